From an optimization exercise on the open Yosys and OpenROAD flow, aimed at small area; shortcuts taken in it are not production practice. Where RTL was checked, it was by simulation tests only, not by an equivalence proof against the original. The runs stand in the order in which they began. Some may have run side by side, so a run need not build on the results above it, and the first need not be the original design. The series may have gaps, and a smaller design here may also do less where the tests do not look. No functional check of the RTL was part of run 5. The flow treats the clock pin as an ideal source, which a real chip does not have.

==> flow/design.v <==
`timescale 1ns / 1ps
module bin_counter #(parameter x = 3, parameter n=8)
(input clk, reset, enable, output reg [x-1:0]count);
always @(posedge clk) begin
 if (reset) begin
    count <= 0; 
 end
  else if(enable) begin
 if(count == n-1)begin
     count <= 0;
    end
  else begin
    count <= count +1;
        end
    end
 end
endmodule
`timescale 1ns / 1ps
module clk_divider #(parameter n = 50_000_000)
(input clk, rst, output reg clk_out, output tick);
wire [31:0] count;
bin_counter #(32,n) C1(.clk(clk), .reset(rst), .enable(1'b1),.count(count));
always @ (posedge clk) begin
if (rst)  
clk_out <= 0;
else if (count == n-1)
clk_out <= ~ clk_out;
end
assign tick = (count == n-1) & ~clk_out;
endmodule
`timescale 1ns / 1ps
module debouncer(input clk, rst, en, in, output out);
reg q1,q2,q3;
always@(posedge clk) begin
 if(rst) begin
 q1 <= 0;
 q2 <= 0;
 q3 <= 0;
 end
 else if (en) begin
 q1 <= in;
 q2 <= q1;
 q3 <= q2;
 end
end
assign out = (rst) ? 0 : q1&q2&q3;
endmodule
`timescale 1ns / 1ps
module synchronizer(input SIG, clk, rst, en, output reg SIG1);
reg META;
always @ (posedge clk) begin
if (rst) begin
META <= 0;
SIG1 <= 0;
end
else if (en) begin
META<= SIG;
SIG1<= META;
end
end
endmodule
`timescale 1ns / 1ps
module rising_egde_detect(input clk, rst, en, x, output z );
reg [1:0] state;
reg [1:0] next_state;
localparam  [1:0] A=2'b00,B=2'b01,C=2'b10;
always @ (*) begin
case (state)
A:if(x==0) 
next_state = A;
else 
next_state = B;
B:if(x==0) 
next_state = A;
else 
next_state = C;
C:if(x==0) 
next_state = A;
else 
next_state = C;
default: next_state = A;
endcase
end 
always @(posedge clk) begin 
if(rst)
state <= A;
else if (en)
state <=next_state ;
end
assign z = (state == B);
endmodule
`timescale 1ns / 1ps
module pushbutton_detect #(parameter n = 50_000) (input clk, rst, in, output out);
wire w1, w2, clk_out, tick;
clk_divider #(n) new_clk(.clk(clk),.rst(rst),.clk_out(clk_out),.tick(tick));
debouncer debounce(.clk(clk), .rst(rst), .en(tick), .in(in),.out(w1));
synchronizer sync(.SIG(w1),.clk(clk),.rst(rst),.en(tick),.SIG1(w2));
rising_egde_detect posedg(.clk(clk),.rst(rst),.en(tick),.x(w2),.z(out));
endmodule
`timescale 1ns / 1ps
module CU #(parameter n = 50_000) (input clk, input rst, input BTNL, input BTNR,
input BTNC, output sel_1,output sel_2, output reg load);
wire clk_out;
wire tick;
clk_divider #(n) clkdiv(.clk(clk), .rst(rst), .clk_out(clk_out), .tick(tick));
reg [1:0]counter;
  always @ (posedge clk) begin
  if (rst)
  load <= 1'b0;
  else if (tick)
  load <= BTNC;
  end
 always @(posedge clk ) begin
 if (rst)
 counter <= 2'b00;
 else if (tick) begin
 if (BTNL & ~BTNR) begin
 if (counter<2)
 counter <= counter + 1;
 end
 else if (BTNR & ~BTNL) begin
 if(counter>0)
 counter <= counter-1;
 end
else
begin
counter <=counter;
end
 end
 end
 assign {sel_1,sel_2}=counter;
endmodule
`timescale 1ns / 1ps
module multiplier(
    input  [7:0] MP,
    input [7:0]MC,
    input clk,
    input rst,
    input load, 
    output  sign,
    output   zero_flag,
    output   done,
    output reg  [15:0] product
    );
wire [7:0] MP_middle;
wire [7:0] MC_middle;
wire b0;
assign MP_middle = (MP[7] == 1'b1)? ~MP+1: MP;
assign MC_middle = (MC[7] == 1'b1)? ~MC+1:MC;
reg [15:0]Shift_Left;
reg [7:0]Shift_Right;
reg done_flag;
always @(posedge clk ) begin
if (rst)
begin
Shift_Left <=16'b0;
Shift_Right <=8'b1;
product <=16'b0;
done_flag <= 0;
end
else if(load)
begin
Shift_Left <={8'd0,MC_middle};
Shift_Right<=MP_middle;
product <=0;
done_flag  <= 1;
end
else if(~zero_flag)
begin
Shift_Left <=Shift_Left <<1;
Shift_Right <=Shift_Right >>1;
if(b0) begin
product <=product +Shift_Left; 
end
else begin
product <=product; 
end
end
end
assign zero_flag=!Shift_Right;   
assign b0=Shift_Right[0];
assign sign = (MC[7]^MP[7])&& product;
assign done = zero_flag && done_flag ;
endmodule
`timescale 1ns / 1ps
module bin_to_BCD (
    input [15:0] bin,
    output reg [19:0] bcd_output
);
  integer i, j;
  reg [20:0] BCD;
  always @* begin
    BCD = 21'b000_0000_0000_0000_0000_0000;
    BCD[15:0] = bin;
    for (i = 0; i <= 12; i = i + 1)
      for (j = 0; j <= i / 3; j = j + 1)
        if (BCD[16 - i + 4 * j -: 4] > 4)
          BCD[16 - i + 4 * j -: 4] = BCD[16 - i + 4 * j -: 4] + 4'd3;
  end
  always @* begin
    bcd_output = BCD[19:0];
  end
endmodule
`timescale 1ns / 1ps
module BCD_to_7seg(
input en, input [1:0]count,
input [3:0] num, input sign,
output reg [6:0] segments,
output reg [3:0] anode_active);
always @ (*) begin
    if(en) begin
    case(count)
    0: anode_active = 4'b1110;
    1: anode_active = 4'b1101;
    2: anode_active = 4'b1011;
    3: if(sign) anode_active = 4'b0111;
    else
    anode_active = 4'b1111;
    endcase
    end 
    else begin
        anode_active = 4'b1111;
    end
if (count < 3)
begin 
 case(num)
0: segments =7'b0000001;
1: segments =7'b1001111;
2: segments =7'b0010010;
3: segments =7'b0000110;
4: segments =7'b1001100;
5: segments =7'b0100100;
6: segments =7'b0100000;
7: segments =7'b0001111;
8: segments =7'b0000000;
9: segments =7'b0000100;
default: segments = 7'd0;
endcase
end
else
begin
case (sign)
0: segments =7'b1111111;  
1: segments =7'b1111110;  
default: segments = 7'd0;
endcase
end
end
endmodule
`timescale 1ns / 1ps
module Top_module(input clk, input rst, input BTNC, input BTNL, input BTNR, input [7:0] MP,input [7:0] MC, output  done, output [6:0] segments, output [3:0]anode_active);
localparam PB_DIV = 8;     
localparam DISP_DIV = 40;  
wire bright;
wire bleft;
wire bcenter;
pushbutton_detect #(PB_DIV) center_pb ( .clk(clk), .rst(rst), .in(BTNC), .out(bcenter));
pushbutton_detect #(PB_DIV) right_pb ( .clk(clk), .rst(rst), .in(BTNR), .out(bright));
pushbutton_detect #(PB_DIV) left_pb ( .clk(clk), .rst(rst), .in(BTNL), .out(bleft));
wire load_int;
wire [15:0] product;
wire zflag; 
wire sign;
multiplier multiply ( .MP(MP) ,.MC(MC),.clk(clk),.rst(rst),.load(load_int), .sign(sign), .zero_flag(zflag), .done(done), .product(product));  
wire s1;
wire s2;
CU #(PB_DIV) control( .clk(clk), .rst(rst), .BTNL(bleft),  .BTNR(bright),  .BTNC(bcenter), .sel_1(s1), .sel_2(s2), .load(load_int));  
wire [19:0] BCD_product;
bin_to_BCD BCD (.bin(product), .bcd_output(BCD_product));  
reg [3:0] digit_1;
reg [3:0] digit_2;
reg [3:0] digit_3;
always @ (*) begin
case ({s1,s2})
0: begin  
digit_1 = BCD_product [3:0];
digit_2 = BCD_product [7:4];
digit_3 = BCD_product [11:8];
end
1: begin
digit_1 = BCD_product [7:4];
digit_2 = BCD_product [11:8];
digit_3 = BCD_product [15:12];
end 
2: begin
digit_1 = BCD_product [11:8];
digit_2 = BCD_product [15:12];
digit_3 = BCD_product [19:16];
end 
default: begin
digit_1 = BCD_product [3:0];
digit_2 = BCD_product [7:4];
digit_3 = BCD_product [11:8];
end
endcase
end
wire const_zero;
assign const_zero = 1'b0;
wire clk_out;
wire disp_tick;
clk_divider #(DISP_DIV) clk_inst( .clk(clk), .rst(rst),.clk_out(clk_out),.tick(disp_tick));
wire const_one;
assign const_one = 1'b1; 
wire [1:0]dis_sel;
bin_counter #( 2, 3) count_dis (.clk(clk), .reset(rst), .enable(disp_tick), .count(dis_sel));
wire [1:0]count;
reg [3:0] num;
always @ (*) begin
case (count)
0: num = digit_1 ;
1: num = digit_2;
2: num = digit_3;
default: num = 4'b0;
endcase
end
bin_counter #( 2, 4) counter (.clk(clk), .reset(rst), .enable(disp_tick), .count(count));
BCD_to_7seg segment(.en(done), .count(count), .num(num), .sign(sign), .segments(segments),.anode_active(anode_active)); 
endmodule
==> flow/run.sh <==
#!/bin/bash
# synth_recipe.tcl (not shown) runs the flow's synth.tcl, then flattens the netlist and writes it again
# the make line also repeats each setting of config.mk as NAME=value (left out here)
make -C /OpenROAD-flow-scripts/flow DESIGN_CONFIG=/design/flow/config.mk WORK_HOME=/design/flow/orfs CLKGATE_MAP_FILE= SYNTH_SCRIPT=/design/flow/synth_recipe.tcl finish
==> flow/config.mk <==
export PLATFORM = sky130hd
export DESIGN_NAME = Top_module
export DESIGN_NICKNAME = Top_module
export VERILOG_FILES = /design/flow/design.v
export SDC_FILE = /design/flow/constraint.sdc
export NUM_CORES = 4
export LEC_CHECK = 0
export CAP_MARGIN = 20
export CORE_MARGIN = 2
export CORE_UTILIZATION = 40
export SLEW_MARGIN = 20
==> flow/constraint.sdc <==
create_clock -name core_clock -period 15.0 [get_ports {clk}]
set_input_delay 3.0000 -clock core_clock [delete_from_list [all_inputs] [get_ports {clk}]]
set_output_delay 3.0000 -clock core_clock [all_outputs]
set_load 0.01 [all_outputs]
==> summary.txt, run 1 <==
Status
  • Outcome: finished clean

Route
  • Number of DRC markers in iteration 0: 1,033
  • Residual DRC count: 0
  • Final Routed Wirelength: 43,500 um
  • Vias: 16.2k
  • Antenna Nets Post-Route: 0
  • DR pass1 iterations: 5
  • WL per Instance: 15.4 um
  • Vias per cell: 5.71

CTS
  • Clk sinks: 232
  • Post-CTS Hold Buffers: 0
  • H-tree levels: 1
  • Worst-path clk slew: 60 ps
  • Num CTS Buffers: 23
  • CTS tree: done
  • Skew-Pair Late Insertion Delay: 520 ps
  • Clock root cell: clkbuf_16
  • CTS max path bufs: 3

STA
  • Ratio of final minimum period to clock period: 0.965
  • Worst Skew: 18.2 ps
  • Worst-margin pin slew: 981 ps
  • Worst rel slew slack: 0.345
  • Max Freq: 69.1 MHz
  • Setup Viol. Count Final: 0
  • Fin crit period: 14,480 ps
  • Slew Viols, Final: 0
  • Final hold violations: 0

Yosys
  • Register area share after synthesis: 0.264
  • Unique cell type count in the Yosys netlist: 126
  • Synth Instances: 2,203
  • Mapped cell area: 17,600 um^2
  • Top post-synthesis cells by count: 337 x nor2_1, 232 x dfxtp_1, 164 x nand2_1
  • Synth top area cells: dfxtp_1 26%, nor2_1 7.2%, ha_1 5.8%, xor2_1 5.8%, mux2i_1 4.0%
  • Post-synth top area share: 0.264
  • YS warnings: 14
  • Number of synthesized flops with an enable pin: 0
  • Most frequent cell after synthesis: nor2_1
  • Primary FF master, synth: dfxtp_1
  • Async SR Flop Fraction: 0
  • Cell taking the most area after synthesis: dfxtp_1
  • Syn_area_per_cell: 7.97 um^2
  • Seq cells post-synth: 232
  • Syn_nets: 2,307

GRT
  • Vias in the first global route: 15.0k
  • GRT Overall Usage: 0.188
  • Largest net degree at the start of global routing: 55
  • GRT Residual Overflow: 0
  • Initial antenna violation count: 0
  • Global-route wire length before repair: 73,100 um

Worst setup path
  • FF-to-FF Start: multiply.product[1]$_SDFFE_PP0P_
  • Critical path peak fanout: 10
  • Worst EP arrival: 11,480 ps
  • Crit start category: register
  • FF-to-FF setup slack: 11,390 ps
  • WS Path Type: register to output port
  • Critical path endpoint category: output port
  • CP dominant cell by count: inv_1
  • Worst r2r dst: multiply.product[15]$_SDFFE_PP0P_
  • CP max stage cell: clkdlybuf4s50_1
  • R2R cell count: 19
  • CP max stage delay: 470 ps
  • Critical path origin: multiply.product[13]$_SDFFE_PP0P_
  • Required time of the critical path: 12,000 ps

Place
  • Routability Congestion: 0.916
  • Placed Cells incl. Taps: 2,766
  • DP HPWL: 31,800 um
  • Placed Area: 18,500 um^2
  • IO Port Bufs: 32

Layout
  • Nets: 2,336
  • Filler instances: 4,241
  • Multi-input gate area: 12,500 um^2
  • Final instance area: 19,700 um^2
  • Non-Filler Instances: 2,833
  • Share of cells above drive strength 1: 0.118
  • Sequential Area: 4650 um^2
  • Antenna Cells: 0
  • Layout area overhead: 12.1%

Run
  • Max-cap violations: 0

Hold path
  • Hold path endpoint: clk_inst.C1.count[0]$_SDFF_PP0_
  • HP Start: clk_inst.C1.count[0]$_SDFF_PP0_
  • Hold WC Path Type: register to register
  • Number of cells on the worst hold path: 1

Die
  • Core ar.: 43,200 um^2
  • Starting density of the core: 0.407
  • Die extent in x: 214 um
  • Full die area: 45,600 um^2
  • Die H: 214 um
  • I/O pin count: 33
  • Number of placement rows: 76
-- worst max-delay path, delay by kind of cell, from the launching register on --
family,cells,cell delay (ps)
and+or+nand+nor,13,2520
muxes,2,650
buffers and inverters,8,1220
AOI/OAI and AO/OA,18,3540
adders and majority gates,9,2090
xor gates and xnor gates,3,530
DFF,1,410
-- final cells by class --
type	count	area share
Clock inverter	11	0.00572
Inverter	79	0.0151
Timing Repair Buffer	93	0.0399
Tap cell	585	0.0372
Clock buffer	30	0.0331
Multi-Input combinational cell	1803	0.633
Sequential cell	232	0.236
-- stage by stage --
stage | setup WS, ps | hold slack [ps] | utilization | setup TNS, ps
after floorplan | 1210 | 418 | - | 0
after global placement | 393 | 427 | 0.428 | 0
after detailed placement | 40.4 | 436 | 0.428 | 0
after CTS | 2.54 | 450 | 0.446 | 0
after global routing | -101 | 463 | 0.456 | -409
final | 520 | 446 | 0.456 | 0
-- routing by layer --
layer,share of wire,routed length (um),up-vias,track usage
met4,0.016,693,0,0.0443
met5,0,0,-,0
met2,0.47,20400,438,0.313
li1,-,-,8078,-
met1,0.47,20500,7606,0.261
met3,0.044,1930,63,0.0180
-- worst max path at each step --
stage	end	slack (ps)	cells after the start
floorplan	segments[6]	1210	53
global placement	segments[2]	390	55
detailed placement	segments[2]	40	53
CTS	segments[2]	3	52
global route	segments[1]	-100	55
finish	segments[6]	520	53
-- timing repair --
item                       4_1_cts  5_1_grt
setup buffers                    0       26
setup endpoints to repair        7        7
pin swaps                        0       19
gates resized for setup         10       57
-- state kept, by name, indices dropped and copies added (netlist names), 2 cells and up --
signal / cells
counter.count: 2
left_pb.posedg.state: 2
control.clkdiv.C1.count: 32
left_pb.new_clk.C1.count: 32
multiply.product: 16
clk_inst.C1.count: 32
right_pb.new_clk.C1.count: 32
multiply.Shift_Right: 8
right_pb.posedg.state: 2
control.counter: 2
center_pb.new_clk.C1.count: 32
center_pb.posedg.state: 2
multiply.Shift_Left: 16
-- cells in the final DEF, fill, tap and decap left out, types with 14 or more instances in the layout --
cell,n
a211oi_1,31
a21o_1,21
a21oi_1,99
a31oi_1,20
and3_1,44
buf_4,59
clkbuf_16,23
clkdlybuf4s50_1,30
dfxtp_1,229
ha_1,72
inv_1,75
mux2i_1,69
nand2_1,162
nand2b_1,19
nand3_1,100
nand4_1,42
nor2_1,334
nor2b_1,15
nor3_1,53
nor4_1,47
o211ai_1,20
o21a_1,18
o21ai_0,51
o21bai_1,14
o22ai_1,15
or3_1,18
xnor2_1,78
xor2_1,116
-- cell families after synthesis --
| group | after synthesis | synth area share |
|---|---|---|
| buffers and inverters | 168 | 0.0408 |
| adders and majority gates | 84 | 0.0602 |
| and+or+nand+nor | 920 | 0.254 |
| AOI/OAI and AO/OA | 510 | 0.225 |
| xor gates and xnor gates | 200 | 0.102 |
| DFF | 232 | 0.264 |
| muxes | 89 | 0.0537 |
Power of run 1 is not shown: the default activity estimate is doubtful for this run.
==> run 2, diff against run 1 <==
==> flow/design.v (replaced) <==
`timescale 1ns / 1ps
module bin_counter(input clk, reset, enable, output reg [1:0] count);
reg [2:0] c5;
always @(posedge clk) begin
  if (reset) begin
    c5 <= 3'd2;
    count <= 2'd0;
  end else if (enable) begin
    c5 <= c5[2] ? 3'd0 : c5 + 3'd1;
    if (c5[2]) count <= count + 2'd1;
  end
end
endmodule
`timescale 1ns / 1ps
module clk_divider(input clk, rst, output tick);
reg [3:0] c16;
always @(posedge clk) begin
  if (rst) c16 <= 4'd8;
  else c16 <= c16 + 4'd1;
end
assign tick = &c16;
endmodule
`timescale 1ns / 1ps
`timescale 1ns / 1ps
`timescale 1ns / 1ps
`timescale 1ns / 1ps
module pushbutton_detect(input clk, rst, en, in, output out);
reg [1:0] run;
reg [2:0] pos;
always @(posedge clk) begin
  if (rst) begin
    run <= 2'd0;
    pos <= 3'd0;
  end else if (en) begin
    run <= in ? (run == 2'd3 ? 2'd3 : run + 2'd1) : 2'd0;
    pos <= (in && run == 2'd2) ? 3'd4 : (pos != 3'd0 ? pos - 3'd1 : 3'd0);
  end
end
assign out = (pos == 3'd1);
endmodule
`timescale 1ns / 1ps
module CU(input clk, input rst, input en, input BTNL, input BTNR,
input BTNC, output reg [1:0] window, output reg load);
always @(posedge clk) begin
  if (rst) begin
    load <= 1'b0;
    window <= 2'd0;
  end else if (en) begin
    load <= BTNC;
    if (BTNL & ~BTNR) begin
      if (window != 2'd2) window <= window + 2'd1;
    end else if (BTNR & ~BTNL) begin
      if (window != 2'd0) window <= window - 2'd1;
    end
  end
end
endmodule
`timescale 1ns / 1ps
module bcd_add_digit(input [3:0] a, input [3:0] b, input ci, output [3:0] r, output co);
wire [4:0] k;
wire [3:0] z;
assign k[0] = ci;
genvar j;
generate for (j = 0; j < 4; j = j + 1) begin : fa
  assign z[j] = a[j] ^ b[j] ^ k[j];
  assign k[j+1] = (a[j] & b[j]) | (k[j] & (a[j] ^ b[j]));
end endgenerate
assign co = k[4];
assign r[0] = z[0];
assign r[1] = z[1] ^ co;
assign r[2] = z[2] ^ (co & ~z[1]);
assign r[3] = z[3] ^ (co & (z[2] | z[1]));
endmodule
module multiplier(
    input  [7:0] MP,
    input  [7:0] MC,
    input clk,
    input rst,
    input load,
    output sign,
    output done,
    output reg [16:0] product
    );
wire [7:0] mp_mag = MP[7] ? -MP : MP;
wire [8:0] mc_bcd;
bin_to_BCD conv(.bin(MC), .bcd(mc_bcd));
localparam [16:0] ZERO = 17'h06666;
reg [7:0] R;
reg [16:0] S;
reg done_flag;
wire [16:0] S2;
wire [3:0] q0, q1, q2, q3;
bcd_dbl b0(.d(S[3:0]), .q(q0));
bcd_dbl b1(.d(S[7:4]), .q(q1));
bcd_dbl b2(.d(S[11:8]), .q(q2));
bcd_dbl b3(.d(S[15:12]), .q(q3));
assign S2 = {q3[3], q3[2:0], q2[3], q2[2:0], q1[3], q1[2:0], q0[3], q0[2:0], 1'b0};
wire [16:0] sum;
wire c1, c2, c3, c4;
bcd_add_digit a0(.a(product[3:0]),   .b(S[3:0]),   .ci(1'b0), .r(sum[3:0]),   .co(c1));
bcd_add_digit a1(.a(product[7:4]),   .b(S[7:4]),   .ci(c1),   .r(sum[7:4]),   .co(c2));
bcd_add_digit a2(.a(product[11:8]),  .b(S[11:8]),  .ci(c2),   .r(sum[11:8]),  .co(c3));
bcd_add_digit a3(.a(product[15:12]), .b(S[15:12]), .ci(c3),   .r(sum[15:12]), .co(c4));
assign sum[16] = product[16] | S[16] | c4;
wire zero_flag = ~|R;
always @(posedge clk) begin
  if (rst) begin
    product <= ZERO;
    done_flag <= 1'b0;
  end else if (load) begin
    product <= ZERO;
    done_flag <= 1'b1;
  end else if (done_flag & R[0]) begin
    product <= sum;
  end
end
always @(posedge clk) begin
  if (load) begin
    R <= mp_mag;
    S <= {8'd0, mc_bcd};
  end else begin
    R <= R >> 1;
    S <= S2;
  end
end
assign sign = (MC[7] ^ MP[7]) & (product != ZERO);
assign done = zero_flag & done_flag;
endmodule
`timescale 1ns / 1ps
module bcd_dbl(input [3:0] d, output [3:0] q);
assign q[0] = (d[3] & ~d[0]) | (~d[3] & ~d[2] & d[0]) | (d[2] & d[1] & ~d[0]);
assign q[1] = (d[3] & ~d[0]) | (~d[2] & d[1]) | (d[1] & d[0]);
assign q[2] = (d[3] & d[0]) | (d[2] & ~d[1] & ~d[0]);
assign q[3] = (d[2] & d[0]) | (d[2] & d[1]) | d[3];
endmodule
module bin_to_BCD(input [7:0] bin, output [8:0] bcd);
wire s = bin[7];
wire [6:0] a = bin[6:0];
wire [6:0] below;
assign below[0] = 1'b0;
genvar i;
generate for (i = 1; i < 7; i = i + 1) begin : neg
  assign below[i] = below[i-1] | a[i-1];
end endgenerate
wire [6:0] m = a ^ ({7{s}} & below);
wire big = s & ~|a;
wire [3:0] o1, o2, o3, o4, t1;
bcd_dbl d1(.d({1'b0, m[6:4]}), .q(o1));
bcd_dbl d2(.d({o1[2:0], m[3]}), .q(o2));
bcd_dbl d3(.d({o2[2:0], m[2]}), .q(o3));
bcd_dbl d4(.d({o3[2:0], m[1]}), .q(o4));
bcd_dbl d5(.d({1'b0, o1[3], o2[3], o3[3]}), .q(t1));
assign bcd[3:0] = {o4[2] | big, o4[1:0], m[0]};
assign bcd[7:4] = {t1[2:1], t1[0] | big, o4[3]};
assign bcd[8] = t1[3] | big;
endmodule
`timescale 1ns / 1ps
module BCD_to_7seg(input [3:0] d, output [6:0] segments);
assign segments[0] = (~d[3] & d[1]) | (d[2] & ~d[1] & d[0]);
assign segments[1] = (~d[3] & d[0]) | (~d[2] & ~d[1]) | (~d[1] & d[0]);
assign segments[2] = d[0] | (~d[2] & d[1]);
assign segments[3] = (~d[3] & d[0]) | (~d[2] & d[1] & ~d[0]) | (d[2] & ~d[1] & d[0]);
assign segments[4] = (~d[2] & ~d[1] & ~d[0]) | (~d[3] & ~d[2]);
assign segments[5] = (~d[2] & d[1] & d[0]) | (d[2] & ~d[1] & ~d[0]) | (~d[3] & ~d[2]);
assign segments[6] = (~d[2] & d[1] & ~d[0]) | (~d[3] & d[0]);
endmodule
`timescale 1ns / 1ps
module Top_module(input clk, input rst, input BTNC, input BTNL, input BTNR, input [7:0] MP,input [7:0] MC, output  done, output [6:0] segments, output [3:0]anode_active);
wire tick;
clk_divider div(.clk(clk), .rst(rst), .tick(tick));
wire bcenter, bleft, bright;
pushbutton_detect center_pb(.clk(clk), .rst(rst), .en(tick), .in(BTNC), .out(bcenter));
pushbutton_detect right_pb (.clk(clk), .rst(rst), .en(tick), .in(BTNR), .out(bright));
pushbutton_detect left_pb  (.clk(clk), .rst(rst), .en(tick), .in(BTNL), .out(bleft));
wire load;
wire [1:0] w;
CU control(.clk(clk), .rst(rst), .en(tick), .BTNL(bleft), .BTNR(bright), .BTNC(bcenter), .window(w), .load(load));
wire [16:0] p;
wire sign;
multiplier multiply(.MP(MP), .MC(MC), .clk(clk), .rst(rst), .load(load), .sign(sign), .done(done), .product(p));
wire [1:0] c;
bin_counter counter(.clk(clk), .reset(rst), .enable(tick), .count(c));
reg [3:0] num;
always @(*) begin
  case ({w, c})
    4'b00_00: num = p[3:0];
    4'b00_01, 4'b01_00: num = p[7:4];
    4'b00_10, 4'b01_01, 4'b10_00: num = p[11:8];
    4'b01_10, 4'b10_01: num = p[15:12];
    4'b10_10: num = {3'b011, p[16]};
    default: num = {2'b00, ~sign, 1'b1};
  endcase
end
BCD_to_7seg segment(.d(num), .segments(segments));
wire on = done & ~(c[1] & c[0] & ~sign);
assign anode_active = ~({4{on}} & (4'b0001 << c));
endmodule
==> summary.txt, run 2 <==
GRT
  • Initial antenna violation count: 0 (unchanged)
  • GRT met1 Usage: 0.226 (-0.0350)
  • GRT Residual Overflow: 0 (unchanged)
  • GRT Overall Usage: 0.166 (-0.0211)
  • Vias in the first global route: 3,881 (-74%)
  • Largest net degree at the start of global routing: 47 (-15%)
  • Top Usage Layer GRT: met2
  • Global Route met3 Usage: 0.0249 (+0.00687)
  • Global-route wire length before repair: 17,900 um (-75%)
  • Met2 Track Usage GR: 0.267 (-0.0464)

Yosys
  • Syn_area_per_cell: 7.81 um^2 (-2.0%)
  • Post-synth top area share: 0.280 (+0.0152)
  • Unique cell type count in the Yosys netlist: 68 (-46%)
  • Primary FF master, synth: dfxtp_1
  • Synth top area cells: dfxtp_1 28%, fa_1 6.2%, a21oi_1 5.9%, nand2_1 5.5%, ha_1 4.6%
  • Cell taking the most area after synthesis: dfxtp_1
  • Most frequent cell after synthesis: nand2_1
  • YS warnings: 6 (-8)
  • Syn_nets: 677 (-71%)
  • Seq cells post-synth: 70 (-70%)
  • Mapped cell area: 4870 um^2 (-72%)
  • Register area share after synthesis: 0.292 (+0.0275)
  • Async SR Flop Fraction: 0 (unchanged)
  • Top post-synthesis cells by count: 71 x nand2_1, 68 x dfxtp_1, 58 x nor2_1
  • Number of synthesized flops with an enable pin: 2 (+2)
  • Synth Instances: 623 (-72%)

CTS
  • Clk sinks: 70 (-70%)
  • Post-CTS Setup Bufs: 0 (unchanged)
  • CTS tree: done
  • Num CTS Buffers: 9 (-61%)
  • Skew-Pair Late Insertion Delay: 330 ps (-190 ps)
  • Clock root cell: clkbuf_16
  • H-tree levels: 3 (+2)
  • Post_cts resized: 0 (-10)
  • Worst-path clk slew: 50 ps (about the same)
  • Post-CTS Hold Buffers: 0 (unchanged)
  • CTS max path bufs: 2 (-1)

Die
  • Die H: 114 um (-46%)
  • Core ar.: 12,000 um^2 (-72%)
  • I/O pin count: 33 (unchanged)
  • Full die area: 13,100 um^2 (-71%)
  • Die extent in x: 114 um (-46%)
  • Starting density of the core: 0.407 (about the same)
  • Number of placement rows: 40 (-47%)

Layout
  • Non-Filler Instances: 779 (-73%)
  • Most common cell after layout, fill and taps aside: nand2_1
  • Register with the most flip-flops: multiply.product
  • Antenna Cells: 0 (unchanged)
  • Multi-input gate area: 3100 um^2 (-75%)
  • Sequential Area: 1420 um^2 (-69%)
  • Filler instances: 1,120 (-74%)
  • Share of cells above drive strength 1: 0.0411 (-0.0772)
  • Biggest regs: multiply.product x17, multiply.S x13, multiply.R x8
  • Nets: 683 (-71%)
  • Final instance area: 5490 um^2 (-72%)
  • Commonest cells after routing, fill and taps aside: 71 x nand2_1, 68 x dfxtp_1, 58 x nor2_1
  • Number of flip-flops in the largest register: 17
  • Layout area overhead: 12.9%

Worst setup path
  • Delay-heaviest family, CP: buffers and inverters
  • CP bufs+invs: 2 (-6)
  • CP dominant cell by count: clkdlybuf4s50_1
  • Required time of the critical path: 12,000 ps (about the same)
  • CP max stage cell: clkdlybuf4s50_1
  • Worst EP arrival: 5830 ps (-5650 ps)
  • Crit start category: input port
  • Critical path endpoint category: output port
  • Critical path peak fanout: 25 (+15)
  • Crit path cell chain: clkdlybuf4s50_1 -> xnor2_1 -> a31oi_1 -> mux2_2 -> or2_2 -> mux2i_1 -> clkdlybuf4s50_1
  • CP max stage delay: 840 ps (+370 ps)
  • WS Path Type: input port to output port

Route
  • Final Routed Wirelength: 10,400 um (-76%)
  • Vias per cell: 5.55 (-2.8%)
  • Number of DRC markers in iteration 0: 205 (-80%)
  • Vias: 4,324 (-73%)
  • Antenna Nets Post-Route: 0 (unchanged)
  • Residual DRC count: 0 (unchanged)
  • DR pass1 iterations: 5 (unchanged)
  • WL per Instance: 13.3 um (-13%)

STA
  • Sum of negative setup slack: 0 ps (unchanged)
  • Ratio of final minimum period to clock period: 0.589 (-0.377)
  • Max Freq: 113 MHz (+64%)
  • Slew Viols, Final: 0 (unchanged)
  • Final hold violations: 0 (unchanged)
  • Worst Skew: 7.72 ps (-10.5 ps)
  • Setup Viol. Count Final: 0 (unchanged)
  • Fin crit period: 8830 ps (-5650 ps)
  • Worst rel slew slack: 0.286 (-0.0594)
  • Worst-margin pin slew: 1040 ps (+60.6 ps)
  • RSZ-0062 raised after global routing: false

Hold path
  • Hold WC Path Type: register to register

Place
  • Placed Area: 5210 um^2 (-72%)
  • IO Port Bufs: 32 (unchanged)
  • Placed Cells incl. Taps: 765 (-72%)
  • Routability Congestion: 0.855 (-6.6%)
  • DP HPWL: 7500 um (-76%)

Run
  • Max-cap violations: 0 (unchanged)

Status
  • Outcome: finished clean
[run 2: path summary, 6_finish.rpt]
check	from	to	slack, ps	depth (start not counted)
worst min-delay path	multiply.R[2]$_DFF_P_	multiply.R[1]$_DFF_P_	470	2
worst min register to register	multiply.R[2]$_DFF_P_	multiply.R[1]$_DFF_P_	470	2
worst max register to register	multiply.S[0]$_SDFF_PN0_	multiply.product[14]$_SDFFE_PP1P_	8590	28
worst max-delay path	MC[7]	segments[6]	6170	7
[run 2: tightest hold or removal path, cell delays in order (launching register included)]
cell and delay (ps):
dfxtp_1 300, nor2_1 80, a21oi_1 40
[run 2: area by class of cell]
cell class	count	area share
inverters	46	0.0314
multi-input cells	468	0.563
flip-flops and latches	70	0.259
repair buffers	34	0.0610
clock buffers	14	0.0519
well taps	147	0.0335
[run 2: cell families after synthesis]
| logic type | Yosys count | synth area share |
|---|---|---|
| adder cells (fa/ha/maj) | 33 | 0.108 |
| multiplexers | 13 | 0.0272 |
| AND/OR/NAND/NOR | 236 | 0.241 |
| AO/OA/AOI/OAI | 160 | 0.213 |
| flip-flops | 70 | 0.292 |
| buffers and inverters | 85 | 0.0720 |
| XOR/XNOR | 26 | 0.0468 |
[run 2: metrics by stage]
stage | hold slack [ps] | worst slack, ps | util
floorplan | 430 | 7700 | -
global placement | 450 | 6230 | 0.435
detailed placement | 456 | 6190 | 0.435
CTS | 468 | 6190 | 0.459
global route | 484 | 6020 | 0.459
finish | 466 | 6170 | 0.459
[run 2: metal layers]
metal,vias to the layer above,routed length [um]
li1,2202,-
met1,2027,5020
met2,82,4850
met3,13,368
met4,0,163
met5,-,0
Power of run 2 is not shown: the default activity estimate is doubtful for this run.
==> run 3, diff against run 2 <==
--- a/flow/config.mk
+++ b/flow/config.mk
@@ -5,7 +5,8 @@
 export SDC_FILE = /design/flow/constraint.sdc
 export NUM_CORES = 4
 export LEC_CHECK = 0
+export ABC_AREA = 1
 export CAP_MARGIN = 20
 export CORE_MARGIN = 2
-export CORE_UTILIZATION = 40
+export CORE_UTILIZATION = 70
 export SLEW_MARGIN = 20
==> summary.txt, run 3 <==
CTS
  • Clk sinks: 70 (unchanged)
  • Worst-path clk slew: 80 ps (+30 ps)
  • Post_cts resized: 0 (unchanged)
  • Post-CTS Hold Buffers: 0 (unchanged)
  • H-tree levels: 3 (unchanged)
  • CTS max path bufs: 2 (unchanged)
  • Num CTS Buffers: 9 (unchanged)
  • Skew-Pair Late Insertion Delay: 350 ps (+20 ps)
  • Clock root cell: clkbuf_8
  • CTS tree: done
  • Post-CTS Setup Bufs: 0 (unchanged)

Worst setup path
  • FF-to-FF Start: multiply.S[0]$_SDFF_PN0_
  • Worst EP arrival: 5410 ps (-420 ps)
  • R2R cell count: 28 (unchanged)
  • Crit start category: input port
  • Crit path cell chain: clkdlybuf4s50_1 -> xor2_1 -> o21a_1 -> nand2_1 -> nand2_1 -> inv_1 -> o31ai_1 -> clkdlybuf4s50_1
  • Critical path origin: MC[7]
  • CP max stage delay: 740 ps (-100 ps)
  • FF-to-FF setup slack: 8520 ps (-70 ps)
  • CP max stage cell: clkdlybuf4s50_1
  • Required time of the critical path: 12,000 ps (about the same)
  • Critical path endpoint category: output port
  • WS Path Type: input port to output port
  • Critical path peak fanout: 13 (-48%)
  • Worst r2r dst: multiply.product[14]$_SDFFE_PP1P_

STA
  • Setup Viol. Count Final: 0 (unchanged)
  • Sum of negative setup slack: 0 ps (unchanged)
  • Final hold violations: 0 (unchanged)
  • Worst rel slew slack: 0.294 (+0.00831)
  • Ratio of final minimum period to clock period: 0.561 (-0.0277)
  • Slew Viols, Final: 0 (unchanged)
  • Worst Skew: 14.2 ps (+6.49 ps)
  • Worst-margin pin slew: 1050 ps (+13.4 ps)
  • Fin crit period: 8410 ps (-416 ps)
  • Max Freq: 119 MHz (+4.9%)
  • RSZ-0062 raised after global routing: false

Hold path
  • Hold path endpoint: div.c16[0]$_SDFF_PP0_
  • HP Start: div.c16[0]$_SDFF_PP0_
  • Number of cells on the worst hold path: 1 (-1)
  • Hold WC Path Type: register to register

Yosys
  • Most frequent cell after synthesis: nand2_1
  • Cell taking the most area after synthesis: dfxtp_1
  • Mapped cell area: 4380 um^2 (-10%)
  • Largest family of logic cells by synthesized area: simple AND/OR/NAND/NOR gates
  • Synthesized-area fraction occupied by xor and xnor cells: 0.0280 (-0.0188)
  • Post-synthesis adder-cell area fraction: 0.120 (+0.0120)
  • Synth Area in Simple Gates: 0.266 (+0.0258)
  • Post-synth top area share: 0.311 (+0.0310)
  • Number of synthesized flops with an enable pin: 2 (unchanged)
  • Register area share after synthesis: 0.324 (+0.0324)
  • Post-synthesis mux area share: 0 (-0.0272)
  • Syn_nets: 664 (-1.9%)
  • Unique cell type count in the Yosys netlist: 40 (-41%)
  • Primary FF master, synth: dfxtp_1
  • Synth Instances: 610 (-2.1%)
  • Synth top area cells: dfxtp_1 31%, nand2_1 11%, inv_1 8.7%, fa_1 6.9%, nand3_1 5.3%
  • Seq cells post-synth: 70 (unchanged)
  • Async SR Flop Fraction: 0 (unchanged)
  • YS warnings: 6 (unchanged)
  • Syn_area_per_cell: 7.18 um^2 (-8.1%)
  • Synth Area in Compound Gates: 0.154 (-0.0597)
  • Top post-synthesis cells by count: 127 x nand2_1, 101 x inv_1, 68 x dfxtp_1

Route
  • Final Routed Wirelength: 9520 um (-8.5%)
  • Number of DRC markers in iteration 0: 265 (+29%)
  • WL per Instance: 13.2 um (-0.98%)
  • Residual DRC count: 0 (unchanged)
  • Vias per cell: 5.65 (+1.7%)
  • Vias: 4,065 (-6.0%)
  • DR pass1 iterations: 6 (+1)
  • Antenna Nets Post-Route: 0 (unchanged)

Layout
  • Share of cells above drive strength 1: 0.0574 (+0.0162)
  • Nets: 694 (+1.6%)
  • Biggest regs: multiply.product x17, multiply.S x13, multiply.R x8
  • Number of flip-flops in the largest register: 17 (unchanged)
  • Register with the most flip-flops: multiply.product
  • Commonest cells after routing, fill and taps aside: 127 x nand2_1, 101 x inv_1, 68 x dfxtp_1
  • Sequential Area: 1420 um^2 (unchanged)
  • Multi-input gate area: 2490 um^2 (-20%)
  • Filler instances: 414 (-63%)
  • Antenna Cells: 0 (unchanged)
  • Most common cell after layout, fill and taps aside: nand2_1
  • Layout area overhead: 12.3%

Place
  • Routability Congestion: 0.895 (+4.7%)
  • DP HPWL: 7220 um (-3.8%)
  • IO Port Bufs: 32 (unchanged)

Die
  • Starting density of the core: 0.731 (+0.325)
  • Die extent in x: 83.1 um (-27%)
  • Die H: 83.1 um (-27%)
  • Core ar.: 5990 um^2 (-50%)
  • I/O pin count: 33 (unchanged)
  • Full die area: 6910 um^2 (-47%)
  • Number of placement rows: 28 (-30%)

GRT
  • GRT Overall Usage: 0.287 (+0.121)
  • Largest net degree at the start of global routing: 33 (-30%)
  • Vias in the first global route: 3,861 (-0.52%)
  • Initial antenna violation count: 0 (unchanged)
  • GRT Residual Overflow: 0 (unchanged)
  • Global-route wire length before repair: 16,500 um (-8.0%)

Status
  • Outcome: finished clean

Run
  • Max-cap violations: 0 (unchanged)
[run 3: worst max-delay path by stage]
stage          depth (start not counted)  slack [ps]          end
2_1_floorplan                          7        7890  segments[4]
3_3_place_gp                           8        6730  segments[4]
3_5_place_dp                           8        6610  segments[4]
4_1_cts                                8        6610  segments[4]
5_1_grt                                8        6490  segments[4]
6_report                               8        6590  segments[4]
[run 3: per-stage QoR]
step / hold slack [ps] / cell area [um^2] / worst slack (ps) / utilization / instances
2_1_floorplan: 418 / 4380 / 7890 / - / 610
3_3_place_gp: 426 / 4730 / 6730 / 0.789 / 704
3_5_place_dp: 446 / 4730 / 6610 / 0.789 / 704
4_1_cts: 457 / 4920 / 6610 / 0.821 / 720
5_1_grt: 482 / 4920 / 6490 / 0.821 / 720
6_report: 455 / 4920 / 6590 / 0.821 / 720
[run 3: layer usage]
metal	up-vias	track usage	wire length (um)
met1	1840	0.355	4150
li1	2055	-	-
met5	-	0	0
met4	0	0.101	161
met2	149	0.501	4690
met3	21	0.0527	518
[run 3: cell type report]
class | instances | share of cell area
tap | 75 | 0.0191
inverter | 105 | 0.0801
timing repair buffer | 33 | 0.0666
clock buffer | 11 | 0.0310
multi-input combinational | 421 | 0.506
sequential | 70 | 0.289
clock inverter | 5 | 0.00839
[run 3: kinds of logic after synthesis]
kind of cell / Yosys count
buf+inv: 119
simple gates: 263
flops: 70
fa+ha+maj: 33
compound gates: 111
xor+xnor: 14
[run 3: worst max-delay path, delay by kind of cell]
family / cells / cell delay, ps
buf+inv: 3 / 1420
compound gates: 2 / 470
xor+xnor: 1 / 310
simple gates: 2 / 230
Power of run 3 is not shown: the default activity estimate is doubtful for this run.
==> run 4, diff against run 3 <==
--- a/flow/design.v
+++ b/flow/design.v
@@ -15,8 +15,8 @@
 module clk_divider(input clk, rst, output tick);
 reg [3:0] c16;
 always @(posedge clk) begin
-  if (rst) c16 <= 4'd8;
-  else c16 <= c16 + 4'd1;
+  if (rst) c16 <= 4'b1000;
+  else c16 <= c16 ^ {c16[2] & c16[1] & c16[0], c16[1] & c16[0], c16[0], 1'b1};
 end
 assign tick = &c16;
 endmodule
@@ -81,13 +81,15 @@
     output done,
     output reg [16:0] product
     );
-wire [7:0] mp_mag = MP[7] ? -MP : MP;
+localparam [16:0] ZERO = 17'h06666;
 wire [8:0] mc_bcd;
 bin_to_BCD conv(.bin(MC), .bcd(mc_bcd));
-localparam [16:0] ZERO = 17'h06666;
 reg [7:0] R;
+reg inv;
 reg [16:0] S;
 reg done_flag;
+wire bit_k = R[0] ^ inv;
+wire zero_flag = ~|R | (inv & &R);
 wire [16:0] S2;
 wire [3:0] q0, q1, q2, q3;
 bcd_dbl b0(.d(S[3:0]), .q(q0));
@@ -95,31 +97,31 @@
 bcd_dbl b2(.d(S[11:8]), .q(q2));
 bcd_dbl b3(.d(S[15:12]), .q(q3));
 assign S2 = {q3[3], q3[2:0], q2[3], q2[2:0], q1[3], q1[2:0], q0[3], q0[2:0], 1'b0};
+wire add = done_flag & bit_k;
+wire [16:0] Sa = S & {17{add}};
 wire [16:0] sum;
 wire c1, c2, c3, c4;
-bcd_add_digit a0(.a(product[3:0]),   .b(S[3:0]),   .ci(1'b0), .r(sum[3:0]),   .co(c1));
-bcd_add_digit a1(.a(product[7:4]),   .b(S[7:4]),   .ci(c1),   .r(sum[7:4]),   .co(c2));
-bcd_add_digit a2(.a(product[11:8]),  .b(S[11:8]),  .ci(c2),   .r(sum[11:8]),  .co(c3));
-bcd_add_digit a3(.a(product[15:12]), .b(S[15:12]), .ci(c3),   .r(sum[15:12]), .co(c4));
-assign sum[16] = product[16] | S[16] | c4;
-wire zero_flag = ~|R;
+bcd_add_digit a0(.a(product[3:0]),   .b(Sa[3:0]),   .ci(1'b0), .r(sum[3:0]),   .co(c1));
+bcd_add_digit a1(.a(product[7:4]),   .b(Sa[7:4]),   .ci(c1),   .r(sum[7:4]),   .co(c2));
+bcd_add_digit a2(.a(product[11:8]),  .b(Sa[11:8]),  .ci(c2),   .r(sum[11:8]),  .co(c3));
+bcd_add_digit a3(.a(product[15:12]), .b(Sa[15:12]), .ci(c3),   .r(sum[15:12]), .co(c4));
+assign sum[16] = product[16] | Sa[16] | c4;
 always @(posedge clk) begin
-  if (rst) begin
-    product <= ZERO;
-    done_flag <= 1'b0;
-  end else if (load) begin
-    product <= ZERO;
-    done_flag <= 1'b1;
-  end else if (done_flag & R[0]) begin
-    product <= sum;
-  end
+  if (rst | load) product <= ZERO;
+  else product <= sum;
+end
+always @(posedge clk) begin
+  if (rst) done_flag <= 1'b0;
+  else if (load) done_flag <= 1'b1;
 end
 always @(posedge clk) begin
   if (load) begin
-    R <= mp_mag;
+    R <= MP;
+    inv <= 1'b0;
     S <= {8'd0, mc_bcd};
   end else begin
-    R <= R >> 1;
+    R <= {R[7], R[7:1]};
+    inv <= inv | (R[7] & R[0]);
     S <= S2;
   end
 end
@@ -180,17 +182,17 @@
 multiplier multiply(.MP(MP), .MC(MC), .clk(clk), .rst(rst), .load(load), .sign(sign), .done(done), .product(p));
 wire [1:0] c;
 bin_counter counter(.clk(clk), .reset(rst), .enable(tick), .count(c));
-reg [3:0] num;
-always @(*) begin
-  case ({w, c})
-    4'b00_00: num = p[3:0];
-    4'b00_01, 4'b01_00: num = p[7:4];
-    4'b00_10, 4'b01_01, 4'b10_00: num = p[11:8];
-    4'b01_10, 4'b10_01: num = p[15:12];
-    4'b10_10: num = {3'b011, p[16]};
-    default: num = {2'b00, ~sign, 1'b1};
-  endcase
-end
+wire c3 = c[1] & c[0];
+wire s0 = ~w[1] & ~w[0] & ~c[1] & ~c[0];
+wire s1 = ~w[1] & ((~w[0] & ~c[1] & c[0]) | (w[0] & ~c[1] & ~c[0]));
+wire s2 = (~w[1] & ~w[0] & c[1] & ~c[0]) | (~w[1] & w[0] & ~c[1] & c[0]) | (w[1] & ~c[1] & ~c[0]);
+wire s3 = (w[0] & c[1] & ~c[0]) | (w[1] & ~c[1] & c[0]);
+wire s4 = w[1] & c[1] & ~c[0];
+wire [3:0] num;
+assign num[3] = (s0 & p[3]) | (s1 & p[7]) | (s2 & p[11]) | (s3 & p[15]);
+assign num[2] = (s0 & p[2]) | (s1 & p[6]) | (s2 & p[10]) | (s3 & p[14]) | s4;
+assign num[1] = (s0 & p[1]) | (s1 & p[5]) | (s2 & p[9])  | (s3 & p[13]) | s4 | (c3 & ~sign);
+assign num[0] = (s0 & p[0]) | (s1 & p[4]) | (s2 & p[8])  | (s3 & p[12]) | (s4 & p[16]) | c3;
 BCD_to_7seg segment(.d(num), .segments(segments));
 wire on = done & ~(c[1] & c[0] & ~sign);
 assign anode_active = ~({4{on}} & (4'b0001 << c));
--- a/flow/config.mk
+++ b/flow/config.mk
@@ -8,5 +8,5 @@
 export ABC_AREA = 1
 export CAP_MARGIN = 20
 export CORE_MARGIN = 2
-export CORE_UTILIZATION = 70
+export CORE_UTILIZATION = 80
 export SLEW_MARGIN = 20
==> summary.txt, run 4 <==
Status
  • Outcome: finished clean

STA
  • RSZ-0062 raised after global routing: false
  • Sum of negative setup slack: 0 ps (unchanged)
  • Worst Skew: 11.7 ps (-2.50 ps)
  • Minimum hold slack: 487 ps (+32.0 ps)
  • Slew Viols, Final: 0 (unchanged)
  • Worst-margin pin slew: 856 ps (-199 ps)
  • Fin crit period: 8450 ps (+31.5 ps)
  • Final hold violations: 0 (unchanged)
  • Worst rel slew slack: 0.428 (+0.134)
  • Ratio of final minimum period to clock period: 0.563 (+0.00210)
  • Setup Viol. Count Final: 0 (unchanged)
  • Max Freq: 118 MHz (-0.37%)

Yosys
  • Post-synth top area share: 0.319 (+0.00857)
  • YS warnings: 5 (-1)
  • Cell taking the most area after synthesis: dfxtp_1
  • Seq cells post-synth: 71 (+1.4%)
  • Number of synthesized flops with an enable pin: 3 (+1)
  • Synth top area cells: dfxtp_1 32%, nand2_1 13%, inv_1 7.5%, fa_1 7.0%, nand3_1 5.5%
  • Syn_nets: 645 (-2.9%)
  • Top post-synthesis cells by count: 148 x nand2_1, 85 x inv_1, 68 x dfxtp_1
  • Async SR Flop Fraction: 0 (unchanged)
  • Register area share after synthesis: 0.340 (+0.0160)
  • Unique cell type count in the Yosys netlist: 45 (+13%)
  • Syn_area_per_cell: 7.20 um^2 (+0.27%)
  • Synth Instances: 592 (-3.0%)
  • Primary FF master, synth: dfxtp_1
  • Mapped cell area: 4260 um^2 (-2.7%)
  • Most frequent cell after synthesis: nand2_1

GRT
  • Initial antenna violation count: 0 (unchanged)
  • Vias in the first global route: 4,486 (+16%)
  • GRT Residual Overflow: 0 (unchanged)
  • Global-route wire length before repair: 20,200 um (+22%)
  • GRT Overall Usage: 0.426 (+0.139)
  • Largest net degree at the start of global routing: 28 (-15%)

CTS
  • Clock root cell: clkbuf_8
  • Skew-Pair Late Insertion Delay: 360 ps (about the same)
  • Num CTS Buffers: 9 (unchanged)
  • Clk sinks: 71 (+1.4%)
  • Worst-path clk slew: 80 ps (about the same)
  • Post-CTS Hold Buffers: 0 (unchanged)
  • Post_cts resized: 0 (unchanged)
  • Post-CTS Setup Bufs: 0 (unchanged)
  • CTS tree: done
  • H-tree levels: 3 (unchanged)
  • CTS max path bufs: 2 (unchanged)

Layout
  • Share of cells above drive strength 1: 0.0728 (+0.0154)
  • Register with the most flip-flops: multiply.product
  • Antenna Cells: 0 (unchanged)
  • Nets: 680 (-2.0%)
  • Filler instances: 168 (-59%)
  • Fin util: 0.939 (+0.118)
  • Number of flip-flops in the largest register: 17 (unchanged)
  • Commonest cells after routing, fill and taps aside: 148 x nand2_1, 85 x inv_1, 68 x dfxtp_1
  • Most common cell after layout, fill and taps aside: nand2_1
  • Layout area overhead: 13.2%
  • Biggest regs: multiply.product x17, multiply.S x13, multiply.R x8

Die
  • Die extent in x: 77.0 um (-7.4%)
  • Core ar.: 5140 um^2 (-14%)
  • Full die area: 5930 um^2 (-14%)
  • Die H: 77.0 um (-7.4%)
  • I/O pin count: 33 (unchanged)
  • Starting density of the core: 0.830 (+0.0982)
  • Number of placement rows: 26 (-7.1%)

Route
  • Final Routed Wirelength: 11,700 um (+22%)
  • WL per Instance: 16.6 um (+26%)
  • Number of DRC markers in iteration 0: 495 (+87%)
  • DR pass1 iterations: 7 (+1)
  • Residual DRC count: 0 (unchanged)
  • Antenna Nets Post-Route: 0 (unchanged)
  • Vias per cell: 6.27 (+11%)
  • Vias: 4,404 (+8.3%)

Place
  • Routability Congestion: 0.883 (-1.4%)
  • IO Port Bufs: 32 (unchanged)
  • DP HPWL: 7640 um (+5.8%)

Worst setup path
  • Critical path endpoint category: output port
  • Crit start category: input port
  • WS Path Type: input port to output port
  • Required time of the critical path: 12,000 ps (about the same)
  • Worst EP arrival: 5450 ps (+40 ps)
  • Critical path peak fanout: 12 (-1)
  • CP max stage delay: 750 ps (about the same)
  • CP max stage cell: clkdlybuf4s50_1
  • Crit path cell chain: clkdlybuf4s50_1 -> xnor2_1 -> o21ai_0 -> nand2_1 -> nor2_1 -> nand2_1 -> o211ai_1 -> clkdlybuf4s50_1

Run
  • Max-cap violations: 0 (unchanged)

Hold path
  • Hold WC Path Type: register to register
## run 4: cell count changes in the layout (fill, tap and decap cells not counted), sizes merged, moves of 3 or more
cell | previous run | this run
nand2 | 140 | 160
inv | 104 | 89
o211ai | 12 | 5
o21ai | 33 | 27
o221ai | 4 | 0
xnor2 | 5 | 1
xor2 | 9 | 5
and3 | 0 | 3
clkinv | 4 | 7
nand3 | 48 | 51
nor3 | 10 | 13
## run 4: final timing paths
check / startpoint / end / slack (ps) / cells past startpoint
setup / recovery: MC[7] / segments[5] / 6550 / 8
hold / removal: multiply.R[1]$_DFF_P_ / multiply.R[0]$_DFF_P_ / 490 / 2
setup reg to reg: multiply.R[0]$_DFF_P_ / multiply.product[15]$_SDFF_PP0_ / 7830 / 32
hold reg to reg: multiply.R[1]$_DFF_P_ / multiply.R[0]$_DFF_P_ / 490 / 2
## run 4: logic make-up (layout without fill, tap and decap cells)
| family | after synthesis | after routing | share of synthesized area |
|---|---|---|---|
| simple gates | 291 | 291 | 0.307 |
| fa+ha+maj | 32 | 32 | 0.120 |
| compound gates | 92 | 92 | 0.129 |
| buf+inv | 100 | 140 | 0.0895 |
| flops | 71 | 71 | 0.340 |
| xor+xnor | 6 | 6 | 0.0141 |
## run 4: layout make-up
cell class	instances	area (um^2)	share of cell area
Clock buffer	9	124	0.0257
Multi-Input combinational cell	421	2430	0.504
Inverter	90	340	0.0705
Timing Repair Buffer	34	335	0.0695
Tap cell	70	87.6	0.0181
Sequential cell	71	1450	0.301
Clock inverter	7	56.3	0.0117
## run 4: routing by layer
layer | vias to the layer above | part of all wire | track usage
met5 | - | 0 | 0
met4 | 0 | 0.063 | 0.245
met3 | 110 | 0.084 | 0.124
met2 | 330 | 0.49 | 0.727
met1 | 1966 | 0.36 | 0.475
li1 | 1998 | - | -
## run 4: critical path, delay by kind of cell
family                 cells  cell delay (ps)
AND/OR/NAND/NOR            3              450
XOR/XNOR                   1              210
AO/OA/AOI/OAI              2              480
buffers and inverters      2             1310
## run 4: through the flow
stage / instance area, um^2 / std cells / setup WS, ps
final: 4830 / 702 / 6550
after global routing: 4830 / 702 / 6410
after CTS: 4830 / 702 / 6650
after detailed placement: 4650 / 686 / 6650
after global placement: 4650 / 686 / 6750
after floorplan: 4260 / 592 / 8030
Power of run 4 is not shown: the default activity estimate is doubtful for this run.
==> run 5, diff against run 4 <==
==> flow/design.v (replaced) <==
`timescale 1ns / 1ps
module bin_counter(input clk, reset, enable, output reg [1:0] count);
reg [2:0] c5;
wire dtick = c5[2] & ~c5[1];
always @(posedge clk) begin
  if (reset) begin
    c5 <= 3'b111;
    count <= 2'b00;
  end else if (enable) begin
    c5 <= {c5[1:0], ~(c5[2] & c5[1])};
    if (dtick) count <= {count[0], ~count[1]};
  end
end
endmodule
`timescale 1ns / 1ps
module clk_divider(input clk, rst, output tick);
reg [3:0] c16;
wire f = c16[3] ^ c16[2] ^ (c16[2:0] == 3'b000);
always @(posedge clk) begin
  if (rst) c16 <= 4'b0000;
  else c16 <= {c16[2:0], f};
end
assign tick = (c16 == 4'b1101);
endmodule
`timescale 1ns / 1ps
`timescale 1ns / 1ps
`timescale 1ns / 1ps
`timescale 1ns / 1ps
module pushbutton_detect #(parameter L = 3) (input clk, rst, en, in, output out);
reg [1:0] run;
reg [L-1:0] s;
wire newp = in & run[1] & run[0];
always @(posedge clk) begin
  if (rst) begin
    run <= 2'b00;
    s <= 0;
  end else if (en) begin
    run <= {in & (run[0] | run[1]), in & ~run[1]};
    s <= {newp | (s[L-1] & ~s[L-2]), s[L-1:1]};
  end
end
assign out = s[0] & ~s[1];
endmodule
`timescale 1ns / 1ps
module CU(input clk, input rst, input en, input BTNL, input BTNR,
output reg [1:0] window);
wire inc = BTNL & ~BTNR;
wire dec = BTNR & ~BTNL;
always @(posedge clk) begin
  if (rst) window <= 2'b00;
  else if (en) begin
    if (inc) window <= {window[0], 1'b1};
    else if (dec) window <= {1'b0, window[1]};
  end
end
endmodule
`timescale 1ns / 1ps
module bcd_add_digit(input [3:0] a, input [3:0] b, input ci, output [3:0] r, output co);
wire [4:0] k;
wire [3:0] z;
assign k[0] = ci;
genvar j;
generate for (j = 0; j < 4; j = j + 1) begin : fa
  assign z[j] = a[j] ^ b[j] ^ k[j];
  assign k[j+1] = (a[j] & b[j]) | (k[j] & (a[j] ^ b[j]));
end endgenerate
assign co = k[4];
assign r[0] = z[0];
assign r[1] = z[1] ^ co;
assign r[2] = z[2] ^ (co & ~z[1]);
assign r[3] = z[3] ^ (co & (z[2] | z[1]));
endmodule
module multiplier(
    input  [7:0] MP,
    input  [7:0] MC,
    input clk,
    input rst,
    input load,
    output sign,
    output done,
    output reg [16:0] product
    );
localparam [16:0] ZERO = 17'h06666;
wire [7:0] mc_half;
bin_to_BCD conv(.bin(MC), .bcd(mc_half));
reg [7:0] R;
reg inv;
reg [16:0] S;
reg done_flag;
wire bit_k = R[0] ^ inv;
wire zero_flag = ~|R | (inv & &R);
wire [15:0] Sd = load ? {8'd0, mc_half} : S[15:0];
wire [16:0] S2;
wire [3:0] q0, q1, q2, q3;
bcd_dbl b0(.d(Sd[3:0]), .q(q0));
bcd_dbl b1(.d(Sd[7:4]), .q(q1));
bcd_dbl b2(.d(Sd[11:8]), .q(q2));
bcd_dbl b3(.d(Sd[15:12]), .q(q3));
assign S2 = {q3[3], q3[2:0], q2[3], q2[2:0], q1[3], q1[2:0], q0[3], q0[2:0], load & MC[0]};
wire add = done_flag & bit_k;
wire [16:0] Sa = S & {17{add}};
wire [16:0] sum;
wire c1, c2, c3, c4;
bcd_add_digit a0(.a(product[3:0]),   .b(Sa[3:0]),   .ci(1'b0), .r(sum[3:0]),   .co(c1));
bcd_add_digit a1(.a(product[7:4]),   .b(Sa[7:4]),   .ci(c1),   .r(sum[7:4]),   .co(c2));
bcd_add_digit a2(.a(product[11:8]),  .b(Sa[11:8]),  .ci(c2),   .r(sum[11:8]),  .co(c3));
bcd_add_digit a3(.a(product[15:12]), .b(Sa[15:12]), .ci(c3),   .r(sum[15:12]), .co(c4));
assign sum[16] = product[16] | Sa[16] | c4;
always @(posedge clk) begin
  if (rst | load) product <= ZERO;
  else product <= sum;
end
always @(posedge clk) begin
  if (rst) done_flag <= 1'b0;
  else if (load) done_flag <= 1'b1;
end
always @(posedge clk) begin
  if (load) begin
    R <= MP;
    inv <= 1'b0;
  end else begin
    R <= {R[7], R[7:1]};
    inv <= inv | (R[7] & R[0]);
  end
  S <= S2;
end
assign sign = (MC[7] ^ MP[7]) & (product != ZERO);
assign done = zero_flag & done_flag;
endmodule
`timescale 1ns / 1ps
module bcd_dbl(input [3:0] d, output [3:0] q);
assign q[0] = (d[3] & ~d[0]) | (~d[3] & ~d[2] & d[0]) | (d[2] & d[1] & ~d[0]);
assign q[1] = (d[3] & ~d[0]) | (~d[2] & d[1]) | (d[1] & d[0]);
assign q[2] = (d[3] & d[0]) | (d[2] & ~d[1] & ~d[0]);
assign q[3] = (d[2] & d[0]) | (d[2] & d[1]) | d[3];
endmodule
module bin_to_BCD(input [7:0] bin, output [7:0] bcd);
wire s = bin[7];
wire [6:0] a = bin[6:0];
wire [6:0] below;
assign below[0] = 1'b0;
genvar i;
generate for (i = 1; i < 7; i = i + 1) begin : neg
  assign below[i] = below[i-1] | a[i-1];
end endgenerate
wire [6:1] m = a[6:1] ^ ({6{s}} & below[6:1]);
wire big = s & ~|a;
wire [3:0] o1, o2, o3;
bcd_dbl d1(.d({1'b0, m[6:4]}), .q(o1));
bcd_dbl d2(.d({o1[2:0], m[3]}), .q(o2));
bcd_dbl d3(.d({o2[2:0], m[2]}), .q(o3));
assign bcd[3:0] = {o3[2:0], m[1]} | {1'b0, big, 2'b00};
assign bcd[7:4] = {1'b0, o1[3], o2[3], o3[3]} | {1'b0, big, big, 1'b0};
endmodule
`timescale 1ns / 1ps
module BCD_to_7seg(input [3:0] d, output [6:0] segments);
assign segments[0] = (~d[3] & d[1]) | (d[2] & ~d[1] & d[0]);
assign segments[1] = (~d[3] & d[0]) | (~d[2] & ~d[1]) | (~d[1] & d[0]);
assign segments[2] = d[0] | (~d[2] & d[1]);
assign segments[3] = (~d[3] & d[0]) | (~d[2] & d[1] & ~d[0]) | (d[2] & ~d[1] & d[0]);
assign segments[4] = (~d[2] & ~d[1] & ~d[0]) | (~d[3] & ~d[2]);
assign segments[5] = (~d[2] & d[1] & d[0]) | (d[2] & ~d[1] & ~d[0]) | (~d[3] & ~d[2]);
assign segments[6] = (~d[2] & d[1] & ~d[0]) | (~d[3] & d[0]);
endmodule
`timescale 1ns / 1ps
module Top_module(input clk, input rst, input BTNC, input BTNL, input BTNR, input [7:0] MP,input [7:0] MC, output  done, output [6:0] segments, output [3:0]anode_active);
wire tick;
clk_divider div(.clk(clk), .rst(rst), .tick(tick));
wire load, bleft, bright;
pushbutton_detect #(4) center_pb(.clk(clk), .rst(rst), .en(tick), .in(BTNC), .out(load));
pushbutton_detect #(3) right_pb (.clk(clk), .rst(rst), .en(tick), .in(BTNR), .out(bright));
pushbutton_detect #(3) left_pb  (.clk(clk), .rst(rst), .en(tick), .in(BTNL), .out(bleft));
wire [1:0] w;
CU control(.clk(clk), .rst(rst), .en(tick), .BTNL(bleft), .BTNR(bright), .window(w));
wire [16:0] p;
wire sign;
multiplier multiply(.MP(MP), .MC(MC), .clk(clk), .rst(rst), .load(load), .sign(sign), .done(done), .product(p));
wire [1:0] c;
bin_counter counter(.clk(clk), .reset(rst), .enable(tick), .count(c));
wire cd0 = ~c[1] & ~c[0], cd1 = ~c[1] & c[0], cd2 = c[1] & c[0], c3 = c[1] & ~c[0];
wire wd0 = ~w[0], wd1 = w[0] & ~w[1], wd2 = w[1];
wire s0 = wd0 & cd0;
wire s1 = (wd0 & cd1) | (wd1 & cd0);
wire s2 = (wd0 & cd2) | (wd1 & cd1) | (wd2 & cd0);
wire s3 = (wd1 & cd2) | (wd2 & cd1);
wire s4 = wd2 & cd2;
wire [3:0] num;
assign num[3] = (s0 & p[3]) | (s1 & p[7]) | (s2 & p[11]) | (s3 & p[15]);
assign num[2] = (s0 & p[2]) | (s1 & p[6]) | (s2 & p[10]) | (s3 & p[14]) | s4;
assign num[1] = (s0 & p[1]) | (s1 & p[5]) | (s2 & p[9])  | (s3 & p[13]) | s4 | (c3 & ~sign);
assign num[0] = (s0 & p[0]) | (s1 & p[4]) | (s2 & p[8])  | (s3 & p[12]) | (s4 & p[16]) | c3;
BCD_to_7seg segment(.d(num), .segments(segments));
assign anode_active = ~({4{done}} & {c3 & sign, cd2, cd1, cd0});
endmodule
==> flow/flow/run.sh (new file) <==
#!/bin/bash
set -euo pipefail
here=$(pwd)

# 1. standard synthesis with the stronger ABC script
rm -rf "$here/scripts_synth"
cp -r "$FLOW_HOME/scripts" "$here/scripts_synth"
cp "$here/flow/abc_area.script" "$here/scripts_synth/abc_area.script"
SCRIPTS_DIR="$here/scripts_synth" bash standard.sh synth > "$here/synth.log" 2>&1

# 2. and 3. the rest of the standard flow's layout
export BUFFER_PORTS_ARGS="-buffer_cell sky130_fd_sc_hd__buf_1"
export CTS_ARGS="-sink_clustering_enable -repair_clock_nets -dont_use_dummy_load -buf_list sky130_fd_sc_hd__clkbuf_4 -root_buf sky130_fd_sc_hd__clkbuf_8"
bash standard.sh finish > "$here/layout.log" 2>&1
test -s "$here/out/final.def"
==> flow/flow/abc_area.script (new file) <==
strash
&get -n
&deepsyn -T 60
&put
dch -f
map -a
strash
dch -f
map -a
topo
stime -c
==> flow/standard.sh (new file) <==
#!/bin/bash
# synth_recipe.tcl (not shown) runs the flow's synth.tcl, then flattens the netlist and writes it again
# the make line also repeats each setting of config.mk as NAME=value (left out here)
make -C /OpenROAD-flow-scripts/flow DESIGN_CONFIG=/design/flow/config.mk WORK_HOME=/design/flow/orfs CLKGATE_MAP_FILE= SYNTH_SCRIPT=/design/flow/synth_recipe.tcl "${@:-finish}"
--- a/flow/config.mk
+++ b/flow/config.mk
@@ -8,5 +8,5 @@
 export ABC_AREA = 1
 export CAP_MARGIN = 20
 export CORE_MARGIN = 2
-export CORE_UTILIZATION = 80
+export CORE_UTILIZATION = 70
 export SLEW_MARGIN = 20
removed: flow/run.sh
==> summary.txt, run 5 <==
Status
  • Outcome: finished clean

GRT
  • GRT Overall Usage: 0.290 (-0.136)
  • GRT met1 Usage: 0.368 (-0.107)
  • Global-route wire length before repair: 12,200 um (-40%)
  • Largest net degree at the start of global routing: 31 (+11%)
  • Global Route met3 Usage: 0.0723 (-0.0512)
  • Initial antenna violation count: 0 (unchanged)
  • Vias in the first global route: 2,881 (-36%)
  • GRT Residual Overflow: 0 (unchanged)
  • Met2 Track Usage GR: 0.474 (-0.254)
  • Top Usage Layer GRT: met2

Worst setup path
  • Cell depth of the worst setup path: 31 (+23)
  • FF-to-FF setup slack: 7380 ps (-450 ps)
  • CP max stage delay: 520 ps (-230 ps)
  • CP max stage cell: fa_1
  • Required time of the critical path: 15,220 ps (+3220 ps)
  • Worst EP arrival: 7840 ps (+2390 ps)
  • Worst r2r dst: multiply.product[15]$_SDFF_PP0_
  • CP bufs+invs: 9 (+7)
  • Critical path peak fanout: 10 (-2)
  • WS Path Type: register to register
  • FF-to-FF Start: multiply.R[0]$_DFF_P_
  • Delay-heaviest family, CP: adder cells
  • R2R cell count: 31 (-3.1%)
  • Crit start category: register
  • Critical path endpoint category: register
  • CP dominant cell by count: fa_1

CTS
  • H-tree levels: 3 (unchanged)
  • Post-CTS Hold Buffers: 0 (unchanged)
  • Post-CTS Setup Bufs: 0 (unchanged)
  • CTS max path bufs: 2 (unchanged)
  • Worst-path clk slew: 70 ps (about the same)
  • CTS tree: done
  • Post_cts resized: 0 (unchanged)
  • Num CTS Buffers: 9 (unchanged)
  • Skew-Pair Late Insertion Delay: 350 ps (about the same)
  • Clock root cell: clkbuf_8
  • Clk sinks: 71 (unchanged)

Layout
  • Most common cell after layout, fill and taps aside: nand2_1
  • Nets: 546 (-20%)
  • Commonest cells after routing, fill and taps aside: 84 x nand2_1, 80 x clkinv_1, 70 x dfxtp_1
  • Layout area overhead: 9.61%
  • Filler instances: 345 (+110%)
  • Antenna Cells: 0 (unchanged)
  • Share of cells above drive strength 1: 0.0359 (-0.0369)
  • Biggest regs: multiply.S x17, multiply.product x17, multiply.R x8

STA
  • Max Freq: 131 MHz (+11%)
  • Ratio of final minimum period to clock period: 0.508 (-0.0552)
  • Slew Viols, Final: 0 (unchanged)
  • Final hold violations: 0 (unchanged)
  • Worst-margin pin slew: 595 ps (-261 ps)
  • Post-layout worst setup margin: 7380 ps (+829 ps)
  • Worst rel slew slack: 0.602 (+0.174)
  • Fin crit period: 7620 ps (-829 ps)
  • RSZ-0062 raised after global routing: false
  • Sum of negative setup slack: 0 ps (unchanged)
  • Worst Skew: 20.1 ps (+8.41 ps)
  • Setup Viol. Count Final: 0 (unchanged)

Yosys
  • Synth Instances: 459 (-22%)
  • Most frequent cell after synthesis: nand2_1
  • Syn_nets: 502 (-22%)
  • YS warnings: 6 (+1)
  • Cell taking the most area after synthesis: dfxtp_1
  • Register area share after synthesis: 0.407 (+0.0669)
  • Syn_area_per_cell: 7.66 um^2 (+6.3%)
  • Top post-synthesis cells by count: 84 x nand2_1, 80 x clkinv_1, 70 x dfxtp_1
  • Synth top area cells: dfxtp_1 40%, nand2_1 9.0%, clkinv_1 8.5%, fa_1 8.5%, nor2_1 6.5%
  • Unique cell type count in the Yosys netlist: 32 (-29%)
  • Mapped cell area: 3510 um^2 (-18%)
  • Post-synth top area share: 0.399 (+0.0795)
  • Primary FF master, synth: dfxtp_1
  • Number of synthesized flops with an enable pin: 1 (-2)
  • Seq cells post-synth: 71 (unchanged)
  • Async SR Flop Fraction: 0 (unchanged)

Hold path
  • HP Start: counter.c5[0]$_SDFFE_PP1P_
  • Hold path endpoint: counter.c5[1]$_SDFFE_PP1P_
  • Number of cells on the worst hold path: 2 (unchanged)
  • Hold WC Path Type: register to register

Route
  • Residual DRC count: 0 (unchanged)
  • WL per Instance: 12.8 um (-23%)
  • Number of DRC markers in iteration 0: 198 (-60%)
  • Final Routed Wirelength: 7260 um (-38%)
  • DR pass1 iterations: 5 (-2)
  • Vias: 3,128 (-29%)
  • Antenna Nets Post-Route: 0 (unchanged)
  • Vias per cell: 5.51 (-12%)

Place
  • Pre-CTS setup slack: 7450 ps (+808 ps)
  • Routability Congestion: 0.863 (-2.3%)
  • IO Port Bufs: 32 (unchanged)
  • DP HPWL: 5570 um (-27%)

Die
  • Die H: 74.9 um (-2.8%)
  • Full die area: 5600 um^2 (-5.5%)
  • Core ar.: 4790 um^2 (-6.9%)
  • Number of placement rows: 25 (-3.8%)
  • Die extent in x: 74.9 um (-2.8%)
  • Starting density of the core: 0.734 (-0.0952)
  • I/O pin count: 33 (unchanged)

Run
  • Max-cap violations: 0 (unchanged)
==> run 5: changes by cell type after synthesis, moves of 7 or more <==
cell	delta
inv_1	-85
clkinv_1	+77
nand2_1	-64
nand3_1	-31
nor2_1	+16
o22ai_1	+14
ha_1	-10
a211oi_1	-9
clkbuf_1	-9
nand2_2	-9
a21oi_1	-7
==> run 5: worst max path at each step <==
stage                                     start                         endpoint  slack [ps]
final                     multiply.R[0]$_DFF_P_  multiply.product[15]$_SDFF_PP0_        7380
after global routing      multiply.R[0]$_DFF_P_  multiply.product[15]$_SDFF_PP0_        6870
after CTS                 multiply.R[0]$_DFF_P_  multiply.product[15]$_SDFF_PP0_        7370
after detailed placement  multiply.R[0]$_DFF_P_  multiply.product[15]$_SDFF_PP0_        7450
after global placement                    MC[7]                      segments[4]        7620
after floorplan                           MC[7]                      segments[4]        7970
==> run 5: layout make-up <==
cell class                 count  area (um^2)  area share
tap                           67         83.8      0.0218
inverter                      80          300      0.0779
timing repair buffer          33          128      0.0331
sequential                    71         1430       0.372
multi-input combinational    308         1790       0.463
clock buffer                   9          124      0.0322
==> run 5: routing by layer <==
metal / share of wire / vias to the layer above
li1: - / 1605
met1: 0.46 / 1405
met2: 0.47 / 102
met3: 0.054 / 16
met4: 0.017 / 0
met5: 0 / -
==> run 5: worst reg2reg max path, delay by kind of cell, from the launching register on <==
kind,cells,cell delay (ps)
fa+ha+maj,16,5170
buf+inv,9,970
simple gates,4,760
flops,1,330
compound gates,2,280
==> run 5: per-stage QoR <==
step            util  hold WS [ps]  instance area [um^2]  cells
5_1_grt        0.805           477                  3850    568
4_1_cts        0.805           432                  3850    568
3_5_place_dp   0.779           440                  3730    559
6_report       0.805           430                  3850    568
3_3_place_gp   0.779           423                  3730    559
2_1_floorplan      -           418                  3510    459
==> run 5: cell families after synthesis <==
family,share of synthesized area
XOR/XNOR,0.0199
buffers and inverters,0.0854
adder cells (fa/ha/maj),0.110
AND/OR/NAND/NOR,0.216
AO/OA/AOI/OAI,0.161
flip-flops,0.407
Power of run 5 is not shown: the default activity estimate is doubtful for this run.
==> run 6, diff against run 5 <==
--- a/flow/design.v
+++ b/flow/design.v
@@ -86,7 +86,7 @@
 reg [7:0] R;
 reg inv;
 reg [16:0] S;
-reg done_flag;
+wire done_flag = ~inv | R[7];
 wire bit_k = R[0] ^ inv;
 wire zero_flag = ~|R | (inv & &R);
 wire [15:0] Sd = load ? {8'd0, mc_half} : S[15:0];
@@ -111,17 +111,19 @@
   else product <= sum;
 end
 always @(posedge clk) begin
-  if (rst) done_flag <= 1'b0;
-  else if (load) done_flag <= 1'b1;
+  if (rst) begin
+    R[7] <= 1'b0;
+    inv <= 1'b1;
+  end else if (load) begin
+    R[7] <= MP[7];
+    inv <= 1'b0;
+  end else begin
+    inv <= inv | (R[7] & R[0]);
+  end
 end
 always @(posedge clk) begin
-  if (load) begin
-    R <= MP;
-    inv <= 1'b0;
-  end else begin
-    R <= {R[7], R[7:1]};
-    inv <= inv | (R[7] & R[0]);
-  end
+  if (load) R[6:0] <= MP[6:0];
+  else R[6:0] <= R[7:1];
   S <= S2;
 end
 assign sign = (MC[7] ^ MP[7]) & (product != ZERO);
==> summary.txt, run 6 <==
STA
  • Final hold violations: 0 (unchanged)
  • Fin crit period: 7460 ps (-162 ps)
  • RSZ-0062 raised after global routing: false
  • Slew Viols, Final: 0 (unchanged)
  • Worst-margin pin slew: 689 ps (+94.0 ps)
  • Worst rel slew slack: 0.539 (-0.0629)
  • Ratio of final minimum period to clock period: 0.497 (-0.0108)
  • Setup Viol. Count Final: 0 (unchanged)
  • Sum of negative setup slack: 0 ps (unchanged)
  • Worst Skew: 21.0 ps (+0.921 ps)
  • Max Freq: 134 MHz (+2.2%)

Worst setup path
  • Worst r2r dst: multiply.product[15]$_SDFF_PP0_
  • Critical path peak fanout: 7 (-3)
  • CP max stage cell: xor2_1
  • FF-to-FF setup slack: 7550 ps (+170 ps)
  • R2R cell count: 32 (+3.2%)
  • Crit start category: input port
  • Critical path endpoint category: output port
  • Worst EP arrival: 4460 ps (-3380 ps)
  • Required time of the critical path: 12,000 ps (-3220 ps)
  • Crit path cell chain: buf_1 -> xor2_1 -> o311ai_0 -> nand2_1 -> nand2_1 -> clkinv_1 -> o21ai_0 -> o21ai_0 -> buf_1
  • WS Path Type: input port to output port
  • CP max stage delay: 290 ps (-230 ps)
  • FF-to-FF Start: multiply.R[0]$_DFF_P_

Route
  • Antenna Nets Post-Route: 0 (unchanged)
  • DR pass1 iterations: 5 (unchanged)
  • Vias: 3,083 (-1.4%)
  • Final Routed Wirelength: 6980 um (-3.8%)
  • Number of DRC markers in iteration 0: 141 (-29%)
  • WL per Instance: 12.4 um (-2.6%)
  • Residual DRC count: 0 (unchanged)
  • Vias per cell: 5.50 (-0.21%)

CTS
  • Worst-path clk slew: 70 ps (about the same)
  • Post_cts resized: 0 (unchanged)
  • Num CTS Buffers: 9 (unchanged)
  • CTS max path bufs: 2 (unchanged)
  • Clock root cell: clkbuf_8
  • Post-CTS Hold Buffers: 0 (unchanged)
  • H-tree levels: 3 (unchanged)
  • CTS tree: done
  • Post-CTS Setup Bufs: 0 (unchanged)
  • Skew-Pair Late Insertion Delay: 350 ps (about the same)
  • Clk sinks: 70 (-1.4%)

GRT
  • GRT Residual Overflow: 0 (unchanged)
  • Initial antenna violation count: 0 (unchanged)
  • Global-route wire length before repair: 11,800 um (-3.4%)
  • Vias in the first global route: 2,869 (-0.42%)
  • Largest net degree at the start of global routing: 30 (-3.2%)
  • GRT Overall Usage: 0.282 (-0.00872)

Layout
  • Layout area overhead: 10.1%
  • Non-Filler Instances: 561 (-1.2%)
  • Nets: 539 (-1.3%)
  • Filler instances: 349 (+1.2%)
  • Most common cell after layout, fill and taps aside: nand2_1
  • Share of cells above drive strength 1: 0.0304 (-0.00556)
  • Commonest cells after routing, fill and taps aside: 81 x nand2_1, 79 x clkinv_1, 70 x dfxtp_1
  • Biggest regs: multiply.S x17, multiply.product x17, multiply.R x8
  • Antenna Cells: 0 (unchanged)

Yosys
  • Top post-synthesis cells by count: 81 x nand2_1, 79 x clkinv_1, 70 x dfxtp_1
  • Synth Instances: 451 (-1.7%)
  • Cell taking the most area after synthesis: dfxtp_1
  • YS warnings: 6 (unchanged)
  • Async SR Flop Fraction: 0 (unchanged)
  • Most frequent cell after synthesis: nand2_1
  • Primary FF master, synth: dfxtp_1
  • Syn_nets: 494 (-1.6%)
  • Syn_area_per_cell: 7.67 um^2 (+0.22%)
  • Mapped cell area: 3460 um^2 (-1.5%)
  • Post-synth top area share: 0.405 (+0.00620)
  • Number of synthesized flops with an enable pin: 0 (-1)
  • Register area share after synthesis: 0.405 (-0.00235)
  • Seq cells post-synth: 70 (-1.4%)
  • Unique cell type count in the Yosys netlist: 26 (-19%)
  • Synth top area cells: dfxtp_1 40%, nand2_1 8.8%, fa_1 8.7%, clkinv_1 8.6%, nor2_1 6.3%

Place
  • DP HPWL: 5410 um (-2.9%)
  • IO Port Bufs: 32 (unchanged)
  • Routability Congestion: 0.877 (+1.6%)
  • Placed Cells incl. Taps: 552 (-1.3%)

Die
  • Starting density of the core: 0.728 (-0.00648)
  • Die H: 74.3 um (-0.73%)
  • Core ar.: 4750 um^2 (-0.65%)
  • I/O pin count: 33 (unchanged)
  • Full die area: 5520 um^2 (-1.5%)
  • Die extent in x: 74.3 um (-0.73%)
  • Number of placement rows: 25 (unchanged)

Hold path
  • Hold path endpoint: counter.c5[0]$_SDFFE_PP1P_
  • Number of cells on the worst hold path: 2 (unchanged)
  • Hold WC Path Type: register to register
  • HP Start: counter.c5[0]$_SDFFE_PP1P_

Status
  • Outcome: finished clean

Run
  • Max-cap violations: 0 (unchanged)
[run 6: cell count changes in the layout (fill, tap and decap cells not counted), sizes merged, moves of 3 or more]
cell and delta:
and3 -3, nand2 -3, nor2 -3, xnor2 +3
[run 6: layout make-up]
| type | instances | area [um^2] | area share |
|---|---|---|---|
| multi-input combinational | 302 | 1770 | 0.465 |
| clock buffer | 9 | 124 | 0.0325 |
| inverter | 79 | 297 | 0.0778 |
| sequential | 70 | 1400 | 0.368 |
| tap | 67 | 83.8 | 0.0220 |
| timing repair buffer | 34 | 135 | 0.0355 |
[run 6: critical path, delay by kind of cell]
family / cells / cell delay, ps
buf+inv: 3 / 530
simple gates: 2 / 180
compound gates: 3 / 470
xor+xnor: 1 / 290
[run 6: worst max-delay path by stage]
stage                                     start  depth (start not counted)                              end  slack, ps
after floorplan           multiply.R[0]$_DFF_P_                         31  multiply.product[15]$_SDFF_PP0_       7690
after global placement                    MC[7]                          9                      segments[4]       7610
after detailed placement                  MC[7]                          9                      segments[4]       7560
after CTS                 multiply.R[0]$_DFF_P_                         32  multiply.product[15]$_SDFF_PP0_       7510
after global routing      multiply.R[0]$_DFF_P_                         32  multiply.product[15]$_SDFF_PP0_       7070
final                                     MC[7]                          9                      segments[4]       7540
[run 6: per-layer routing]
metal / global-route usage / routed length, um / up-vias
met5: 0 / 0 / -
met4: 0.117 / 101 / 0
met3: 0.0610 / 354 / 9
met2: 0.490 / 3350 / 92
met1: 0.339 / 3180 / 1409
li1: - / - / 1573
[run 6: per-stage QoR]
stage | utilization | worst slack [ps] | hold WS [ps] | instance area [um^2]
2_1_floorplan | - | 7690 | 418 | 3460
3_3_place_gp | 0.774 | 7610 | 434 | 3680
3_5_place_dp | 0.774 | 7560 | 438 | 3680
4_1_cts | 0.800 | 7510 | 449 | 3800
5_1_grt | 0.802 | 7070 | 463 | 3810
6_report | 0.802 | 7540 | 447 | 3810
[run 6: cell families after synthesis]
| family | after synthesis | share of synthesized area |
|---|---|---|
| fa+ha+maj | 22 | 0.112 |
| buf+inv | 79 | 0.0857 |
| flops | 70 | 0.405 |
| compound gates | 94 | 0.160 |
| xor+xnor | 12 | 0.0304 |
| simple gates | 174 | 0.207 |
Power of run 6 is not shown: the default activity estimate is doubtful for this run.
==> run 7, diff against run 6 <==
--- a/flow/design.v
+++ b/flow/design.v
@@ -26,29 +26,33 @@
 `timescale 1ns / 1ps
 `timescale 1ns / 1ps
 `timescale 1ns / 1ps
-module pushbutton_detect #(parameter L = 3) (input clk, rst, en, in, output out);
+module pushbutton_detect(input clk, rst, en, in, output out);
 reg [1:0] run;
-reg [L-1:0] s;
+reg [1:0] st;
 wire newp = in & run[1] & run[0];
+wire fresh = ~st[1] & st[0] & ~run[1] & run[0];
 always @(posedge clk) begin
   if (rst) begin
     run <= 2'b00;
-    s <= 0;
+    st <= 2'b00;
   end else if (en) begin
-    run <= {in & (run[0] | run[1]), in & ~run[1]};
-    s <= {newp | (s[L-1] & ~s[L-2]), s[L-1:1]};
-  end
-end
-assign out = s[0] & ~s[1];
+    run <= {in & ~newp & (run[1] | run[0]), newp | (in & ~run[1] & ~fresh)};
+    st <= {~newp & st[0] & ~fresh, newp | (st[0] & ~st[1])};
+  end
+end
+assign out = st[1] & ~st[0];
 endmodule
 `timescale 1ns / 1ps
 module CU(input clk, input rst, input en, input BTNL, input BTNR,
-output reg [1:0] window);
+input BTNC, output reg [1:0] window, output reg load);
 wire inc = BTNL & ~BTNR;
 wire dec = BTNR & ~BTNL;
 always @(posedge clk) begin
-  if (rst) window <= 2'b00;
-  else if (en) begin
+  if (rst) begin
+    window <= 2'b00;
+    load <= 1'b0;
+  end else if (en) begin
+    load <= BTNC;
     if (inc) window <= {window[0], 1'b1};
     else if (dec) window <= {1'b0, window[1]};
   end
@@ -168,12 +172,13 @@
 module Top_module(input clk, input rst, input BTNC, input BTNL, input BTNR, input [7:0] MP,input [7:0] MC, output  done, output [6:0] segments, output [3:0]anode_active);
 wire tick;
 clk_divider div(.clk(clk), .rst(rst), .tick(tick));
-wire load, bleft, bright;
-pushbutton_detect #(4) center_pb(.clk(clk), .rst(rst), .en(tick), .in(BTNC), .out(load));
-pushbutton_detect #(3) right_pb (.clk(clk), .rst(rst), .en(tick), .in(BTNR), .out(bright));
-pushbutton_detect #(3) left_pb  (.clk(clk), .rst(rst), .en(tick), .in(BTNL), .out(bleft));
+wire bcenter, bleft, bright;
+pushbutton_detect center_pb(.clk(clk), .rst(rst), .en(tick), .in(BTNC), .out(bcenter));
+pushbutton_detect right_pb (.clk(clk), .rst(rst), .en(tick), .in(BTNR), .out(bright));
+pushbutton_detect left_pb  (.clk(clk), .rst(rst), .en(tick), .in(BTNL), .out(bleft));
+wire load;
 wire [1:0] w;
-CU control(.clk(clk), .rst(rst), .en(tick), .BTNL(bleft), .BTNR(bright), .window(w));
+CU control(.clk(clk), .rst(rst), .en(tick), .BTNL(bleft), .BTNR(bright), .BTNC(bcenter), .window(w), .load(load));
 wire [16:0] p;
 wire sign;
 multiplier multiply(.MP(MP), .MC(MC), .clk(clk), .rst(rst), .load(load), .sign(sign), .done(done), .product(p));
==> summary.txt, run 7 <==
Die
  • I/O pin count: 33 (unchanged)
  • Die extent in x: 74.7 um (+0.51%)
  • Number of placement rows: 25 (unchanged)
  • Full die area: 5580 um^2 (+1.0%)
  • Starting density of the core: 0.731 (+0.00309)
  • Core ar.: 4790 um^2 (+0.66%)
  • Die H: 74.7 um (+0.51%)

STA
  • Slew Viols, Final: 0 (unchanged)
  • Worst rel slew slack: 0.435 (-0.104)
  • Setup Viol. Count Final: 0 (unchanged)
  • Final hold violations: 0 (unchanged)
  • Worst-margin pin slew: 844 ps (+156 ps)
  • RSZ-0062 raised after global routing: false
  • Sum of negative setup slack: 0 ps (unchanged)
  • Ratio of final minimum period to clock period: 0.507 (+0.00982)
  • Post-layout worst setup margin: 7400 ps (-147 ps)
  • Fin crit period: 7600 ps (+147 ps)
  • Max Freq: 132 MHz (-1.9%)
  • Worst Skew: 25.1 ps (+4.10 ps)

Yosys
  • Top post-synthesis cells by count: 86 x clkinv_1, 69 x nand2_1, 67 x dfxtp_1
  • YS warnings: 5 (-1)
  • Cell taking the most area after synthesis: dfxtp_1
  • Syn_area_per_cell: 7.44 um^2 (-3.0%)
  • Synth Area in Simple Gates: 0.213 (+0.00636)
  • Synth Area in Compound Gates: 0.178 (+0.0176)
  • Synth Instances: 470 (+4.2%)
  • Primary FF master, synth: dfxtp_1
  • Post-synth top area share: 0.383 (-0.0215)
  • Largest family of logic cells by synthesized area: simple AND/OR/NAND/NOR gates
  • Register area share after synthesis: 0.383 (-0.0215)
  • Mapped cell area: 3500 um^2 (+1.1%)
  • Most frequent cell after synthesis: clkinv_1
  • Seq cells post-synth: 67 (-4.3%)
  • Post-synthesis mux area share: 0 (unchanged)
  • Synth top area cells: dfxtp_1 38%, clkinv_1 9.2%, fa_1 8.6%, nand2_1 7.4%, nor2_1 6.5%
  • Syn_nets: 513 (+3.8%)
  • Unique cell type count in the Yosys netlist: 31 (+19%)
  • Async SR Flop Fraction: 0 (unchanged)
  • Post-synthesis adder-cell area fraction: 0.111 (-0.00120)
  • Synthesized-area fraction occupied by xor and xnor cells: 0.0225 (-0.00784)
  • Number of synthesized flops with an enable pin: 0 (unchanged)

Layout
  • Final instance area: 3850 um^2 (+0.98%)
  • Biggest regs: multiply.S x17, multiply.product x17, multiply.R x8
  • Layout area overhead: 10.0% (about the same)
  • Commonest cells after routing, fill and taps aside: 86 x clkinv_1, 69 x nand2_1, 67 x dfxtp_1
  • Most common cell after layout, fill and taps aside: clkinv_1
  • Nets: 559 (+3.7%)
  • Share of cells above drive strength 1: 0.0370 (+0.00660)
  • Filler instances: 357 (+2.3%)
  • Antenna Cells: 0 (unchanged)

Route
  • Antenna Nets Post-Route: 0 (unchanged)
  • Number of DRC markers in iteration 0: 164 (+16%)
  • Vias: 3,256 (+5.6%)
  • DR pass1 iterations: 4 (-1)
  • WL per Instance: 12.6 um (+1.2%)
  • Vias per cell: 5.60 (+2.0%)
  • Final Routed Wirelength: 7320 um (+4.9%)
  • Residual DRC count: 0 (unchanged)

Worst setup path
  • WS Path Type: input port to output port
  • Critical path endpoint category: output port
  • Critical path peak fanout: 8 (+1)
  • CP max stage delay: 320 ps (+30 ps)
  • FF-to-FF Start: multiply.R[0]$_DFF_P_
  • Crit start category: input port
  • Critical path origin: MC[7]
  • Worst EP arrival: 4600 ps (+140 ps)
  • Crit path cell chain: buf_1 -> o211ai_1 -> a21oi_1 -> o21a_1 -> nand3b_1 -> o21ai_0 -> nor2_1 -> nor2_1 -> nand2_1 -> nand2_1 -> buf_1
  • CP max stage cell: buf_1
  • Required time of the critical path: 12,000 ps (about the same)

Status
  • Outcome: finished clean

CTS
  • Num CTS Buffers: 9 (unchanged)
  • H-tree levels: 3 (unchanged)
  • Clock root cell: clkbuf_8
  • Skew-Pair Late Insertion Delay: 340 ps (about the same)
  • Post_cts resized: 0 (unchanged)
  • Post-CTS Hold Buffers: 0 (unchanged)
  • Post-CTS Setup Bufs: 0 (unchanged)
  • Worst-path clk slew: 60 ps (about the same)
  • CTS tree: done
  • Clk sinks: 67 (-4.3%)
  • CTS max path bufs: 2 (unchanged)

Place
  • DP HPWL: 5720 um (+5.6%)
  • Pre-CTS setup slack: 7400 ps (-156 ps)
  • Routability Congestion: 0.925 (+5.5%)
  • Placed Area: 3720 um^2 (+1.2%)
  • IO Port Bufs: 32 (unchanged)

GRT
  • GRT Residual Overflow: 0 (unchanged)
  • Vias in the first global route: 3,067 (+6.9%)
  • Initial antenna violation count: 0 (unchanged)
  • Largest net degree at the start of global routing: 31 (+3.3%)
  • GRT Overall Usage: 0.293 (+0.0111)
  • Global-route wire length before repair: 12,400 um (+5.9%)

Run
  • Max-cap violations: 0 (unchanged)

Hold path
  • Hold WC Path Type: register to register
  • HP Start: div.c16[1]$_SDFF_PP0_
[run 7: cell types whose count changed after synthesis, sizes merged, moves of 5 or more]
cell    previous run  this run
a21oi             28        38
a32o               5         0
clkinv            79        86
nand2             81        69
o21ai             31        42
o22ai             16         7
[run 7: layer usage]
metal	up-vias	global-route usage	share of wire
met5	-	0	0
li1	1652	-	-
met4	0	0.127	0.031
met3	22	0.0656	0.041
met1	1499	0.315	0.41
met2	83	0.547	0.51
[run 7: final cells by class]
cell class	count	area, um^2	share of cell area
inverters	86	323	0.0839
well taps	67	83.8	0.0218
repair buffers	35	143	0.0371
multi-input cells	317	1830	0.477
flip-flops and latches	67	1340	0.349
clock buffers	9	124	0.0322
[run 7: worst paths after layout]
kind	endpoint	slack [ps]	depth (start not counted)
setup reg to reg	multiply.product[14]$_SDFF_PP1_	7500	32
hold / removal	div.c16[2]$_SDFF_PP0_	450	2
hold reg to reg	div.c16[2]$_SDFF_PP0_	450	2
setup / recovery	segments[3]	7400	11
[run 7: per-stage QoR]
step           utilization  hold WS [ps]  cells
2_1_floorplan            -           425    470
3_3_place_gp         0.778           437    572
3_5_place_dp         0.778           440    572
4_1_cts              0.804           451    581
5_1_grt              0.804           466    581
6_report             0.804           450    581
[run 7: kinds of logic after synthesis]
group	Yosys count
flops	67
compound gates	110
fa+ha+maj	22
xor+xnor	9
simple gates	176
buf+inv	86
[run 7: worst max-delay path: cells and delay by family]
kind | cells | cell delay, ps
buffers and inverters | 2 | 440
and+or+nand+nor | 5 | 520
AOI/OAI and AO/OA | 4 | 640
Power of run 7 is not shown: the default activity estimate is doubtful for this run.
==> run 8, diff against run 7 <==
==> flow/flow/abc_area.script (replaced) <==
strash
&get -n
&deepsyn -T 60
&dch -f
&nf -R 1000 -p -a
&put
topo
stime -c
==> summary.txt, run 8 <==
Status
  • Outcome: finished clean

Place
  • IO Port Bufs: 32 (unchanged)
  • DP HPWL: 4970 um (-13%)
  • Routability Congestion: 0.791 (-14%)
  • Pre-CTS setup slack: 7220 ps (-177 ps)

Yosys
  • Synth Area in Simple Gates: 0.216 (+0.00324)
  • Synth Area in Compound Gates: 0.193 (+0.0148)
  • Syn_nets: 442 (-14%)
  • Most frequent cell after synthesis: dfxtp_1
  • Largest family of logic cells by synthesized area: simple AND/OR/NAND/NOR gates
  • Register area share after synthesis: 0.387 (+0.00388)
  • Synth top area cells: dfxtp_1 39%, fa_1 8.7%, nand2_1 5.3%, a21oi_1 5.1%, nor2_1 3.5%
  • Post-synthesis mux area share: 0.0285 (+0.0285)
  • YS warnings: 5 (unchanged)
  • Synthesized-area fraction occupied by xor and xnor cells: 0.0329 (+0.0103)
  • Async SR Flop Fraction: 0 (unchanged)
  • Top post-synthesis cells by count: 67 x dfxtp_1, 49 x nand2_1, 35 x a21oi_1
  • Cell taking the most area after synthesis: dfxtp_1
  • Unique cell type count in the Yosys netlist: 44 (+42%)
  • Mapped cell area: 3460 um^2 (-1.0%)
  • Post-synth top area share: 0.387 (+0.00388)
  • Primary FF master, synth: dfxtp_1
  • Syn_area_per_cell: 8.68 um^2 (+17%)
  • Number of synthesized flops with an enable pin: 0 (unchanged)
  • Synth Instances: 399 (-15%)
  • Post-synthesis adder-cell area fraction: 0.112 (+0.00112)
  • Seq cells post-synth: 67 (unchanged)

Die
  • Core ar.: 4750 um^2 (-0.65%)
  • Full die area: 5530 um^2 (-0.95%)
  • Starting density of the core: 0.728 (-0.00256)
  • Die extent in x: 74.3 um (-0.48%)
  • I/O pin count: 33 (unchanged)
  • Die H: 74.3 um (-0.48%)
  • Number of placement rows: 25 (unchanged)

Route
  • Vias: 2,875 (-12%)
  • Vias per cell: 5.64 (+0.59%)
  • Residual DRC count: 0 (unchanged)
  • Final Routed Wirelength: 6630 um (-9.4%)
  • Number of DRC markers in iteration 0: 171 (+4.3%)
  • DR pass1 iterations: 4 (unchanged)
  • Antenna Nets Post-Route: 0 (unchanged)
  • WL per Instance: 13.0 um (+3.2%)

Worst setup path
  • R2R cell count: 30 (-6.3%)
  • Crit start category: input port
  • Worst r2r dst: multiply.product[14]$_SDFF_PP1_
  • Worst EP arrival: 4820 ps (+220 ps)
  • WS Path Type: input port to output port
  • Critical path peak fanout: 10 (+2)
  • FF-to-FF setup slack: 7860 ps (+360 ps)
  • FF-to-FF Start: multiply.R[0]$_DFF_P_
  • Critical path endpoint category: output port
  • Required time of the critical path: 12,000 ps (about the same)

CTS
  • Post-CTS Setup Bufs: 0 (unchanged)
  • Clk sinks: 67 (unchanged)
  • Clock root cell: clkbuf_8
  • H-tree levels: 3 (unchanged)
  • CTS tree: done
  • CTS max path bufs: 2 (unchanged)
  • Skew-Pair Late Insertion Delay: 340 ps (about the same)
  • Post-CTS Hold Buffers: 0 (unchanged)
  • Num CTS Buffers: 9 (unchanged)
  • Worst-path clk slew: 70 ps (about the same)
  • Post_cts resized: 0 (unchanged)

Layout
  • Biggest regs: multiply.S x17, multiply.product x17, multiply.R x8
  • Fin util: 0.802 (-0.00208)
  • Antenna Cells: 0 (unchanged)
  • Commonest cells after routing, fill and taps aside: 67 x dfxtp_1, 49 x nand2_1, 35 x a21oi_1
  • Layout area overhead: 10.1% (about the same)
  • Share of cells above drive strength 1: 0.0271 (-0.00988)
  • Most common cell after layout, fill and taps aside: dfxtp_1
  • Filler instances: 351 (-1.7%)
  • Nets: 488 (-13%)

GRT
  • GRT Residual Overflow: 0 (unchanged)
  • GRT Overall Usage: 0.267 (-0.0261)
  • Initial antenna violation count: 0 (unchanged)
  • Vias in the first global route: 2,653 (-13%)
  • Global-route wire length before repair: 11,200 um (-10%)
  • Largest net degree at the start of global routing: 31 (unchanged)

Hold path
  • Number of cells on the worst hold path: 1 (-1)
  • HP Start: multiply.R[4]$_DFF_P_
  • Hold WC Path Type: register to register
  • Hold path endpoint: multiply.R[3]$_DFF_P_

STA
  • Slew Viols, Final: 0 (unchanged)
  • Worst Skew: 20.2 ps (-4.90 ps)
  • Worst rel slew slack: 0.428 (-0.00729)
  • RSZ-0062 raised after global routing: false
  • Max Freq: 128 MHz (-2.8%)
  • Fin crit period: 7820 ps (+215 ps)
  • Ratio of final minimum period to clock period: 0.521 (+0.0143)
  • Worst-margin pin slew: 855 ps (+10.4 ps)
  • Setup Viol. Count Final: 0 (unchanged)
  • Sum of negative setup slack: 0 ps (unchanged)
  • Final hold violations: 0 (unchanged)
  • Post-layout worst setup margin: 7180 ps (-215 ps)

Run
  • Max-cap violations: 0 (unchanged)
[run 8: cell count changes in the layout (fill, tap and decap cells not counted), sizes merged, moves of 6 or more]
cell	before	now
nand2	69	49
and2	0	16
nor2b	0	8
mux2	0	7
nand2b	0	16
nor2	61	32
nand3	17	10
a21boi	0	6
clkinv	86	28
o21ai	42	22
[run 8: worst max path at each step]
stage,cells after the start,endpoint,from
detailed placement,8,segments[3],MC[7]
CTS,8,segments[3],MC[7]
floorplan,6,segments[3],MP[7]
global placement,8,segments[3],MC[7]
finish,8,segments[3],MC[7]
global route,8,segments[3],MC[7]
[run 8: metal layers]
metal	vias up	part of all wire	global-route usage
li1	1493	-	-
met1	1327	0.48	0.316
met2	42	0.48	0.467
met3	13	0.029	0.0556
met4	0	0.020	0.119
met5	-	0	0
[run 8: cells by family (layout without fill, tap and decap cells)]
group / count (synthesis) / count (layout)
fa+ha+maj: 22 / 22
simple gates: 155 / 155
xor+xnor: 13 / 13
compound gates: 105 / 105
flops: 67 / 67
buf+inv: 28 / 72
mux: 9 / 9
[run 8: layout make-up]
type                    instances  area (um^2)  area share
multi-input cells             304         2020       0.529
inverters                      28          105      0.0276
flip-flops and latches         67         1340       0.352
well taps                      67         83.8      0.0220
repair buffers                 35          143      0.0374
clock buffers                   9          124      0.0325
[run 8: through the flow]
step                      hold WS (ps)  std cells  instance area (um^2)
after floorplan                    429        399                  3460
after CTS                          480        510                  3810
after detailed placement           473        501                  3690
after global placement             464        501                  3690
after global routing               501        510                  3810
final                              486        510                  3810
[run 8: worst max-delay path: stages]
cell      delay (ps)
buf_1            360
xor2_1           250
nand4b_1         150
a32oi_1          420
o21ai_0          200
a21boi_0         180
nand2b_1         150
buf_1            120
Power of run 8 is not shown: the default activity estimate is doubtful for this run.
==> run 9, diff against run 8 <==
--- a/flow/flow/run.sh
+++ b/flow/flow/run.sh
@@ -10,6 +10,6 @@
 
 # 2. and 3. the rest of the standard flow's layout
 export BUFFER_PORTS_ARGS="-buffer_cell sky130_fd_sc_hd__buf_1"
-export CTS_ARGS="-sink_clustering_enable -repair_clock_nets -dont_use_dummy_load -buf_list sky130_fd_sc_hd__clkbuf_4 -root_buf sky130_fd_sc_hd__clkbuf_8"
+export CTS_ARGS="-sink_clustering_enable -repair_clock_nets -dont_use_dummy_load -buf_list sky130_fd_sc_hd__clkbuf_4 -root_buf sky130_fd_sc_hd__clkbuf_4"
 bash standard.sh finish > "$here/layout.log" 2>&1
 test -s "$here/out/final.def"
==> summary.txt, run 9 <==
CTS
  • Post-CTS Hold Buffers: 0 (unchanged)
  • Worst-path clk slew: 110 ps (+40 ps)
  • H-tree levels: 3 (unchanged)
  • Skew-Pair Late Insertion Delay: 400 ps (+60 ps)
  • CTS max path bufs: 2 (unchanged)
  • Clk sinks: 67 (unchanged)
  • CTS tree: done
  • Post-CTS Setup Bufs: 0 (unchanged)
  • Clock root cell: clkbuf_4
  • Num CTS Buffers: 9 (unchanged)
  • Post_cts resized: 0 (unchanged)

STA
  • Fin crit period: 7840 ps (+17.8 ps)
  • Ratio of final minimum period to clock period: 0.522 (+0.00118)
  • Worst rel slew slack: 0.422 (-0.00657)
  • RSZ-0062 raised after global routing: false
  • Slew Viols, Final: 0 (unchanged)
  • Worst Skew: 29.6 ps (+9.35 ps)
  • Max Freq: 128 MHz (-0.23%)
  • Final hold violations: 0 (unchanged)
  • Setup Viol. Count Final: 0 (unchanged)
  • Worst-margin pin slew: 864 ps (+9.81 ps)
  • Sum of negative setup slack: 0 ps (unchanged)

Yosys
  • Syn_area_per_cell: 8.68 um^2 (unchanged)
  • Mapped cell area: 3460 um^2 (unchanged)
  • Top post-synthesis cells by count: 67 x dfxtp_1, 49 x nand2_1, 35 x a21oi_1
  • Unique cell type count in the Yosys netlist: 44 (unchanged)
  • Synth Instances: 399 (unchanged)
  • Seq cells post-synth: 67 (unchanged)
  • Register area share after synthesis: 0.387 (unchanged)
  • Async SR Flop Fraction: 0 (unchanged)
  • Syn_nets: 442 (unchanged)
  • Primary FF master, synth: dfxtp_1
  • Cell taking the most area after synthesis: dfxtp_1
  • YS warnings: 5 (unchanged)
  • Synth top area cells: dfxtp_1 39%, fa_1 8.7%, nand2_1 5.3%, a21oi_1 5.1%, nor2_1 3.5%
  • Most frequent cell after synthesis: dfxtp_1
  • Post-synth top area share: 0.387 (unchanged)
  • Number of synthesized flops with an enable pin: 0 (unchanged)

Die
  • Number of placement rows: 25 (unchanged)
  • Core ar.: 4750 um^2 (unchanged)
  • Full die area: 5530 um^2 (unchanged)
  • Die extent in x: 74.3 um (unchanged)
  • Starting density of the core: 0.728 (unchanged)
  • Die H: 74.3 um (unchanged)
  • I/O pin count: 33 (unchanged)

Place
  • IO Port Bufs: 32 (unchanged)
  • Placed Area: 3690 um^2 (unchanged)
  • DP HPWL: 4970 um (unchanged)
  • Routability Congestion: 0.791 (unchanged)

Layout
  • Filler instances: 363 (+3.4%)
  • Nets: 488 (unchanged)
  • Biggest regs: multiply.S x17, multiply.product x17, multiply.R x8
  • Most common cell after layout, fill and taps aside: dfxtp_1
  • Final instance area: 3760 um^2 (-1.5%)
  • Antenna Cells: 0 (unchanged)
  • Commonest cells after routing, fill and taps aside: 67 x dfxtp_1, 49 x nand2_1, 35 x a21oi_1
  • Share of cells above drive strength 1: 0.0271 (unchanged)
  • Layout area overhead: 8.49%

Route
  • Vias: 2,861 (-0.49%)
  • DR pass1 iterations: 4 (unchanged)
  • WL per Instance: 12.6 um (-3.3%)
  • Antenna Nets Post-Route: 0 (unchanged)
  • Vias per cell: 5.61 (-0.49%)
  • Residual DRC count: 0 (unchanged)
  • Number of DRC markers in iteration 0: 177 (+3.5%)
  • Final Routed Wirelength: 6420 um (-3.3%)

GRT
  • GRT Residual Overflow: 0 (unchanged)
  • GRT Overall Usage: 0.258 (-0.00841)
  • Largest net degree at the start of global routing: 31 (unchanged)
  • Vias in the first global route: 2,590 (-2.4%)
  • Global-route wire length before repair: 10,900 um (-2.7%)
  • Initial antenna violation count: 0 (unchanged)

Worst setup path
  • Crit path cell chain: buf_1 -> xor2_1 -> nand4b_1 -> a32oi_1 -> o21ai_0 -> a21boi_0 -> nand2b_1 -> buf_1
  • Critical path endpoint category: output port
  • Crit start category: input port
  • CP max stage cell: a32oi_1
  • CP dominant cell by count: buf_1
  • Worst EP arrival: 4840 ps (+20 ps)
  • WS Path Type: input port to output port
  • CP max stage delay: 430 ps (about the same)
  • Critical path peak fanout: 10 (unchanged)
  • Required time of the critical path: 12,000 ps (about the same)

Hold path
  • Hold WC Path Type: register to register

Status
  • Outcome: finished clean

Run
  • Max-cap violations: 0 (unchanged)
==> run 9: layer usage <==
layer  vias to the layer above  GRT usage  share of wire
li1                       1491          -              -
met1                      1294      0.313           0.47
met2                        63      0.448           0.47
met3                        13     0.0393          0.043
met4                         0      0.127          0.022
met5                         -          0              0
==> run 9: path summary, 6_finish.rpt <==
path	slack (ps)	start	cells after the start	endpoint
worst min-delay path	480	multiply.R[4]$_DFF_P_	1	multiply.R[3]$_DFF_P_
worst max-delay path	7160	MC[7]	8	segments[3]
worst max register to register	7920	multiply.R[0]$_DFF_P_	30	multiply.product[14]$_SDFF_PP1_
worst min register to register	480	multiply.R[4]$_DFF_P_	1	multiply.R[3]$_DFF_P_
==> run 9: area by class of cell <==
cell class              count  area (um^2)  area share
multi-input cells         304         2020       0.537
flip-flops and latches     67         1340       0.357
repair buffers             35          143      0.0380
inverters                  28          105      0.0280
well taps                  67         83.8      0.0223
clock buffers               9         67.6      0.0180
==> run 9: kinds of logic (layout without fill, tap and decap cells) <==
kind of cell	count (synthesis)	count (layout)	synth area share
DFF	67	67	0.387
xor gates and xnor gates	13	13	0.0329
adders and majority gates	22	22	0.112
muxes	9	9	0.0285
buffers and inverters	28	72	0.0303
and+or+nand+nor	155	155	0.216
AOI/OAI and AO/OA	105	105	0.193
==> run 9: worst max-delay path, delay by kind of cell <==
kind	cells	cell delay [ps]
buf+inv	2	480
compound gates	3	800
simple gates	2	300
xor+xnor	1	260
==> run 9: per-stage QoR <==
stage	hold slack, ps	util	worst slack [ps]	instances
floorplan	429	-	7630	399
global placement	464	0.776	7270	501
detailed placement	473	0.776	7220	501
CTS	477	0.790	7220	510
global route	506	0.790	6980	510
finish	479	0.790	7160	510
Power of run 9 is not shown: the default activity estimate is doubtful for this run.
==> run 10, diff against run 9 <==
==> flow/flow/run.sh (replaced) <==
#!/bin/bash
# Own layout flow: the standard flow (standard.sh) with three changes that
# only affect which cells make up the layout:
#  1. synthesis is the standard synthesis script, but ABC maps the logic with
#     a stronger area script (flow/abc_area.script, deepsyn). It runs with four
#     random seeds side by side and the smallest netlist is kept. Yosys's
#     passes before ABC, and so the registers, are the same in all of them;
#  2. the port buffers are sky130_fd_sc_hd__buf_1;
#  3. clock tree synthesis adds no dummy loads and uses clkbuf_4 buffers.
# Each step's output goes to a log file of its own in this folder; ORFS's own
# logs are under orfs/logs and trial*/orfs/logs.
set -euo pipefail
here=$(pwd)

# 1. standard synthesis with the stronger ABC script, four seeds
for s in 0 1 2 3; do
  d="$here/trial$s"
  rm -rf "$d"; mkdir -p "$d"
  cp -r "$FLOW_HOME/scripts" "$d/scripts"
  sed "s/@SEED@/$s/" "$here/flow/abc_area.script" > "$d/scripts/abc_area.script"
  sed "s#WORK_HOME=[^ ]*#WORK_HOME=$d/orfs#" "$here/standard.sh" > "$d/standard.sh"
  (SCRIPTS_DIR="$d/scripts" bash "$d/standard.sh" synth > "$here/synth_seed$s.log" 2>&1) &
done
wait
best=""; bestarea=""
for s in 0 1 2 3; do
  f="$here/trial$s/orfs/reports/sky130hd/Top_module/base/synth_stat.txt"
  [[ -s "$here/trial$s/orfs/results/sky130hd/Top_module/base/1_synth.odb" ]] || continue
  a=$(awk '/Chip area for module/ {print $NF}' "$f" | tail -1)
  echo "seed $s: synthesized area $a" >> "$here/synth_pick.log"
  if [[ -z "$best" ]] || awk -v a="$a" -v b="$bestarea" 'BEGIN{exit !(a < b)}'; then
    best=$s; bestarea=$a
  fi
done
[[ -n "$best" ]]
echo "kept seed $best ($bestarea)" >> "$here/synth_pick.log"
rm -rf "$here/orfs"
mv "$here/trial$best/orfs" "$here/orfs"
for s in 0 1 2 3; do rm -rf "$here/trial$s"; done

# 2. and 3. the rest of the standard flow's layout
export BUFFER_PORTS_ARGS="-buffer_cell sky130_fd_sc_hd__buf_1"
export CTS_ARGS="-sink_clustering_enable -repair_clock_nets -dont_use_dummy_load -buf_list sky130_fd_sc_hd__clkbuf_4 -root_buf sky130_fd_sc_hd__clkbuf_4"
bash standard.sh finish > "$here/layout.log" 2>&1
test -s "$here/out/final.def"
==> flow/flow/abc_area.script (replaced) <==
strash
&get -n
&deepsyn -T 60 -S @SEED@
&dch -f
&nf -R 1000 -p -a
&put
topo
stime -c
==> summary.txt, run 10 <==
Place
  • IO Port Bufs: 32 (unchanged)
  • DP HPWL: 5850 um (+18%)
  • Placed Cells incl. Taps: 513 (+2.4%)
  • Routability Congestion: 0.950 (+20%)

Worst setup path
  • R2R cell count: 31 (+3.3%)
  • Worst EP arrival: 4810 ps (-30 ps)
  • Worst r2r dst: multiply.product[14]$_SDFF_PP1_
  • FF-to-FF setup slack: 7900 ps (-20 ps)
  • Critical path endpoint category: output port
  • Required time of the critical path: 12,000 ps (about the same)
  • WS Path Type: input port to output port
  • Crit start category: input port
  • Critical path origin: MC[7]
  • FF-to-FF Start: multiply.R[7]$_SDFFE_PP0P_
  • Critical path peak fanout: 11 (+1)
  • CP Capture Point: segments[3]

Layout
  • Multi-input gate area: 2020 um^2 (unchanged)
  • Nets: 500 (+2.5%)
  • Fin util: 0.789 (about the same)
  • Share of cells above drive strength 1: 0.0242 (-0.00291)
  • Sequential Area: 1340 um^2 (unchanged)
  • Non-Filler Instances: 522 (+2.4%)
  • Layout area overhead: 8.26%
  • Antenna Cells: 0 (unchanged)
  • Biggest regs: multiply.S x17, multiply.product x17, multiply.R x8
  • Commonest cells after routing, fill and taps aside: 67 x dfxtp_1, 56 x nand2_1, 39 x a21oi_1, 39 x o21ai_0, 32 x buf_1
  • Filler instances: 352 (-3.0%)
  • Most common cell after layout, fill and taps aside: dfxtp_1

CTS
  • Num CTS Buffers: 9 (unchanged)
  • Post-CTS Setup Bufs: 0 (unchanged)
  • H-tree levels: 3 (unchanged)
  • CTS max path bufs: 2 (unchanged)
  • Clock root cell: clkbuf_4
  • Skew-Pair Late Insertion Delay: 390 ps (about the same)
  • Clk sinks: 67 (unchanged)
  • CTS tree: done
  • Worst-path clk slew: 90 ps (-20 ps)
  • Post-CTS Hold Buffers: 0 (unchanged)
  • Post_cts resized: 0 (unchanged)

Hold path
  • Hold WC Path Type: register to register
  • HP Start: multiply.S[16]$_DFF_P_

Die
  • Full die area: 5530 um^2 (about the same)
  • Die extent in x: 74.4 um (about the same)
  • Starting density of the core: 0.729 (+0.000789)
  • Die H: 74.4 um (about the same)
  • Core ar.: 4750 um^2 (unchanged)
  • I/O pin count: 33 (unchanged)
  • Number of placement rows: 25 (unchanged)

STA
  • Sum of negative setup slack: 0 ps (unchanged)
  • Worst Skew: 26.4 ps (-3.22 ps)
  • Minimum hold slack: 471 ps (-8.35 ps)
  • RSZ-0062 raised after global routing: false
  • Final hold violations: 0 (unchanged)
  • Fin crit period: 7810 ps (-23.5 ps)
  • Slew Viols, Final: 0 (unchanged)
  • Worst rel slew slack: 0.438 (+0.0161)
  • Max Freq: 128 MHz (+0.30%)
  • Worst-margin pin slew: 840 ps (-24.1 ps)
  • Setup Viol. Count Final: 0 (unchanged)
  • Ratio of final minimum period to clock period: 0.521 (-0.00157)

Route
  • Antenna Nets Post-Route: 0 (unchanged)
  • DR pass1 iterations: 4 (unchanged)
  • WL per Instance: 14.4 um (+14%)
  • Vias: 3,064 (+7.1%)
  • Final Routed Wirelength: 7520 um (+17%)
  • Residual DRC count: 0 (unchanged)
  • Vias per cell: 5.87 (+4.6%)
  • Number of DRC markers in iteration 0: 93 (-47%)

Yosys
  • Mapped cell area: 3470 um^2 (+0.11%)
  • Primary FF master, synth: dfxtp_1
  • Syn_area_per_cell: 8.42 um^2 (-3.1%)
  • YS warnings: 5 (unchanged)
  • Most frequent cell after synthesis: dfxtp_1
  • Register area share after synthesis: 0.387 (-0.000419)
  • Post-synth top area share: 0.387 (-0.000419)
  • Cell taking the most area after synthesis: dfxtp_1
  • Synth Instances: 412 (+3.3%)
  • Number of synthesized flops with an enable pin: 0 (unchanged)
  • Async SR Flop Fraction: 0 (unchanged)
  • Top post-synthesis cells by count: 67 x dfxtp_1, 56 x nand2_1, 39 x a21oi_1, 39 x o21ai_0, 29 x clkinv_1
  • Syn_nets: 455 (+2.9%)
  • Unique cell type count in the Yosys netlist: 41 (-6.8%)
  • Seq cells post-synth: 67 (unchanged)
  • Synth top area cells: dfxtp_1 39%, fa_1 8.7%, nand2_1 6.1%, a21oi_1 5.6%, o21ai_0 5.6%

Status
  • Outcome: finished clean

GRT
  • Initial antenna violation count: 0 (unchanged)
  • GRT Overall Usage: 0.304 (+0.0455)
  • Global Route met3 Usage: 0.0908 (+0.0515)
  • Vias in the first global route: 2,896 (+12%)
  • Global-route wire length before repair: 12,700 um (+17%)
  • Largest net degree at the start of global routing: 24 (-23%)
  • Top Usage Layer GRT: met2
  • Met2 Track Usage GR: 0.535 (+0.0865)
  • GRT Residual Overflow: 0 (unchanged)
  • GRT met1 Usage: 0.355 (+0.0419)

Run
  • Max-cap violations: 0 (unchanged)
## run 10: cell types whose count changed in the layout (fill, tap and decap cells not counted), moves of 3 or more
cell / delta
o211ai_1: +3
xor2_1: -4
nor3_1: -5
nand2_1: +7
a22o_1: -3
nand3_1: +10
a21oi_1: +4
o21ai_0: +17
nor2_1: -4
nand2b_1: -6
## run 10: cells by family after synthesis
| kind of cell | count (synthesis) | share of synthesized area |
|---|---|---|
| AND/OR/NAND/NOR | 161 | 0.224 |
| XOR/XNOR | 7 | 0.0177 |
| buffers and inverters | 29 | 0.0314 |
| flip-flops | 67 | 0.387 |
| multiplexers | 7 | 0.0224 |
| AO/OA/AOI/OAI | 119 | 0.205 |
| adder cells (fa/ha/maj) | 22 | 0.112 |
## run 10: metal layers
layer  vias to the layer above  part of all wire  wire length [um]
met3                        12             0.049               366
met2                        88              0.51              3810
met4                         0             0.015               116
met5                         -                 0                 0
li1                       1543                 -                 -
met1                      1421              0.43              3220
## run 10: critical path, cell delays in order
cell and delay [ps]:
buf_1 300, o21ai_0 140, a21oi_1 190, nand2_1 120, a22oi_1 370, o21ai_0 200
a21boi_0 180, nand2b_1 170, buf_1 130
## run 10: through the flow
step / setup WS (ps) / area, um^2
final: 7190 / 3750
after floorplan: 7660 / 3470
after CTS: 7240 / 3750
after global routing: 7010 / 3750
after detailed placement: 7260 / 3690
after global placement: 7360 / 3690
## run 10: worst min path at each step
stage,end,cells after the start
3_3_place_gp,counter.c5[1]$_SDFFE_PP1P_,1
3_5_place_dp,counter.c5[1]$_SDFFE_PP1P_,1
5_1_grt,counter.c5[1]$_SDFFE_PP1P_,1
4_1_cts,multiply.product[16]$_SDFF_PP0_,2
2_1_floorplan,multiply.S[6]$_DFF_P_,1
6_report,multiply.product[16]$_SDFF_PP0_,2
## run 10: cell type report
type | count | area share
Clock buffer | 9 | 0.0180
Inverter | 29 | 0.0290
Multi-Input combinational cell | 316 | 0.537
Sequential cell | 67 | 0.357
Tap cell | 67 | 0.0223
Timing Repair Buffer | 34 | 0.0360
Power of run 10 is not shown: the default activity estimate is doubtful for this run.
==> run 11, diff against run 10 <==
--- a/flow/flow/run.sh
+++ b/flow/flow/run.sh
@@ -1,14 +1,4 @@
 #!/bin/bash
-# Own layout flow: the standard flow (standard.sh) with three changes that
-# only affect which cells make up the layout:
-#  1. synthesis is the standard synthesis script, but ABC maps the logic with
-#     a stronger area script (flow/abc_area.script, deepsyn). It runs with four
-#     random seeds side by side and the smallest netlist is kept. Yosys's
-#     passes before ABC, and so the registers, are the same in all of them;
-#  2. the port buffers are sky130_fd_sc_hd__buf_1;
-#  3. clock tree synthesis adds no dummy loads and uses clkbuf_4 buffers.
-# Each step's output goes to a log file of its own in this folder; ORFS's own
-# logs are under orfs/logs and trial*/orfs/logs.
 set -euo pipefail
 here=$(pwd)
 
@@ -40,6 +30,16 @@
 
 # 2. and 3. the rest of the standard flow's layout
 export BUFFER_PORTS_ARGS="-buffer_cell sky130_fd_sc_hd__buf_1"
-export CTS_ARGS="-sink_clustering_enable -repair_clock_nets -dont_use_dummy_load -buf_list sky130_fd_sc_hd__clkbuf_4 -root_buf sky130_fd_sc_hd__clkbuf_4"
-bash standard.sh finish > "$here/layout.log" 2>&1
+cts="-sink_clustering_enable -repair_clock_nets -dont_use_dummy_load"
+CTS_ARGS="$cts -buf_list sky130_fd_sc_hd__clkbuf_4 -root_buf sky130_fd_sc_hd__clkbuf_4" \
+  bash standard.sh finish > "$here/layout.log" 2>&1
+res="$here/orfs/results/sky130hd/Top_module/base"
+slew=$(RES="$res" openroad -no_init -exit "$here/flow/clkslew.tcl" 2>&1 | tee "$here/clkslew.log" | awk '/^CLKSLEW/ {print $2}') || slew=""
+if [[ -z "$slew" ]] || awk -v s="$slew" 'BEGIN{exit !(s > 120)}'; then
+  echo "clock pin slew ${slew:-unknown} ps: clock tree again with clkbuf_8" >> "$here/clkslew.log"
+  rm -f "$res"/4_* "$res"/5_* "$res"/6_* "$here/out/final.def"
+  CTS_ARGS="$cts -buf_list sky130_fd_sc_hd__clkbuf_8 -root_buf sky130_fd_sc_hd__clkbuf_8" \
+    bash standard.sh finish > "$here/layout_clkbuf8.log" 2>&1
+  RES="$res" openroad -no_init -exit "$here/flow/clkslew.tcl" >> "$here/clkslew.log" 2>&1 || true
+fi
 test -s "$here/out/final.def"
==> flow/flow/abc_area.script (replaced) <==
strash
&get -n
&deepsyn -T 150 -S @SEED@
&dch -f
&nf -R 1000 -p -a
&put
topo
stime -c
==> flow/flow/clkslew.tcl (new file) <==
# Largest slew at the flip-flop clock pins of the final layout, in ps: per pin
# the largest of its early and late slews on either edge, with the parasitics
# ORFS extracted.
set platform $::env(FLOW_HOME)/platforms/sky130hd
read_lef $platform/lef/sky130_fd_sc_hd.tlef
read_lef $platform/lef/sky130_fd_sc_hd_merged.lef
read_liberty $platform/lib/sky130_fd_sc_hd__tt_025C_1v80.lib
read_db $::env(RES)/6_final.odb
read_sdc $::env(RES)/6_final.sdc
read_spef $::env(RES)/6_final.spef
set_propagated_clock [all_clocks]
set worst 0
foreach pin [all_registers -clock_pins -edge_triggered] {
  foreach edge {rise fall} {
    foreach analysis {min max} {
      set s [sta::time_ui_sta [get_property $pin slew_${analysis}_$edge]]
      set worst [expr {max($worst, $s * 1e12)}]
    }
  }
}
puts "CLKSLEW $worst"
==> summary.txt, run 11 <==
Layout
  • Share of cells above drive strength 1: 0.0221 (-0.00210)
  • Most common cell after layout, fill and taps aside: dfxtp_1
  • Nets: 498 (-0.40%)
  • Biggest regs: multiply.S x17, multiply.product x17, multiply.R x8
  • Antenna Cells: 0 (unchanged)
  • Layout area overhead: 9.76%
  • Commonest cells after routing, fill and taps aside: 67 x dfxtp_1, 59 x nand2_1, 40 x a21oi_1

Yosys
  • Largest family of logic cells by synthesized area: simple AND/OR/NAND/NOR gates
  • Primary FF master, synth: dfxtp_1
  • Synthesized-area fraction occupied by xor and xnor cells: 0.0178 (+0.000154)
  • Syn_area_per_cell: 8.36 um^2 (-0.62%)
  • Synth top area cells: dfxtp_1 39%, fa_1 8.7%, nand2_1 6.4%, a21oi_1 5.8%, o21ai_0 5.0%
  • YS warnings: 5 (unchanged)
  • Seq cells post-synth: 67 (unchanged)
  • Post-synthesis adder-cell area fraction: 0.113 (+0.000977)
  • Mapped cell area: 3440 um^2 (-0.87%)
  • Syn_nets: 454 (-0.22%)
  • Post-synthesis mux area share: 0.0226 (+0.000195)
  • Top post-synthesis cells by count: 67 x dfxtp_1, 59 x nand2_1, 40 x a21oi_1
  • Cell taking the most area after synthesis: dfxtp_1
  • Number of synthesized flops with an enable pin: 0 (unchanged)
  • Synth Instances: 411 (-0.24%)
  • Synth Area in Compound Gates: 0.186 (-0.0193)
  • Post-synth top area share: 0.390 (+0.00338)
  • Register area share after synthesis: 0.390 (+0.00338)
  • Unique cell type count in the Yosys netlist: 45 (+9.8%)
  • Synth Area in Simple Gates: 0.239 (+0.0143)
  • Most frequent cell after synthesis: dfxtp_1
  • Async SR Flop Fraction: 0 (unchanged)

GRT
  • GRT Overall Usage: 0.291 (-0.0125)
  • Global-route wire length before repair: 12,000 um (-5.1%)
  • Largest net degree at the start of global routing: 28 (+17%)
  • GRT Residual Overflow: 0 (unchanged)
  • Initial antenna violation count: 0 (unchanged)
  • Vias in the first global route: 2,724 (-5.9%)

Route
  • Residual DRC count: 0 (unchanged)
  • Final Routed Wirelength: 7230 um (-3.8%)
  • Vias per cell: 5.80 (-1.3%)
  • Number of DRC markers in iteration 0: 152 (+63%)
  • Vias: 3,014 (-1.6%)
  • WL per Instance: 13.9 um (-3.5%)
  • Antenna Nets Post-Route: 0 (unchanged)
  • DR pass1 iterations: 5 (+1)

Die
  • Die H: 74.1 um (-0.41%)
  • Starting density of the core: 0.728 (-0.00153)
  • Die extent in x: 74.1 um (-0.41%)
  • Number of placement rows: 25 (unchanged)
  • Core ar.: 4720 um^2 (-0.66%)
  • I/O pin count: 33 (unchanged)
  • Full die area: 5490 um^2 (-0.82%)

Place
  • Routability Congestion: 0.952 (+0.17%)
  • DP HPWL: 5210 um (-11%)
  • IO Port Bufs: 32 (unchanged)

CTS
  • H-tree levels: 3 (unchanged)
  • Post-CTS Setup Bufs: 0 (unchanged)
  • Worst-path clk slew: 50 ps (-40 ps)
  • Num CTS Buffers: 9 (unchanged)
  • Skew-Pair Late Insertion Delay: 350 ps (-40 ps)
  • Post_cts resized: 0 (unchanged)
  • Clock root cell: clkbuf_8
  • Post-CTS Hold Buffers: 0 (unchanged)
  • Clk sinks: 67 (unchanged)
  • CTS tree: done
  • CTS max path bufs: 2 (unchanged)

Worst setup path
  • Required time of the critical path: 12,000 ps (about the same)
  • R2R cell count: 30 (-3.2%)
  • Critical path peak fanout: 13 (+2)
  • Worst EP arrival: 4590 ps (-220 ps)
  • WS Path Type: input port to output port
  • Critical path endpoint category: output port
  • Crit start category: input port

STA
  • Slew Viols, Final: 0 (unchanged)
  • Worst-margin pin slew: 982 ps (+142 ps)
  • RSZ-0062 raised after global routing: false
  • Final hold violations: 0 (unchanged)
  • Fin crit period: 7590 ps (-224 ps)
  • Setup Viol. Count Final: 0 (unchanged)
  • Max Freq: 132 MHz (+2.9%)
  • Sum of negative setup slack: 0 ps (unchanged)
  • Worst rel slew slack: 0.344 (-0.0933)
  • Worst Skew: 23.4 ps (-2.92 ps)
  • Ratio of final minimum period to clock period: 0.506 (-0.0149)

Hold path
  • Hold WC Path Type: register to register
  • Number of cells on the worst hold path: 1 (-1)

Run
  • Max-cap violations: 0 (unchanged)

Status
  • Outcome: finished clean
## run 11: worst paths after layout
kind                                 from                         endpoint  slack (ps)
setup / recovery                    MC[7]                      segments[3]        7410
hold / removal      multiply.S[4]$_DFF_P_            multiply.S[6]$_DFF_P_         460
setup reg to reg  multiply.inv$_SDFF_PP1_  multiply.product[15]$_SDFF_PP0_        7810
hold reg to reg     multiply.S[4]$_DFF_P_            multiply.S[6]$_DFF_P_         460
## run 11: stage by stage
step	utilization	worst slack (ps)	instances	hold WS (ps)	instance area, um^2
after floorplan	-	8030	411	429	3440
after global placement	0.772	7550	511	456	3650
after detailed placement	0.772	7430	511	453	3650
after CTS	0.799	7430	520	457	3770
after global routing	0.799	7250	520	480	3770
final	0.799	7410	520	456	3770
## run 11: cells by family (layout without fill, tap and decap cells)
| group | Yosys count | in the layout |
|---|---|---|
| compound gates | 108 | 108 |
| xor+xnor | 7 | 7 |
| buf+inv | 29 | 71 |
| fa+ha+maj | 22 | 22 |
| mux | 7 | 7 |
| flops | 67 | 67 |
| simple gates | 171 | 171 |
## run 11: critical path: stages
cell      delay, ps
buf_1           220
a21oi_1         200
o211ai_1        190
a22oi_1         370
nand2_1         170
nand2_1         120
a21oi_1          50
nand2b_1        140
buf_1           120
## run 11: area by class of cell
type,instances,area [um^2]
clock buffers,9,124
fillers,366,951
inverters,29,109
multi-input cells,315,1990
flip-flops and latches,67,1340
well taps,67,83.8
repair buffers,33,128
## run 11: per-layer routing
layer | part of all wire | GRT usage | wire [um]
met5 | 0 | 0 | 0
met3 | 0.070 | 0.0528 | 505
met4 | 0.017 | 0.127 | 120
met1 | 0.45 | 0.381 | 3260
met2 | 0.46 | 0.474 | 3340
Power of run 11 is not shown: the default activity estimate is doubtful for this run.
==> run 12, diff against run 11 <==
--- a/flow/flow/run.sh
+++ b/flow/flow/run.sh
@@ -30,6 +30,7 @@
 
 # 2. and 3. the rest of the standard flow's layout
 export BUFFER_PORTS_ARGS="-buffer_cell sky130_fd_sc_hd__buf_1"
+export POST_CTS_TCL="$here/flow/post_cts.tcl"
 cts="-sink_clustering_enable -repair_clock_nets -dont_use_dummy_load"
 CTS_ARGS="$cts -buf_list sky130_fd_sc_hd__clkbuf_4 -root_buf sky130_fd_sc_hd__clkbuf_4" \
   bash standard.sh finish > "$here/layout.log" 2>&1
@@ -38,6 +39,7 @@
 if [[ -z "$slew" ]] || awk -v s="$slew" 'BEGIN{exit !(s > 120)}'; then
   echo "clock pin slew ${slew:-unknown} ps: clock tree again with clkbuf_8" >> "$here/clkslew.log"
   rm -f "$res"/4_* "$res"/5_* "$res"/6_* "$here/out/final.def"
+  unset POST_CTS_TCL
   CTS_ARGS="$cts -buf_list sky130_fd_sc_hd__clkbuf_8 -root_buf sky130_fd_sc_hd__clkbuf_8" \
     bash standard.sh finish > "$here/layout_clkbuf8.log" 2>&1
   RES="$res" openroad -no_init -exit "$here/flow/clkslew.tcl" >> "$here/clkslew.log" 2>&1 || true
==> flow/flow/post_cts.tcl (new file) <==
estimate_parasitics -placement
set bigger 0
foreach inst [get_cells -filter "ref_name==sky130_fd_sc_hd__clkbuf_4"] {
  set net [get_nets -of_objects [get_pins -of_objects $inst -filter "direction==output"]]
  set worst 0
  set flops 0
  foreach pin [get_pins -of_objects $net -filter "direction==input"] {
    if {[get_property $pin name] ne "CLK"} { continue }
    incr flops
    foreach edge {rise fall} {
      foreach a {min max} {
        set worst [expr {max($worst, [sta::time_ui_sta [get_property $pin slew_${a}_$edge]] * 1e12)}]
      }
    }
  }
  if {$flops > 0 && $worst > 95} {
    replace_cell $inst sky130_fd_sc_hd__clkbuf_8
    incr bigger
    puts "post_cts: [get_full_name $inst] clock pin slew [format %.1f $worst] ps, now clkbuf_8"
  }
}
if {$bigger > 0} {
  detailed_placement
  estimate_parasitics -placement
}
==> summary.txt, run 12 <==
Hold path
  • Hold WC Path Type: register to register

STA
  • Slew Viols, Final: 0 (unchanged)
  • Worst Skew: 27.0 ps (+3.58 ps)
  • Ratio of final minimum period to clock period: 0.541 (+0.0356)
  • Worst-margin pin slew: 953 ps (-29.1 ps)
  • Max Freq: 123 MHz (-6.6%)
  • Worst rel slew slack: 0.362 (+0.0179)
  • Final hold violations: 0 (unchanged)
  • Fin crit period: 8120 ps (+534 ps)
  • RSZ-0062 raised after global routing: false
  • Sum of negative setup slack: 0 ps (unchanged)
  • Setup Viol. Count Final: 0 (unchanged)

Yosys
  • Register area share after synthesis: 0.393 (+0.00257)
  • Unique cell type count in the Yosys netlist: 43 (-4.4%)
  • Syn_area_per_cell: 8.47 um^2 (+1.3%)
  • Most frequent cell after synthesis: dfxtp_1
  • Syn_nets: 446 (-1.8%)
  • Top post-synthesis cells by count: 67 x dfxtp_1, 54 x nand2_1, 46 x a21oi_1
  • Async SR Flop Fraction: 0 (unchanged)
  • Seq cells post-synth: 67 (unchanged)
  • Synth top area cells: dfxtp_1 39%, fa_1 8.8%, a21oi_1 6.7%, nand2_1 5.9%, nor2_1 4.2%
  • Synth Instances: 403 (-1.9%)
  • Post-synth top area share: 0.393 (+0.00257)
  • Cell taking the most area after synthesis: dfxtp_1
  • Number of synthesized flops with an enable pin: 0 (unchanged)
  • Primary FF master, synth: dfxtp_1
  • Mapped cell area: 3410 um^2 (-0.66%)
  • YS warnings: 5 (unchanged)

Route
  • Routed wl met2: 3240 um (-3.0%)
  • Top Metal Used: met4
  • Vias per cell: 5.73 (-1.1%)
  • Vias: 2,952 (-2.1%)
  • M1 wire length: 3080 um (-5.4%)
  • Final Routed Wirelength: 6790 um (-6.0%)
  • Met3 wire length: 345 um (-32%)
  • Number of DRC markers in iteration 0: 124 (-18%)
  • DR pass1 iterations: 4 (-1)
  • WL per Instance: 13.2 um (-5.1%)
  • Residual DRC count: 0 (unchanged)
  • Antenna Nets Post-Route: 0 (unchanged)

Layout
  • Commonest cells after routing, fill and taps aside: 67 x dfxtp_1, 54 x nand2_1, 46 x a21oi_1
  • Sequential Area: 1340 um^2 (unchanged)
  • Biggest regs: multiply.S x17, multiply.product x17, multiply.R x8
  • Nets: 493 (-1.0%)
  • Filler instances: 334 (-8.7%)
  • Antenna Cells: 0 (unchanged)
  • Share of cells above drive strength 1: 0.0290 (+0.00694)
  • Multi-input gate area: 1970 um^2 (-0.76%)
  • Layout area overhead: 9.20%
  • Most common cell after layout, fill and taps aside: dfxtp_1

Status
  • Outcome: finished clean

Die
  • Die extent in x: 73.8 um (-0.31%)
  • I/O pin count: 33 (unchanged)
  • Die H: 73.8 um (-0.31%)
  • Full die area: 5450 um^2 (-0.62%)
  • Starting density of the core: 0.723 (-0.00477)
  • Core ar.: 4720 um^2 (unchanged)
  • Number of placement rows: 25 (unchanged)

Worst setup path
  • Crit start category: input port
  • Required time of the critical path: 12,000 ps (about the same)
  • Critical path peak fanout: 14 (+1)
  • WS Path Type: input port to output port
  • Critical path endpoint category: output port
  • Worst EP arrival: 5120 ps (+530 ps)

GRT
  • Initial antenna violation count: 0 (unchanged)
  • Largest net degree at the start of global routing: 29 (+3.6%)
  • GRT Overall Usage: 0.275 (-0.0162)
  • Global-route wire length before repair: 11,200 um (-6.9%)
  • GRT Residual Overflow: 0 (unchanged)
  • Vias in the first global route: 2,619 (-3.9%)

Place
  • Routability Congestion: 0.869 (-8.7%)
  • IO Port Bufs: 32 (unchanged)
  • DP HPWL: 5140 um (-1.3%)

CTS
  • CTS tree: done
  • Skew-Pair Late Insertion Delay: 400 ps (+50 ps)
  • Worst-path clk slew: 90 ps (+40 ps)
  • Clk sinks: 67 (unchanged)

Run
  • Max-cap violations: 0 (unchanged)
-- run 12: cells by family after synthesis --
logic type	synth area share
muxes	0.0260
DFF	0.393
AOI/OAI and AO/OA	0.194
buffers and inverters	0.0297
and+or+nand+nor	0.224
adders and majority gates	0.114
xor gates and xnor gates	0.0205
-- run 12: stage by stage --
step	setup slack [ps]	std cells	cell area, um^2	hold slack (ps)	utilization
detailed placement	6940	506	3650	448	0.772
finish	6880	515	3730	446	0.789
global route	6680	515	3730	473	0.789
floorplan	7660	403	3410	416	-
global placement	7050	506	3650	424	0.772
-- run 12: worst paths after layout --
| check | start | end | slack [ps] | depth (start not counted) |
|---|---|---|---|---|
| setup / recovery | MC[7] | segments[3] | 6880 | 9 |
| setup reg to reg | multiply.R[7]$_SDFFE_PP0P_ | multiply.product[15]$_SDFF_PP0_ | 7760 | 30 |
| hold / removal | multiply.S[16]$_DFF_P_ | multiply.product[16]$_SDFF_PP0_ | 450 | 2 |
| hold reg to reg | multiply.S[16]$_DFF_P_ | multiply.product[16]$_SDFF_PP0_ | 450 | 2 |
-- run 12: final cells by class --
cell class	count	share of cell area
clock buffer	9	0.0215
inverter	27	0.0272
multi-input combinational	309	0.529
sequential	67	0.360
tap	67	0.0225
timing repair buffer	36	0.0403
-- run 12: critical path, cell delays in order --
cell and delay, ps:
buf_1 380, o21ai_0 140, a211oi_1 540, nor2_1 110
a21oi_1 330, o21ai_0 180, and2_0 190, nand2b_1 140
buf_1 120
-- run 12: routing by layer --
layer,vias up,global-route usage
met3,12,0.0878
li1,1504,-
met2,86,0.444
met1,1350,0.344
met4,0,0.101
met5,-,0
Power of run 12 is not shown: the default activity estimate is doubtful for this run.
==> run 13, diff against run 12 <==
--- a/flow/flow/run.sh
+++ b/flow/flow/run.sh
@@ -2,18 +2,21 @@
 set -euo pipefail
 here=$(pwd)
 
-# 1. standard synthesis with the stronger ABC script, four seeds
-for s in 0 1 2 3; do
-  d="$here/trial$s"
-  rm -rf "$d"; mkdir -p "$d"
-  cp -r "$FLOW_HOME/scripts" "$d/scripts"
-  sed "s/@SEED@/$s/" "$here/flow/abc_area.script" > "$d/scripts/abc_area.script"
-  sed "s#WORK_HOME=[^ ]*#WORK_HOME=$d/orfs#" "$here/standard.sh" > "$d/standard.sh"
-  (SCRIPTS_DIR="$d/scripts" bash "$d/standard.sh" synth > "$here/synth_seed$s.log" 2>&1) &
+# 1. standard synthesis with the stronger ABC script, eight seeds, four at a
+# time
+for batch in "0 1 2 3" "4 5 6 7"; do
+  for s in $batch; do
+    d="$here/trial$s"
+    rm -rf "$d"; mkdir -p "$d"
+    cp -r "$FLOW_HOME/scripts" "$d/scripts"
+    sed "s/@SEED@/$s/" "$here/flow/abc_area.script" > "$d/scripts/abc_area.script"
+    sed "s#WORK_HOME=[^ ]*#WORK_HOME=$d/orfs#" "$here/standard.sh" > "$d/standard.sh"
+    (SCRIPTS_DIR="$d/scripts" bash "$d/standard.sh" synth > "$here/synth_seed$s.log" 2>&1) &
+  done
+  wait
 done
-wait
 best=""; bestarea=""
-for s in 0 1 2 3; do
+for s in 0 1 2 3 4 5 6 7; do
   f="$here/trial$s/orfs/reports/sky130hd/Top_module/base/synth_stat.txt"
   [[ -s "$here/trial$s/orfs/results/sky130hd/Top_module/base/1_synth.odb" ]] || continue
   a=$(awk '/Chip area for module/ {print $NF}' "$f" | tail -1)
@@ -26,7 +29,7 @@
 echo "kept seed $best ($bestarea)" >> "$here/synth_pick.log"
 rm -rf "$here/orfs"
 mv "$here/trial$best/orfs" "$here/orfs"
-for s in 0 1 2 3; do rm -rf "$here/trial$s"; done
+for s in 0 1 2 3 4 5 6 7; do rm -rf "$here/trial$s"; done
 
 # 2. and 3. the rest of the standard flow's layout
 export BUFFER_PORTS_ARGS="-buffer_cell sky130_fd_sc_hd__buf_1"
==> summary.txt, run 13 <==
Layout
  • Biggest regs: multiply.S x17, multiply.product x17, multiply.R x8
  • Share of cells above drive strength 1: 0.0221 (-0.00694)
  • Fin util: 0.789 (unchanged)
  • Layout area overhead: 8.48%
  • Sequential Area: 1340 um^2 (unchanged)
  • Multi-input gate area: 1990 um^2 (+0.76%)
  • Commonest cells after routing, fill and taps aside: 67 x dfxtp_1, 59 x nand2_1, 40 x a21oi_1
  • Most common cell after layout, fill and taps aside: dfxtp_1
  • Nets: 498 (+1.0%)
  • Antenna Cells: 0 (unchanged)
  • Filler instances: 372 (+11%)

STA
  • Worst Skew: 15.1 ps (-11.9 ps)
  • Setup Viol. Count Final: 0 (unchanged)
  • Worst-margin pin slew: 967 ps (+13.8 ps)
  • Sum of negative setup slack: 0 ps (unchanged)
  • Worst rel slew slack: 0.355 (-0.00776)
  • Max Freq: 132 MHz (+7.1%)
  • Fin crit period: 7580 ps (-539 ps)
  • RSZ-0062 raised after global routing: false
  • Final hold violations: 0 (unchanged)
  • Ratio of final minimum period to clock period: 0.506 (-0.0360)
  • Slew Viols, Final: 0 (unchanged)

Die
  • Number of placement rows: 25 (unchanged)
  • Core ar.: 4720 um^2 (unchanged)
  • Die extent in x: 74.1 um (+0.31%)
  • Die H: 74.1 um (+0.31%)
  • Full die area: 5490 um^2 (+0.62%)
  • I/O pin count: 33 (unchanged)
  • Starting density of the core: 0.728 (+0.00477)

GRT
  • Largest net degree at the start of global routing: 28 (-3.4%)
  • Vias in the first global route: 2,677 (+2.2%)
  • GRT Residual Overflow: 0 (unchanged)
  • Initial antenna violation count: 0 (unchanged)
  • GRT Overall Usage: 0.281 (+0.00596)
  • Global-route wire length before repair: 11,700 um (+4.1%)

Yosys
  • Mapped cell area: 3440 um^2 (+0.66%)
  • Cell taking the most area after synthesis: dfxtp_1
  • Seq cells post-synth: 67 (unchanged)
  • YS warnings: 5 (unchanged)
  • Most frequent cell after synthesis: dfxtp_1
  • Number of synthesized flops with an enable pin: 0 (unchanged)
  • Synth Area in Simple Gates: 0.239 (+0.0153)
  • Async SR Flop Fraction: 0 (unchanged)
  • Unique cell type count in the Yosys netlist: 45 (+4.7%)
  • Syn_area_per_cell: 8.36 um^2 (-1.3%)
  • Primary FF master, synth: dfxtp_1
  • Top post-synthesis cells by count: 67 x dfxtp_1, 59 x nand2_1, 40 x a21oi_1
  • Synth top area cells: dfxtp_1 39%, fa_1 8.7%, nand2_1 6.4%, a21oi_1 5.8%, o21ai_0 5.0%
  • Syn_nets: 454 (+1.8%)
  • Post-synthesis mux area share: 0.0226 (-0.00345)
  • Synth Area in Compound Gates: 0.186 (-0.00782)
  • Synthesized-area fraction occupied by xor and xnor cells: 0.0178 (-0.00268)
  • Post-synth top area share: 0.390 (-0.00257)
  • Register area share after synthesis: 0.390 (-0.00257)
  • Post-synthesis adder-cell area fraction: 0.113 (-0.000744)
  • Largest family of logic cells by synthesized area: simple AND/OR/NAND/NOR gates
  • Synth Instances: 411 (+2.0%)

Worst setup path
  • Worst r2r dst: multiply.product[15]$_SDFF_PP0_
  • Worst EP arrival: 4580 ps (-540 ps)
  • FF-to-FF setup slack: 7930 ps (+170 ps)
  • Crit start category: input port
  • Critical path endpoint category: output port
  • Required time of the critical path: 12,000 ps (about the same)
  • Critical path peak fanout: 13 (-1)
  • R2R cell count: 30 (unchanged)
  • WS Path Type: input port to output port
  • FF-to-FF Start: multiply.inv$_SDFF_PP1_

Place
  • DP HPWL: 5210 um (+1.3%)
  • IO Port Bufs: 32 (unchanged)
  • Routability Congestion: 0.952 (+9.5%)

CTS
  • Worst-path clk slew: 80 ps (about the same)
  • CTS tree: done
  • Clk sinks: 67 (unchanged)
  • Skew-Pair Late Insertion Delay: 410 ps (about the same)

Route
  • Vias per cell: 5.75 (+0.38%)
  • Final Routed Wirelength: 6940 um (+2.1%)
  • Antenna Nets Post-Route: 0 (unchanged)
  • Residual DRC count: 0 (unchanged)
  • Number of DRC markers in iteration 0: 137 (+10%)
  • WL per Instance: 13.3 um (+1.1%)
  • Vias: 2,992 (+1.4%)
  • DR pass1 iterations: 5 (+1)

Hold path
  • Hold WC Path Type: register to register
  • Number of cells on the worst hold path: 1 (-1)
  • Hold path endpoint: multiply.S[6]$_DFF_P_
  • HP Start: multiply.S[4]$_DFF_P_

Status
  • Outcome: finished clean

Run
  • Max-cap violations: 0 (unchanged)
## run 13: changes by cell type after synthesis, moves of 3 or more
cell and delta:
nor3b_1 +4, nand2b_1 +3, nor3_1 +3, o21bai_1 -4, o21ai_0 +7, nand2_1 +5, a22oi_1 -6, o211ai_1 +3
or3_1 -4, a21oi_1 -6, o22a_1 +4, nand3_1 +5
## run 13: worst max-delay path, stage by stage
cell and delay (ps):
buf_1 210, a21oi_1 200, o211ai_1 190, a22oi_1 370, nand2_1 170, nand2_1 120
a21oi_1 50, nand2b_1 140, buf_1 120
## run 13: per-stage QoR
step / std cells / setup WS (ps) / cell area (um^2) / hold slack [ps]
2_1_floorplan: 411 / 8030 / 3440 / 429
3_3_place_gp: 511 / 7550 / 3650 / 456
3_5_place_dp: 511 / 7430 / 3650 / 453
5_1_grt: 520 / 7250 / 3730 / 484
6_report: 520 / 7420 / 3730 / 468
## run 13: layout make-up
type / count / area share
tap: 67 / 0.0225
inverter: 29 / 0.0292
sequential: 67 / 0.360
clock buffer: 9 / 0.0215
multi-input combinational: 315 / 0.533
timing repair buffer: 33 / 0.0342
## run 13: routing by layer
layer | up-vias | GRT usage | share of wire
li1 | 1526 | - | -
met1 | 1372 | 0.365 | 0.48
met2 | 79 | 0.454 | 0.45
met3 | 15 | 0.0542 | 0.050
met4 | 0 | 0.131 | 0.020
met5 | - | 0 | 0
## run 13: worst max-delay path by stage
| stage | start | end | cells after the start |
|---|---|---|---|
| global placement | MC[7] | segments[3] | 9 |
| floorplan | MC[7] | segments[3] | 7 |
| finish | MC[7] | segments[3] | 9 |
| global route | MC[7] | segments[3] | 8 |
| detailed placement | MC[7] | segments[3] | 9 |
## run 13: logic make-up (layout without fill, tap and decap cells)
group,after synthesis,after routing
and+or+nand+nor,171,171
AOI/OAI and AO/OA,108,108
DFF,67,67
adders and majority gates,22,22
xor gates and xnor gates,7,7
buffers and inverters,29,71
muxes,7,7
Power of run 13 is not shown: the default activity estimate is doubtful for this run.
==> run 14, diff against run 13 <==
--- a/flow/config.mk
+++ b/flow/config.mk
@@ -6,7 +6,8 @@
 export NUM_CORES = 4
 export LEC_CHECK = 0
 export ABC_AREA = 1
-export CAP_MARGIN = 20
+export CAP_MARGIN = 10
 export CORE_MARGIN = 2
 export CORE_UTILIZATION = 70
-export SLEW_MARGIN = 20
+export GPL_TIMING_DRIVEN = 0
+export SLEW_MARGIN = 10
==> summary.txt, run 14 <==
Layout
  • Commonest cells after routing, fill and taps aside: 67 x dfxtp_1, 59 x nand2_1, 40 x a21oi_1
  • Layout area overhead: 8.45% (about the same)
  • Fin util: 0.789 (about the same)
  • Antenna Cells: 0 (unchanged)
  • Most common cell after layout, fill and taps aside: dfxtp_1
  • Biggest regs: multiply.S x17, multiply.product x17, multiply.R x8
  • Multi-input gate area: 1990 um^2 (unchanged)
  • Share of cells above drive strength 1: 0.0199 (-0.00216)
  • Sequential Area: 1340 um^2 (unchanged)
  • Nets: 497 (-0.20%)
  • Filler instances: 345 (-7.3%)

STA
  • RSZ-0062 raised after global routing: false
  • Post-layout worst setup margin: 7410 ps (-5.68 ps)
  • Max Freq: 132 MHz (about the same)
  • Final hold violations: 0 (unchanged)
  • Slew Viols, Final: 0 (unchanged)
  • Ratio of final minimum period to clock period: 0.506 (about the same)
  • Worst Skew: 25.2 ps (+10.1 ps)
  • Fin crit period: 7590 ps (+5.68 ps)
  • Sum of negative setup slack: 0 ps (unchanged)
  • Worst rel slew slack: 0.289 (-0.0661)
  • Worst-margin pin slew: 1070 ps (+100 ps)
  • Setup Viol. Count Final: 0 (unchanged)

CTS
  • CTS tree: done
  • Worst-path clk slew: 90 ps (about the same)
  • Skew-Pair Late Insertion Delay: 410 ps (about the same)
  • Clk sinks: 67 (unchanged)

Route
  • Final Routed Wirelength: 6860 um (-1.1%)
  • Vias per cell: 5.80 (+0.80%)
  • Residual DRC count: 0 (unchanged)
  • Vias: 3,010 (+0.60%)
  • Antenna Nets Post-Route: 0 (unchanged)
  • DR pass1 iterations: 6 (+1)
  • Number of DRC markers in iteration 0: 120 (-12%)
  • WL per Instance: 13.2 um (-0.91%)

Worst setup path
  • WS Path Type: input port to output port
  • Required time of the critical path: 12,000 ps (about the same)
  • Crit start category: input port
  • CP max stage delay: 430 ps (+60 ps)
  • Critical path peak fanout: 13 (unchanged)
  • R2R cell count: 29 (-3.3%)
  • FF-to-FF Start: multiply.inv$_SDFF_PP1_
  • CP max stage cell: buf_1
  • Worst r2r dst: multiply.product[15]$_SDFF_PP0_
  • Crit path cell chain: buf_1 -> o211ai_1 -> a22oi_1 -> nand2_1 -> nand2_1 -> a21oi_1 -> nand2b_1 -> buf_1
  • Worst EP arrival: 4590 ps (about the same)
  • Critical path endpoint category: output port
  • Critical path origin: MC[7]
  • CP Capture Point: segments[3]
  • FF-to-FF setup slack: 7410 ps (-520 ps)

GRT
  • Largest net degree at the start of global routing: 28 (unchanged)
  • Global-route wire length before repair: 11,500 um (-1.9%)
  • GRT Overall Usage: 0.276 (-0.00540)
  • GRT Residual Overflow: 0 (unchanged)
  • Vias in the first global route: 2,676 (-0.037%)
  • Initial antenna violation count: 0 (unchanged)

Place
  • IO Port Bufs: 32 (unchanged)
  • Routability Congestion: 0.919 (-3.5%)
  • Pre-CTS setup slack: 7380 ps (-55.5 ps)
  • DP HPWL: 5230 um (+0.41%)

Hold path
  • Hold WC Path Type: register to register
  • Number of cells on the worst hold path: 1 (unchanged)

Yosys
  • Primary FF master, synth: dfxtp_1
  • YS warnings: 5 (unchanged)
  • Most frequent cell after synthesis: dfxtp_1
  • Seq cells post-synth: 67 (unchanged)
  • Synth top area cells: dfxtp_1 39%, fa_1 8.7%, nand2_1 6.4%, a21oi_1 5.8%, o21ai_0 5.0%
  • Number of synthesized flops with an enable pin: 0 (unchanged)
  • Post-synth top area share: 0.390 (unchanged)
  • Syn_area_per_cell: 8.36 um^2 (unchanged)
  • Synth Instances: 411 (unchanged)
  • Top post-synthesis cells by count: 67 x dfxtp_1, 59 x nand2_1, 40 x a21oi_1
  • Async SR Flop Fraction: 0 (unchanged)
  • Register area share after synthesis: 0.390 (unchanged)
  • Unique cell type count in the Yosys netlist: 45 (unchanged)
  • Mapped cell area: 3440 um^2 (unchanged)
  • Syn_nets: 454 (unchanged)
  • Cell taking the most area after synthesis: dfxtp_1

Run
  • Max-cap violations: 0 (unchanged)

Die
  • Core ar.: 4720 um^2 (unchanged)
  • I/O pin count: 33 (unchanged)
  • Die H: 74.1 um (unchanged)
  • Die extent in x: 74.1 um (unchanged)
  • Full die area: 5490 um^2 (unchanged)
  • Starting density of the core: 0.728 (unchanged)
  • Number of placement rows: 25 (unchanged)

Status
  • Outcome: finished clean
## run 14: through the flow
stage / hold slack [ps] / std cells / cell area, um^2
floorplan: 429 / 411 / 3440
global route: 487 / 519 / 3730
detailed placement: 463 / 510 / 3640
finish: 460 / 519 / 3730
global placement: 460 / 510 / 3640
## run 14: logic make-up after synthesis
logic type / share of synthesized area
AOI/OAI and AO/OA: 0.186
buffers and inverters: 0.0317
DFF: 0.390
and+or+nand+nor: 0.239
muxes: 0.0226
xor gates and xnor gates: 0.0178
adders and majority gates: 0.113
## run 14: area by class of cell
class                   count  share of cell area
clock buffers               9              0.0232
inverters                  29              0.0292
multi-input cells         315               0.533
flip-flops and latches     67               0.360
well taps                  67              0.0225
repair buffers             32              0.0322
## run 14: how the worst min path moves through the flow
| stage | startpoint | to | slack [ps] |
|---|---|---|---|
| detailed placement | counter.c5[0]$_SDFFE_PP1P_ | counter.c5[1]$_SDFFE_PP1P_ | 460 |
| global route | counter.c5[0]$_SDFFE_PP1P_ | counter.c5[1]$_SDFFE_PP1P_ | 490 |
| floorplan | multiply.S[4]$_DFF_P_ | multiply.S[6]$_DFF_P_ | 430 |
| global placement | counter.c5[0]$_SDFFE_PP1P_ | counter.c5[1]$_SDFFE_PP1P_ | 460 |
| finish | counter.c5[0]$_SDFFE_PP1P_ | counter.c5[1]$_SDFFE_PP1P_ | 460 |
## run 14: worst max-delay path: cells and delay by family
| kind | cells | cell delay (ps) |
|---|---|---|
| AO/OA/AOI/OAI | 3 | 610 |
| buffers and inverters | 2 | 550 |
| AND/OR/NAND/NOR | 3 | 410 |
## run 14: layer usage
metal | vias up | GRT usage | wire, um
li1 | 1519 | - | -
met3 | 16 | 0.0488 | 453
met5 | - | 0 | 0
met1 | 1379 | 0.364 | 3070
met4 | 0 | 0.135 | 159
met2 | 96 | 0.439 | 3170
Power of run 14 is not shown: the default activity estimate is doubtful for this run.
==> run 15, diff against run 14 <==
--- a/flow/flow/run.sh
+++ b/flow/flow/run.sh
@@ -2,16 +2,18 @@
 set -euo pipefail
 here=$(pwd)
 
-# 1. standard synthesis with the stronger ABC script, eight seeds, four at a
-# time
+# 1. standard synthesis with the stronger ABC scripts, eight runs, four at a
+# time: trial s uses script ${script[s]} with seed ${seed[s]}
+script=(a a a a b b b b)
+seed=(0 1 2 3 0 4 5 6)
 for batch in "0 1 2 3" "4 5 6 7"; do
   for s in $batch; do
     d="$here/trial$s"
     rm -rf "$d"; mkdir -p "$d"
     cp -r "$FLOW_HOME/scripts" "$d/scripts"
-    sed "s/@SEED@/$s/" "$here/flow/abc_area.script" > "$d/scripts/abc_area.script"
+    sed "s/@SEED@/${seed[s]}/" "$here/flow/abc_${script[s]}.script" > "$d/scripts/abc_area.script"
     sed "s#WORK_HOME=[^ ]*#WORK_HOME=$d/orfs#" "$here/standard.sh" > "$d/standard.sh"
-    (SCRIPTS_DIR="$d/scripts" bash "$d/standard.sh" synth > "$here/synth_seed$s.log" 2>&1) &
+    (SCRIPTS_DIR="$d/scripts" bash "$d/standard.sh" synth > "$here/synth_trial$s.log" 2>&1) &
   done
   wait
 done
@@ -20,13 +22,13 @@
   f="$here/trial$s/orfs/reports/sky130hd/Top_module/base/synth_stat.txt"
   [[ -s "$here/trial$s/orfs/results/sky130hd/Top_module/base/1_synth.odb" ]] || continue
   a=$(awk '/Chip area for module/ {print $NF}' "$f" | tail -1)
-  echo "seed $s: synthesized area $a" >> "$here/synth_pick.log"
+  echo "trial $s (script ${script[s]}, seed ${seed[s]}): synthesized area $a" >> "$here/synth_pick.log"
   if [[ -z "$best" ]] || awk -v a="$a" -v b="$bestarea" 'BEGIN{exit !(a < b)}'; then
     best=$s; bestarea=$a
   fi
 done
 [[ -n "$best" ]]
-echo "kept seed $best ($bestarea)" >> "$here/synth_pick.log"
+echo "kept trial $best ($bestarea)" >> "$here/synth_pick.log"
 rm -rf "$here/orfs"
 mv "$here/trial$best/orfs" "$here/orfs"
 for s in 0 1 2 3 4 5 6 7; do rm -rf "$here/trial$s"; done
==> flow/flow/abc_a.script (new file) <==
strash
&get -n
&deepsyn -T 150 -S @SEED@
&dch -f
&nf -R 1000 -p -a
&put
topo
stime -c
==> flow/flow/abc_b.script (new file) <==
strash
&get -n
&deepsyn -T 150 -S @SEED@
&dch -f
&nf -R 1000 -p -a -E 10
&put
topo
stime -c
removed: flow/flow/abc_area.script
==> summary.txt, run 15 <==
Status
  • Outcome: finished clean

STA
  • Max Freq: 126 MHz (-4.7%)
  • Worst rel slew slack: 0.322 (+0.0333)
  • Fin crit period: 7960 ps (+372 ps)
  • Slew Viols, Final: 0 (unchanged)
  • RSZ-0062 raised after global routing: false
  • Setup Viol. Count Final: 0 (unchanged)
  • Ratio of final minimum period to clock period: 0.531 (+0.0248)
  • Sum of negative setup slack: 0 ps (unchanged)
  • Worst Skew: 18.6 ps (-6.55 ps)
  • Worst-margin pin slew: 1020 ps (-49.9 ps)
  • Final hold violations: 0 (unchanged)

Route
  • Vias: 2,906 (-3.5%)
  • Vias per cell: 5.73 (-1.2%)
  • WL per Instance: 13.2 um (+0.19%)
  • Residual DRC count: 0 (unchanged)
  • Antenna Nets Post-Route: 0 (unchanged)
  • Number of DRC markers in iteration 0: 132 (+10%)
  • DR pass1 iterations: 4 (-2)
  • Final Routed Wirelength: 6720 um (-2.1%)

Yosys
  • Largest family of logic cells by synthesized area: simple AND/OR/NAND/NOR gates
  • Top post-synthesis cells by count: 67 x dfxtp_1, 58 x nand2_1, 35 x a21oi_1
  • YS warnings: 5 (unchanged)
  • Most frequent cell after synthesis: dfxtp_1
  • Unique cell type count in the Yosys netlist: 45 (unchanged)
  • Register area share after synthesis: 0.393 (+0.00286)
  • Post-synthesis adder-cell area fraction: 0.114 (+0.000828)
  • Cell taking the most area after synthesis: dfxtp_1
  • Primary FF master, synth: dfxtp_1
  • Mapped cell area: 3410 um^2 (-0.73%)
  • Syn_area_per_cell: 8.55 um^2 (+2.3%)
  • Post-synth top area share: 0.393 (+0.00286)
  • Seq cells post-synth: 67 (unchanged)
  • Synth Area in Simple Gates: 0.212 (-0.0265)
  • Synth Instances: 399 (-2.9%)
  • Post-synthesis mux area share: 0.0257 (+0.00310)
  • Syn_nets: 442 (-2.6%)
  • Synth Area in Compound Gates: 0.201 (+0.0153)
  • Number of synthesized flops with an enable pin: 0 (unchanged)
  • Synth top area cells: dfxtp_1 39%, fa_1 8.8%, nand2_1 6.4%, a21oi_1 5.1%, o21ai_0 4.0%
  • Async SR Flop Fraction: 0 (unchanged)
  • Synthesized-area fraction occupied by xor and xnor cells: 0.0231 (+0.00526)

CTS
  • Clk sinks: 67 (unchanged)
  • CTS tree: done
  • Skew-Pair Late Insertion Delay: 410 ps (about the same)
  • Worst-path clk slew: 70 ps (-20 ps)

Die
  • Number of placement rows: 25 (unchanged)
  • Core ar.: 4720 um^2 (unchanged)
  • Die extent in x: 73.8 um (-0.34%)
  • Full die area: 5450 um^2 (-0.69%)
  • I/O pin count: 33 (unchanged)
  • Die H: 73.8 um (-0.34%)
  • Starting density of the core: 0.722 (-0.00530)

GRT
  • GRT Residual Overflow: 0 (unchanged)
  • Global-route wire length before repair: 11,100 um (-3.1%)
  • Vias in the first global route: 2,601 (-2.8%)
  • Initial antenna violation count: 0 (unchanged)
  • GRT Overall Usage: 0.269 (-0.00613)
  • Largest net degree at the start of global routing: 27 (-3.6%)

Worst setup path
  • R2R cell count: 30 (+3.4%)
  • CP max stage cell: buf_1
  • CP max stage delay: 360 ps (-70 ps)
  • WS Path Type: input port to output port
  • Crit path cell chain: buf_1 -> o21ai_0 -> a41oi_1 -> a31oi_1 -> a21oi_1 -> o21ai_0 -> a21boi_0 -> nand2b_1 -> buf_1
  • CP bufs+invs: 2 (unchanged)
  • Required time of the critical path: 12,000 ps (about the same)
  • Critical path peak fanout: 13 (unchanged)
  • Worst EP arrival: 4960 ps (+370 ps)
  • Cell depth of the worst setup path: 9 (+1)
  • Delay-heaviest family, CP: compound AO/OA/AOI/OAI gates
  • Crit start category: input port
  • Critical path endpoint category: output port

Place
  • IO Port Bufs: 32 (unchanged)
  • DP HPWL: 5160 um (-1.4%)
  • Routability Congestion: 0.886 (-3.5%)

Layout
  • Multi-input gate area: 1970 um^2 (-1.1%)
  • Share of cells above drive strength 1: 0.0205 (+0.000543)
  • Sequential Area: 1340 um^2 (unchanged)
  • Commonest cells after routing, fill and taps aside: 67 x dfxtp_1, 58 x nand2_1, 35 x a21oi_1
  • Biggest regs: multiply.S x17, multiply.product x17, multiply.R x8
  • Nets: 485 (-2.4%)
  • Antenna Cells: 0 (unchanged)
  • Filler instances: 367 (+6.4%)
  • Most common cell after layout, fill and taps aside: dfxtp_1
  • Layout area overhead: 8.69%

Hold path
  • Hold WC Path Type: register to register
  • Number of cells on the worst hold path: 2 (+1)

Run
  • Max-cap violations: 0 (unchanged)
==> run 15: cell count changes after synthesis, sizes merged, moves of 4 or more <==
cell,delta
a22oi,+10
o21ai,-7
a21oi,-5
nand3,-5
nor3b,-4
o21bai,+4
o22a,-4
==> run 15: through the flow <==
stage,cell area (um^2),hold slack [ps],setup WS [ps],utilization,cells
after floorplan,3410,416,7570,-,399
after global placement,3620,428,7150,0.766,498
after detailed placement,3620,432,7110,0.766,498
after global routing,3710,482,6800,0.785,507
final,3710,442,7040,0.785,507
==> run 15: tightest hold or removal path, stage by stage (launching register included) <==
cell     delay (ps)
dfxtp_1         310
nand2_1          50
nand2_1          40
==> run 15: worst paths after layout <==
| check | endpoint | slack (ps) | start |
|---|---|---|---|
| hold / removal | counter.c5[1]$_SDFFE_PP1P_ | 440 | counter.c5[1]$_SDFFE_PP1P_ |
| hold reg to reg | counter.c5[1]$_SDFFE_PP1P_ | 440 | counter.c5[1]$_SDFFE_PP1P_ |
| setup reg to reg | multiply.product[14]$_SDFF_PP1_ | 7340 | multiply.inv$_SDFF_PP1_ |
| setup / recovery | segments[3] | 7040 | MC[7] |
==> run 15: routing by layer <==
metal	routed length (um)	vias to the layer above	track usage
met5	0	-	0
met4	140	0	0.121
met3	308	13	0.0604
met2	3140	71	0.438
met1	3120	1335	0.342
li1	-	1487	-
==> run 15: logic make-up after synthesis <==
kind of cell | Yosys count
xor gates and xnor gates | 9
DFF | 67
muxes | 8
AOI/OAI and AO/OA | 111
adders and majority gates | 22
and+or+nand+nor | 154
buffers and inverters | 28
==> run 15: layout make-up <==
cell class              count  share of cell area
clock buffers               9              0.0250
inverters                  28              0.0283
multi-input cells         304               0.530
flip-flops and latches     67               0.362
well taps                  67              0.0226
repair buffers             32              0.0324
Power of run 15 is not shown: the default activity estimate is doubtful for this run.
==> run 16, diff against run 15 <==
--- a/flow/flow/run.sh
+++ b/flow/flow/run.sh
@@ -2,11 +2,11 @@
 set -euo pipefail
 here=$(pwd)
 
-# 1. standard synthesis with the stronger ABC scripts, eight runs, four at a
+# 1. standard synthesis with the stronger ABC scripts, twelve runs, four at a
 # time: trial s uses script ${script[s]} with seed ${seed[s]}
-script=(a a a a b b b b)
-seed=(0 1 2 3 0 4 5 6)
-for batch in "0 1 2 3" "4 5 6 7"; do
+script=(a a a a b b b b c c c c)
+seed=(0 1 2 3 0 4 5 6 0 7 8 9)
+for batch in "0 1 2 3" "4 5 6 7" "8 9 10 11"; do
   for s in $batch; do
     d="$here/trial$s"
     rm -rf "$d"; mkdir -p "$d"
@@ -18,7 +18,7 @@
   wait
 done
 best=""; bestarea=""
-for s in 0 1 2 3 4 5 6 7; do
+for s in 0 1 2 3 4 5 6 7 8 9 10 11; do
   f="$here/trial$s/orfs/reports/sky130hd/Top_module/base/synth_stat.txt"
   [[ -s "$here/trial$s/orfs/results/sky130hd/Top_module/base/1_synth.odb" ]] || continue
   a=$(awk '/Chip area for module/ {print $NF}' "$f" | tail -1)
@@ -31,7 +31,7 @@
 echo "kept trial $best ($bestarea)" >> "$here/synth_pick.log"
 rm -rf "$here/orfs"
 mv "$here/trial$best/orfs" "$here/orfs"
-for s in 0 1 2 3 4 5 6 7; do rm -rf "$here/trial$s"; done
+for s in 0 1 2 3 4 5 6 7 8 9 10 11; do rm -rf "$here/trial$s"; done
 
 # 2. and 3. the rest of the standard flow's layout
 export BUFFER_PORTS_ARGS="-buffer_cell sky130_fd_sc_hd__buf_1"
==> flow/flow/abc_c.script (new file) <==
strash
&get -n
&deepsyn -T 150 -S @SEED@
&dc2
&dch -f
&nf -R 1000 -p -a
&put
topo
stime -c
==> summary.txt, run 16 <==
Route
  • Residual DRC count: 0 (unchanged)
  • DR pass1 iterations: 4 (unchanged)
  • Final Routed Wirelength: 6720 um (unchanged)
  • Vias: 2,906 (unchanged)
  • Antenna Nets Post-Route: 0 (unchanged)
  • WL per Instance: 13.2 um (unchanged)
  • Number of DRC markers in iteration 0: 132 (unchanged)
  • Vias per cell: 5.73 (unchanged)

STA
  • Setup Viol. Count Final: 0 (unchanged)
  • Ratio of final minimum period to clock period: 0.531 (unchanged)
  • Final hold violations: 0 (unchanged)
  • Worst Skew: 18.6 ps (unchanged)
  • Worst rel slew slack: 0.322 (unchanged)
  • RSZ-0062 raised after global routing: false
  • Max Freq: 126 MHz (unchanged)
  • Slew Viols, Final: 0 (unchanged)
  • Sum of negative setup slack: 0 ps (unchanged)
  • Worst-margin pin slew: 1020 ps (unchanged)
  • Fin crit period: 7960 ps (unchanged)

Yosys
  • Seq cells post-synth: 67 (unchanged)
  • Syn_area_per_cell: 8.55 um^2 (unchanged)
  • Most frequent cell after synthesis: dfxtp_1
  • Syn_nets: 442 (unchanged)
  • Primary FF master, synth: dfxtp_1
  • Register area share after synthesis: 0.393 (unchanged)
  • Cell taking the most area after synthesis: dfxtp_1
  • Synth top area cells: dfxtp_1 39%, fa_1 8.8%, nand2_1 6.4%, a21oi_1 5.1%, o21ai_0 4.0%
  • Unique cell type count in the Yosys netlist: 45 (unchanged)
  • Post-synth top area share: 0.393 (unchanged)
  • YS warnings: 5 (unchanged)
  • Number of synthesized flops with an enable pin: 0 (unchanged)
  • Top post-synthesis cells by count: 67 x dfxtp_1, 58 x nand2_1, 35 x a21oi_1
  • Async SR Flop Fraction: 0 (unchanged)
  • Mapped cell area: 3410 um^2 (unchanged)
  • Synth Instances: 399 (unchanged)

Layout
  • Sequential Area: 1340 um^2 (unchanged)
  • Commonest cells after routing, fill and taps aside: 67 x dfxtp_1, 58 x nand2_1, 35 x a21oi_1
  • Antenna Cells: 0 (unchanged)
  • Filler instances: 367 (unchanged)
  • Share of cells above drive strength 1: 0.0205 (unchanged)
  • Most common cell after layout, fill and taps aside: dfxtp_1
  • Multi-input gate area: 1970 um^2 (unchanged)
  • Nets: 485 (unchanged)
  • Biggest regs: multiply.S x17, multiply.product x17, multiply.R x8
  • Layout area overhead: 8.69% (unchanged)

Run
  • Max-cap violations: 0 (unchanged)

CTS
  • CTS tree: done
  • Skew-Pair Late Insertion Delay: 410 ps (about the same)
  • Clk sinks: 67 (unchanged)
  • Worst-path clk slew: 70 ps (about the same)

Place
  • DP HPWL: 5160 um (unchanged)
  • IO Port Bufs: 32 (unchanged)
  • Routability Congestion: 0.886 (unchanged)

Worst setup path
  • CP max stage cell: buf_1
  • Critical path peak fanout: 13 (unchanged)
  • Delay-heaviest family, CP: compound AO/OA/AOI/OAI gates
  • CP bufs+invs: 2 (unchanged)
  • Required time of the critical path: 12,000 ps (about the same)
  • Crit path cell chain: buf_1 -> o21ai_0 -> a41oi_1 -> a31oi_1 -> a21oi_1 -> o21ai_0 -> a21boi_0 -> nand2b_1 -> buf_1
  • CP max stage delay: 360 ps (about the same)
  • Critical path endpoint category: output port
  • Crit start category: input port
  • WS Path Type: input port to output port
  • Worst EP arrival: 4960 ps (about the same)

Hold path
  • Hold WC Path Type: register to register

Die
  • Die extent in x: 73.8 um (unchanged)
  • Core ar.: 4720 um^2 (unchanged)
  • Die H: 73.8 um (unchanged)
  • Starting density of the core: 0.722 (unchanged)
  • I/O pin count: 33 (unchanged)
  • Full die area: 5450 um^2 (unchanged)
  • Number of placement rows: 25 (unchanged)

GRT
  • Top Usage Layer GRT: met2
  • Met2 Track Usage GR: 0.438 (unchanged)
  • GRT Overall Usage: 0.269 (unchanged)
  • Largest net degree at the start of global routing: 27 (unchanged)
  • GRT Residual Overflow: 0 (unchanged)
  • Vias in the first global route: 2,601 (unchanged)
  • Initial antenna violation count: 0 (unchanged)
  • GRT met1 Usage: 0.342 (unchanged)
  • Global Route met3 Usage: 0.0604 (unchanged)
  • Global-route wire length before repair: 11,100 um (unchanged)

Status
  • Outcome: finished clean
==> run 16: cell counts in the layout (fill, tap and decap cells not counted) <==
No cell type changed its count.
==> run 16: per-stage QoR <==
stage               utilization  setup slack, ps  cells  cell area (um^2)  hold WS, ps
detailed placement        0.766             7110    498              3620          432
finish                    0.785             7040    507              3710          442
global route              0.785             6800    507              3710          482
global placement          0.766             7150    498              3620          428
floorplan                     -             7570    399              3410          416
==> run 16: cell families after synthesis <==
group                    Yosys count  synth area share
adder cells (fa/ha/maj)           22             0.114
multiplexers                       8            0.0257
buffers and inverters             28            0.0308
AO/OA/AOI/OAI                    111             0.201
XOR/XNOR                           9            0.0231
AND/OR/NAND/NOR                  154             0.212
flip-flops                        67             0.393
==> run 16: worst paths after layout <==
kind | start | endpoint | slack [ps] | depth (start not counted)
hold / removal | counter.c5[1]$_SDFFE_PP1P_ | counter.c5[1]$_SDFFE_PP1P_ | 440 | 2
setup reg to reg | multiply.inv$_SDFF_PP1_ | multiply.product[14]$_SDFF_PP1_ | 7340 | 30
setup / recovery | MC[7] | segments[3] | 7040 | 9
hold reg to reg | counter.c5[1]$_SDFFE_PP1P_ | counter.c5[1]$_SDFFE_PP1P_ | 440 | 2
==> run 16: worst reg2reg max path: cells and delay by family (launching register included) <==
kind	cells	cell delay, ps
AO/OA/AOI/OAI	2	860
XOR/XNOR	1	130
adder cells (fa/ha/maj)	17	5210
buffers and inverters	8	600
flip-flops	1	400
AND/OR/NAND/NOR	2	300
==> run 16: per-layer routing <==
layer / share of wire / wire [um]
met1: 0.47 / 3120
met2: 0.47 / 3140
met5: 0 / 0
met3: 0.046 / 308
met4: 0.021 / 140
==> run 16: area by class of cell <==
| cell class | instances | share of cell area |
|---|---|---|
| Clock buffer | 9 | 0.0250 |
| Inverter | 28 | 0.0283 |
| Multi-Input combinational cell | 304 | 0.530 |
| Sequential cell | 67 | 0.362 |
| Tap cell | 67 | 0.0226 |
| Timing Repair Buffer | 32 | 0.0324 |
Power of run 16 is not shown: the default activity estimate is doubtful for this run.
==> run 17, diff against run 16 <==
--- a/flow/flow/post_cts.tcl
+++ b/flow/flow/post_cts.tcl
@@ -13,7 +13,7 @@
       }
     }
   }
-  if {$flops > 0 && $worst > 95} {
+  if {$flops > 0 && $worst > 110} {
     replace_cell $inst sky130_fd_sc_hd__clkbuf_8
     incr bigger
     puts "post_cts: [get_full_name $inst] clock pin slew [format %.1f $worst] ps, now clkbuf_8"
==> summary.txt, run 17 <==
Status
  • Outcome: finished clean

Worst setup path
  • Worst EP arrival: 4810 ps (-150 ps)
  • Required time of the critical path: 12,000 ps (about the same)
  • Critical path endpoint category: output port
  • WS Path Type: input port to output port
  • Critical path peak fanout: 13 (unchanged)
  • Crit start category: input port
  • FF-to-FF setup slack: 7330 ps (about the same)

Layout
  • Filler instances: 335 (-8.7%)
  • Commonest cells after routing, fill and taps aside: 67 x dfxtp_1, 52 x nand2_1, 47 x a21oi_1
  • Most common cell after layout, fill and taps aside: dfxtp_1
  • Multi-input gate area: 1970 um^2 (+0.32%)
  • Share of cells above drive strength 1: 0.0202 (-0.000275)
  • Layout area overhead: 8.14%
  • Biggest regs: multiply.S x17, multiply.product x17, multiply.R x8
  • Antenna Cells: 0 (unchanged)
  • Sequential Area: 1340 um^2 (unchanged)
  • Nets: 491 (+1.2%)

Die
  • I/O pin count: 33 (unchanged)
  • Full die area: 5450 um^2 (about the same)
  • Core ar.: 4720 um^2 (unchanged)
  • Number of placement rows: 25 (unchanged)
  • Starting density of the core: 0.722 (about the same)
  • Die extent in x: 73.8 um (about the same)
  • Die H: 73.8 um (about the same)

Place
  • IO Port Bufs: 32 (unchanged)
  • Routability Congestion: 0.871 (-1.7%)
  • DP HPWL: 5080 um (-1.5%)

CTS
  • CTS tree: done
  • Worst-path clk slew: 100 ps (+30 ps)
  • Skew-Pair Late Insertion Delay: 400 ps (about the same)
  • Clk sinks: 67 (unchanged)

STA
  • Sum of negative setup slack: 0 ps (unchanged)
  • Fin crit period: 7810 ps (-151 ps)
  • Setup Viol. Count Final: 0 (unchanged)
  • Slew Viols, Final: 0 (unchanged)
  • RSZ-0062 raised after global routing: false
  • Final hold violations: 0 (unchanged)
  • Max Freq: 128 MHz (+1.9%)
  • Ratio of final minimum period to clock period: 0.521 (-0.0100)
  • Worst Skew: 31.3 ps (+12.6 ps)
  • Worst rel slew slack: 0.228 (-0.0937)
  • Worst-margin pin slew: 1160 ps (+141 ps)

Yosys
  • Post-synthesis adder-cell area fraction: 0.114 (about the same)
  • Synth Instances: 405 (+1.5%)
  • Post-synth top area share: 0.393 (about the same)
  • Syn_nets: 448 (+1.4%)
  • Top post-synthesis cells by count: 67 x dfxtp_1, 52 x nand2_1, 47 x a21oi_1
  • Synth top area cells: dfxtp_1 39%, fa_1 8.8%, a21oi_1 6.9%, nand2_1 5.7%, o21ai_0 4.4%
  • Register area share after synthesis: 0.393 (about the same)
  • YS warnings: 5 (unchanged)
  • Cell taking the most area after synthesis: dfxtp_1
  • Async SR Flop Fraction: 0 (unchanged)
  • Synth Area in Compound Gates: 0.192 (-0.00910)
  • Synthesized-area fraction occupied by xor and xnor cells: 0.0180 (-0.00513)
  • Most frequent cell after synthesis: dfxtp_1
  • Syn_area_per_cell: 8.42 um^2 (-1.5%)
  • Number of synthesized flops with an enable pin: 0 (unchanged)
  • Largest family of logic cells by synthesized area: simple AND/OR/NAND/NOR gates
  • Unique cell type count in the Yosys netlist: 39 (-13%)
  • Seq cells post-synth: 67 (unchanged)
  • Post-synthesis mux area share: 0.0227 (-0.00293)
  • Synth Area in Simple Gates: 0.231 (+0.0192)
  • Primary FF master, synth: dfxtp_1
  • Mapped cell area: 3410 um^2 (about the same)

Route
  • WL per Instance: 12.9 um (-2.2%)
  • Vias: 2,934 (+0.96%)
  • Vias per cell: 5.72 (-0.22%)
  • DR pass1 iterations: 5 (+1)
  • Residual DRC count: 0 (unchanged)
  • Antenna Nets Post-Route: 0 (unchanged)
  • Final Routed Wirelength: 6640 um (-1.1%)
  • Number of DRC markers in iteration 0: 196 (+48%)

GRT
  • Initial antenna violation count: 0 (unchanged)
  • Vias in the first global route: 2,665 (+2.5%)
  • GRT Overall Usage: 0.268 (-0.00121)
  • Global-route wire length before repair: 11,300 um (+1.4%)
  • Largest net degree at the start of global routing: 33 (+22%)
  • GRT Residual Overflow: 0 (unchanged)

Run
  • Max-cap violations: 0 (unchanged)

Hold path
  • Hold WC Path Type: register to register
[run 17: cell types whose count changed in the layout (fill, tap and decap cells not counted), sizes merged, moves of 3 or more]
cell / change
a21oi: +12
nor2: +4
nand2: -6
o21ai: +3
nand2b: +3
a22oi: -4
[run 17: per-stage QoR]
stage / instances / area [um^2] / setup slack [ps] / utilization / hold WS, ps
2_1_floorplan: 405 / 3410 / 7660 / - / 416
3_3_place_gp: 504 / 3610 / 7260 / 0.765 / 428
3_5_place_dp: 504 / 3610 / 7210 / 0.765 / 449
5_1_grt: 513 / 3690 / 6820 / 0.781 / 491
6_report: 513 / 3690 / 7190 / 0.781 / 460
[run 17: worst paths after layout]
kind / startpoint / endpoint / depth (start not counted)
min: counter.c5[1]$_SDFFE_PP1P_ / counter.c5[1]$_SDFFE_PP1P_ / 2
max reg2reg: multiply.inv$_SDFF_PP1_ / multiply.product[15]$_SDFF_PP0_ / 29
min reg2reg: counter.c5[1]$_SDFFE_PP1P_ / counter.c5[1]$_SDFFE_PP1P_ / 2
max: MC[7] / segments[3] / 9
[run 17: area by class of cell]
class / count / area share
Multi-Input combinational cell: 312 / 0.535
Inverter: 26 / 0.0265
Sequential cell: 67 / 0.364
Tap cell: 67 / 0.0227
Timing Repair Buffer: 32 / 0.0326
Clock buffer: 9 / 0.0200
[run 17: critical path, stage by stage]
cell and delay [ps]:
buf_1 410, o21ai_0 150, a21oi_1 210, a41oi_1 70, a21oi_1 350, o21ai_0 170
and2_0 180, nand2b_1 140, buf_1 120
[run 17: metal layers]
layer  part of all wire  up-vias  global-route usage  wire, um
met1               0.48     1359               0.349      3210
met2               0.46       72               0.436      3080
met3              0.043        8              0.0700       284
met4             0.0098        0              0.0869        65
li1                   -     1495                   -         -
met5                  0        -                   0         0
[run 17: cell families (layout without fill, tap and decap cells)]
| kind of cell | count (synthesis) | after routing |
|---|---|---|
| AOI/OAI and AO/OA | 113 | 113 |
| xor gates and xnor gates | 7 | 7 |
| adders and majority gates | 22 | 22 |
| buffers and inverters | 26 | 67 |
| DFF | 67 | 67 |
| muxes | 7 | 7 |
| and+or+nand+nor | 163 | 163 |
Power of run 17 is not shown: the default activity estimate is doubtful for this run.

## static timing again, ports no longer ideal
The results above use ideal ports. As a check the final layouts listed here were re-extracted and re-timed, cells and wires unchanged.
Step 1: set_driving_cell puts a clkbuf_16 on clk and a buf_2 on each other input, an assumption about the parent block.
Step 2 also shifts input and output timing later by t, the mid clock arrival at the registers, as if the neighbouring blocks saw the same clock.
Slacks: ideal / step 1 / step 2; pairs: ideal / step 1.
run	shift t [ns]	setup slack, ns	hold slack, ns	worst setup path at the end	clock arrival spread, ns
run 1	0.557	0.520 / 0.471 / 1.028	0.446 / 0.446 / 0.446	register to output	0.018 / 0.018
run 2	0.360	6.169 / 6.145 / 6.145	0.466 / 0.466 / 0.466	input to output	0.008 / 0.008
run 3	0.372	6.585 / 6.563 / 6.563	0.455 / 0.455 / 0.455	input to output	0.015 / 0.015
run 4	0.387	6.554 / 6.532 / 6.532	0.487 / 0.487 / 0.487	input to output	0.012 / 0.012
run 5	0.370	7.382 / 7.382 / 7.382	0.430 / 0.430 / 0.430	register to register	0.020 / 0.021
run 6	0.368	7.544 / 7.524 / 7.524	0.447 / 0.447 / 0.447	input to output	0.021 / 0.021
run 7	0.356	7.397 / 7.374 / 7.374	0.450 / 0.450 / 0.450	input to output	0.025 / 0.025
run 8	0.359	7.182 / 7.160 / 7.160	0.486 / 0.486 / 0.486	input to output	0.023 / 0.023
run 9	0.414	7.164 / 7.142 / 7.142	0.479 / 0.479 / 0.479	input to output	0.035 / 0.035
run 10	0.411	7.188 / 7.166 / 7.166	0.471 / 0.471 / 0.471	input to output	0.041 / 0.041
run 11	0.368	7.411 / 7.391 / 7.391	0.456 / 0.456 / 0.456	input to output	0.030 / 0.030
run 12	0.418	6.878 / 6.855 / 6.855	0.446 / 0.446 / 0.446	input to output	0.027 / 0.027
run 13	0.431	7.417 / 7.397 / 7.397	0.468 / 0.468 / 0.468	input to output	0.015 / 0.016
run 14	0.428	7.411 / 7.389 / 7.389	0.460 / 0.460 / 0.460	input to output	0.025 / 0.025
run 15	0.428	7.040 / 7.015 / 7.015	0.442 / 0.442 / 0.442	input to output	0.021 / 0.021
run 16	0.428	7.040 / 7.015 / 7.015	0.442 / 0.442 / 0.442	input to output	0.021 / 0.021
run 17	0.413	7.190 / 7.167 / 7.167	0.460 / 0.460 / 0.460	input to output	0.032 / 0.031
After both steps every run listed still meets setup and hold.
